What follows belongs to an exercise in optimizing a design on an open flow for small area; a production flow would make more cautious choices.
At most, simulation tests tie the RTL to the original design; equivalence was not proved.
Runs are listed by start time; runs that overlapped did not see each other's results, and the first one shown may already differ from the original design.
Some runs may be left out. An edit can pass the tests and still lose a function that they never use.
Function not checked in runs 1 and 3 to 5: the RTL went through the layout flow alone.
No activity file was given, so power comes from the tool's default toggle rates.

**config.mk**
```make
export PLATFORM = sky130hd
export DESIGN_NAME = lights
export DESIGN_NICKNAME = lights
export VERILOG_FILES = /design/flow/design.v
export SDC_FILE = /design/flow/constraint.sdc
export NUM_CORES = 4
export LEC_CHECK = 0
export CAP_MARGIN = 20
export CORE_MARGIN = 2
export CORE_UTILIZATION = 45
export SLEW_MARGIN = 20
```
**design.v**
```verilog
`timescale 1ns / 1ps
module ram72bit(
    input clka,
    input wea,
    input [3:0] addra,
    input [71:0] dina,
    output reg [71:0] douta
    );
    reg [71:0] mem [0:15];
    always @ (posedge clka) begin
        if (wea) begin
            mem[addra] <= dina;
            douta <= dina;
        end else begin
            douta <= mem[addra];
        end
    end
endmodule
`timescale 1ns / 1ps
module serial(
    input clk_uart,
    input rst,
    input rx,
    output tx,
    output [7:0] a,
    output [71:0] d,
    output we,
    output [1:0] pattern_type,  
    output [71:0] specific_led_values
    );
    wire done, rdy, xmit, busy;
    wire [7:0] rxd;
    wire [7:0] txd;
    wire tick_8x;
    uart_clk_synth u(clk_uart, rst, tick_8x);
    tx t(.clk(clk_uart),
         .reset(rst),
         .tick_8x(tick_8x),
         .xmit_data(xmit),
         .txd(txd),
         .tx(tx),
         .done(done),
         .busy(busy),
         .error());
    rx r(.clk(clk_uart),
         .reset(rst),
         .tick_8x(tick_8x),
         .rx(rx),
         .data_received(rdy),
         .rxd(rxd));
    new_pattern statem(clk_uart,
                       rst,
                       rxd, 
                       rdy, 
                       txd, 
                       xmit, 
                       busy, 
                       a, 
                       d, 
                       we, 
                       pattern_type, 
                       specific_led_values);
endmodule
module new_pattern(
    input clk,
    input reset,
    input [7:0] rxd,
    input data_received,
    output reg [7:0] txd,
    output reg xmit,
    input busy,
    output reg [7:0] a,
    output reg [71:0] d,
    output reg we,
    output reg [1:0] mode,
    output reg [71:0] individual_leds
    );
    reg [4:0] led;
    reg [2:0] led_brightness;
    integer s;
    always @ (posedge clk) begin
        xmit <= 0;
        we <= 0;
        if (reset) begin
            txd <= 0;
            a <= 0;
            d <= 0;
            mode <= 0;
            individual_leds <= 0;
            led <= 0;
            led_brightness <= 0;
            s <= 0;
        end else
        case (s)
            0: if (data_received) begin
                case (rxd)
                    "w":        s <= 1;
                    "m":        s <= ((2 + 9) + 11);
                    "i":        s <= (((2 + 9) + 11) + 1);
                    default:    s <= 0;
                endcase
            end
            1:      if (data_received) begin a <= rxd; s <= s + 1; end
            2:      if (data_received) begin d <= {d[63:0], rxd}; s <= s + 1; end
            2 + 1:  if (data_received) begin d <= {d[63:0], rxd}; s <= s + 1; end
            2 + 2:  if (data_received) begin d <= {d[63:0], rxd}; s <= s + 1; end
            2 + 3:  if (data_received) begin d <= {d[63:0], rxd}; s <= s + 1; end
            2 + 4:  if (data_received) begin d <= {d[63:0], rxd}; s <= s + 1; end
            2 + 5:  if (data_received) begin d <= {d[63:0], rxd}; s <= s + 1; end
            2 + 6:  if (data_received) begin d <= {d[63:0], rxd}; s <= s + 1; end
            2 + 7:  if (data_received) begin d <= {d[63:0], rxd}; s <= s + 1; end
            2 + 8:  if (data_received) begin d <= {d[63:0], rxd}; txd <= "o"; xmit <= 1; we <= 1; s <= (2 + 9); end
            (2 + 9):          if (!busy) begin txd <= a;          xmit <= 1; s <= s + 1; end
            (2 + 9) + 1:      if (!busy) begin txd <= d[71:64];   xmit <= 1; s <= s + 1; end
            (2 + 9) + 2:      if (!busy) begin txd <= d[63:56];   xmit <= 1; s <= s + 1; end
            (2 + 9) + 3:      if (!busy) begin txd <= d[55:48];   xmit <= 1; s <= s + 1; end
            (2 + 9) + 4:      if (!busy) begin txd <= d[47:40];   xmit <= 1; s <= s + 1; end
            (2 + 9) + 5:      if (!busy) begin txd <= d[39:32];   xmit <= 1; s <= s + 1; end
            (2 + 9) + 6:      if (!busy) begin txd <= d[31:24];   xmit <= 1; s <= s + 1; end
            (2 + 9) + 7:      if (!busy) begin txd <= d[23:16];   xmit <= 1; s <= s + 1; end
            (2 + 9) + 8:      if (!busy) begin txd <= d[15:8];    xmit <= 1; s <= s + 1; end
            (2 + 9) + 9:      if (!busy) begin txd <= d[7:0];     xmit <= 1; s <= s + 1; end
            (2 + 9) +10:      if (!busy) begin txd <= "d";        xmit <= 1; s <= 0; end
            ((2 + 9) + 11):       if (data_received) begin mode <= rxd; txd <= rxd; xmit <= 1; s <= 0; end
            (((2 + 9) + 11) + 1):   if (data_received) begin led <= rxd; s <= s + 1; end
            (((2 + 9) + 11) + 1)+1: if (data_received) begin led_brightness <= rxd; txd <= led; xmit <= 1; s <= s + 1; end
            (((2 + 9) + 11) + 1)+2: if (!busy) begin
                                                         txd <= led_brightness;
                                                         individual_leds <= (individual_leds & (~(3'b111 << (led*3)))) | (led_brightness << (led*3));
                                                         xmit <= 1;
                                                         s <= 0;
                                           end
        endcase
    end
endmodule
module rx(
    input clk,
    input reset,
    input tick_8x,
    input rx,
    output reg [7:0] rxd,
    output reg data_received
    );
    wire go;
    reg rst_clk_cnt;
    clk_div #(.RESET_TYPE(1)) clk_div_i(clk, reset, tick_8x, rst_clk_cnt, go);
    reg [7:0] rxd_shift;
    reg [3:0] receive_cnt;
    always @ (posedge clk) begin
        data_received <= 0;
        rst_clk_cnt <= 0;
        if (reset) begin
            rxd <= 0;
            rxd_shift <= 0;
            receive_cnt <= 0;
        end else if (receive_cnt == 1) begin
            if (rx) receive_cnt <= 0;
        end else if (receive_cnt) begin
            if (go) begin
                rxd_shift <= {rx, rxd_shift[7:1]};
                receive_cnt <= receive_cnt - 1;
                if (receive_cnt == 2) begin
                    data_received <= 1;
                    rxd <= rxd_shift;
                end
            end
        end else begin
            if (!rx) begin
                rst_clk_cnt <= 1;
                receive_cnt <= 11;
            end
        end
    end
endmodule
module tx(
    input clk,
    input reset,
    input tick_8x,
    input [7:0] txd,
    input xmit_data,
    output reg done,
    output busy,
    output tx,
    output reg error
    );
    wire go;
    reg rst_clk_cnt;
    clk_div #(.RESET_TYPE(0)) clk_div_i(clk, reset, tick_8x, rst_clk_cnt, go);
    reg transmitting;
    reg [9:0] txd_shift;
    assign tx = txd_shift[0];
    reg [3:0] xmit_cnt;
    assign busy = xmit_data || (xmit_cnt != 0);
    always @ (posedge clk) begin
        rst_clk_cnt <= 0;
        done <= 0;
        if (reset) begin
            transmitting <= 0;
            xmit_cnt <= 0;
            txd_shift <= 10'b1111111111;
        end else if (xmit_data) begin
            transmitting <= 1;
            rst_clk_cnt <= 1;
            xmit_cnt <= 10;
            txd_shift <= {1'b1, txd, 1'b0};
        end else if (xmit_cnt) begin
            if (go) begin
                txd_shift <= {1'b1, txd_shift[9:1]};
                xmit_cnt <= xmit_cnt - 1;
                if (xmit_cnt == 1) begin
                    transmitting <= 0;
                    done <= 1;
                    if (xmit_data) begin
                        transmitting <= 1;
                        rst_clk_cnt <= 1;
                        xmit_cnt <= 10;
                        txd_shift <= {1'b1, txd, 1'b0};
                    end 
                end
            end
        end
    end
    always @ (posedge clk) begin
        error <= 0;
        if (!reset && xmit_data) begin
            if (!transmitting) begin
            end else if (go && xmit_cnt == 1) begin
            end else begin
                error <= 1;
            end
        end
    end
endmodule
module uart_clk_synth(
    input clk,
    input reset,
    output reg uart_8x_tick
    );
    reg [2:0] clk_div;
    always @ (posedge clk) begin
        clk_div <= clk_div + 1;
        uart_8x_tick <= 0;
        if (reset) begin
            clk_div <= 0;
        end else if (clk_div == 6) begin
            clk_div <= 0;
            uart_8x_tick <= 1;
        end
    end
endmodule
module clk_div(
    input clk,
    input reset,
    input tick_8x,
    input rst,
    output go
    );
    parameter RESET_TYPE = 0;  
    reg [2:0] clk_div;
    always @ (posedge clk) begin
        if (reset) begin
            clk_div <= 0;
        end else if (rst) begin
            if (RESET_TYPE == 0) begin
                clk_div <= 0;
            end else begin
                clk_div <= 4;
            end
        end else if (tick_8x) begin 
            clk_div <= clk_div + 1;
        end
    end
    assign go = !rst & tick_8x & clk_div == 3'b111;
endmodule
`timescale 1ns / 1ps
module lights(
    input clk,
    input rst,
    input rx,
    output tx,
    output [2*12-1:0] leds
    );
    wire clk_uart = clk;
    wire rx_i;
    reg [4:0] rx_sync;
    always @ (posedge clk_uart)
        if (rst) rx_sync <= 5'b11111;
        else     rx_sync <= {rx_sync[3:0], rx};
    assign rx_i = rx_sync[4];
    reg [20:0] clk_div;
    always @ (posedge clk_uart)
        if (rst) clk_div <= 0;
        else     clk_div <= clk_div + 1;
    wire clk_step = clk_div[11];
    reg clk_step_l;
    always @ (posedge clk_uart)
        if (rst) clk_step_l <= 0;
        else     clk_step_l <= clk_step;
    reg step;
    always @ (posedge clk_uart)
        if (rst)                        step <= 0;
        else if (clk_step && ~clk_step_l) step <= 1;
        else                            step <= 0;
    wire [7:0] pwm_counter = clk_div[7:0];
    wire [71:0] leds_p, leds_r, leds_i;
    reg [71:0] leds_mux;
    wire [7:0] pat_up_a;
    wire [71:0] pat_up_d;
    wire pat_up_we;
    wire [1:0] pattern_type;  
    genvar gi;
    generate
        for (gi = 0; gi < 12; gi = gi + 1) begin : specific_leds
            led led_i(
                .pwm_counter(pwm_counter),
                .values(leds_mux[6*gi +: 6]),
                .leds(leds[2*gi +: 2])
            );
        end
    endgenerate
    stored_pattern p(clk_uart, rst, step, pat_up_a, pat_up_d, pat_up_we, leds_p);
    random r(clk_uart, rst, step, pwm_counter, leds_r);
    serial s(clk_uart, rst, rx_i, tx, pat_up_a, pat_up_d, pat_up_we, pattern_type, leds_i);
    wire clk_switch = clk_div[20];
    always @ (*)
        case (pattern_type)
            0: begin
                case(clk_switch)
                    0: leds_mux = leds_p;
                    1: leds_mux = leds_r;
                endcase
            end
            1: leds_mux = leds_p;
            2: leds_mux = leds_r;
            3: leds_mux = leds_i;
        endcase
endmodule
module random(
    input clk,
    input reset,
    input step,
    input [7:0] pwm_counter,
    output [71:0] leds
    );
    reg [23:0] initializer;
    always @ (posedge clk)
        if (reset) initializer <= 24'hffffff;
        else if (initializer) if (pwm_counter[2]) initializer <= {initializer[22:0], 1'b0};
    genvar gi;
    generate
        for (gi = 0; gi < 12; gi = gi + 1) begin : l
            random_led rl(
                .clk(clk),
                .reset(reset),
                .rst(initializer[2*gi +: 2]),
                .step(step),
                .values(leds[6*gi +: 6])
            );
        end
    endgenerate
endmodule
module random_led(
    input clk,
    input reset,
    input [1:0] rst,
    input step,
    output [5:0] values);
    genvar gi;
    generate
        for (gi = 0; gi < 2; gi = gi + 1) begin : each_color
            twinkler tw(.clk(clk),
                        .reset(reset),
                        .rst(rst[gi]),
                        .step(step),
                        .signal(values[3*gi +: 3]));
        end
    endgenerate
endmodule
module lfsr3(input clk, input reset, input step, input rst, output value);
    reg [7:0] lfsr;
    wire feedback = lfsr[7] ^ lfsr[5] ^ lfsr[4] ^ lfsr[3];
    always @ (posedge clk)
        if (reset)     lfsr <= 0;
        else if (rst)  lfsr <= lfsr + 1;
        else if (step) lfsr <= {lfsr[6:0], feedback};
    assign value = lfsr[7] & lfsr[6] & lfsr[5] & lfsr[4] & lfsr[3];
endmodule
module twinkler(
    input clk,
    input reset,
    input rst,
    input step,
    output [2:0] signal);
    wire go;
    lfsr3 rng(.clk(clk), .reset(reset), .step(step), .rst(rst), .value(go));
    reg [2:0] intensity;
    assign signal = intensity;
    reg direction;
    reg state;
    always @ (posedge clk) begin
        if (reset) begin
            intensity <= 0;
            direction <= 0;
            state <= 0;
        end else
        case (state)
            0: if (go) state <= 1;
            1: begin
                case (direction)
                    0: begin
                        if (step) begin
                            intensity <= intensity + 1;
                            if (intensity == 3'b110) direction <= 1;
                        end
                    end
                    1: begin
                        if (step) begin
                            intensity <= intensity - 1;
                            if (intensity == 3'b001) begin
                                direction <= 0;
                                state <= 0;
                            end
                        end
                    end
                endcase
            end
        endcase
    end
endmodule
module stored_pattern(
    input clk,
    input reset,
    input step,
    input [7:0] pat_up_a,
    input [71:0] pat_up_d,
    input pat_up_we,
    output [71:0] leds
    );
    wire [71:0] led_values;
    assign leds = led_values;
    reg [3:0] prog_addr;
    ram72bit pattern_ram (
      .clka(clk),  
      .wea(pat_up_we),  
      .addra(pat_up_we ? pat_up_a[3:0] : prog_addr),  
      .dina(pat_up_d),  
      .douta(led_values)  
    );
    always @ (posedge clk)
        if (reset)     prog_addr <= 0;
        else if (step) prog_addr <= prog_addr + 1;
    reg [16:0] clk_div;
    always @ (posedge clk)
        if (reset) clk_div <= 0;
        else       clk_div <= clk_div + 1;
endmodule
module led(
    input [7:0] pwm_counter,
    input [5:0] values,
    output [1:0] leds
);
    genvar gi;
    generate
        for (gi = 0; gi < 2; gi = gi + 1) begin : pwms
            pwm pwm_i(
                .counter(pwm_counter),
                .value(values[3*gi +: 3]),
                .signal(leds[gi])
            );
        end
    endgenerate
endmodule
module pwm(
    input [7:0] counter,
    input [2:0] value,
    output reg signal
);
    reg [7:0] counter_value;
    always @ (*) begin
        case (value)
            0: counter_value = 0;
            1: counter_value = 15;
            2: counter_value = 35;
            3: counter_value = 63;
            4: counter_value = 99;
            5: counter_value = 143;
            6: counter_value = 195;
            7: counter_value = 255;
        endcase
    end
    always @ (*) begin
        signal = (counter_value > counter);
    end
endmodule
```
**constraint.sdc**
```tcl
create_clock -name core_clock -period 10.0 [get_ports {clk}]
set_input_delay 2.0000 -clock core_clock [delete_from_list [all_inputs] [get_ports {clk}]]
set_output_delay 2.0000 -clock core_clock [all_outputs]
set_load 0.01 [all_outputs]
```
**run.sh**
```bash
#!/bin/bash
# synth_recipe.tcl (not shown) runs the flow's synth.tcl, then flattens the netlist and writes it again
# the make line also repeats each setting of config.mk as NAME=value (left out here)
make -C /OpenROAD-flow-scripts/flow DESIGN_CONFIG=/design/flow/config.mk WORK_HOME=/design/flow/orfs CLKGATE_MAP_FILE= SYNTH_SCRIPT=/design/flow/synth_recipe.tcl finish
```
==> impl_metrics.sql, run 1 <==
INSERT INTO impl_metrics (metric_group, metric, value, unit) VALUES
('critical_path', 'worst-path-max-fanout', '39', ''),
('timing', 'transition_time_at_the_pin_with_the_least_slew_margin', '1170', 'ps'),
('floorplan', 'core_area', '0.179', 'sq mm'),
('critical_path', 'worst_setup_path_start_kind', 'flip-flop', ''),
('yosys', 'synth_xor_xnor_area_share', '0.0166', ''),
('detailed_routing', 'vias', '50960', ''),
('timing', 'fin_worst_skew', '60.0', 'ps'),
('timing', 'setup-violations-final', '0', ''),
('timing', 'final_min_period_over_clock_period', '0.815', ''),
('clock_tree', 'postCtsSetupBuffers', '0', ''),
('clock_tree', 'worstSkewPairLatency', '860', 'ps'),
('floorplan', 'io_pins', '28', ''),
('placement', 'place_hpwl', '124000', 'microns'),
('yosys', 'postSynth.asyncResetShare', '0', ''),
('layout', 'finalNonFillerCells', '8756', ''),
('detailed_routing', 'route.antenna.remaining_nets', '0', ''),
('timing', 'finalHoldViolCount', '0', ''),
('floorplan', 'fp.dieArea', '0.184', 'sq mm'),
('yosys', 'syn-mean-instance-area', '12.8', 'sq um'),
('global_route', 'grt_pass1_vias', '49164', ''),
('outcome', 'outcome', 'no timing/DRC/antenna violations', ''),
('placement', 'finalWeightedCongestion', '0.871', ''),
('yosys', 'synth_commonest_cells', 'sky130_fd_sc_hd__edfxtp_1 (1,152), sky130_fd_sc_hd__dfxtp_1 (622), sky130_fd_sc_hd__nand2_1 (547), sky130_fd_sc_hd__nor2_1 (508), sky130_fd_sc_hd__a21oi_1 (412)', ''),
('clock_tree', 'clock_transition_at_the_registers_of_the_reported_paths', '60', 'ps'),
('critical_path', 'cp_data_arrival_time', '6150', 'ps'),
('yosys', 'synthMostInstantiatedCell', 'sky130_fd_sc_hd__edfxtp_1', ''),
('clock_tree', 'cts.root.buffer_cell', 'sky130_fd_sc_hd__clkbuf_16', ''),
('hold_path', 'min-delay-path-class', 'flip-flop to flip-flop', ''),
('placement', 'port_buffers', '27', ''),
('floorplan', 'floorplan.rows', '155', ''),
('yosys', 'synth_cells', '6323', ''),
('global_route', 'grt.total_usage', '0.218', ''),
('critical_path', 'crit_path_end_kind', 'primary output', ''),
('yosys', 'share_of_the_synthesized_area_in_compound_gates_ao_oa_aoi_oai', '0.0807', ''),
('global_route', 'grt_pass1_wl', '307000', 'microns'),
('timing', 'report.final.slew_viol_count', '0', ''),
('yosys', 'synth_flop_cell', 'sky130_fd_sc_hd__edfxtp_1', ''),
('critical_path', 'cp_data_required_time', '8000', 'ps'),
('yosys', 'post_synth_main_area_contributors', 'sky130_fd_sc_hd__edfxtp_1 (43%), sky130_fd_sc_hd__dfxtp_1 (15%), sky130_fd_sc_hd__mux4_2 (10%)', ''),
('yosys', 'synth_enable_flop_cells', '1152', ''),
('global_route', 'grt_antenna_before_repair', '7', ''),
('clock_tree', 'holdBufCountCts', '0', ''),
('timing', 'totalNegativeSetupSlack', '0', 'ps'),
('yosys', 'syn-cell-area', '0.0812', 'sq mm'),
('clock_tree', 'ctsHtreeMaxLevel', '4', ''),
('yosys', 'synth_warnings', '13', ''),
('job', 'cap_violations', '0', ''),
('clock_tree', 'cts.path.max_buffers', '3', ''),
('yosys', 'ys_seq_elements', '1774', ''),
('pwr', 'powerDensity', '168', 'mW/mm^2'),
('pwr', 'static_leakage', '31.2', 'nW'),
('detailed_routing', 'drc_violations_left', '0', ''),
('layout', 'final_cell_area', '0.0899', 'sq mm'),
('timing', 'timing.slew.headroom', '0.223', ''),
('layout', 'area.growth.synth_to_final', '10.8', '%'),
('placement', 'placement.cell_area', '0.0837', 'sq mm'),
('global_route', 'global_route.overflow_total', '0', ''),
('yosys', 'synth_fa_ha_area_frac', '0.0620', ''),
('floorplan', 'die_h', '429', 'microns'),
('global_route', 'largest_net_degree_at_the_start_of_global_routing', '187', ''),
('yosys', 'yosysSeqAreaShare', '0.579', ''),
('clock_tree', 'cts_repair_resized_insts', '0', ''),
('layout', 'layout-drive-gt1-share', '0.125', ''),
('yosys', 'synth_cell_types', '75', ''),
('yosys', 'yosysTopAreaCellShare', '0.426', ''),
('yosys', 'synth_top_family_by_area', 'multiplexers', ''),
('timing', 'max_freq', '0.123', 'GHz'),
('layout', 'finish.utilization', '0.503', ''),
('detailed_routing', 'drt_first_pass_iters', '6', ''),
('yosys', 'mux_share_of_post_synthesis_cell_area', '0.130', ''),
('yosys', 'synth_nets', '6728', '');
-- registers in the layout, indices dropped and copies added, names as in the netlist, 32 cells and up, named ones only --
register	flops
p.pattern_ram.mem	1152
r.l.rl.each_color.tw.intensity	72
r.l.rl.each_color.tw.rng.lfsr	192
s.statem.d	72
s.statem.individual_leds	72
s.statem.s	32
-- critical path: stages, from the launching register on --
cell and delay (ps):
sky130_fd_sc_hd__dfxtp_4 960, sky130_fd_sc_hd__buf_4 630, sky130_fd_sc_hd__mux4_2 600, sky130_fd_sc_hd__mux4_2 580, sky130_fd_sc_hd__nand2b_1 140, sky130_fd_sc_hd__nand2_1 80, sky130_fd_sc_hd__o21a_1 180, sky130_fd_sc_hd__inv_1 80
sky130_fd_sc_hd__ha_1 150, sky130_fd_sc_hd__nand2_1 70, sky130_fd_sc_hd__ha_1 300, sky130_fd_sc_hd__nor2b_1 130, sky130_fd_sc_hd__o21a_1 120, sky130_fd_sc_hd__o21ai_0 70, sky130_fd_sc_hd__nand2b_1 70, sky130_fd_sc_hd__a21oi_1 60
sky130_fd_sc_hd__o21ai_0 140, sky130_fd_sc_hd__o31a_1 280, sky130_fd_sc_hd__clkdlybuf4s50_1 580
-- metal layers --
metal,routed length [microns],global-route usage,vias up
met3,12200,0.0335,284
met4,4960,0.0629,0
li1,-,-,23511
met1,90100,0.302,25781
met5,0,0,-
met2,97000,0.357,1384
-- placed cells by master (no fill, tap or decap), types with 93 or more instances in the layout --
| cell type | n |
|---|---|
| sky130_fd_sc_hd__a211oi_1 | 98 |
| sky130_fd_sc_hd__a21oi_1 | 412 |
| sky130_fd_sc_hd__clkbuf_16 | 187 |
| sky130_fd_sc_hd__dfxtp_1 | 612 |
| sky130_fd_sc_hd__edfxtp_1 | 1152 |
| sky130_fd_sc_hd__ha_1 | 402 |
| sky130_fd_sc_hd__inv_1 | 180 |
| sky130_fd_sc_hd__mux2i_1 | 232 |
| sky130_fd_sc_hd__mux4_2 | 360 |
| sky130_fd_sc_hd__nand2_1 | 547 |
| sky130_fd_sc_hd__nand2b_1 | 93 |
| sky130_fd_sc_hd__nand3_1 | 109 |
| sky130_fd_sc_hd__nor2_1 | 495 |
| sky130_fd_sc_hd__nor2b_1 | 97 |
| sky130_fd_sc_hd__nor3_1 | 129 |
| sky130_fd_sc_hd__o21ai_0 | 206 |
| sky130_fd_sc_hd__xnor2_1 | 105 |
-- cells by family (layout without fill, tap and decap cells) --
family | count (synthesis) | count (layout)
fa+ha+maj | 402 | 402
other cells | 0 | 2
compound gates | 1045 | 1045
xor+xnor | 154 | 154
flops | 1774 | 1774
simple gates | 1785 | 1785
buf+inv | 558 | 634
mux | 605 | 605
-- metrics by stage --
stage	hold slack (ps)	setup WS [ps]	power, W
after floorplan	367	3470	0.00817
after global placement	363	2620	0.00824
after detailed placement	372	2600	0.00825
after CTS	382	1690	0.0153
after global routing	388	1420	0.0156
final	379	1850	0.0151
-- where the power goes --
group	leakage [nW]	switching [W]	total, W	internal (W)
logic	12.4	0.000196	0.000308	0.000112
registers	15.7	0.0000459	0.00779	0.00774
clock network	3.03	0.00295	0.00702	0.00407
-- final cells by class --
cell class | instances | area (sq um)
multi-input cells | 3991 | 32000
fillers | 15121 | 88900
inverters | 188 | 706
repair buffers | 105 | 961
clock inverters | 90 | 1120
diodes | 2 | 5.00
clock buffers | 251 | 5110
well taps | 2355 | 2950
flip-flops and latches | 1774 | 47100
-- final timing paths --
path / startpoint / to / slack [ps] / cells past startpoint
setup / recovery: flip-flop / leds[10] / 1850 / 18
hold / removal: clk_step_l / step / 380 / 1
setup reg to reg: s.statem.we / p.pattern_ram.mem[2][38] / 6410 / 4
hold reg to reg: clk_step_l / step / 380 / 1
==> run 2, diff against run 1 <==
==> design.v (replaced) <==
`timescale 1ns / 1ps
module ram72bit(
    input clk,
    input we,               
    input [3:0] wa,         
    input [71:0] wd,        
    input [3:0] pa,         
    input adv,              
    output [71:0] douta
    );
    reg [15*72-1:0] ring;    
    reg [3:0] q;
    reg pend;
    reg [71:0] w0, cur, nxt;
    reg byp;
    wire ins = pend && (q == wa);
    wire [71:0] x = ins ? wd : ring[71:0];
    always @ (posedge clk) begin
        ring <= {x, ring[15*72-1:72]};
        q <= (q == 4'd15) ? 4'd1 : q + 4'd1;
    end
    always @ (posedge clk) begin
        if (we && wa != 0) pend <= 1'b1;
        else if (ins)      pend <= 1'b0;
        if (we && wa == 0) w0 <= wd;
        if (q == pa + 4'd1) nxt <= x;
        if (pa == 0)        cur <= w0;
        else if (q == pa)   cur <= x;
        else if (adv)       cur <= nxt;
        byp <= we || (pend && wa == pa);
    end
    assign douta = byp ? wd : cur;
endmodule
`timescale 1ns / 1ps
module serial(
    input clk,
    input rst,
    input rx,                    
    output tx,
    output [3:0] wa,             
    output reg [71:0] d,         
    output reg we,               
    output reg [1:0] mode,       
    output reg [71:0] ind        
    );
    reg [2:0] tdiv7;
    always @ (posedge clk)
        if (rst)                tdiv7 <= 3'd7;
        else if (tdiv7 == 3'd6) tdiv7 <= 3'd0;
        else if (tdiv7 == 3'd7) tdiv7 <= 3'd1;
        else                    tdiv7 <= tdiv7 + 3'd1;
    wire tick = (tdiv7 == 3'd0);
    reg [2:0] rdiv;
    reg rrst;
    reg [3:0] rcnt;
    reg [7:0] rsh;               
    reg dr;                      
    wire rgo = !rrst && tick && rdiv == 3'd7;
    always @ (posedge clk) begin
        if (rst)       rdiv <= 3'd0;
        else if (rrst) rdiv <= 3'd4;
        else if (tick) rdiv <= rdiv + 3'd1;
    end
    always @ (posedge clk) begin
        dr <= 1'b0;
        rrst <= 1'b0;
        if (rst) begin
            rcnt <= 4'd0;
        end else if (rcnt == 4'd1) begin
            if (rx) rcnt <= 4'd0;
        end else if (rcnt != 4'd0) begin
            if (rgo) begin
                if (rcnt != 4'd2) rsh <= {rx, rsh[7:1]};
                else              dr <= 1'b1;
                rcnt <= rcnt - 4'd1;
            end
        end else if (!rx) begin
            rrst <= 1'b1;
            rcnt <= 4'd11;
        end
    end
    reg xmit;
    reg [2:0] tdiv;
    reg trst;
    reg [3:0] tcnt;
    reg [8:0] tsh;               
    wire [7:0] src;              
    assign tx = tsh[0];
    wire tgo = !trst && tick && tdiv == 3'd7;
    wire busy = xmit || tcnt != 4'd0;
    always @ (posedge clk) begin
        if (rst || trst) tdiv <= 3'd0;
        else if (tick)   tdiv <= tdiv + 3'd1;
    end
    always @ (posedge clk) begin
        trst <= 1'b0;
        if (rst) begin
            tcnt <= 4'd0;
            tsh <= 9'h1ff;
        end else if (xmit) begin
            trst <= 1'b1;
            tcnt <= 4'd10;
            tsh <= {src, 1'b0};
        end else if (tcnt != 4'd0 && tgo) begin
            tsh <= {1'b1, tsh[8:1]};
            tcnt <= tcnt - 4'd1;
        end
    end
    localparam [4:0] IDLE = 5'd0, IDLE_D = 5'd1, IDLE_M = 5'd2, IDLE_I = 5'd3,
                     RA = 5'd4, RD0 = 5'd5, RD8 = 5'd13,
                     RB0 = 5'd14, RB1 = 5'd15, RB2 = 5'd16, RB10 = 5'd24,
                     SM = 5'd25, IND = 5'd26, IND1 = 5'd27, IND2 = 5'd28;
    reg [4:0] s;
    reg [7:0] a;
    reg [4:0] led;
    reg [2:0] lb;
    assign wa = a[3:0];
    wire in_rd = s >= RD0 && s <= RD8;
    wire in_rbd = s >= RB2 && s <= RB10;
    wire idle = s <= IDLE_I;
    assign src = (s == RB0)    ? 8'h6f :
                 (s == RB1)    ? a :
                 in_rbd        ? d[71:64] :
                 (s == IDLE_D) ? 8'h64 :
                 (s == IDLE_M) ? rsh :
                 (s == IDLE_I) ? {5'd0, lb} :
                                 {3'd0, led};
    always @ (posedge clk)
        if ((dr && in_rd) || (xmit && in_rbd)) d <= {d[63:0], rsh};
    integer c;
    always @ (posedge clk) begin
        xmit <= 1'b0;
        we <= 1'b0;
        if (rst) begin
            mode <= 2'd0;
            ind <= 72'd0;
            s <= IDLE;
        end else if (idle) begin
            if (dr) begin
                if (rsh == "w")      s <= RA;
                else if (rsh == "m") s <= SM;
                else if (rsh == "i") s <= IND;
                else                 s <= IDLE;
            end
        end else if (s == RA) begin
            if (dr) begin a <= rsh; s <= RD0; end
        end else if (in_rd) begin
            if (dr) begin
                s <= s + 5'd1;
                if (s == RD8) begin xmit <= 1'b1; we <= 1'b1; end
            end
        end else if (s >= RB0 && s <= RB10) begin
            if (!busy) begin
                xmit <= 1'b1;
                s <= (s == RB10) ? IDLE_D : s + 5'd1;
            end
        end else if (s == SM) begin
            if (dr) begin mode <= rsh[1:0]; xmit <= 1'b1; s <= IDLE_M; end
        end else if (s == IND) begin
            if (dr) begin led <= rsh[4:0]; s <= IND1; end
        end else if (s == IND1) begin
            if (dr) begin lb <= rsh[2:0]; xmit <= 1'b1; s <= IND2; end
        end else if (s == IND2) begin
            if (!busy) begin
                for (c = 0; c < 24; c = c + 1)
                    if (led == c) ind[3*c +: 3] <= lb;
                xmit <= 1'b1;
                s <= IDLE_I;
            end
        end else begin
            s <= IDLE;
        end
    end
endmodule
`timescale 1ns / 1ps
module lights(
    input clk,
    input rst,
    input rx,
    output tx,
    output [2*12-1:0] leds
    );
    reg [4:0] rx_sync;
    always @ (posedge clk)
        if (rst) rx_sync <= 5'b11111;
        else     rx_sync <= {rx_sync[3:0], rx};
    reg [20:0] clk_div;
    always @ (posedge clk)
        if (rst) clk_div <= 21'd0;
        else     clk_div <= clk_div + 21'd1;
    wire step = clk_div[11:0] == 12'h801;
    wire adv  = clk_div[11:0] == 12'h802;    
    reg [3:0] pa;
    always @ (posedge clk)
        if (rst)       pa <= 4'd0;
        else if (step) pa <= pa + 4'd1;
    wire [3:0] wa;
    wire [71:0] wd, leds_i, leds_p;
    wire we;
    wire [1:0] mode;
    serial s(.clk(clk), .rst(rst), .rx(rx_sync[4]), .tx(tx),
             .wa(wa), .d(wd), .we(we), .mode(mode), .ind(leds_i));
    ram72bit p(.clk(clk), .we(we), .wa(wa), .wd(wd), .pa(pa), .adv(adv),
               .douta(leds_p));
    reg [7:0] r;
    always @ (posedge clk)
        if (rst)       r <= 8'd5;
        else if (step) r <= {r[6:0], r[7] ^ r[5] ^ r[4] ^ r[3]};
    wire [23:0] go;
    assign go[0] = (r[3]) & (r[4]) & (r[5]) & (r[6]) & (r[7]);
    assign go[1] = (r[0] ^ r[1] ^ r[2] ^ r[4] ^ r[6] ^ r[7]) & (r[0] ^ r[1] ^ r[2] ^ r[3] ^ r[4] ^ r[6] ^ r[7]) & (r[0] ^ r[1] ^ r[2] ^ r[3] ^ r[6] ^ r[7]) & (r[0] ^ r[1] ^ r[2] ^ r[3] ^ r[5] ^ r[6] ^ r[7]) & (r[0] ^ r[1] ^ r[2] ^ r[3] ^ r[5] ^ r[7]);
    assign go[2] = (r[1] ^ r[4] ^ r[7]) & (r[0] ^ r[2] ^ r[4] ^ r[6]) & (r[1] ^ r[3] ^ r[5] ^ r[7]) & (r[0] ^ r[2] ^ r[5]) & (r[1] ^ r[3] ^ r[6]);
    assign go[3] = (r[1] ^ r[2] ^ r[3] ^ r[4] ^ r[7]) & (r[0] ^ r[2] ^ r[3] ^ r[6]) & (r[1] ^ r[3] ^ r[4] ^ r[7]) & (r[0] ^ r[2] ^ r[6]) & (r[1] ^ r[3] ^ r[7]);
    assign go[4] = (r[1] ^ r[2] ^ r[4] ^ r[7]) & (r[0] ^ r[2] ^ r[3] ^ r[4] ^ r[6]) & (r[1] ^ r[3] ^ r[4] ^ r[5] ^ r[7]) & (r[0] ^ r[2]) & (r[1] ^ r[3]);
    assign go[5] = (r[0] ^ r[3] ^ r[6]) & (r[1] ^ r[4] ^ r[7]) & (r[0] ^ r[2] ^ r[4] ^ r[6]) & (r[1] ^ r[3] ^ r[5] ^ r[7]) & (r[0] ^ r[2] ^ r[5]);
    assign go[6] = (r[2] ^ r[3]) & (r[3] ^ r[4]) & (r[4] ^ r[5]) & (r[5] ^ r[6]) & (r[6] ^ r[7]);
    assign go[7] = (r[1] ^ r[3]) & (r[2] ^ r[4]) & (r[3] ^ r[5]) & (r[4] ^ r[6]) & (r[5] ^ r[7]);
    assign go[8] = (r[1]) & (r[2]) & (r[3]) & (r[4]) & (r[5]);
    assign go[9] = (r[0] ^ r[2] ^ r[3] ^ r[4] ^ r[6] ^ r[7]) & (r[0] ^ r[1] ^ r[3] ^ r[6] ^ r[7]) & (r[0] ^ r[1] ^ r[2] ^ r[5] ^ r[6] ^ r[7]) & (r[0] ^ r[1] ^ r[2] ^ r[3] ^ r[4] ^ r[5] ^ r[7]) & (r[0] ^ r[1] ^ r[2] ^ r[3]);
    assign go[10] = (r[3] ^ r[4] ^ r[7]) & (r[0] ^ r[6]) & (r[1] ^ r[7]) & (r[0] ^ r[2] ^ r[4] ^ r[5] ^ r[6]) & (r[1] ^ r[3] ^ r[5] ^ r[6] ^ r[7]);
    assign go[11] = (r[2] ^ r[4] ^ r[7]) & (r[0] ^ r[3] ^ r[4] ^ r[6]) & (r[1] ^ r[4] ^ r[5] ^ r[7]) & (r[0] ^ r[2] ^ r[4]) & (r[1] ^ r[3] ^ r[5]);
    assign go[12] = (r[2] ^ r[3] ^ r[4] ^ r[7]) & (r[0] ^ r[3] ^ r[6]) & (r[1] ^ r[4] ^ r[7]) & (r[0] ^ r[2] ^ r[4] ^ r[6]) & (r[1] ^ r[3] ^ r[5] ^ r[7]);
    assign go[13] = (r[0] ^ r[1] ^ r[6]) & (r[1] ^ r[2] ^ r[7]) & (r[0] ^ r[2] ^ r[3] ^ r[4] ^ r[5] ^ r[6]) & (r[1] ^ r[3] ^ r[4] ^ r[5] ^ r[6] ^ r[7]) & (r[0] ^ r[2] ^ r[7]);
    assign go[14] = (r[1] ^ r[2]) & (r[2] ^ r[3]) & (r[3] ^ r[4]) & (r[4] ^ r[5]) & (r[5] ^ r[6]);
    assign go[15] = (r[6]) & (r[7]) & (r[0] ^ r[4] ^ r[5] ^ r[6]) & (r[1] ^ r[5] ^ r[6] ^ r[7]) & (r[0] ^ r[2] ^ r[4] ^ r[5] ^ r[7]);
    assign go[16] = (r[3] ^ r[6]) & (r[4] ^ r[7]) & (r[0] ^ r[4] ^ r[6]) & (r[1] ^ r[5] ^ r[7]) & (r[0] ^ r[2] ^ r[4] ^ r[5]);
    assign go[17] = (r[0] ^ r[1] ^ r[2] ^ r[4] ^ r[7]) & (r[0] ^ r[1] ^ r[2] ^ r[3] ^ r[4] ^ r[6]) & (r[1] ^ r[2] ^ r[3] ^ r[4] ^ r[5] ^ r[7]) & (r[0] ^ r[2] ^ r[3]) & (r[1] ^ r[3] ^ r[4]);
    assign go[18] = (r[1] ^ r[4] ^ r[6] ^ r[7]) & (r[0] ^ r[2] ^ r[4] ^ r[6] ^ r[7]) & (r[0] ^ r[1] ^ r[3] ^ r[4] ^ r[6] ^ r[7]) & (r[0] ^ r[1] ^ r[2] ^ r[6] ^ r[7]) & (r[0] ^ r[1] ^ r[2] ^ r[3] ^ r[4] ^ r[5] ^ r[6] ^ r[7]);
    assign go[19] = (r[1] ^ r[2] ^ r[3] ^ r[4] ^ r[6] ^ r[7]) & (r[0] ^ r[2] ^ r[3] ^ r[6] ^ r[7]) & (r[0] ^ r[1] ^ r[3] ^ r[5] ^ r[6] ^ r[7]) & (r[0] ^ r[1] ^ r[2] ^ r[5] ^ r[7]) & (r[0] ^ r[1] ^ r[2] ^ r[3] ^ r[4] ^ r[5]);
    assign go[20] = (r[1] ^ r[2] ^ r[4] ^ r[6] ^ r[7]) & (r[0] ^ r[2] ^ r[3] ^ r[4] ^ r[6] ^ r[7]) & (r[0] ^ r[1] ^ r[3] ^ r[6] ^ r[7]) & (r[0] ^ r[1] ^ r[2] ^ r[5] ^ r[6] ^ r[7]) & (r[0] ^ r[1] ^ r[2] ^ r[3] ^ r[4] ^ r[5] ^ r[7]);
    assign go[21] = (r[0] ^ r[3]) & (r[1] ^ r[4]) & (r[2] ^ r[5]) & (r[3] ^ r[6]) & (r[4] ^ r[7]);
    assign go[22] = (r[2] ^ r[3] ^ r[6]) & (r[3] ^ r[4] ^ r[7]) & (r[0] ^ r[6]) & (r[1] ^ r[7]) & (r[0] ^ r[2] ^ r[4] ^ r[5] ^ r[6]);
    assign go[23] = (r[1] ^ r[3] ^ r[6]) & (r[2] ^ r[4] ^ r[7]) & (r[0] ^ r[3] ^ r[4] ^ r[6]) & (r[1] ^ r[4] ^ r[5] ^ r[7]) & (r[0] ^ r[2] ^ r[4]);
    reg [2:0] tw_i [0:23];
    reg [23:0] tw_d;
    wire [71:0] leds_r;
    genvar k;
    generate
        for (k = 0; k < 24; k = k + 1) begin : tw
            always @ (posedge clk)
                if (rst) begin
                    tw_i[k] <= 3'd0;
                    tw_d[k] <= 1'b0;
                end else if (step) begin
                    if (tw_i[k] == 3'd0) begin
                        if (go[k]) tw_i[k] <= 3'd1;
                    end else if (!tw_d[k]) begin
                        tw_i[k] <= tw_i[k] + 3'd1;
                        if (tw_i[k] == 3'd6) tw_d[k] <= 1'b1;
                    end else begin
                        tw_i[k] <= tw_i[k] - 3'd1;
                        if (tw_i[k] == 3'd1) tw_d[k] <= 1'b0;
                    end
                end
            assign leds_r[3*k +: 3] = tw_i[k];
        end
    endgenerate
    wire [7:0] pc = clk_div[7:0];
    wire [2:0] lvl = (pc < 8'd15)  ? 3'd0 :
                     (pc < 8'd35)  ? 3'd1 :
                     (pc < 8'd63)  ? 3'd2 :
                     (pc < 8'd99)  ? 3'd3 :
                     (pc < 8'd143) ? 3'd4 :
                     (pc < 8'd195) ? 3'd5 :
                     (pc < 8'd255) ? 3'd6 : 3'd7;
    wire sel_r = mode == 2'd2 || (mode == 2'd0 && clk_div[20]);
    wire sel_i = mode == 2'd3;
    wire [71:0] v = sel_i ? leds_i : sel_r ? leds_r : leds_p;
    generate
        for (k = 0; k < 24; k = k + 1) begin : pwm
            assign leds[k] = v[3*k +: 3] > lvl;
        end
    endgenerate
endmodule
==> impl_metrics.sql, run 2 <==
INSERT INTO impl_metrics (metric_group, metric, value, unit) VALUES
('critical_path', 'critical_path_buf_inv_count', '3', ''),
('yosys', 'ys_seq_elements', '1642', ''),
('detailed_routing', 'drt_first_pass_iters', '5', ''),
('critical_path', 'worst-path-max-fanout', '32', ''),
('placement', 'port_buffers', '27', ''),
('yosys', 'synth_commonest_cells', 'sky130_fd_sc_hd__dfxtp_1 (1,330), sky130_fd_sc_hd__edfxtp_1 (312), sky130_fd_sc_hd__nand2_1 (298), sky130_fd_sc_hd__o21ai_0 (242), sky130_fd_sc_hd__ha_1 (195)', ''),
('clock_tree', 'clock_transition_at_the_registers_of_the_reported_paths', '60', 'ps'),
('placement', 'pre_cts_slack', '4330', 'ps'),
('layout', 'layout-drive-gt1-share', '0.113', ''),
('pwr', 'vdd_ir_drop_max', '0.155', 'mV'),
('floorplan', 'floorplan.die.width', '344', 'microns'),
('pwr', 'power_switching', '0.00269', 'W'),
('critical_path', 'critPathSlowestCell', 'sky130_fd_sc_hd__clkdlybuf4s50_1', ''),
('yosys', 'synth_flop_cell', 'sky130_fd_sc_hd__dfxtp_1', ''),
('yosys', 'synth_cells', '4027', ''),
('pwr', 'cellInternalPower', '0.0102', 'W'),
('clock_tree', 'ctsHtreeMaxLevel', '4', ''),
('layout', 'nets', '4253', ''),
('pwr', 'static_leakage', '23.0', 'nW'),
('yosys', 'synth_nets', '4225', ''),
('timing', 'setup_repair_after_global_routing_missed_its_margin', 'no', ''),
('global_route', 'largest_net_degree_at_the_start_of_global_routing', '87', ''),
('global_route', 'grt_pass1_wl', '162000', 'microns'),
('critical_path', 'cp_data_arrival_time', '4450', 'ps'),
('yosys', 'syn-mean-instance-area', '12.9', 'sq um'),
('timing', 'smallest_setup_slack_after_layout', '3550', 'ps'),
('layout', 'fill_cells', '9755', ''),
('layout', 'number_of_flip_flops_under_the_largest_register_name', '1080', ''),
('critical_path', 'worst_path_most_repeated_cell', 'sky130_fd_sc_hd__o21ai_0', ''),
('floorplan', 'floorplan.rows', '124', ''),
('critical_path', 'worst-setup-path-type', 'flip-flop to primary output', ''),
('critical_path', 'cp_data_required_time', '8000', 'ps'),
('clock_tree', 'cts-buffers-inserted', '154', ''),
('detailed_routing', 'route.antenna.remaining_nets', '0', ''),
('timing', 'setup-violations-final', '0', ''),
('global_route', 'grt.total_usage', '0.176', ''),
('detailed_routing', 'wl_per_cell', '18.3', 'microns'),
('yosys', 'yosysTopAreaCellShare', '0.512', ''),
('floorplan', 'fp.dieArea', '0.118', 'sq mm'),
('timing', 'transition_time_at_the_pin_with_the_least_slew_margin', '1150', 'ps'),
('floorplan', 'core_area', '0.115', 'sq mm'),
('timing', 'final_min_period_over_clock_period', '0.645', ''),
('timing', 'fin_crit', '6450', 'ps'),
('clock_tree', 'tritoncts_clock_tree', 'done', ''),
('clock_tree', 'worstSkewPairLatency', '770', 'ps'),
('timing', 'max_freq', '0.155', 'GHz'),
('yosys', 'postSynth.asyncResetShare', '0', ''),
('pwr', 'power_frac_comb', '0.021', ''),
('critical_path', 'slowest_delay', '650', 'ps'),
('clock_tree', 'cts.root.buffer_cell', 'sky130_fd_sc_hd__clkbuf_16', ''),
('placement', 'place_hpwl', '64600', 'microns'),
('yosys', 'synth_warnings', '4', ''),
('critical_path', 'cpLargestDelayFamily', 'buffers and inverters', ''),
('yosys', 'synthMostInstantiatedCell', 'sky130_fd_sc_hd__dfxtp_1', ''),
('clock_tree', 'holdBufCountCts', '0', ''),
('layout', 'mostFrequentLayoutCells', 'sky130_fd_sc_hd__dfxtp_1 (1,328), sky130_fd_sc_hd__edfxtp_1 (312), sky130_fd_sc_hd__nand2_1 (296), sky130_fd_sc_hd__o21ai_0 (241), sky130_fd_sc_hd__ha_1 (195)', ''),
('floorplan', 'io_pins', '28', ''),
('yosys', 'synthDominantAreaCellType', 'sky130_fd_sc_hd__dfxtp_1', ''),
('detailed_routing', 'detailedRoute.firstIterationViolations', '2029', ''),
('clock_tree', 'cts_repair_resized_insts', '0', ''),
('critical_path', 'critical_path.cell_chain', 'buf_4, and2_2, buf_4, o21ai_0, ha_1, o21ai_0, o21ba_2, o21ai_0, clkdlybuf4s50_1', ''),
('critical_path', 'crit_path_end_kind', 'primary output', ''),
('detailed_routing', 'drc_violations_left', '0', ''),
('layout', 'finish.utilization', '0.515', ''),
('detailed_routing', 'vias', '28982', ''),
('timing', 'totalNegativeSetupSlack', '0', 'ps'),
('yosys', 'synth_cell_types', '89', ''),
('layout', 'final_common_cell', 'sky130_fd_sc_hd__dfxtp_1', ''),
('timing', 'finalHoldViolCount', '0', ''),
('global_route', 'grt_pass1_vias', '27906', ''),
('clock_tree', 'cts_num_sinks', '1642', ''),
('job', 'cap_violations', '0', ''),
('timing', 'timing.slew.headroom', '0.224', ''),
('layout', 'top_register', 'p.ring', ''),
('detailed_routing', 'vias_per_cell', '5.09', ''),
('placement', 'finalWeightedCongestion', '0.877', ''),
('yosys', 'synth_enable_flop_cells', '312', ''),
('outcome', 'outcome', 'no timing/DRC/antenna violations', ''),
('critical_path', 'worst_setup_path_start_kind', 'flip-flop', ''),
('pwr', 'share_clk_of_total_power', '0.451', ''),
('yosys', 'syn-cell-area', '0.0520', 'sq mm'),
('yosys', 'post_synth_main_area_contributors', 'sky130_fd_sc_hd__dfxtp_1 (51%), sky130_fd_sc_hd__edfxtp_1 (18%), sky130_fd_sc_hd__ha_1 (4.7%)', ''),
('detailed_routing', 'wl', '104000', 'microns'),
('clock_tree', 'cts.path.max_buffers', '3', ''),
('yosys', 'yosysSeqAreaShare', '0.692', ''),
('pwr', 'power.share.sequential', '0.528', ''),
('global_route', 'grt_antenna_before_repair', '1', ''),
('clock_tree', 'postCtsSetupBuffers', '0', ''),
('pwr', 'swShare', '0.209', ''),
('floorplan', 'initial_core_util', '0.454', ''),
('layout', 'area.growth.synth_to_final', '13.3', '%'),
('hold_path', 'min-delay-path-class', 'flip-flop to flip-flop', ''),
('floorplan', 'die_h', '344', 'microns'),
('timing', 'fin_worst_skew', '29.8', 'ps'),
('timing', 'report.final.slew_viol_count', '0', ''),
('timing', 'holdWs', '312', 'ps'),
('global_route', 'global_route.overflow_total', '0', ''),
('pwr', 'powerDensity', '218', 'mW/mm^2'),
('critical_path', 'rrSetupSlack', '6640', 'ps');
## run 2: final timing paths
kind / start / endpoint / depth (start not counted)
worst min register to register: p.ring[92] / p.ring[20] / 0
worst min-delay path: p.ring[92] / p.ring[20] / 0
worst max-delay path: s.mode[1] / leds[7] / 9
worst max register to register: pa[2] / p.cur[33] / 6
## run 2: cell type report
class	instances	area, sq um	area share
well taps	1512	1890	0.0321
multi-input cells	2102	15000	0.254
clock buffers	221	4590	0.0778
repair buffers	69	587	0.00995
flip-flops and latches	1642	36000	0.611
diodes	1	2.50	0.0000424
inverters	86	323	0.00548
clock inverters	63	584	0.00991
## run 2: kinds of logic (layout without fill, tap and decap cells)
logic type / count (synthesis) / count (layout) / synth area share
fa+ha+maj: 201 / 201 / 0.0480
other cells: 0 / 1 / 0
simple gates: 793 / 793 / 0.0745
mux: 308 / 308 / 0.0621
flops: 1642 / 1642 / 0.692
compound gates: 684 / 684 / 0.0800
buf+inv: 283 / 439 / 0.0222
xor+xnor: 116 / 116 / 0.0215
## run 2: metal layers
layer  routed length, microns  vias to the layer above  GRT usage
li1                         -                    14116          -
met1                    51900                    14034      0.257
met4                     2570                        0     0.0593
met5                        0                        -          0
met3                     4680                      197     0.0304
met2                    44900                      635      0.264
## run 2: power by group through the flow
| stage | Clock (W) | Combinational (W) | Sequential [W] |
|---|---|---|---|
| 4_1_cts | 0.00595 | 0.000270 | 0.00679 |
| 6_report | 0.00580 | 0.000276 | 0.00679 |
| 3_3_place_gp | 0 | 0.000266 | 0.00694 |
| 5_1_grt | 0.00621 | 0.000303 | 0.00679 |
| 2_1_floorplan | 0 | 0.000228 | 0.00691 |
| 3_5_place_dp | 0 | 0.000269 | 0.00694 |
## run 2: through the flow
| step | total power (W) | area (sq um) | std cells |
|---|---|---|---|
| after floorplan | 0.00714 | 52000 | 4027 |
| after global placement | 0.00720 | 53800 | 5411 |
| after detailed placement | 0.00721 | 53800 | 5411 |
| after CTS | 0.0130 | 58900 | 5695 |
| after global routing | 0.0133 | 59000 | 5695 |
| final | 0.0129 | 59000 | 5696 |
==> run 3, diff against run 2 <==
--- a/design.v
+++ b/design.v
@@ -7,13 +7,17 @@
     input [3:0] pa,         
     input adv,              
-    output [71:0] douta
+    output reg [71:0] w0,
+    output reg [71:0] cur,
+    output reg [71:0] nxt,
+    output reg byp,         
+    output reg pz,          
+    output reg nsel         
     );
     reg [15*72-1:0] ring;    
     reg [3:0] q;
     reg pend;
-    reg [71:0] w0, cur, nxt;
-    reg byp;
     wire ins = pend && (q == wa);
     wire [71:0] x = ins ? wd : ring[71:0];
+    wire stale = adv || nsel;
     always @ (posedge clk) begin
         ring <= {x, ring[15*72-1:72]};
@@ -24,11 +28,10 @@
         else if (ins)      pend <= 1'b0;
         if (we && wa == 0) w0 <= wd;
-        if (q == pa + 4'd1) nxt <= x;
-        if (pa == 0)        cur <= w0;
-        else if (q == pa)   cur <= x;
-        else if (adv)       cur <= nxt;
+        if (q == pa) cur <= x;
+        if (q == pa + 4'd1 && !stale) nxt <= x;
+        nsel <= stale && q != pa && pa != 0;
+        pz <= pa == 0;
         byp <= we || (pend && wa == pa);
     end
-    assign douta = byp ? wd : cur;
 endmodule
 `timescale 1ns / 1ps
@@ -196,5 +199,6 @@
         else if (step) pa <= pa + 4'd1;
     wire [3:0] wa;
-    wire [71:0] wd, leds_i, leds_p;
+    wire [71:0] wd, leds_i, w0, cur, nxt;
+    wire byp, pz, nsel;
     wire we;
     wire [1:0] mode;
@@ -202,5 +206,5 @@
              .wa(wa), .d(wd), .we(we), .mode(mode), .ind(leds_i));
     ram72bit p(.clk(clk), .we(we), .wa(wa), .wd(wd), .pa(pa), .adv(adv),
-               .douta(leds_p));
+               .w0(w0), .cur(cur), .nxt(nxt), .byp(byp), .pz(pz), .nsel(nsel));
     reg [7:0] r;
     always @ (posedge clk)
@@ -232,26 +236,33 @@
     assign go[22] = (r[2] ^ r[3] ^ r[6]) & (r[3] ^ r[4] ^ r[7]) & (r[0] ^ r[6]) & (r[1] ^ r[7]) & (r[0] ^ r[2] ^ r[4] ^ r[5] ^ r[6]);
     assign go[23] = (r[1] ^ r[3] ^ r[6]) & (r[2] ^ r[4] ^ r[7]) & (r[0] ^ r[3] ^ r[4] ^ r[6]) & (r[1] ^ r[4] ^ r[5] ^ r[7]) & (r[0] ^ r[2] ^ r[4]);
-    reg [2:0] tw_i [0:23];
-    reg [23:0] tw_d;
     wire [71:0] leds_r;
     genvar k;
     generate
         for (k = 0; k < 24; k = k + 1) begin : tw
+            reg [3:0] st;
+            reg f;
+            reg [2:0] o;
+            always @ (*)
+                case (st)
+                    4'b0000: begin f = go[k]; o = 3'd0; end
+                    4'b0001: begin f = 1'b0;  o = 3'd1; end
+                    4'b0010: begin f = 1'b0;  o = 3'd2; end
+                    4'b0100: begin f = 1'b1;  o = 3'd3; end
+                    4'b1001: begin f = 1'b1;  o = 3'd4; end
+                    4'b0011: begin f = 1'b1;  o = 3'd5; end
+                    4'b0111: begin f = 1'b1;  o = 3'd6; end
+                    4'b1111: begin f = 1'b0;  o = 3'd7; end
+                    4'b1110: begin f = 1'b1;  o = 3'd6; end
+                    4'b1101: begin f = 1'b1;  o = 3'd5; end
+                    4'b1011: begin f = 1'b0;  o = 3'd4; end
+                    4'b0110: begin f = 1'b0;  o = 3'd3; end
+                    4'b1100: begin f = 1'b0;  o = 3'd2; end
+                    4'b1000: begin f = 1'b0;  o = 3'd1; end
+                    default: begin f = 1'b0;  o = 3'd0; end
+                endcase
             always @ (posedge clk)
-                if (rst) begin
-                    tw_i[k] <= 3'd0;
-                    tw_d[k] <= 1'b0;
-                end else if (step) begin
-                    if (tw_i[k] == 3'd0) begin
-                        if (go[k]) tw_i[k] <= 3'd1;
-                    end else if (!tw_d[k]) begin
-                        tw_i[k] <= tw_i[k] + 3'd1;
-                        if (tw_i[k] == 3'd6) tw_d[k] <= 1'b1;
-                    end else begin
-                        tw_i[k] <= tw_i[k] - 3'd1;
-                        if (tw_i[k] == 3'd1) tw_d[k] <= 1'b0;
-                    end
-                end
-            assign leds_r[3*k +: 3] = tw_i[k];
+                if (rst)       st <= 4'b0000;
+                else if (step) st <= {st[2:0], f};
+            assign leds_r[3*k +: 3] = o;
         end
     endgenerate
@@ -266,5 +277,11 @@
     wire sel_r = mode == 2'd2 || (mode == 2'd0 && clk_div[20]);
     wire sel_i = mode == 2'd3;
-    wire [71:0] v = sel_i ? leds_i : sel_r ? leds_r : leds_p;
+    wire sel_p = !sel_r && !sel_i;
+    wire e_wd = sel_p && byp;
+    wire e_w0 = sel_p && !byp && pz;
+    wire e_n  = sel_p && !byp && !pz && nsel;
+    wire e_c  = sel_p && !byp && !pz && !nsel;
+    wire [71:0] v = ({72{e_wd}} & wd) | ({72{e_w0}} & w0) | ({72{e_n}} & nxt) |
+                    ({72{e_c}} & cur) | ({72{sel_r}} & leds_r) | ({72{sel_i}} & leds_i);
     generate
         for (k = 0; k < 24; k = k + 1) begin : pwm
--- a/config.mk
+++ b/config.mk
@@ -6,6 +6,7 @@
 export NUM_CORES = 4
 export LEC_CHECK = 0
-export CAP_MARGIN = 20
+export CAP_MARGIN = 0
 export CORE_MARGIN = 2
-export CORE_UTILIZATION = 45
-export SLEW_MARGIN = 20
+export CORE_UTILIZATION = 70
+export CTS_BUF_LIST = sky130_fd_sc_hd__clkbuf_4
+export SLEW_MARGIN = 0
==> impl_metrics.sql, run 3 <==
INSERT INTO impl_metrics (metric_group, metric, value, unit) VALUES
('global_route', 'grt_pass1_wl', '176000', 'microns'),
('floorplan', 'floorplan.die.width', '271', 'microns'),
('global_route', 'grt_pass1_vias', '32318', ''),
('hold_path', 'min-delay-path-class', 'flip-flop to flip-flop', ''),
('yosys', 'synthDominantAreaCellType', 'sky130_fd_sc_hd__dfxtp_1', ''),
('pwr', 'static_leakage', '21.4', 'nW'),
('yosys', 'yosysSeqAreaShare', '0.720', ''),
('timing', 'totalNegativeSetupSlack', '0', 'ps'),
('clock_tree', 'holdBufCountCts', '0', ''),
('detailed_routing', 'vias', '31059', ''),
('timing', 'transition_time_at_the_pin_with_the_least_slew_margin', '1220', 'ps'),
('clock_tree', 'worstSkewPairLatency', '1230', 'ps'),
('timing', 'fin_crit', '6870', 'ps'),
('pwr', 'powerDensity', '221', 'mW/mm^2'),
('layout', 'final_cell_area', '0.0557', 'sq mm'),
('hold_path', 'min-delay-start', 'p.ring[207]', ''),
('yosys', 'postSynth.asyncResetShare', '0', ''),
('clock_tree', 'cts.path.max_buffers', '4', ''),
('detailed_routing', 'drc_violations_left', '0', ''),
('floorplan', 'die_h', '271', 'microns'),
('floorplan', 'floorplan.rows', '98', ''),
('yosys', 'syn-mean-instance-area', '12.9', 'sq um'),
('critical_path', 'worst-setup-path-type', 'flip-flop to primary output', ''),
('detailed_routing', 'drt_first_pass_iters', '6', ''),
('timing', 'max_freq', '0.146', 'GHz'),
('critical_path', 'critPathSlowestCell', 'sky130_fd_sc_hd__and2_2', ''),
('timing', 'fin_worst_skew', '193', 'ps'),
('detailed_routing', 'wl', '113000', 'microns'),
('global_route', 'global_route.overflow_total', '0', ''),
('clock_tree', 'tritoncts_clock_tree', 'done', ''),
('layout', 'final_common_cell', 'sky130_fd_sc_hd__dfxtp_1', ''),
('pwr', 'power_frac_comb', '0.027', ''),
('pwr', 'vdd_ir_drop_max', '0.208', 'mV'),
('layout', 'finalNonFillerCells', '5336', ''),
('detailed_routing', 'vias_per_cell', '5.82', ''),
('floorplan', 'initial_core_util', '0.704', ''),
('placement', 'finalWeightedCongestion', '0.860', ''),
('hold_path', 'endpoint_worst_hold', 'p.ring[135]', ''),
('clock_tree', 'cts_repair_resized_insts', '0', ''),
('job', 'cap_violations', '0', ''),
('layout', 'number_of_flip_flops_under_the_largest_register_name', '1080', ''),
('critical_path', 'critical_path_buf_inv_count', '2', ''),
('placement', 'place_hpwl', '65600', 'microns'),
('layout', 'area.growth.synth_to_final', '11.2', '%'),
('yosys', 'synth_cell_types', '83', ''),
('layout', 'nets', '4206', ''),
('timing', 'finalHoldViolCount', '0', ''),
('critical_path', 'critical_path.cell_chain', 'and2_2, nor3b_2, buf_4, a222oi_1, nand2_1, ha_1, a21o_1, a21oi_1, a31oi_1, clkdlybuf4s50_1', ''),
('yosys', 'synth_nets', '3989', ''),
('yosys', 'ys_seq_elements', '1644', ''),
('yosys', 'synth_commonest_cells', 'sky130_fd_sc_hd__dfxtp_1 (1,332), sky130_fd_sc_hd__nand2_1 (351), sky130_fd_sc_hd__edfxtp_1 (312), sky130_fd_sc_hd__a21oi_1 (292), sky130_fd_sc_hd__clkbuf_1 (170)', ''),
('clock_tree', 'clock_transition_at_the_registers_of_the_reported_paths', '70', 'ps'),
('layout', 'mostFrequentLayoutCells', 'sky130_fd_sc_hd__dfxtp_1 (1,331), sky130_fd_sc_hd__clkbuf_4 (575), sky130_fd_sc_hd__nand2_1 (350), sky130_fd_sc_hd__edfxtp_1 (312), sky130_fd_sc_hd__a21oi_1 (292)', ''),
('critical_path', 'cpLargestDelayFamily', 'simple AND/OR/NAND/NOR gates', ''),
('timing', 'timing.slew.headroom', '0.172', ''),
('layout', 'layout-drive-gt1-share', '0.185', ''),
('yosys', 'synth_enable_flop_cells', '312', ''),
('timing', 'setup_repair_after_global_routing_missed_its_margin', 'no', ''),
('global_route', 'grt_antenna_before_repair', '1', ''),
('clock_tree', 'ctsHtreeMaxLevel', '5', ''),
('floorplan', 'core_area', '0.0711', 'sq mm'),
('critical_path', 'critical_path.reg2reg.endpoint', 's.d[71]', ''),
('critical_path', 'worst-path-max-fanout', '39', ''),
('layout', 'largestRegisters', 'p.ring x1080, tw.st x96', ''),
('yosys', 'synth_cells', '3887', ''),
('clock_tree', 'cts_num_sinks', '1644', ''),
('pwr', 'share_clk_of_total_power', '0.419', ''),
('detailed_routing', 'detailedRoute.firstIterationViolations', '2728', ''),
('critical_path', 'slowest_delay', '890', 'ps'),
('yosys', 'yosysTopAreaCellShare', '0.533', ''),
('timing', 'setup-violations-final', '0', ''),
('yosys', 'synth_warnings', '3', ''),
('global_route', 'largest_net_degree_at_the_start_of_global_routing', '93', ''),
('outcome', 'outcome', 'no timing/DRC/antenna violations', ''),
('clock_tree', 'postCtsSetupBuffers', '0', ''),
('placement', 'port_buffers', '27', ''),
('detailed_routing', 'wl_per_cell', '21.2', 'microns'),
('critical_path', 'cp_data_arrival_time', '4870', 'ps'),
('placement', 'placement.cell_area', '0.0509', 'sq mm'),
('critical_path', 'worst_setup_path_start_kind', 'flip-flop', ''),
('critical_path', 'cp_data_required_time', '8000', 'ps'),
('yosys', 'syn-cell-area', '0.0500', 'sq mm'),
('yosys', 'synth_flop_cell', 'sky130_fd_sc_hd__dfxtp_1', ''),
('pwr', 'power.share.sequential', '0.554', ''),
('clock_tree', 'cts-buffers-inserted', '383', ''),
('pwr', 'cellInternalPower', '0.00952', 'W'),
('placement', 'placed_cells', '4669', ''),
('floorplan', 'fp.dieArea', '0.0737', 'sq mm'),
('critical_path', 'crit_path_end_kind', 'primary output', ''),
('critical_path', 'start_of_the_worst_register_to_register_path', 's.s[1]', ''),
('hold_path', 'worst_hold_path.num_cells', '0', ''),
('global_route', 'grt.total_usage', '0.309', ''),
('pwr', 'power_switching', '0.00277', 'W'),
('critical_path', 'rrSetupSlack', '6660', 'ps'),
('yosys', 'synthMostInstantiatedCell', 'sky130_fd_sc_hd__dfxtp_1', ''),
('timing', 'final_min_period_over_clock_period', '0.687', ''),
('floorplan', 'io_pins', '28', ''),
('timing', 'report.final.slew_viol_count', '0', ''),
('clock_tree', 'cts.root.buffer_cell', 'sky130_fd_sc_hd__clkbuf_4', ''),
('layout', 'top_register', 'p.ring', ''),
('critical_path', 'timing.reg2reg.worst_path_depth', '7', ''),
('detailed_routing', 'route.antenna.remaining_nets', '0', ''),
('pwr', 'swShare', '0.225', ''),
('yosys', 'post_synth_main_area_contributors', 'sky130_fd_sc_hd__dfxtp_1 (53%), sky130_fd_sc_hd__edfxtp_1 (19%), sky130_fd_sc_hd__mux2_2 (3.1%)', '');
run 3: changes by cell type after synthesis, sizes merged, moves of 21 or more:
cell	delta
a31oi	+21
a21oi	+113
o21ai	-119
clkbuf	+49
and3	-23
nand2	+53
ha	-96
mux2i	-131
o221ai	-30
a222oi	+46
o211ai	-31
run 3: cell type report:
type | instances | area (sq um)
repair buffers | 61 | 527
clock buffers | 575 | 4320
diodes | 5 | 12.5
inverters | 77 | 289
flip-flops and latches | 1644 | 36000
fillers | 4106 | 15500
well taps | 950 | 1190
clock inverters | 87 | 395
multi-input cells | 1937 | 12900
run 3: power groups by stage:
stage          combinational (W)  clock (W)  sequential, W
4_1_cts                 0.000330    0.00529        0.00680
3_5_place_dp            0.000328          0        0.00696
6_report                0.000330    0.00516        0.00681
3_3_place_gp            0.000322          0        0.00695
2_1_floorplan           0.000265          0        0.00693
5_1_grt                 0.000373    0.00559        0.00681
run 3: worst reg2reg max path: cells and delay by family (launching register included):
kind / cells / cell delay (ps)
and+or+nand+nor: 1 / 400
buffers and inverters: 3 / 1380
adders and majority gates: 1 / 440
DFF: 1 / 400
AOI/OAI and AO/OA: 2 / 280
run 3: cell families after synthesis:
group / share of synthesized area
AOI/OAI and AO/OA: 0.0891
xor gates and xnor gates: 0.0217
adders and majority gates: 0.0248
buffers and inverters: 0.0245
DFF: 0.720
muxes: 0.0426
and+or+nand+nor: 0.0774
run 3: how the worst max path moves through the flow:
stage	from	endpoint	slack, ps	cells past startpoint
detailed placement	p.nsel	leds[22]	4300	9
CTS	p.nsel	leds[11]	3100	9
global placement	p.nsel	leds[22]	4400	9
floorplan	pa[0]	p.cur[0]	1700	3
finish	s.mode[0]	leds[14]	3130	10
global route	s.mode[0]	leds[19]	2860	11
run 3: metrics by stage:
step / util / hold slack, ps / power (W) / worst slack (ps)
finish: 0.783 / 249 / 0.0123 / 3130
global route: 0.782 / 234 / 0.0128 / 2860
CTS: 0.782 / 234 / 0.0124 / 3100
detailed placement: 0.716 / 312 / 0.00728 / 4300
global placement: 0.716 / 310 / 0.00728 / 4400
floorplan: - / 310 / 0.00719 / 1700
run 3: routing by layer:
layer,track usage,wire (microns)
met1,0.386,45100
met3,0.0732,8610
met2,0.503,54800
met5,0,0
met4,0.161,4630
==> run 4, diff against run 3 <==
--- a/design.v
+++ b/design.v
@@ -275,4 +275,8 @@
                      (pc < 8'd195) ? 3'd5 :
                      (pc < 8'd255) ? 3'd6 : 3'd7;
+    function gt3(input [2:0] a, input [2:0] b);
+        gt3 = (a[2] & ~b[2]) |
+              (~(a[2] ^ b[2]) & ((a[1] & ~b[1]) | (~(a[1] ^ b[1]) & a[0] & ~b[0])));
+    endfunction
     wire sel_r = mode == 2'd2 || (mode == 2'd0 && clk_div[20]);
     wire sel_i = mode == 2'd3;
@@ -286,5 +290,5 @@
     generate
         for (k = 0; k < 24; k = k + 1) begin : pwm
-            assign leds[k] = v[3*k +: 3] > lvl;
+            assign leds[k] = gt3(v[3*k +: 3], lvl);
         end
     endgenerate
==> flow/run.sh (new file) <==
#!/bin/bash
# Standard ORFS layout (standard.sh) with clock tree synthesis
# arguments of our own: one clock buffer type, sized sink clusters and no
# dummy loads. The make output goes to flow.log; ORFS keeps each step's log
# under orfs/logs.
set -euo pipefail
export CTS_ARGS="-sink_clustering_enable -repair_clock_nets -dont_use_dummy_load -buf_list sky130_fd_sc_hd__clkbuf_8 -sink_clustering_size 18 -sink_clustering_max_diameter 50"
bash standard.sh > flow.log 2>&1
==> standard.sh (new file) <==
#!/bin/bash
# synth_recipe.tcl (not shown) runs the flow's synth.tcl, then flattens the netlist and writes it again
# the make line also repeats each setting of config.mk as NAME=value (left out here)
make -C /OpenROAD-flow-scripts/flow DESIGN_CONFIG=/design/flow/config.mk WORK_HOME=/design/flow/orfs CLKGATE_MAP_FILE= SYNTH_SCRIPT=/design/flow/synth_recipe.tcl "${@:-finish}"
--- a/config.mk
+++ b/config.mk
@@ -6,7 +6,6 @@
 export NUM_CORES = 4
 export LEC_CHECK = 0
-export CAP_MARGIN = 0
+export CAP_MARGIN = 20
 export CORE_MARGIN = 2
 export CORE_UTILIZATION = 70
-export CTS_BUF_LIST = sky130_fd_sc_hd__clkbuf_4
-export SLEW_MARGIN = 0
+export SLEW_MARGIN = 20
removed: run.sh
==> impl_metrics.sql, run 4 <==
INSERT INTO impl_metrics (metric_group, metric, value, unit) VALUES
('outcome', 'outcome', 'no timing/DRC/antenna violations', ''),
('timing', 'timing.slew.headroom', '0.223', ''),
('timing', 'transition_time_at_the_pin_with_the_least_slew_margin', '1160', 'ps'),
('timing', 'setup-violations-final', '0', ''),
('timing', 'smallest_setup_slack_after_layout', '3430', 'ps'),
('layout', 'finalNonFillerCells', '4724', ''),
('yosys', 'ys_seq_elements', '1644', ''),
('global_route', 'grt-busiest-layer', 'met2', ''),
('yosys', 'synth_cell_types', '83', ''),
('critical_path', 'cp_data_required_time', '8000', 'ps'),
('yosys', 'synth_cells', '3874', ''),
('detailed_routing', 'drc_violations_left', '0', ''),
('detailed_routing', 'detailedRoute.firstIterationViolations', '2695', ''),
('clock_tree', 'cts_repair_resized_insts', '0', ''),
('clock_tree', 'cts_num_sinks', '1644', ''),
('timing', 'fin_crit', '6570', 'ps'),
('critical_path', 'critPathLaunch', 's.mode[1]', ''),
('clock_tree', 'cts.path.max_buffers', '3', ''),
('layout', 'final_common_cell', 'sky130_fd_sc_hd__dfxtp_1', ''),
('yosys', 'share_of_the_synthesized_area_in_compound_gates_ao_oa_aoi_oai', '0.0895', ''),
('pwr', 'powerDensity', '191', 'mW/mm^2'),
('layout', 'layout-drive-gt1-share', '0.0854', ''),
('yosys', 'synth_simple_gate_area_share', '0.0761', ''),
('detailed_routing', 'route.antenna.remaining_nets', '0', ''),
('critical_path', 'rrSetupSlack', '6640', 'ps'),
('yosys', 'synth_enable_flop_cells', '312', ''),
('yosys', 'yosysSeqAreaShare', '0.722', ''),
('layout', 'top_register', 'p.ring', ''),
('layout', 'mostFrequentLayoutCells', 'sky130_fd_sc_hd__dfxtp_1 (1,331), sky130_fd_sc_hd__nand2_1 (368), sky130_fd_sc_hd__edfxtp_1 (312), sky130_fd_sc_hd__a21oi_1 (246), sky130_fd_sc_hd__nor2_1 (148)', ''),
('clock_tree', 'clock_transition_at_the_registers_of_the_reported_paths', '100', 'ps'),
('clock_tree', 'worstSkewPairLatency', '780', 'ps'),
('yosys', 'postSynth.asyncResetShare', '0', ''),
('critical_path', 'cp_data_arrival_time', '4570', 'ps'),
('global_route', 'global_route_met3_usage', '0.0448', ''),
('yosys', 'syn-mean-instance-area', '12.9', 'sq um'),
('global_route', 'grt_pass1_wl', '157000', 'microns'),
('timing', 'finalHoldViolCount', '0', ''),
('critical_path', 'worst-path-max-fanout', '42', ''),
('floorplan', 'fp.dieArea', '0.0734', 'sq mm'),
('placement', 'place_hpwl', '64200', 'microns'),
('global_route', 'grt_antenna_before_repair', '1', ''),
('floorplan', 'die_h', '271', 'microns'),
('placement', 'finalWeightedCongestion', '0.878', ''),
('job', 'cap_violations', '0', ''),
('critical_path', 'crit_path_end_kind', 'primary output', ''),
('detailed_routing', 'wl_per_cell', '21.4', 'microns'),
('hold_path', 'min-delay-path-class', 'flip-flop to flip-flop', ''),
('global_route', 'groute.layer.met1.usage', '0.372', ''),
('critical_path', 'critical_path.reg2reg.endpoint', 's.led[2]', ''),
('yosys', 'synth_flop_cell', 'sky130_fd_sc_hd__dfxtp_1', ''),
('timing', 'setup_repair_after_global_routing_missed_its_margin', 'no', ''),
('critical_path', 'worst-setup-path-type', 'flip-flop to primary output', ''),
('yosys', 'synthMostInstantiatedCell', 'sky130_fd_sc_hd__dfxtp_1', ''),
('placement', 'port_buffers', '27', ''),
('layout', 'fill_cells', '4318', ''),
('timing', 'max_freq', '0.152', 'GHz'),
('layout', 'area.growth.synth_to_final', '4.64', '%'),
('clock_tree', 'cts-buffers-inserted', '118', ''),
('global_route', 'global_route.overflow_total', '0', ''),
('layout', 'largestRegisters', 'p.ring x1080, tw.st x96', ''),
('yosys', 'post_synth_main_area_contributors', 'sky130_fd_sc_hd__dfxtp_1 (53%), sky130_fd_sc_hd__edfxtp_1 (19%), sky130_fd_sc_hd__nand2_1 (2.8%)', ''),
('floorplan', 'core_area', '0.0703', 'sq mm'),
('yosys', 'mux_share_of_post_synthesis_cell_area', '0.0421', ''),
('layout', 'nets', '3863', ''),
('clock_tree', 'ctsHtreeMaxLevel', '3', ''),
('yosys', 'synth_fa_ha_area_frac', '0.0188', ''),
('floorplan', 'io_pins', '28', ''),
('yosys', 'yosysTopAreaCellShare', '0.534', ''),
('layout', 'ff_latch_area', '0.0360', 'sq mm'),
('floorplan', 'floorplan.rows', '97', ''),
('pwr', 'vdd_ir_drop_max', '0.231', 'mV'),
('critical_path', 'setup.worst_path.end', 'leds[21]', ''),
('timing', 'final_min_period_over_clock_period', '0.657', ''),
('global_route', 'grt.total_usage', '0.274', ''),
('detailed_routing', 'vias', '28218', ''),
('clock_tree', 'holdBufCountCts', '0', ''),
('layout', 'number_of_flip_flops_under_the_largest_register_name', '1080', ''),
('critical_path', 'worst_setup_path_start_kind', 'flip-flop', ''),
('timing', 'fin_worst_skew', '87.0', 'ps'),
('clock_tree', 'tritoncts_clock_tree', 'done', ''),
('yosys', 'synth_xor_xnor_area_share', '0.0234', ''),
('detailed_routing', 'vias_per_cell', '5.97', ''),
('placement', 'pre_cts_slack', '4200', 'ps'),
('yosys', 'synthDominantAreaCellType', 'sky130_fd_sc_hd__dfxtp_1', ''),
('yosys', 'synth_top_family_by_area', 'compound AO/OA/AOI/OAI gates', ''),
('yosys', 'synth_nets', '3952', ''),
('floorplan', 'initial_core_util', '0.710', ''),
('critical_path', 'start_of_the_worst_register_to_register_path', 's.s[1]', ''),
('layout', 'multi_input_area', '0.0126', 'sq mm'),
('detailed_routing', 'drt_first_pass_iters', '8', ''),
('yosys', 'synth_commonest_cells', 'sky130_fd_sc_hd__dfxtp_1 (1,332), sky130_fd_sc_hd__nand2_1 (369), sky130_fd_sc_hd__edfxtp_1 (312), sky130_fd_sc_hd__a21oi_1 (246), sky130_fd_sc_hd__clkbuf_1 (191)', ''),
('detailed_routing', 'wl', '101000', 'microns'),
('placement', 'placed_cells', '4603', ''),
('global_route', 'grt_pass1_vias', '27832', ''),
('clock_tree', 'cts.root.buffer_cell', 'sky130_fd_sc_hd__clkbuf_8', ''),
('yosys', 'syn-cell-area', '0.0499', 'sq mm'),
('critical_path', 'timing.reg2reg.worst_path_depth', '8', ''),
('yosys', 'synth_warnings', '3', ''),
('floorplan', 'floorplan.die.width', '271', 'microns'),
('global_route', 'largest_net_degree_at_the_start_of_global_routing', '103', ''),
('pwr', 'static_leakage', '19.2', 'nW'),
('timing', 'totalNegativeSetupSlack', '0', 'ps'),
('global_route', 'grt_util_met2', '0.444', ''),
('layout', 'finish.utilization', '0.743', ''),
('clock_tree', 'postCtsSetupBuffers', '0', ''),
('timing', 'report.final.slew_viol_count', '0', ''),
('pwr', 'design_power_total', '0.00995', 'W');
run 4: worst max-delay path, stage by stage (launching register included):
cell and delay [ps]:
sky130_fd_sc_hd__dfxtp_1 460, sky130_fd_sc_hd__nor2_1 120, sky130_fd_sc_hd__nor2_4 800, sky130_fd_sc_hd__nor4b_4 100, sky130_fd_sc_hd__buf_4 310, sky130_fd_sc_hd__a222oi_1 430, sky130_fd_sc_hd__nand2_1 110, sky130_fd_sc_hd__ha_1 280
sky130_fd_sc_hd__nand2_1 50, sky130_fd_sc_hd__o31ai_1 510, sky130_fd_sc_hd__clkdlybuf4s50_1 650
run 4: area by class of cell:
| cell class | count | share of cell area |
|---|---|---|
| Multi-Input combinational cell | 1901 | 0.241 |
| Timing Repair Buffer | 63 | 0.0111 |
| Tap cell | 940 | 0.0225 |
| Sequential cell | 1644 | 0.690 |
| Inverter | 57 | 0.00410 |
| Antenna cell | 1 | 0.0000479 |
| Clock buffer | 118 | 0.0311 |
run 4: worst min-delay path by stage:
stage,startpoint,to,cells past startpoint
after floorplan,p.ring[72],p.ring[0],0
after global placement,p.ring[601],p.ring[529],0
after detailed placement,p.ring[281],p.ring[209],0
after CTS,p.ring[1009],p.ring[937],0
after global routing,p.ring[1009],p.ring[937],0
final,p.ring[1009],p.ring[937],0
run 4: through the flow:
step	area (sq um)	hold WS [ps]
2_1_floorplan	49900	310
3_3_place_gp	50500	310
3_5_place_dp	50500	312
4_1_cts	52100	253
5_1_grt	52200	264
6_report	52200	262
run 4: cell families (layout without fill, tap and decap cells):
kind of cell / count (synthesis) / count (layout)
xor gates and xnor gates: 130 / 130
AOI/OAI and AO/OA: 684 / 684
buffers and inverters: 329 / 238
muxes: 195 / 195
DFF: 1644 / 1644
adders and majority gates: 75 / 75
other: 0 / 1
and+or+nand+nor: 817 / 817
run 4: where the power goes:
part	switching (W)	internal, W
sequential	0.0000531	0.00675
combinational	0.000158	0.0000966
clock	0.00184	0.00105
run 4: metal layers:
| layer | vias to the layer above | share of wire |
|---|---|---|
| met1 | 13617 | 0.42 |
| met3 | 254 | 0.067 |
| li1 | 13239 | - |
| met2 | 1108 | 0.47 |
| met4 | 0 | 0.039 |
| met5 | - | 0 |
==> run 5, diff against run 4 <==
==> flow/run.sh (replaced) <==
#!/bin/bash
# Standard ORFS layout (standard.sh) with clock tree synthesis
# arguments of our own: one clock buffer type, sized sink clusters and no
# dummy loads. The make output goes to flow.log; ORFS keeps each step's log
# under orfs/logs.
set -euo pipefail
export CTS_ARGS="-sink_clustering_enable -repair_clock_nets -dont_use_dummy_load -buf_list sky130_fd_sc_hd__clkbuf_16 -sink_clustering_size 30 -sink_clustering_max_diameter 60"
bash standard.sh > flow.log 2>&1
==> impl_metrics.sql, run 5 <==
INSERT INTO impl_metrics (metric_group, metric, value, unit) VALUES
('timing', 'max_freq', '0.152', 'GHz'),
('layout', 'layout-drive-gt1-share', '0.0766', ''),
('pwr', 'powerDensity', '198', 'mW/mm^2'),
('critical_path', 'slowest_delay', '740', 'ps'),
('layout', 'finish.utilization', '0.749', ''),
('layout', 'number_of_diodes', '0', ''),
('floorplan', 'floorplan.die.width', '271', 'microns'),
('yosys', 'synthMostInstantiatedCell', 'sky130_fd_sc_hd__dfxtp_1', ''),
('detailed_routing', 'vias_per_cell', '6.09', ''),
('yosys', 'synth_cell_types', '83', ''),
('detailed_routing', 'route.antenna.remaining_nets', '0', ''),
('global_route', 'grt.total_usage', '0.290', ''),
('timing', 'setup_repair_after_global_routing_missed_its_margin', 'no', ''),
('floorplan', 'die_h', '271', 'microns'),
('global_route', 'grt_antenna_before_repair', '2', ''),
('critical_path', 'cp_data_arrival_time', '4560', 'ps'),
('global_route', 'grt_util_met2', '0.473', ''),
('layout', 'nets', '3827', ''),
('global_route', 'largest_net_degree_at_the_start_of_global_routing', '103', ''),
('clock_tree', 'clock_transition_at_the_registers_of_the_reported_paths', '90', 'ps'),
('yosys', 'syn-mean-instance-area', '12.9', 'sq um'),
('timing', 'totalNegativeSetupSlack', '0', 'ps'),
('global_route', 'groute.layer.met1.usage', '0.391', ''),
('yosys', 'synth_cells', '3874', ''),
('yosys', 'synth_enable_flop_cells', '312', ''),
('global_route', 'grt-busiest-layer', 'met2', ''),
('clock_tree', 'postCtsSetupBuffers', '0', ''),
('detailed_routing', 'detailedRoute.firstIterationViolations', '3003', ''),
('critical_path', 'worst-setup-path-type', 'flip-flop to primary output', ''),
('detailed_routing', 'drt_first_pass_iters', '6', ''),
('clock_tree', 'worstSkewPairLatency', '690', 'ps'),
('yosys', 'postSynth.asyncResetShare', '0', ''),
('job', 'cap_violations', '0', ''),
('global_route', 'global_route.overflow_total', '0', ''),
('global_route', 'global_route_met3_usage', '0.0441', ''),
('clock_tree', 'holdBufCountCts', '0', ''),
('timing', 'fin_crit', '6560', 'ps'),
('timing', 'holdWs', '281', 'ps'),
('timing', 'final_min_period_over_clock_period', '0.656', ''),
('yosys', 'synth_warnings', '3', ''),
('global_route', 'grt_pass1_wl', '165000', 'microns'),
('pwr', 'vdd_ir_drop_max', '0.219', 'mV'),
('critical_path', 'critical_path.cell_chain', 'buf_4, mux2_2, a221oi_1, nand2_1, ha_1, nand2_1, o31ai_1, clkdlybuf4s50_1', ''),
('layout', 'top_register', 'p.ring', ''),
('yosys', 'synth_flop_cell', 'sky130_fd_sc_hd__dfxtp_1', ''),
('layout', 'ff_latch_area', '0.0360', 'sq mm'),
('critical_path', 'worst_setup_path_start_kind', 'flip-flop', ''),
('yosys', 'ys_seq_elements', '1644', ''),
('critical_path', 'worst_path_most_repeated_cell', 'sky130_fd_sc_hd__nand2_1', ''),
('clock_tree', 'cts.path.max_buffers', '3', ''),
('clock_tree', 'cts_repair_resized_insts', '0', ''),
('yosys', 'synthDominantAreaCellType', 'sky130_fd_sc_hd__dfxtp_1', ''),
('clock_tree', 'cts-buffers-inserted', '81', ''),
('floorplan', 'io_pins', '28', ''),
('yosys', 'post_synth_main_area_contributors', 'sky130_fd_sc_hd__dfxtp_1 (53%), sky130_fd_sc_hd__edfxtp_1 (19%), sky130_fd_sc_hd__nand2_1 (2.8%)', ''),
('layout', 'final_cell_area', '0.0526', 'sq mm'),
('critical_path', 'cp_data_required_time', '8000', 'ps'),
('floorplan', 'fp.dieArea', '0.0734', 'sq mm'),
('detailed_routing', 'drc_violations_left', '0', ''),
('layout', 'mostFrequentLayoutCells', 'sky130_fd_sc_hd__dfxtp_1 (1,331), sky130_fd_sc_hd__nand2_1 (368), sky130_fd_sc_hd__edfxtp_1 (312), sky130_fd_sc_hd__a21oi_1 (246), sky130_fd_sc_hd__nor2_1 (148)', ''),
('hold_path', 'min-delay-path-class', 'flip-flop to flip-flop', ''),
('timing', 'fin_worst_skew', '99.6', 'ps'),
('clock_tree', 'tritoncts_clock_tree', 'done', ''),
('outcome', 'outcome', 'no timing/DRC/antenna violations', ''),
('layout', 'final_common_cell', 'sky130_fd_sc_hd__dfxtp_1', ''),
('placement', 'port_buffers', '27', ''),
('yosys', 'synth_nets', '3952', ''),
('placement', 'place_hpwl', '64200', 'microns'),
('layout', 'area.growth.synth_to_final', '5.47', '%'),
('layout', 'number_of_flip_flops_under_the_largest_register_name', '1080', ''),
('detailed_routing', 'wl', '107000', 'microns'),
('floorplan', 'core_area', '0.0703', 'sq mm'),
('layout', 'multi_input_area', '0.0126', 'sq mm'),
('detailed_routing', 'vias', '28522', ''),
('critical_path', 'worst-path-max-fanout', '39', ''),
('placement', 'finalWeightedCongestion', '0.878', ''),
('global_route', 'grt_pass1_vias', '28395', ''),
('timing', 'timing.slew.headroom', '0.176', ''),
('critical_path', 'critPathSlowestCell', 'sky130_fd_sc_hd__dfxtp_4', ''),
('clock_tree', 'ctsHtreeMaxLevel', '3', ''),
('yosys', 'syn-cell-area', '0.0499', 'sq mm'),
('timing', 'transition_time_at_the_pin_with_the_least_slew_margin', '1240', 'ps'),
('floorplan', 'floorplan.rows', '97', ''),
('yosys', 'synth_commonest_cells', 'sky130_fd_sc_hd__dfxtp_1 (1,332), sky130_fd_sc_hd__nand2_1 (369), sky130_fd_sc_hd__edfxtp_1 (312), sky130_fd_sc_hd__a21oi_1 (246), sky130_fd_sc_hd__clkbuf_1 (191)', ''),
('critical_path', 'crit_path_end_kind', 'primary output', ''),
('pwr', 'static_leakage', '19.4', 'nW'),
('critical_path', 'cpLargestDelayFamily', 'buffers and inverters', ''),
('layout', 'largestRegisters', 'p.ring x1080, tw.st x96', ''),
('placement', 'placement.cell_area', '0.0505', 'sq mm'),
('timing', 'report.final.slew_viol_count', '0', ''),
('detailed_routing', 'wl_per_cell', '22.8', 'microns'),
('placement', 'placed_cells', '4603', ''),
('yosys', 'yosysTopAreaCellShare', '0.534', ''),
('critical_path', 'critical_path_buf_inv_count', '2', ''),
('layout', 'fill_cells', '4204', ''),
('layout', 'finalNonFillerCells', '4687', ''),
('floorplan', 'initial_core_util', '0.710', ''),
('yosys', 'yosysSeqAreaShare', '0.722', ''),
('timing', 'finalHoldViolCount', '0', ''),
('clock_tree', 'cts.root.buffer_cell', 'sky130_fd_sc_hd__clkbuf_16', ''),
('clock_tree', 'cts_num_sinks', '1644', ''),
('timing', 'setup-violations-final', '0', '');
==> run 5: worst paths after layout <==
path,start,to,slack [ps],cells after the start
min reg2reg,p.ring[1009],p.ring[937],280,0
max,p.nsel,leds[11],3440,8
min,p.ring[1009],p.ring[937],280,0
max reg2reg,s.s[1],s.led[2],6600,8
==> run 5: worst register-to-register path, cell delays in order, from the launching register on <==
cell and delay (ps):
sky130_fd_sc_hd__dfxtp_1 610, sky130_fd_sc_hd__inv_1 160, sky130_fd_sc_hd__ha_1 360, sky130_fd_sc_hd__or4_4 460, sky130_fd_sc_hd__o211ai_2 170, sky130_fd_sc_hd__nand2_1 260, sky130_fd_sc_hd__nor2_1 190, sky130_fd_sc_hd__nand2_1 100
sky130_fd_sc_hd__nor3_1 680
==> run 5: cell type report <==
type | count | area share
multi-input cells | 1901 | 0.239
inverters | 57 | 0.00407
repair buffers | 64 | 0.0113
flip-flops and latches | 1644 | 0.685
clock buffers | 81 | 0.0385
well taps | 940 | 0.0223
==> run 5: report_power, final <==
part           internal (W)  leakage, nW  total [W]  switching (W)
combinational     0.0000978         4.57   0.000258       0.000160
clock               0.00145        0.998    0.00337        0.00192
sequential          0.00675         13.8    0.00681      0.0000537
==> run 5: cells by family (layout without fill, tap and decap cells) <==
kind of cell | Yosys count | in the layout | share of synthesized area
xor gates and xnor gates | 130 | 130 | 0.0234
AOI/OAI and AO/OA | 684 | 684 | 0.0895
DFF | 1644 | 1644 | 0.722
adders and majority gates | 75 | 75 | 0.0188
buffers and inverters | 329 | 202 | 0.0279
muxes | 195 | 195 | 0.0421
and+or+nand+nor | 817 | 817 | 0.0761
==> run 5: through the flow <==
stage / setup slack [ps] / total power [W]
after floorplan: 1650 / 0.00715
after global placement: 4280 / 0.00720
after detailed placement: 4200 / 0.00721
after CTS: 3520 / 0.0105
after global routing: 3350 / 0.0107
final: 3440 / 0.0104
==> run 5: metal layers <==
layer	part of all wire	routed length (microns)
met5	0.00012	13
met4	0.043	4640
met3	0.069	7380
met2	0.47	50700
met1	0.41	44300
==> run 6, diff against run 5 <==
--- a/design.v
+++ b/design.v
@@ -131,5 +131,10 @@
     always @ (posedge clk)
         if ((dr && in_rd) || (xmit && in_rbd)) d <= {d[63:0], rsh};
+    wire upd = s == IND2 && !busy;
+    wire [2:0] lbr = lb & {3{~rst}};
     integer c;
+    always @ (posedge clk)
+        for (c = 0; c < 24; c = c + 1)
+            if (rst || (upd && led == c)) ind[3*c +: 3] <= lbr;
     always @ (posedge clk) begin
         xmit <= 1'b0;
@@ -137,5 +142,4 @@
         if (rst) begin
             mode <= 2'd0;
-            ind <= 72'd0;
             s <= IDLE;
         end else if (idle) begin
@@ -166,6 +170,4 @@
         end else if (s == IND2) begin
             if (!busy) begin
-                for (c = 0; c < 24; c = c + 1)
-                    if (led == c) ind[3*c +: 3] <= lb;
                 xmit <= 1'b1;
                 s <= IDLE_I;
@@ -196,6 +198,5 @@
     reg [3:0] pa;
     always @ (posedge clk)
-        if (rst)       pa <= 4'd0;
-        else if (step) pa <= pa + 4'd1;
+        if (rst || step) pa <= (pa + 4'd1) & {4{~rst}};
     wire [3:0] wa;
     wire [71:0] wd, leds_i, w0, cur, nxt;
@@ -209,6 +210,5 @@
     reg [7:0] r;
     always @ (posedge clk)
-        if (rst)       r <= 8'd5;
-        else if (step) r <= {r[6:0], r[7] ^ r[5] ^ r[4] ^ r[3]};
+        if (rst || step) r <= rst ? 8'd5 : {r[6:0], r[7] ^ r[5] ^ r[4] ^ r[3]};
     wire [23:0] go;
     assign go[0] = (r[3]) & (r[4]) & (r[5]) & (r[6]) & (r[7]);
@@ -262,6 +262,5 @@
                 endcase
             always @ (posedge clk)
-                if (rst)       st <= 4'b0000;
-                else if (step) st <= {st[2:0], f};
+                if (rst || step) st <= {st[2:0], f} & {4{~rst}};
             assign leds_r[3*k +: 3] = o;
         end
==> flow/run.sh (replaced) <==
#!/bin/bash
# Standard ORFS layout (standard.sh) with clock tree synthesis
# arguments of our own: one clock buffer type, sized sink clusters and no
# dummy loads. The make output goes to flow.log; ORFS keeps each step's log
# under orfs/logs.
set -euo pipefail
export CTS_ARGS="-sink_clustering_enable -repair_clock_nets -dont_use_dummy_load -buf_list sky130_fd_sc_hd__clkbuf_8 -sink_clustering_size 18 -sink_clustering_max_diameter 50"
bash standard.sh > flow.log 2>&1
==> impl_metrics.sql, run 6 <==
INSERT INTO impl_metrics (metric_group, metric, value, unit) VALUES
('critical_path', 'crit_path_end_kind', 'primary output', ''),
('clock_tree', 'postCtsSetupBuffers', '0', ''),
('critical_path', 'worst_setup_path_start_kind', 'flip-flop', ''),
('clock_tree', 'worstSkewPairLatency', '790', 'ps'),
('pwr', 'power.share.sequential', '0.677', ''),
('clock_tree', 'holdBufCountCts', '0', ''),
('yosys', 'postSynth.asyncResetShare', '0', ''),
('layout', 'nets', '3496', ''),
('critical_path', 'timing.reg2reg.worst_path_depth', '5', ''),
('layout', 'largestRegisters', 'p.ring x1080, tw.st x96', ''),
('timing', 'fin_crit', '6670', 'ps'),
('critical_path', 'worst-path-max-fanout', '32', ''),
('detailed_routing', 'route.antenna.remaining_nets', '0', ''),
('outcome', 'outcome', 'no timing/DRC/antenna violations', ''),
('yosys', 'synth_warnings', '3', ''),
('yosys', 'synth_commonest_cells', 'sky130_fd_sc_hd__dfxtp_1 (1,152), sky130_fd_sc_hd__edfxtp_1 (492), sky130_fd_sc_hd__nand2_1 (169), sky130_fd_sc_hd__o21ai_0 (143), sky130_fd_sc_hd__nor2b_1 (141)', ''),
('detailed_routing', 'drc_violations_left', '0', ''),
('global_route', 'largest_net_degree_at_the_start_of_global_routing', '109', ''),
('floorplan', 'floorplan.rows', '97', ''),
('detailed_routing', 'route.layer.met1.wl', '42700', 'microns'),
('pwr', 'static_leakage', '19.2', 'nW'),
('pwr', 'power_switching', '0.00219', 'W'),
('critical_path', 'critPathSlowestCell', 'sky130_fd_sc_hd__clkdlybuf4s50_1', ''),
('pwr', 'swShare', '0.211', ''),
('global_route', 'grt_antenna_before_repair', '1', ''),
('yosys', 'synthDominantAreaCellType', 'sky130_fd_sc_hd__dfxtp_1', ''),
('yosys', 'synth_cells', '3424', ''),
('timing', 'setup_repair_after_global_routing_missed_its_margin', 'no', ''),
('detailed_routing', 'length_of_routed_met2_wiring', '44300', 'microns'),
('timing', 'fin_worst_skew', '125', 'ps'),
('floorplan', 'fp.dieArea', '0.0736', 'sq mm'),
('placement', 'finalWeightedCongestion', '0.853', ''),
('critical_path', 'cpLargestDelayFamily', 'buffers and inverters', ''),
('critical_path', 'slowest_delay', '620', 'ps'),
('floorplan', 'floorplan.die.width', '271', 'microns'),
('detailed_routing', 'top_layer_used', 'met4', ''),
('hold_path', 'min-delay-path-class', 'flip-flop to flip-flop', ''),
('yosys', 'ys_seq_elements', '1644', ''),
('pwr', 'powerDensity', '197', 'mW/mm^2'),
('detailed_routing', 'vias', '26192', ''),
('placement', 'port_buffers', '27', ''),
('yosys', 'synth_flop_cell', 'sky130_fd_sc_hd__dfxtp_1', ''),
('global_route', 'grt_pass1_vias', '25993', ''),
('placement', 'place_hpwl', '61900', 'microns'),
('timing', 'finalHoldViolCount', '0', ''),
('timing', 'smallest_setup_slack_after_layout', '3330', 'ps'),
('global_route', 'grt_pass1_wl', '149000', 'microns'),
('layout', 'top_register', 'p.ring', ''),
('clock_tree', 'ctsHtreeMaxLevel', '3', ''),
('hold_path', 'worst_hold_path.num_cells', '0', ''),
('detailed_routing', 'routed-wl-met3', '6480', 'microns'),
('timing', 'holdWs', '263', 'ps'),
('pwr', 'cellInternalPower', '0.00816', 'W'),
('detailed_routing', 'wl', '96400', 'microns'),
('timing', 'max_freq', '0.150', 'GHz'),
('yosys', 'synth_cell_types', '90', ''),
('detailed_routing', 'wl_per_cell', '22.1', 'microns'),
('critical_path', 'cp_num_cells', '10', ''),
('layout', 'area.growth.synth_to_final', '5.09', '%'),
('clock_tree', 'cts_repair_resized_insts', '0', ''),
('timing', 'totalNegativeSetupSlack', '0', 'ps'),
('floorplan', 'die_h', '271', 'microns'),
('yosys', 'syn-cell-area', '0.0500', 'sq mm'),
('clock_tree', 'clock_transition_at_the_registers_of_the_reported_paths', '110', 'ps'),
('critical_path', 'worst_path_most_repeated_cell', 'sky130_fd_sc_hd__o21ai_0', ''),
('yosys', 'post_synth_main_area_contributors', 'sky130_fd_sc_hd__dfxtp_1 (46%), sky130_fd_sc_hd__edfxtp_1 (30%), sky130_fd_sc_hd__mux2_2 (2.3%)', ''),
('layout', 'number_of_flip_flops_under_the_largest_register_name', '1080', ''),
('detailed_routing', 'drt_first_pass_iters', '6', ''),
('critical_path', 'cp_data_arrival_time', '4670', 'ps'),
('critical_path', 'cp_data_required_time', '8000', 'ps'),
('critical_path', 'worst-setup-path-type', 'flip-flop to primary output', ''),
('floorplan', 'io_pins', '28', ''),
('placement', 'pre_cts_slack', '4160', 'ps'),
('global_route', 'grt.total_usage', '0.261', ''),
('detailed_routing', 'detailedRoute.firstIterationViolations', '2456', ''),
('critical_path', 'critical_path.cell_chain', 'nor2b_1, or4_2, buf_4, o21ai_0, a221oi_1, o21ai_0, ha_1, nand2_1, o31ai_1, clkdlybuf4s50_1', ''),
('clock_tree', 'cts.path.max_buffers', '3', ''),
('critical_path', 'critical_path_buf_inv_count', '2', ''),
('detailed_routing', 'vias_per_cell', '6.01', ''),
('floorplan', 'initial_core_util', '0.710', ''),
('timing', 'report.final.slew_viol_count', '0', ''),
('yosys', 'synthMostInstantiatedCell', 'sky130_fd_sc_hd__dfxtp_1', ''),
('floorplan', 'core_area', '0.0704', 'sq mm'),
('pwr', 'vdd_ir_drop_max', '0.188', 'mV'),
('pwr', 'power_frac_comb', '0.046', ''),
('timing', 'final_min_period_over_clock_period', '0.667', ''),
('clock_tree', 'tritoncts_clock_tree', 'done', ''),
('layout', 'layout-drive-gt1-share', '0.0852', ''),
('layout', 'mostFrequentLayoutCells', 'sky130_fd_sc_hd__dfxtp_1 (1,151), sky130_fd_sc_hd__edfxtp_1 (492), sky130_fd_sc_hd__nand2_1 (167), sky130_fd_sc_hd__o21ai_0 (143), sky130_fd_sc_hd__nor2b_1 (140)', ''),
('clock_tree', 'cts.root.buffer_cell', 'sky130_fd_sc_hd__clkbuf_8', ''),
('timing', 'transition_time_at_the_pin_with_the_least_slew_margin', '1140', 'ps'),
('job', 'cap_violations', '0', ''),
('yosys', 'yosysSeqAreaShare', '0.757', ''),
('clock_tree', 'cts_num_sinks', '1644', ''),
('timing', 'timing.slew.headroom', '0.235', ''),
('layout', 'final_common_cell', 'sky130_fd_sc_hd__dfxtp_1', ''),
('pwr', 'share_clk_of_total_power', '0.277', ''),
('timing', 'setup-violations-final', '0', ''),
('global_route', 'global_route.overflow_total', '0', ''),
('yosys', 'yosysTopAreaCellShare', '0.461', ''),
('yosys', 'synth_nets', '3502', ''),
('clock_tree', 'cts-buffers-inserted', '116', ''),
('yosys', 'syn-mean-instance-area', '14.6', 'sq um'),
('yosys', 'synth_enable_flop_cells', '492', '');
==> run 6: cell count changes after synthesis, moves of 105 or more <==
cell,previous run,this run
sky130_fd_sc_hd__clkbuf_1,191,86
sky130_fd_sc_hd__nand2_1,369,169
sky130_fd_sc_hd__dfxtp_1,1332,1152
sky130_fd_sc_hd__edfxtp_1,312,492
sky130_fd_sc_hd__nor2b_1,16,141
sky130_fd_sc_hd__a21oi_1,246,73
==> run 6: kinds of logic after synthesis <==
| logic type | Yosys count | synth area share |
|---|---|---|
| compound gates | 547 | 0.0775 |
| xor+xnor | 99 | 0.0185 |
| fa+ha+maj | 75 | 0.0188 |
| buf+inv | 228 | 0.0208 |
| flops | 1644 | 0.757 |
| mux | 175 | 0.0376 |
| simple gates | 656 | 0.0701 |
==> run 6: area by class of cell <==
class,count,area (sq um)
fill,4161,17900
clock buffer,116,1600
tap,940,1180
timing repair buffer,55,529
multi-input combinational,1552,11200
antenna,2,5.00
sequential,1644,37800
inverter,49,184
==> run 6: through the flow <==
stage / area, sq um / power (W) / utilization / std cells
final: 52500 / 0.0103 / 0.746 / 4358
after global placement: 50900 / 0.00758 / 0.723 / 4237
after floorplan: 50000 / 0.00749 / - / 3424
after global routing: 52500 / 0.0107 / 0.746 / 4357
after CTS: 52500 / 0.0104 / 0.746 / 4354
after detailed placement: 50900 / 0.00763 / 0.723 / 4238
==> run 6: worst paths after layout <==
check / from / end / slack (ps)
max: clk_div[20] / leds[20] / 3330
min: p.ring[1002] / p.ring[930] / 260
max reg2reg: clk_div[6] / r[0] / 6430
min reg2reg: p.ring[1002] / p.ring[930] / 260
==> run 6: power by group through the flow <==
stage	logic (W)	clock network, W	registers, W
after global placement	0.000442	0	0.00714
after CTS	0.000477	0.00293	0.00700
after floorplan	0.000379	0	0.00712
after global routing	0.000529	0.00315	0.00701
final	0.000481	0.00286	0.00700
after detailed placement	0.000475	0	0.00715
==> run 6: layer usage <==
metal  vias to the layer above  global-route usage
met1                     12918               0.374
met5                         -                   0
met3                       204              0.0425
met4                         0              0.0870
met2                       945               0.413
li1                      12125                   -
==> run 7, diff against run 6 <==
==> flow/run.sh (replaced) <==
#!/bin/bash
# Standard ORFS layout (standard.sh) with clock tree synthesis
# arguments of our own: one clock buffer type, sized sink clusters and no
# dummy loads. The make output goes to flow.log; ORFS keeps each step's log
# under orfs/logs.
set -euo pipefail
export CTS_ARGS="-sink_clustering_enable -repair_clock_nets -dont_use_dummy_load -buf_list sky130_fd_sc_hd__clkbuf_8 -sink_clustering_size 22 -sink_clustering_max_diameter 55"
bash standard.sh > flow.log 2>&1
==> impl_metrics.sql, run 7 <==
INSERT INTO impl_metrics (metric_group, metric, value, unit) VALUES
('placement', 'finalWeightedCongestion', '0.853', ''),
('global_route', 'global_route.overflow_total', '0', ''),
('floorplan', 'core_area', '0.0704', 'sq mm'),
('yosys', 'synthDominantAreaCellType', 'sky130_fd_sc_hd__dfxtp_1', ''),
('placement', 'placement.cell_area', '0.0509', 'sq mm'),
('yosys', 'synth_simple_gate_area_share', '0.0701', ''),
('pwr', 'static_leakage', '19.0', 'nW'),
('yosys', 'synth_cells', '3424', ''),
('critical_path', 'worst_path_most_repeated_cell', 'sky130_fd_sc_hd__o21ai_0', ''),
('detailed_routing', 'detailedRoute.firstIterationViolations', '2418', ''),
('timing', 'timing.slew.headroom', '0.249', ''),
('placement', 'port_buffers', '27', ''),
('critical_path', 'cp_data_required_time', '8000', 'ps'),
('hold_path', 'min-delay-path-class', 'flip-flop to flip-flop', ''),
('timing', 'transition_time_at_the_pin_with_the_least_slew_margin', '1120', 'ps'),
('detailed_routing', 'wl_per_cell', '22.2', 'microns'),
('yosys', 'syn-cell-area', '0.0500', 'sq mm'),
('layout', 'final_cell_area', '0.0523', 'sq mm'),
('clock_tree', 'cts-buffers-inserted', '98', ''),
('yosys', 'synth_xor_xnor_area_share', '0.0185', ''),
('timing', 'finalHoldViolCount', '0', ''),
('detailed_routing', 'route.antenna.remaining_nets', '0', ''),
('yosys', 'postSynth.asyncResetShare', '0', ''),
('layout', 'mostFrequentLayoutCells', 'sky130_fd_sc_hd__dfxtp_1 (1,151), sky130_fd_sc_hd__edfxtp_1 (492), sky130_fd_sc_hd__nand2_1 (167), sky130_fd_sc_hd__o21ai_0 (143), sky130_fd_sc_hd__nor2b_1 (140)', ''),
('critical_path', 'worst-setup-path-type', 'flip-flop to primary output', ''),
('timing', 'fin_worst_skew', '100', 'ps'),
('timing', 'fin_crit', '6650', 'ps'),
('yosys', 'synth_fa_ha_area_frac', '0.0188', ''),
('critical_path', 'critPathLaunch', 'clk_div[20]', ''),
('floorplan', 'floorplan.die.width', '271', 'microns'),
('floorplan', 'floorplan.rows', '97', ''),
('clock_tree', 'holdBufCountCts', '0', ''),
('clock_tree', 'cts.path.max_buffers', '3', ''),
('layout', 'largestRegisters', 'p.ring x1080, tw.st x96', ''),
('timing', 'setup-violations-final', '0', ''),
('layout', 'area.growth.synth_to_final', '4.58', '%'),
('yosys', 'synth_nets', '3502', ''),
('placement', 'place_hpwl', '61900', 'microns'),
('hold_path', 'min-delay-start', 'p.ring[1048]', ''),
('global_route', 'grt_antenna_before_repair', '2', ''),
('layout', 'layout-drive-gt1-share', '0.0803', ''),
('detailed_routing', 'vias_per_cell', '6.01', ''),
('yosys', 'yosysSeqAreaShare', '0.757', ''),
('yosys', 'share_of_the_synthesized_area_in_compound_gates_ao_oa_aoi_oai', '0.0775', ''),
('yosys', 'ys_seq_elements', '1644', ''),
('critical_path', 'critPathSlowestCell', 'sky130_fd_sc_hd__clkdlybuf4s50_1', ''),
('clock_tree', 'tritoncts_clock_tree', 'done', ''),
('timing', 'totalNegativeSetupSlack', '0', 'ps'),
('outcome', 'outcome', 'no timing/DRC/antenna violations', ''),
('yosys', 'synth_top_family_by_area', 'compound AO/OA/AOI/OAI gates', ''),
('critical_path', 'cp_data_arrival_time', '4650', 'ps'),
('clock_tree', 'cts.root.buffer_cell', 'sky130_fd_sc_hd__clkbuf_8', ''),
('yosys', 'synth_enable_flop_cells', '492', ''),
('yosys', 'synthMostInstantiatedCell', 'sky130_fd_sc_hd__dfxtp_1', ''),
('critical_path', 'slowest_delay', '630', 'ps'),
('critical_path', 'crit_path_end_kind', 'primary output', ''),
('layout', 'nets', '3478', ''),
('global_route', 'grt_pass1_vias', '25848', ''),
('floorplan', 'fp.dieArea', '0.0736', 'sq mm'),
('critical_path', 'start_of_the_worst_register_to_register_path', 'clk_div[6]', ''),
('detailed_routing', 'wl', '96100', 'microns'),
('detailed_routing', 'drc_violations_left', '0', ''),
('job', 'cap_violations', '0', ''),
('timing', 'setup_repair_after_global_routing_missed_its_margin', 'no', ''),
('yosys', 'synth_commonest_cells', 'sky130_fd_sc_hd__dfxtp_1 (1,152), sky130_fd_sc_hd__edfxtp_1 (492), sky130_fd_sc_hd__nand2_1 (169), sky130_fd_sc_hd__o21ai_0 (143), sky130_fd_sc_hd__nor2b_1 (141)', ''),
('critical_path', 'worst-path-max-fanout', '32', ''),
('yosys', 'synth_warnings', '3', ''),
('clock_tree', 'cts_repair_resized_insts', '0', ''),
('yosys', 'synth_flop_cell', 'sky130_fd_sc_hd__dfxtp_1', ''),
('pwr', 'vdd_ir_drop_max', '0.202', 'mV'),
('clock_tree', 'clock_transition_at_the_registers_of_the_reported_paths', '120', 'ps'),
('yosys', 'post_synth_main_area_contributors', 'sky130_fd_sc_hd__dfxtp_1 (46%), sky130_fd_sc_hd__edfxtp_1 (30%), sky130_fd_sc_hd__mux2_2 (2.3%)', ''),
('floorplan', 'io_pins', '28', ''),
('global_route', 'grt_pass1_wl', '148000', 'microns'),
('floorplan', 'die_h', '271', 'microns'),
('yosys', 'yosysTopAreaCellShare', '0.461', ''),
('yosys', 'syn-mean-instance-area', '14.6', 'sq um'),
('timing', 'holdWs', '255', 'ps'),
('layout', 'top_register', 'p.ring', ''),
('clock_tree', 'postCtsSetupBuffers', '0', ''),
('clock_tree', 'cts_num_sinks', '1644', ''),
('timing', 'final_min_period_over_clock_period', '0.665', ''),
('timing', 'max_freq', '0.150', 'GHz'),
('yosys', 'synth_cell_types', '90', ''),
('detailed_routing', 'vias', '26081', ''),
('floorplan', 'initial_core_util', '0.710', ''),
('timing', 'report.final.slew_viol_count', '0', ''),
('global_route', 'grt.total_usage', '0.260', ''),
('global_route', 'largest_net_degree_at_the_start_of_global_routing', '109', ''),
('yosys', 'mux_share_of_post_synthesis_cell_area', '0.0376', ''),
('detailed_routing', 'drt_first_pass_iters', '8', ''),
('layout', 'number_of_flip_flops_under_the_largest_register_name', '1080', ''),
('pwr', 'powerDensity', '195', 'mW/mm^2'),
('clock_tree', 'worstSkewPairLatency', '760', 'ps'),
('clock_tree', 'ctsHtreeMaxLevel', '3', ''),
('layout', 'final_common_cell', 'sky130_fd_sc_hd__dfxtp_1', ''),
('critical_path', 'critical_path.cell_chain', 'nor2b_1, or4_2, buf_4, o21ai_0, a221oi_1, o21ai_0, ha_1, nand2_1, o31ai_1, clkdlybuf4s50_1', ''),
('critical_path', 'worst_setup_path_start_kind', 'flip-flop', ''),
('layout', 'finish.utilization', '0.743', ''),
('pwr', 'design_power_total', '0.0102', 'W');
## run 7: cell counts after synthesis
Identical to the previous run, type by type.
## run 7: layout make-up
type	count	area, sq um
diodes	1	2.50
clock buffers	98	1350
fillers	4202	18100
inverters	49	184
multi-input cells	1552	11200
flip-flops and latches	1644	37800
well taps	940	1180
repair buffers	55	529
## run 7: critical path, delay by kind of cell (launching register included)
| family | cells | cell delay, ps |
|---|---|---|
| buffers and inverters | 2 | 1100 |
| and+or+nand+nor | 3 | 1030 |
| AOI/OAI and AO/OA | 4 | 980 |
| DFF | 1 | 450 |
| adders and majority gates | 1 | 360 |
## run 7: stage by stage
stage	setup WS, ps	cells
5_1_grt	3210	4339
4_1_cts	3370	4336
3_3_place_gp	4350	4237
3_5_place_dp	4160	4238
2_1_floorplan	1610	3424
6_report	3350	4339
## run 7: cell families after synthesis
group,count (synthesis)
AO/OA/AOI/OAI,547
flip-flops,1644
XOR/XNOR,99
adder cells (fa/ha/maj),75
AND/OR/NAND/NOR,656
multiplexers,175
buffers and inverters,228
## run 7: path summary, 6_finish.rpt
check	endpoint	slack, ps	depth (start not counted)
min	p.ring[976]	250	0
min reg2reg	p.ring[976]	250	0
max	leds[20]	3350	10
max reg2reg	r[1]	6460	5
## run 7: power breakdown
part	total (W)	switching [W]	internal [W]
combinational	0.000481	0.000277	0.000204
sequential	0.00700	0.0000806	0.00692
clock	0.00269	0.00181	0.000883
total	0.0102	0.00216	0.00801
## run 7: metal layers
| layer | share of wire | track usage | vias to the layer above | wire [microns] |
|---|---|---|---|---|
| met5 | 0 | 0 | - | 0 |
| met4 | 0.031 | 0.0888 | 0 | 3010 |
| met3 | 0.071 | 0.0411 | 215 | 6790 |
| met2 | 0.46 | 0.410 | 1000 | 44100 |
| met1 | 0.44 | 0.372 | 12791 | 42200 |
| li1 | - | - | 12075 | - |
==> run 8, diff against run 7 <==
==> flow/run.sh (replaced) <==
#!/bin/bash
# Standard ORFS layout (standard.sh) with clock tree synthesis
# arguments of our own: one clock buffer type, sized sink clusters and no
# dummy loads. The make output goes to flow.log; ORFS keeps each step's log
# under orfs/logs.
set -euo pipefail
export CTS_ARGS="-sink_clustering_enable -repair_clock_nets -dont_use_dummy_load -buf_list sky130_fd_sc_hd__clkbuf_8 -sink_clustering_size 18 -sink_clustering_max_diameter 50"
bash standard.sh > flow.log 2>&1
--- a/config.mk
+++ b/config.mk
@@ -6,4 +6,5 @@
 export NUM_CORES = 4
 export LEC_CHECK = 0
+export ABC_AREA = 1
 export CAP_MARGIN = 20
 export CORE_MARGIN = 2
==> impl_metrics.sql, run 8 <==
INSERT INTO impl_metrics (metric_group, metric, value, unit) VALUES
('detailed_routing', 'vias', '29916', ''),
('timing', 'final_min_period_over_clock_period', '0.692', ''),
('pwr', 'static_leakage', '21.5', 'nW'),
('timing', 'report.final.slew_viol_count', '0', ''),
('hold_path', 'worst_hold_path.num_cells', '0', ''),
('yosys', 'synth_warnings', '3', ''),
('timing', 'timing.slew.headroom', '0.184', ''),
('placement', 'pre_cts_slack', '3940', 'ps'),
('critical_path', 'cp_data_arrival_time', '4920', 'ps'),
('layout', 'final_common_cell', 'sky130_fd_sc_hd__dfxtp_1', ''),
('yosys', 'syn-cell-area', '0.0508', 'sq mm'),
('floorplan', 'die_h', '273', 'microns'),
('yosys', 'synthMostInstantiatedCell', 'sky130_fd_sc_hd__dfxtp_1', ''),
('timing', 'max_freq', '0.144', 'GHz'),
('clock_tree', 'worstSkewPairLatency', '850', 'ps'),
('layout', 'fill_cells', '4579', ''),
('placement', 'port_buffers', '27', ''),
('yosys', 'ys_seq_elements', '1644', ''),
('layout', 'nets', '4437', ''),
('layout', 'finish.utilization', '0.748', ''),
('yosys', 'synth_nets', '4386', ''),
('global_route', 'grt.total_usage', '0.291', ''),
('timing', 'totalNegativeSetupSlack', '0', 'ps'),
('critical_path', 'crit_path_end_kind', 'primary output', ''),
('yosys', 'synth_cells', '4308', ''),
('yosys', 'synthDominantAreaCellType', 'sky130_fd_sc_hd__dfxtp_1', ''),
('global_route', 'grt_pass1_wl', '163000', 'microns'),
('critical_path', 'worst_path_most_repeated_cell', 'sky130_fd_sc_hd__nand2_1', ''),
('timing', 'finalHoldViolCount', '0', ''),
('global_route', 'grt_antenna_before_repair', '9', ''),
('timing', 'setup_repair_after_global_routing_missed_its_margin', 'no', ''),
('critical_path', 'slowest_delay', '710', 'ps'),
('detailed_routing', 'wl_per_cell', '20.2', 'microns'),
('layout', 'area.growth.synth_to_final', '5.54', '%'),
('yosys', 'yosysTopAreaCellShare', '0.454', ''),
('clock_tree', 'holdBufCountCts', '0', ''),
('yosys', 'syn-mean-instance-area', '11.8', 'sq um'),
('placement', 'finalWeightedCongestion', '0.959', ''),
('timing', 'fin_worst_skew', '101', 'ps'),
('global_route', 'grt_pass1_vias', '28564', ''),
('yosys', 'yosysSeqAreaShare', '0.745', ''),
('yosys', 'synth_flop_cell', 'sky130_fd_sc_hd__dfxtp_1', ''),
('layout', 'mostFrequentLayoutCells', 'sky130_fd_sc_hd__dfxtp_1 (1,152), sky130_fd_sc_hd__nand2_1 (832), sky130_fd_sc_hd__edfxtp_1 (492), sky130_fd_sc_hd__inv_1 (374), sky130_fd_sc_hd__nor2_1 (310)', ''),
('clock_tree', 'cts-buffers-inserted', '131', ''),
('layout', 'layout-drive-gt1-share', '0.0537', ''),
('detailed_routing', 'vias_per_cell', '5.63', ''),
('outcome', 'outcome', 'no timing/DRC/antenna violations', ''),
('detailed_routing', 'detailedRoute.firstIterationViolations', '3349', ''),
('detailed_routing', 'drt_first_pass_iters', '8', ''),
('detailed_routing', 'drc_violations_left', '0', ''),
('timing', 'transition_time_at_the_pin_with_the_least_slew_margin', '1210', 'ps'),
('placement', 'place_hpwl', '71900', 'microns'),
('timing', 'setup-violations-final', '0', ''),
('clock_tree', 'ctsHtreeMaxLevel', '4', ''),
('yosys', 'synth_enable_flop_cells', '492', ''),
('critical_path', 'worst-setup-path-type', 'flip-flop to primary output', ''),
('layout', 'largestRegisters', 'p.ring x1080, tw.st x96', ''),
('yosys', 'synth_cell_types', '58', ''),
('floorplan', 'io_pins', '28', ''),
('critical_path', 'timing.reg2reg.worst_path_depth', '6', ''),
('timing', 'smallest_setup_slack_after_layout', '3080', 'ps'),
('detailed_routing', 'wl', '108000', 'microns'),
('floorplan', 'core_area', '0.0716', 'sq mm'),
('floorplan', 'floorplan.rows', '98', ''),
('critical_path', 'critical_path.cell_chain', 'inv_2, a21oi_4, nand3_4, clkinv_2, buf_4, nand2_1, o21ai_0, a21oi_1, nand4_1, ha_1, inv_1, nor2_1, nand2_1, nand2_1, nand2_1, nand2_1, clkdlybuf4s50_1', ''),
('yosys', 'post_synth_main_area_contributors', 'sky130_fd_sc_hd__dfxtp_1 (45%), sky130_fd_sc_hd__edfxtp_1 (29%), sky130_fd_sc_hd__nand2_1 (6.2%)', ''),
('pwr', 'vdd_ir_drop_max', '0.195', 'mV'),
('clock_tree', 'cts.path.max_buffers', '3', ''),
('timing', 'fin_crit', '6920', 'ps'),
('critical_path', 'critPathSlowestCell', 'sky130_fd_sc_hd__a21oi_4', ''),
('critical_path', 'critical_path.reg2reg.endpoint', 's.d[45]', ''),
('critical_path', 'worst_setup_path_start_kind', 'flip-flop', ''),
('critical_path', 'cp_data_required_time', '8000', 'ps'),
('clock_tree', 'cts_num_sinks', '1644', ''),
('clock_tree', 'clock_transition_at_the_registers_of_the_reported_paths', '100', 'ps'),
('yosys', 'synth_commonest_cells', 'sky130_fd_sc_hd__dfxtp_1 (1,152), sky130_fd_sc_hd__nand2_1 (832), sky130_fd_sc_hd__edfxtp_1 (492), sky130_fd_sc_hd__inv_1 (377), sky130_fd_sc_hd__nor2_1 (312)', ''),
('job', 'cap_violations', '0', ''),
('hold_path', 'min-delay-path-class', 'flip-flop to flip-flop', ''),
('clock_tree', 'cts.root.buffer_cell', 'sky130_fd_sc_hd__clkbuf_8', ''),
('clock_tree', 'cts_repair_resized_insts', '0', ''),
('global_route', 'largest_net_degree_at_the_start_of_global_routing', '85', ''),
('hold_path', 'endpoint_worst_hold', 'p.ring[913]', ''),
('layout', 'number_of_flip_flops_under_the_largest_register_name', '1080', ''),
('floorplan', 'initial_core_util', '0.709', ''),
('layout', 'top_register', 'p.ring', ''),
('critical_path', 'worst-path-max-fanout', '50', ''),
('yosys', 'postSynth.asyncResetShare', '0', ''),
('floorplan', 'floorplan.die.width', '273', 'microns'),
('critical_path', 'start_of_the_worst_register_to_register_path', 's.s[2]', ''),
('clock_tree', 'tritoncts_clock_tree', 'done', ''),
('detailed_routing', 'route.antenna.remaining_nets', '0', ''),
('clock_tree', 'postCtsSetupBuffers', '0', ''),
('global_route', 'global_route.overflow_total', '0', ''),
('floorplan', 'fp.dieArea', '0.0747', 'sq mm'),
('critical_path', 'rrSetupSlack', '6900', 'ps'),
('critical_path', 'critPathLaunch', 's.mode[0]', ''),
('hold_path', 'min-delay-start', 'p.ring[985]', ''),
('pwr', 'powerDensity', '198', 'mW/mm^2');
==> run 8: changes by cell type after synthesis, sizes merged, moves of 46 or more <==
cell,delta
a222oi,-47
inv,+346
mux2,-101
mux2i,-74
nand2,+675
nand3,+181
nand4,+79
nor2,+202
nor2b,-141
o21ai,+74
xnor2,-46
==> run 8: final cells by class <==
cell class / instances / area, sq um / area share
antenna: 7 / 17.5 / 0.000327
inverter: 395 / 1490 / 0.0277
sequential: 1644 / 37800 / 0.706
clock buffer: 131 / 1800 / 0.0337
multi-input combinational: 2133 / 10800 / 0.201
tap: 950 / 1190 / 0.0222
timing repair buffer: 54 / 470 / 0.00878
==> run 8: cell families after synthesis <==
kind of cell    after synthesis  synth area share
flops                      1644             0.745
simple gates               1550             0.130
buf+inv                     531            0.0441
compound gates              454            0.0519
fa+ha+maj                    75            0.0185
xor+xnor                     54            0.0102
==> run 8: metrics by stage <==
step           total power (W)  hold WS (ps)  std cells  cell area, sq um
2_1_floorplan          0.00752           310       4308             50800
6_report                0.0106           286       5314             53600
3_5_place_dp           0.00766           312       5176             51700
5_1_grt                 0.0109           296       5310             53600
3_3_place_gp           0.00764           310       5176             51700
4_1_cts                 0.0106           282       5307             53500
==> run 8: power breakdown <==
part / internal, W / switching [W]
clock network: 0.00117 / 0.00189
logic: 0.000174 / 0.000351
registers: 0.00693 / 0.0000649
total: 0.00828 / 0.00231
==> run 8: routing by layer <==
layer / global-route usage / vias to the layer above / share of wire
met3: 0.0554 / 261 / 0.094
met1: 0.408 / 14011 / 0.42
met4: 0.118 / 0 / 0.036
li1: - / 14241 / -
met2: 0.452 / 1403 / 0.45
met5: 0 / - / 0
==> run 8: worst max path at each step <==
stage               endpoint  slack, ps
floorplan              pa[0]       1000
global placement    leds[21]       4130
detailed placement  leds[23]       3940
CTS                 leds[23]       3140
global route        leds[23]       2890
finish              leds[21]       3080
==> run 8: critical path: cells and delay by family, from the launching register on <==
family	cells	cell delay, ps
AO/OA/AOI/OAI	3	900
flip-flops	1	420
buffers and inverters	5	1650
adder cells (fa/ha/maj)	1	130
AND/OR/NAND/NOR	8	980
==> run 9, diff against run 8 <==
--- a/design.v
+++ b/design.v
@@ -190,13 +190,12 @@
         if (rst) rx_sync <= 5'b11111;
         else     rx_sync <= {rx_sync[3:0], rx};
-    reg [20:0] clk_div;
-    always @ (posedge clk)
-        if (rst) clk_div <= 21'd0;
-        else     clk_div <= clk_div + 21'd1;
-    wire step = clk_div[11:0] == 12'h801;
-    wire adv  = clk_div[11:0] == 12'h802;    
-    reg [3:0] pa;
-    always @ (posedge clk)
-        if (rst || step) pa <= (pa + 4'd1) & {4{~rst}};
+    reg [20:0] cd;
+    always @ (posedge clk)
+        if (rst) cd <= 21'h7fe;
+        else     cd <= cd + 21'd1;
+    wire step = &cd[11:0];
+    wire adv  = ~|cd[11:0];                  
+    wire [3:0] pa = cd[15:12];
+    wire cd20 = cd[20] ^ (cd[19:0] < 20'h7fe);    
     wire [3:0] wa;
     wire [71:0] wd, leds_i, w0, cur, nxt;
@@ -266,17 +265,18 @@
         end
     endgenerate
-    wire [7:0] pc = clk_div[7:0];
-    wire [2:0] lvl = (pc < 8'd15)  ? 3'd0 :
-                     (pc < 8'd35)  ? 3'd1 :
-                     (pc < 8'd63)  ? 3'd2 :
-                     (pc < 8'd99)  ? 3'd3 :
-                     (pc < 8'd143) ? 3'd4 :
-                     (pc < 8'd195) ? 3'd5 :
-                     (pc < 8'd255) ? 3'd6 : 3'd7;
+    wire [7:0] pc = cd[7:0];
+    wire [2:0] lvl = (pc >= 8'd254) ? 3'd0 :
+                     (pc < 8'd13)   ? 3'd0 :
+                     (pc < 8'd33)   ? 3'd1 :
+                     (pc < 8'd61)   ? 3'd2 :
+                     (pc < 8'd97)   ? 3'd3 :
+                     (pc < 8'd141)  ? 3'd4 :
+                     (pc < 8'd193)  ? 3'd5 :
+                     (pc < 8'd253)  ? 3'd6 : 3'd7;
     function gt3(input [2:0] a, input [2:0] b);
         gt3 = (a[2] & ~b[2]) |
               (~(a[2] ^ b[2]) & ((a[1] & ~b[1]) | (~(a[1] ^ b[1]) & a[0] & ~b[0])));
     endfunction
-    wire sel_r = mode == 2'd2 || (mode == 2'd0 && clk_div[20]);
+    wire sel_r = mode == 2'd2 || (mode == 2'd0 && cd20);
     wire sel_i = mode == 2'd3;
     wire sel_p = !sel_r && !sel_i;
==> flow/run.sh (replaced) <==
#!/bin/bash
# The standard layout (standard.sh) with two changes:
#  - synthesis maps the logic with an area-oriented ABC script (flow/area.abc)
#    in place of ORFS's speed script; the standard flow's synthesis script is otherwise
#    used as is (same flip-flop mapping and register names);
#  - clock tree synthesis uses clkbuf_8 leaf clusters of at most 18 sinks and
#    no dummy loads.
# The make output goes to flow.log; ORFS keeps each step's log in orfs/logs.
set -euo pipefail
here=$(pwd)
cat > "$here/area_synth.tcl" <<TCL
proc abc {args} {
    set i [lsearch -exact \$args -script]
    if {\$i >= 0} { lset args [expr {\$i + 1}] $here/flow/area.abc }
    yosys abc {*}\$args
}
source $here/synth_recipe.tcl
TCL
sed "s#SYNTH_SCRIPT=[^ ]*#SYNTH_SCRIPT=$here/area_synth.tcl#" standard.sh > area_standard.sh
export CTS_ARGS="-sink_clustering_enable -repair_clock_nets -dont_use_dummy_load -buf_list sky130_fd_sc_hd__clkbuf_8 -sink_clustering_size 18 -sink_clustering_max_diameter 50"
bash area_standard.sh > flow.log 2>&1
==> flow/area.abc (new file) <==
strash
dch -f
map -a
mfs2
strash
dch -f
map -a
mfs2
strash
dch -f
map -a
topo
--- a/config.mk
+++ b/config.mk
@@ -6,5 +6,4 @@
 export NUM_CORES = 4
 export LEC_CHECK = 0
-export ABC_AREA = 1
 export CAP_MARGIN = 20
 export CORE_MARGIN = 2
==> impl_metrics.sql, run 9 <==
INSERT INTO impl_metrics (metric_group, metric, value, unit) VALUES
('detailed_routing', 'detailedRoute.firstIterationViolations', '3208', ''),
('floorplan', 'fp.dieArea', '0.0705', 'sq mm'),
('global_route', 'grt_util_met2', '0.479', ''),
('timing', 'transition_time_at_the_pin_with_the_least_slew_margin', '1060', 'ps'),
('clock_tree', 'postCtsSetupBuffers', '0', ''),
('clock_tree', 'clock_transition_at_the_registers_of_the_reported_paths', '100', 'ps'),
('detailed_routing', 'drt_first_pass_iters', '8', ''),
('placement', 'port_buffers', '27', ''),
('layout', 'number_of_flip_flops_under_the_largest_register_name', '1080', ''),
('layout', 'layout-drive-gt1-share', '0.0602', ''),
('placement', 'finalWeightedCongestion', '0.897', ''),
('critical_path', 'worst_setup_path_start_kind', 'flip-flop', ''),
('clock_tree', 'worstSkewPairLatency', '810', 'ps'),
('detailed_routing', 'route.antenna.remaining_nets', '0', ''),
('pwr', 'vdd_ir_drop_max', '0.186', 'mV'),
('timing', 'timing.slew.headroom', '0.294', ''),
('timing', 'totalNegativeSetupSlack', '0', 'ps'),
('yosys', 'yosysTopAreaCellShare', '0.482', ''),
('timing', 'report.final.slew_viol_count', '0', ''),
('yosys', 'synth_commonest_cells', 'sky130_fd_sc_hd__dfxtp_1 (1,152), sky130_fd_sc_hd__edfxtp_1 (488), sky130_fd_sc_hd__clkinv_1 (302), sky130_fd_sc_hd__nor2_1 (302), sky130_fd_sc_hd__nand2_1 (208)', ''),
('critical_path', 'cp_data_arrival_time', '5880', 'ps'),
('pwr', 'design_power_total', '0.0113', 'W'),
('timing', 'fin_crit', '7880', 'ps'),
('critical_path', 'worst-setup-path-type', 'flip-flop to primary output', ''),
('layout', 'final_common_cell', 'sky130_fd_sc_hd__dfxtp_1', ''),
('job', 'cap_violations', '0', ''),
('global_route', 'global_route_met3_usage', '0.0458', ''),
('detailed_routing', 'vias_per_cell', '6.07', ''),
('yosys', 'post_synth_main_area_contributors', 'sky130_fd_sc_hd__dfxtp_1 (48%), sky130_fd_sc_hd__edfxtp_1 (31%), sky130_fd_sc_hd__a22oi_1 (2.4%)', ''),
('yosys', 'synth_flop_cell', 'sky130_fd_sc_hd__dfxtp_1', ''),
('timing', 'setup-violations-final', '0', ''),
('pwr', 'static_leakage', '18.9', 'nW'),
('global_route', 'grt_antenna_before_repair', '2', ''),
('yosys', 'postSynth.asyncResetShare', '0', ''),
('floorplan', 'core_area', '0.0674', 'sq mm'),
('yosys', 'synth_nets', '3549', ''),
('timing', 'fin_worst_skew', '145', 'ps'),
('hold_path', 'min-delay-path-class', 'flip-flop to flip-flop', ''),
('detailed_routing', 'wl', '104000', 'microns'),
('placement', 'placement.cell_area', '0.0494', 'sq mm'),
('floorplan', 'die_h', '266', 'microns'),
('timing', 'final_min_period_over_clock_period', '0.788', ''),
('critical_path', 'cp_data_required_time', '8000', 'ps'),
('yosys', 'synth_cells', '3472', ''),
('layout', 'final_cell_area', '0.0510', 'sq mm'),
('yosys', 'syn-cell-area', '0.0479', 'sq mm'),
('timing', 'setup_repair_after_global_routing_missed_its_margin', 'no', ''),
('floorplan', 'io_pins', '28', ''),
('placement', 'placed_cells', '4375', ''),
('detailed_routing', 'wl_per_cell', '23.1', 'microns'),
('yosys', 'synth_cell_types', '38', ''),
('layout', 'area.growth.synth_to_final', '6.53', '%'),
('global_route', 'grt-busiest-layer', 'met2', ''),
('layout', 'mostFrequentLayoutCells', 'sky130_fd_sc_hd__dfxtp_1 (1,152), sky130_fd_sc_hd__edfxtp_1 (488), sky130_fd_sc_hd__nor2_1 (299), sky130_fd_sc_hd__clkinv_1 (298), sky130_fd_sc_hd__nand2_1 (206)', ''),
('critical_path', 'worst-path-max-fanout', '38', ''),
('clock_tree', 'ctsHtreeMaxLevel', '3', ''),
('pwr', 'powerDensity', '221', 'mW/mm^2'),
('yosys', 'synth_enable_flop_cells', '488', ''),
('global_route', 'grt_pass1_vias', '27144', ''),
('layout', 'finalNonFillerCells', '4494', ''),
('clock_tree', 'cts.root.buffer_cell', 'sky130_fd_sc_hd__clkbuf_8', ''),
('floorplan', 'initial_core_util', '0.710', ''),
('global_route', 'global_route.overflow_total', '0', ''),
('detailed_routing', 'drc_violations_left', '0', ''),
('yosys', 'synth_warnings', '3', ''),
('yosys', 'synthDominantAreaCellType', 'sky130_fd_sc_hd__dfxtp_1', ''),
('yosys', 'syn-mean-instance-area', '13.8', 'sq um'),
('critical_path', 'crit_path_end_kind', 'primary output', ''),
('clock_tree', 'cts-buffers-inserted', '118', ''),
('clock_tree', 'cts_num_sinks', '1640', ''),
('placement', 'place_hpwl', '66000', 'microns'),
('floorplan', 'floorplan.die.width', '266', 'microns'),
('clock_tree', 'cts.path.max_buffers', '3', ''),
('layout', 'nets', '3699', ''),
('clock_tree', 'tritoncts_clock_tree', 'done', ''),
('timing', 'finalHoldViolCount', '0', ''),
('layout', 'top_register', 'p.ring', ''),
('yosys', 'ys_seq_elements', '1640', ''),
('global_route', 'grt_pass1_wl', '158000', 'microns'),
('outcome', 'outcome', 'no timing/DRC/antenna violations', ''),
('yosys', 'yosysSeqAreaShare', '0.788', ''),
('global_route', 'groute.layer.met1.usage', '0.403', ''),
('floorplan', 'floorplan.rows', '95', ''),
('clock_tree', 'cts_repair_resized_insts', '0', ''),
('layout', 'fill_cells', '3751', ''),
('global_route', 'largest_net_degree_at_the_start_of_global_routing', '74', ''),
('clock_tree', 'holdBufCountCts', '0', ''),
('detailed_routing', 'vias', '27279', ''),
('yosys', 'synthMostInstantiatedCell', 'sky130_fd_sc_hd__dfxtp_1', ''),
('timing', 'max_freq', '0.127', 'GHz'),
('layout', 'largestRegisters', 'p.ring x1080, tw.st x96', ''),
('global_route', 'grt.total_usage', '0.296', '');
## run 9: cell count changes in the layout (fill, tap and decap cells not counted), moves of 22 or more
cell and delta:
sky130_fd_sc_hd__a21oi_1 +46, sky130_fd_sc_hd__a22oi_1 +146, sky130_fd_sc_hd__a31oi_1 +44, sky130_fd_sc_hd__clkinv_1 +296, sky130_fd_sc_hd__inv_1 -374, sky130_fd_sc_hd__mux2_2 +45, sky130_fd_sc_hd__nand2_1 -626, sky130_fd_sc_hd__nand3_1 -135
sky130_fd_sc_hd__nand4_1 -61, sky130_fd_sc_hd__o2111ai_1 +22, sky130_fd_sc_hd__o21ai_0 -41, sky130_fd_sc_hd__o21bai_1 +23
## run 9: per-stage QoR
stage	setup WS [ps]	hold slack, ps	util
global route	1780	272	0.757
finish	2120	265	0.757
CTS	2100	258	0.757
global placement	3230	310	0.733
detailed placement	3070	312	0.733
floorplan	1800	310	-
## run 9: worst paths after layout
check | start | slack (ps) | to | cells past startpoint
max | cd[6] | 2120 | leds[7] | 20
min | p.ring[92] | 260 | p.ring[20] | 0
max reg2reg | s.s[3] | 6000 | s.d[60] | 12
min reg2reg | p.ring[92] | 260 | p.ring[20] | 0
## run 9: logic make-up after synthesis
| group | synth area share |
|---|---|
| AO/OA/AOI/OAI | 0.0870 |
| adder cells (fa/ha/maj) | 0.0193 |
| XOR/XNOR | 0.00878 |
| multiplexers | 0.0106 |
| buffers and inverters | 0.0274 |
| AND/OR/NAND/NOR | 0.0591 |
| flip-flops | 0.788 |
## run 9: worst max-delay path, cell delays in order, from the launching register on
cell and delay, ps:
sky130_fd_sc_hd__dfxtp_1 420, sky130_fd_sc_hd__clkinv_1 150, sky130_fd_sc_hd__nor2_1 160, sky130_fd_sc_hd__clkinv_1 100, sky130_fd_sc_hd__nor2_1 140, sky130_fd_sc_hd__clkinv_1 120, sky130_fd_sc_hd__nor2_1 200, sky130_fd_sc_hd__clkinv_1 130
sky130_fd_sc_hd__o2111ai_1 290, sky130_fd_sc_hd__or2_2 190, sky130_fd_sc_hd__a31oi_4 90, sky130_fd_sc_hd__buf_4 310, sky130_fd_sc_hd__inv_2 520, sky130_fd_sc_hd__buf_4 410, sky130_fd_sc_hd__a211oi_1 110, sky130_fd_sc_hd__a221oi_1 300
sky130_fd_sc_hd__o211ai_1 200, sky130_fd_sc_hd__ha_1 350, sky130_fd_sc_hd__clkinv_1 60, sky130_fd_sc_hd__o21bai_1 270, sky130_fd_sc_hd__clkdlybuf4s50_1 600
## run 9: power breakdown
group	internal, W	switching (W)
logic	0.000454	0.000868
registers	0.00694	0.0000991
clock network	0.00105	0.00187
## run 9: area by class of cell
cell class,count,area (sq um),share of cell area
clock buffer,118,1620,0.0318
tap,873,1090,0.0214
antenna,1,2.50,0.0000491
timing repair buffer,54,499,0.00979
sequential,1640,37700,0.739
multi-input combinational,1506,8940,0.175
inverter,302,1130,0.0222
## run 9: routing by layer
layer	wire [microns]	part of all wire
met5	0	0
met4	4440	0.043
met3	7900	0.076
met2	49000	0.47
met1	42300	0.41
==> run 10, diff against run 9 <==
--- a/flow/run.sh
+++ b/flow/run.sh
@@ -18,4 +18,4 @@
 TCL
 sed "s#SYNTH_SCRIPT=[^ ]*#SYNTH_SCRIPT=$here/area_synth.tcl#" standard.sh > area_standard.sh
-export CTS_ARGS="-sink_clustering_enable -repair_clock_nets -dont_use_dummy_load -buf_list sky130_fd_sc_hd__clkbuf_8 -sink_clustering_size 18 -sink_clustering_max_diameter 50"
+export CTS_ARGS="-sink_clustering_enable -repair_clock_nets -dont_use_dummy_load -buf_list sky130_fd_sc_hd__clkbuf_8 -sink_clustering_size 20 -sink_clustering_max_diameter 45"
 bash area_standard.sh > flow.log 2>&1
==> impl_metrics.sql, run 10 <==
INSERT INTO impl_metrics (metric_group, metric, value, unit) VALUES
('outcome', 'outcome', 'no timing/DRC/antenna violations', ''),
('floorplan', 'die_h', '266', 'microns'),
('yosys', 'synth_flop_cell', 'sky130_fd_sc_hd__dfxtp_1', ''),
('yosys', 'syn-cell-area', '0.0479', 'sq mm'),
('yosys', 'synth_nets', '3549', ''),
('floorplan', 'fp.dieArea', '0.0705', 'sq mm'),
('pwr', 'static_leakage', '18.9', 'nW'),
('pwr', 'power.share.sequential', '0.623', ''),
('placement', 'finalWeightedCongestion', '0.897', ''),
('layout', 'final_common_cell', 'sky130_fd_sc_hd__dfxtp_1', ''),
('timing', 'totalNegativeSetupSlack', '0', 'ps'),
('global_route', 'grt.total_usage', '0.292', ''),
('critical_path', 'worst-setup-path-type', 'flip-flop to primary output', ''),
('floorplan', 'io_pins', '28', ''),
('yosys', 'postSynth.asyncResetShare', '0', ''),
('yosys', 'ys_seq_elements', '1640', ''),
('layout', 'area.growth.synth_to_final', '6.63', '%'),
('yosys', 'post_synth_main_area_contributors', 'sky130_fd_sc_hd__dfxtp_1 (48%), sky130_fd_sc_hd__edfxtp_1 (31%), sky130_fd_sc_hd__a22oi_1 (2.4%)', ''),
('clock_tree', 'cts-buffers-inserted', '121', ''),
('detailed_routing', 'vias_per_cell', '6.06', ''),
('detailed_routing', 'wl', '102000', 'microns'),
('timing', 'setup_repair_after_global_routing_missed_its_margin', 'no', ''),
('hold_path', 'min-delay-path-class', 'flip-flop to flip-flop', ''),
('floorplan', 'floorplan.die.width', '266', 'microns'),
('timing', 'finalHoldViolCount', '0', ''),
('detailed_routing', 'vias', '27269', ''),
('layout', 'nets', '3702', ''),
('yosys', 'synth_cells', '3472', ''),
('clock_tree', 'cts.path.max_buffers', '3', ''),
('layout', 'top_register', 'p.ring', ''),
('yosys', 'yosysSeqAreaShare', '0.788', ''),
('detailed_routing', 'drt_first_pass_iters', '6', ''),
('floorplan', 'core_area', '0.0674', 'sq mm'),
('layout', 'finalNonFillerCells', '4499', ''),
('layout', 'fill_cells', '3751', ''),
('timing', 'transition_time_at_the_pin_with_the_least_slew_margin', '1040', 'ps'),
('clock_tree', 'cts.root.buffer_cell', 'sky130_fd_sc_hd__clkbuf_8', ''),
('floorplan', 'initial_core_util', '0.710', ''),
('critical_path', 'critical_path_buf_inv_count', '9', ''),
('critical_path', 'critical_path.cell_chain', 'clkinv_1, nor2_1, clkinv_1, nor2_1, clkinv_1, nor2_1, clkinv_1, o2111ai_1, or2_2, a31oi_4, buf_4, inv_2, buf_4, a21oi_1, a221oi_1, nand3_1, ha_1, clkinv_1, o21bai_1, clkdlybuf4s50_1', ''),
('timing', 'timing.slew.headroom', '0.297', ''),
('detailed_routing', 'detailedRoute.firstIterationViolations', '3107', ''),
('layout', 'ff_latch_area', '0.0377', 'sq mm'),
('yosys', 'synth_enable_flop_cells', '488', ''),
('pwr', 'power_frac_comb', '0.116', ''),
('clock_tree', 'worstSkewPairLatency', '790', 'ps'),
('timing', 'fin_worst_skew', '116', 'ps'),
('detailed_routing', 'route.antenna.remaining_nets', '0', ''),
('timing', 'report.final.slew_viol_count', '0', ''),
('pwr', 'share_clk_of_total_power', '0.261', ''),
('layout', 'largestRegisters', 'p.ring x1080, tw.st x96', ''),
('timing', 'holdWs', '277', 'ps'),
('yosys', 'synth_cell_types', '38', ''),
('pwr', 'swShare', '0.251', ''),
('clock_tree', 'cts_num_sinks', '1640', ''),
('clock_tree', 'clock_transition_at_the_registers_of_the_reported_paths', '110', 'ps'),
('detailed_routing', 'drc_violations_left', '0', ''),
('yosys', 'synthDominantAreaCellType', 'sky130_fd_sc_hd__dfxtp_1', ''),
('global_route', 'grt_pass1_wl', '157000', 'microns'),
('timing', 'final_min_period_over_clock_period', '0.791', ''),
('critical_path', 'crit_path_end_kind', 'primary output', ''),
('layout', 'multi_input_area', '0.00894', 'sq mm'),
('floorplan', 'floorplan.rows', '95', ''),
('global_route', 'largest_net_degree_at_the_start_of_global_routing', '74', ''),
('clock_tree', 'ctsHtreeMaxLevel', '3', ''),
('timing', 'setup-violations-final', '0', ''),
('layout', 'mostFrequentLayoutCells', 'sky130_fd_sc_hd__dfxtp_1 (1,152), sky130_fd_sc_hd__edfxtp_1 (488), sky130_fd_sc_hd__nor2_1 (299), sky130_fd_sc_hd__clkinv_1 (298), sky130_fd_sc_hd__nand2_1 (206)', ''),
('pwr', 'cellInternalPower', '0.00847', 'W'),
('layout', 'number_of_flip_flops_under_the_largest_register_name', '1080', ''),
('critical_path', 'cp_data_arrival_time', '5910', 'ps'),
('layout', 'finish.utilization', '0.758', ''),
('placement', 'port_buffers', '27', ''),
('yosys', 'synthMostInstantiatedCell', 'sky130_fd_sc_hd__dfxtp_1', ''),
('clock_tree', 'postCtsSetupBuffers', '0', ''),
('critical_path', 'cpLargestDelayFamily', 'buffers and inverters', ''),
('critical_path', 'worst_path_most_repeated_cell', 'sky130_fd_sc_hd__clkinv_1', ''),
('yosys', 'synth_commonest_cells', 'sky130_fd_sc_hd__dfxtp_1 (1,152), sky130_fd_sc_hd__edfxtp_1 (488), sky130_fd_sc_hd__clkinv_1 (302), sky130_fd_sc_hd__nor2_1 (302), sky130_fd_sc_hd__nand2_1 (208)', ''),
('clock_tree', 'tritoncts_clock_tree', 'done', ''),
('pwr', 'powerDensity', '222', 'mW/mm^2'),
('yosys', 'syn-mean-instance-area', '13.8', 'sq um'),
('global_route', 'global_route.overflow_total', '0', ''),
('clock_tree', 'cts_repair_resized_insts', '0', ''),
('yosys', 'yosysTopAreaCellShare', '0.482', ''),
('critical_path', 'worst_setup_path_start_kind', 'flip-flop', ''),
('pwr', 'vdd_ir_drop_max', '0.178', 'mV'),
('critical_path', 'cp_data_required_time', '8000', 'ps'),
('global_route', 'grt_pass1_vias', '27133', ''),
('critical_path', 'worst-path-max-fanout', '38', ''),
('pwr', 'power_switching', '0.00284', 'W'),
('detailed_routing', 'wl_per_cell', '22.8', 'microns'),
('yosys', 'synth_warnings', '3', ''),
('critical_path', 'slowest_delay', '600', 'ps'),
('timing', 'max_freq', '0.126', 'GHz'),
('layout', 'layout-drive-gt1-share', '0.0610', ''),
('placement', 'placed_cells', '4375', ''),
('placement', 'place_hpwl', '66000', 'microns'),
('job', 'cap_violations', '0', ''),
('timing', 'fin_crit', '7910', 'ps'),
('global_route', 'grt_antenna_before_repair', '3', ''),
('critical_path', 'critPathSlowestCell', 'sky130_fd_sc_hd__clkdlybuf4s50_1', ''),
('clock_tree', 'holdBufCountCts', '0', '');
run 10: layout make-up:
| class | instances | share of cell area |
|---|---|---|
| Antenna cell | 3 | 0.000147 |
| Clock buffer | 121 | 0.0326 |
| Inverter | 302 | 0.0222 |
| Multi-Input combinational cell | 1506 | 0.175 |
| Sequential cell | 1640 | 0.739 |
| Tap cell | 873 | 0.0214 |
| Timing Repair Buffer | 54 | 0.00978 |
run 10: metal layers:
| layer | up-vias | global-route usage | part of all wire |
|---|---|---|---|
| met2 | 1502 | 0.475 | 0.47 |
| met3 | 321 | 0.0393 | 0.080 |
| met1 | 13095 | 0.399 | 0.41 |
| met5 | - | 0 | 0 |
| met4 | 0 | 0.126 | 0.044 |
| li1 | 12351 | - | - |
run 10: path summary, 6_finish.rpt:
| kind | cells after the start | from | slack, ps | to |
|---|---|---|---|---|
| setup / recovery | 20 | cd[6] | 2090 | leds[5] |
| hold / removal | 0 | p.ring[486] | 280 | p.ring[414] |
| setup reg to reg | 12 | s.s[3] | 6000 | s.d[60] |
| hold reg to reg | 0 | p.ring[486] | 280 | p.ring[414] |
run 10: per-stage QoR:
stage	area (sq um)	power, W	worst slack [ps]
floorplan	47900	0.00800	1800
global placement	49400	0.00837	3230
detailed placement	49400	0.00847	3070
CTS	51000	0.0113	2160
global route	51100	0.0117	1830
finish	51100	0.0113	2090
run 10: cell families (layout without fill, tap and decap cells):
logic type / Yosys count / count (layout) / synth area share
buf+inv: 326 / 477 / 0.0274
other cells: 0 / 3 / 0
simple gates: 680 / 680 / 0.0591
xor+xnor: 48 / 48 / 0.00878
fa+ha+maj: 74 / 74 / 0.0193
mux: 45 / 45 / 0.0106
flops: 1640 / 1640 / 0.788
compound gates: 659 / 659 / 0.0870
run 10: power groups by stage:
| stage | Sequential, W | Clock [W] | Combinational (W) |
|---|---|---|---|
| floorplan | 0.00716 | 0 | 0.000848 |
| CTS | 0.00704 | 0.00300 | 0.00130 |
| global placement | 0.00718 | 0 | 0.00119 |
| finish | 0.00704 | 0.00295 | 0.00132 |
| detailed placement | 0.00719 | 0 | 0.00128 |
| global route | 0.00705 | 0.00320 | 0.00143 |
==> run 11, diff against run 10 <==
--- a/flow/run.sh
+++ b/flow/run.sh
@@ -18,4 +18,4 @@
 TCL
 sed "s#SYNTH_SCRIPT=[^ ]*#SYNTH_SCRIPT=$here/area_synth.tcl#" standard.sh > area_standard.sh
-export CTS_ARGS="-sink_clustering_enable -repair_clock_nets -dont_use_dummy_load -buf_list sky130_fd_sc_hd__clkbuf_8 -sink_clustering_size 20 -sink_clustering_max_diameter 45"
+export CTS_ARGS="-sink_clustering_enable -repair_clock_nets -dont_use_dummy_load -buf_list sky130_fd_sc_hd__clkbuf_8 -sink_clustering_size 18 -sink_clustering_max_diameter 50"
 bash area_standard.sh > flow.log 2>&1
==> flow/area.abc (replaced) <==
strash
&get -n
&deepsyn -T 60
&put
dc2
strash
dch -f
map -a
mfs2
strash
dc2
strash
dch -f
map -a
mfs2
strash
dc2
dch -f
map -a
topo
==> impl_metrics.sql, run 11 <==
INSERT INTO impl_metrics (metric_group, metric, value, unit) VALUES
('job', 'cap_violations', '0', ''),
('floorplan', 'io_pins', '28', ''),
('clock_tree', 'clock_transition_at_the_registers_of_the_reported_paths', '90', 'ps'),
('critical_path', 'start_of_the_worst_register_to_register_path', 's.s[2]', ''),
('critical_path', 'cpLargestDelayFamily', 'simple AND/OR/NAND/NOR gates', ''),
('detailed_routing', 'drt_first_pass_iters', '6', ''),
('layout', 'finish.utilization', '0.753', ''),
('critical_path', 'crit_path_end_kind', 'primary output', ''),
('global_route', 'largest_net_degree_at_the_start_of_global_routing', '78', ''),
('yosys', 'share_of_the_synthesized_area_in_compound_gates_ao_oa_aoi_oai', '0.0763', ''),
('layout', 'nets', '3607', ''),
('yosys', 'synth_cells', '3380', ''),
('yosys', 'synthDominantAreaCellType', 'sky130_fd_sc_hd__dfxtp_1', ''),
('yosys', 'synth_commonest_cells', 'sky130_fd_sc_hd__dfxtp_1 (1,152), sky130_fd_sc_hd__edfxtp_1 (488), sky130_fd_sc_hd__nor2_1 (297), sky130_fd_sc_hd__clkinv_1 (272), sky130_fd_sc_hd__nand2_1 (226)', ''),
('layout', 'final_common_cell', 'sky130_fd_sc_hd__dfxtp_1', ''),
('critical_path', 'cp_num_cells', '21', ''),
('timing', 'setup_repair_after_global_routing_missed_its_margin', 'no', ''),
('layout', 'mostFrequentLayoutCells', 'sky130_fd_sc_hd__dfxtp_1 (1,149), sky130_fd_sc_hd__edfxtp_1 (488), sky130_fd_sc_hd__nor2_1 (293), sky130_fd_sc_hd__clkinv_1 (267), sky130_fd_sc_hd__nand2_1 (223)', ''),
('pwr', 'design_power_total', '0.0110', 'W'),
('yosys', 'synth_xor_xnor_area_share', '0.00683', ''),
('yosys', 'synth_warnings', '3', ''),
('detailed_routing', 'vias_per_cell', '5.97', ''),
('clock_tree', 'tritoncts_clock_tree', 'done', ''),
('timing', 'report.final.slew_viol_count', '0', ''),
('placement', 'port_buffers', '27', ''),
('floorplan', 'die_h', '264', 'microns'),
('detailed_routing', 'wl', '98100', 'microns'),
('critical_path', 'critical_path.reg2reg.endpoint', 's.d[71]', ''),
('critical_path', 'slowest_delay', '770', 'ps'),
('yosys', 'yosysTopAreaCellShare', '0.486', ''),
('layout', 'fill_cells', '3824', ''),
('critical_path', 'timing.reg2reg.worst_path_depth', '10', ''),
('yosys', 'synth_enable_flop_cells', '488', ''),
('detailed_routing', 'wl_per_cell', '22.3', 'microns'),
('outcome', 'outcome', 'no timing/DRC/antenna violations', ''),
('clock_tree', 'postCtsSetupBuffers', '0', ''),
('layout', 'number_of_flip_flops_under_the_largest_register_name', '1080', ''),
('hold_path', 'min-delay-path-class', 'flip-flop to flip-flop', ''),
('clock_tree', 'cts_repair_resized_insts', '0', ''),
('timing', 'timing.slew.headroom', '0.272', ''),
('layout', 'largestRegisters', 'p.ring x1080, tw.st x96', ''),
('detailed_routing', 'drc_violations_left', '0', ''),
('yosys', 'postSynth.asyncResetShare', '0', ''),
('layout', 'top_register', 'p.ring', ''),
('timing', 'transition_time_at_the_pin_with_the_least_slew_margin', '1080', 'ps'),
('floorplan', 'fp.dieArea', '0.0698', 'sq mm'),
('floorplan', 'initial_core_util', '0.706', ''),
('detailed_routing', 'vias', '26280', ''),
('floorplan', 'floorplan.die.width', '264', 'microns'),
('placement', 'finalWeightedCongestion', '0.940', ''),
('yosys', 'post_synth_main_area_contributors', 'sky130_fd_sc_hd__dfxtp_1 (49%), sky130_fd_sc_hd__edfxtp_1 (31%), sky130_fd_sc_hd__nor2_1 (2.4%)', ''),
('clock_tree', 'holdBufCountCts', '0', ''),
('global_route', 'grt_pass1_wl', '151000', 'microns'),
('timing', 'setup-violations-final', '0', ''),
('critical_path', 'cp_data_required_time', '8000', 'ps'),
('timing', 'max_freq', '0.122', 'GHz'),
('clock_tree', 'cts.path.max_buffers', '3', ''),
('floorplan', 'core_area', '0.0672', 'sq mm'),
('timing', 'fin_worst_skew', '77.6', 'ps'),
('critical_path', 'critPathSlowestCell', 'sky130_fd_sc_hd__buf_4', ''),
('critical_path', 'cp_data_arrival_time', '6170', 'ps'),
('global_route', 'grt_antenna_before_repair', '2', ''),
('timing', 'fin_crit', '8170', 'ps'),
('yosys', 'synth_nets', '3457', ''),
('detailed_routing', 'route.antenna.remaining_nets', '0', ''),
('yosys', 'yosysSeqAreaShare', '0.795', ''),
('yosys', 'synth_top_family_by_area', 'compound AO/OA/AOI/OAI gates', ''),
('yosys', 'synth_flop_cell', 'sky130_fd_sc_hd__dfxtp_1', ''),
('timing', 'finalHoldViolCount', '0', ''),
('clock_tree', 'cts_num_sinks', '1640', ''),
('layout', 'ff_latch_area', '0.0377', 'sq mm'),
('clock_tree', 'worstSkewPairLatency', '750', 'ps'),
('pwr', 'static_leakage', '18.9', 'nW'),
('placement', 'place_hpwl', '64200', 'microns'),
('global_route', 'global_route.overflow_total', '0', ''),
('yosys', 'synth_fa_ha_area_frac', '0.0195', ''),
('layout', 'multi_input_area', '0.00863', 'sq mm'),
('yosys', 'synth_cell_types', '43', ''),
('yosys', 'synthMostInstantiatedCell', 'sky130_fd_sc_hd__dfxtp_1', ''),
('yosys', 'synth_simple_gate_area_share', '0.0623', ''),
('critical_path', 'worst-setup-path-type', 'flip-flop to primary output', ''),
('clock_tree', 'cts.root.buffer_cell', 'sky130_fd_sc_hd__clkbuf_8', ''),
('critical_path', 'critical_path.cell_chain', 'clkinv_2, nor3_2, clkinv_1, a21oi_2, nand2_1, nor2_1, nor4_1, xor2_1, nand2_2, nand2_8, clkinv_8, nor2_1, nand3_1, nor2_4, buf_4, nand2_1, nand3_1, ha_1, clkinv_1, o21bai_1, clkdlybuf4s50_1', ''),
('critical_path', 'setup.worst_path.end', 'leds[6]', ''),
('yosys', 'mux_share_of_post_synthesis_cell_area', '0.0142', ''),
('yosys', 'syn-mean-instance-area', '14.0', 'sq um'),
('pwr', 'vdd_ir_drop_max', '0.203', 'mV'),
('global_route', 'grt_pass1_vias', '26491', ''),
('detailed_routing', 'detailedRoute.firstIterationViolations', '2852', ''),
('floorplan', 'floorplan.rows', '95', ''),
('layout', 'layout-drive-gt1-share', '0.0689', ''),
('clock_tree', 'ctsHtreeMaxLevel', '3', ''),
('timing', 'final_min_period_over_clock_period', '0.817', ''),
('clock_tree', 'cts-buffers-inserted', '116', ''),
('global_route', 'grt.total_usage', '0.283', ''),
('critical_path', 'worst-path-max-fanout', '63', ''),
('critical_path', 'worst_setup_path_start_kind', 'flip-flop', ''),
('yosys', 'syn-cell-area', '0.0474', 'sq mm'),
('critical_path', 'critical_path_buf_inv_count', '6', ''),
('critical_path', 'rrSetupSlack', '6230', 'ps'),
('pwr', 'powerDensity', '218', 'mW/mm^2'),
('critical_path', 'critPathLaunch', 'cd[7]', ''),
('layout', 'area.growth.synth_to_final', '6.69', '%'),
('yosys', 'ys_seq_elements', '1640', '');
[run 11: cell count changes after synthesis, moves of 14 or more]
cell                        delta
sky130_fd_sc_hd__a22oi_1      -58
sky130_fd_sc_hd__xnor2_1      -14
sky130_fd_sc_hd__clkinv_1     -30
sky130_fd_sc_hd__nand2_1      +18
sky130_fd_sc_hd__o21ai_0      -37
sky130_fd_sc_hd__o2111ai_1    -18
sky130_fd_sc_hd__nand3_1      +14
sky130_fd_sc_hd__mux2_2       +15
sky130_fd_sc_hd__a221oi_1     +22
sky130_fd_sc_hd__a31oi_1      -14
[run 11: kinds of logic after synthesis]
logic type / Yosys count
AO/OA/AOI/OAI: 567
XOR/XNOR: 37
adder cells (fa/ha/maj): 74
buffers and inverters: 296
flip-flops: 1640
multiplexers: 60
AND/OR/NAND/NOR: 706
[run 11: final cells by class]
class,count,share of cell area
antenna,3,0.000148
clock buffer,116,0.0316
inverter,272,0.0205
multi-input combinational,1444,0.171
sequential,1640,0.746
tap,873,0.0216
timing repair buffer,56,0.00999
[run 11: stage by stage]
stage               area, sq um  TNS, ps  setup slack [ps]  cells  hold slack, ps
floorplan                 47500    -2880              -185   3380             310
global placement          48900        0              2880   4284             310
finish                    50600        0              1830   4404             286
CTS                       50600        0              1930   4401             276
detailed placement        49000        0              2750   4285             312
global route              50600        0              1380   4404             276
[run 11: how the worst min path moves through the flow]
| stage | start | to | cells after the start |
|---|---|---|---|
| finish | p.ring[498] | p.ring[426] | 0 |
| CTS | p.ring[784] | p.ring[712] | 0 |
| global placement | p.ring[1003] | p.ring[931] | 0 |
| global route | p.ring[784] | p.ring[712] | 0 |
| floorplan | p.ring[72] | p.ring[0] | 0 |
| detailed placement | p.ring[632] | p.ring[560] | 0 |
[run 11: report_power, final]
group          leakage, nW  switching, W  internal (W)  total (W)
combinational         3.85      0.000772      0.000432    0.00120
sequential            14.2     0.0000681       0.00691    0.00698
clock                0.834       0.00182       0.00103    0.00286
total                 18.9       0.00266       0.00837     0.0110
[run 11: layer usage]
layer,global-route usage,share of wire,vias up
li1,-,-,11995
met1,0.384,0.41,12650
met2,0.455,0.47,1339
met3,0.0513,0.081,296
met4,0.118,0.040,0
met5,0,0,-
==> run 12, diff against run 11 <==
--- a/flow/run.sh
+++ b/flow/run.sh
@@ -19,3 +19,4 @@
 sed "s#SYNTH_SCRIPT=[^ ]*#SYNTH_SCRIPT=$here/area_synth.tcl#" standard.sh > area_standard.sh
 export CTS_ARGS="-sink_clustering_enable -repair_clock_nets -dont_use_dummy_load -buf_list sky130_fd_sc_hd__clkbuf_8 -sink_clustering_size 18 -sink_clustering_max_diameter 50"
+export BUFFER_PORTS_ARGS="-buffer_cell sky130_fd_sc_hd__buf_1"
 bash area_standard.sh > flow.log 2>&1
==> impl_metrics.sql, run 12 <==
INSERT INTO impl_metrics (metric_group, metric, value, unit) VALUES
('outcome', 'outcome', 'no timing/DRC/antenna violations', ''),
('yosys', 'yosysTopAreaCellShare', '0.486', ''),
('timing', 'report.final.slew_viol_count', '0', ''),
('floorplan', 'core_area', '0.0672', 'sq mm'),
('critical_path', 'timing.reg2reg.worst_path_depth', '10', ''),
('critical_path', 'critical_path.reg2reg.endpoint', 's.d[58]', ''),
('critical_path', 'cp_data_arrival_time', '5980', 'ps'),
('floorplan', 'floorplan.die.width', '264', 'microns'),
('layout', 'fill_cells', '3855', ''),
('detailed_routing', 'vias', '26263', ''),
('placement', 'place_hpwl', '63600', 'microns'),
('layout', 'top_register', 'p.ring', ''),
('yosys', 'synthMostInstantiatedCell', 'sky130_fd_sc_hd__dfxtp_1', ''),
('layout', 'multi_input_area', '0.00862', 'sq mm'),
('yosys', 'post_synth_main_area_contributors', 'sky130_fd_sc_hd__dfxtp_1 (49%), sky130_fd_sc_hd__edfxtp_1 (31%), sky130_fd_sc_hd__nor2_1 (2.4%)', ''),
('layout', 'number_of_flip_flops_under_the_largest_register_name', '1080', ''),
('critical_path', 'crit_path_end_kind', 'primary output', ''),
('detailed_routing', 'route.antenna.remaining_nets', '0', ''),
('layout', 'area.growth.synth_to_final', '6.28', '%'),
('layout', 'largestRegisters', 'p.ring x1080, tw.st x96', ''),
('yosys', 'synthDominantAreaCellType', 'sky130_fd_sc_hd__dfxtp_1', ''),
('placement', 'port_buffers', '27', ''),
('pwr', 'powerDensity', '218', 'mW/mm^2'),
('layout', 'nets', '3606', ''),
('timing', 'holdWs', '273', 'ps'),
('placement', 'finalWeightedCongestion', '0.898', ''),
('yosys', 'synth_flop_cell', 'sky130_fd_sc_hd__dfxtp_1', ''),
('timing', 'timing.slew.headroom', '0.249', ''),
('yosys', 'postSynth.asyncResetShare', '0', ''),
('detailed_routing', 'vias_per_cell', '5.96', ''),
('yosys', 'synth_enable_flop_cells', '488', ''),
('critical_path', 'rrSetupSlack', '6100', 'ps'),
('timing', 'smallest_setup_slack_after_layout', '2020', 'ps'),
('clock_tree', 'tritoncts_clock_tree', 'done', ''),
('yosys', 'ys_seq_elements', '1640', ''),
('timing', 'fin_worst_skew', '101', 'ps'),
('detailed_routing', 'drt_first_pass_iters', '7', ''),
('clock_tree', 'cts_num_sinks', '1640', ''),
('clock_tree', 'cts_repair_resized_insts', '0', ''),
('critical_path', 'slowest_delay', '650', 'ps'),
('detailed_routing', 'wl_per_cell', '22.6', 'microns'),
('layout', 'ff_latch_area', '0.0377', 'sq mm'),
('layout', 'layout-drive-gt1-share', '0.0683', ''),
('timing', 'fin_crit', '7980', 'ps'),
('critical_path', 'cp_data_required_time', '8000', 'ps'),
('job', 'cap_violations', '0', ''),
('layout', 'finalNonFillerCells', '4403', ''),
('global_route', 'largest_net_degree_at_the_start_of_global_routing', '84', ''),
('yosys', 'syn-cell-area', '0.0474', 'sq mm'),
('placement', 'placed_cells', '4284', ''),
('clock_tree', 'ctsHtreeMaxLevel', '3', ''),
('timing', 'totalNegativeSetupSlack', '0', 'ps'),
('critical_path', 'cp_num_cells', '20', ''),
('yosys', 'synth_warnings', '3', ''),
('critical_path', 'worst-path-max-fanout', '42', ''),
('floorplan', 'die_h', '264', 'microns'),
('timing', 'finalHoldViolCount', '0', ''),
('clock_tree', 'holdBufCountCts', '0', ''),
('yosys', 'synth_commonest_cells', 'sky130_fd_sc_hd__dfxtp_1 (1,152), sky130_fd_sc_hd__edfxtp_1 (488), sky130_fd_sc_hd__nor2_1 (297), sky130_fd_sc_hd__clkinv_1 (272), sky130_fd_sc_hd__nand2_1 (226)', ''),
('timing', 'transition_time_at_the_pin_with_the_least_slew_margin', '1120', 'ps'),
('global_route', 'grt_antenna_before_repair', '2', ''),
('yosys', 'synth_cell_types', '43', ''),
('global_route', 'grt_pass1_wl', '152000', 'microns'),
('critical_path', 'critical_path_buf_inv_count', '6', ''),
('critical_path', 'setup.worst_path.end', 'leds[17]', ''),
('pwr', 'design_power_total', '0.0110', 'W'),
('critical_path', 'critPathLaunch', 'cd[6]', ''),
('global_route', 'grt.total_usage', '0.287', ''),
('yosys', 'yosysSeqAreaShare', '0.795', ''),
('critical_path', 'worst_setup_path_start_kind', 'flip-flop', ''),
('timing', 'max_freq', '0.125', 'GHz'),
('detailed_routing', 'drc_violations_left', '0', ''),
('detailed_routing', 'detailedRoute.firstIterationViolations', '2728', ''),
('yosys', 'synth_nets', '3457', ''),
('pwr', 'vdd_ir_drop_max', '0.175', 'mV'),
('global_route', 'grt_pass1_vias', '26225', ''),
('critical_path', 'worst-setup-path-type', 'flip-flop to primary output', ''),
('clock_tree', 'worstSkewPairLatency', '770', 'ps'),
('critical_path', 'start_of_the_worst_register_to_register_path', 's.s[2]', ''),
('layout', 'final_common_cell', 'sky130_fd_sc_hd__dfxtp_1', ''),
('critical_path', 'critical_path.cell_chain', 'clkinv_2, nor3_2, clkinv_1, a21oi_2, nand2_1, nor2_1, nor4_1, xor2_1, nand2_2, nand2_8, clkinv_8, nor4_2, buf_4, buf_4, a221oi_1, nand3_1, ha_1, a31oi_1, o21bai_1, buf_1', ''),
('detailed_routing', 'wl', '99500', 'microns'),
('hold_path', 'min-delay-path-class', 'flip-flop to flip-flop', ''),
('floorplan', 'floorplan.rows', '95', ''),
('floorplan', 'io_pins', '28', ''),
('floorplan', 'fp.dieArea', '0.0698', 'sq mm'),
('clock_tree', 'postCtsSetupBuffers', '0', ''),
('timing', 'final_min_period_over_clock_period', '0.798', ''),
('clock_tree', 'cts.root.buffer_cell', 'sky130_fd_sc_hd__clkbuf_8', ''),
('critical_path', 'critPathSlowestCell', 'sky130_fd_sc_hd__nor4_2', ''),
('global_route', 'global_route.overflow_total', '0', ''),
('timing', 'setup-violations-final', '0', ''),
('pwr', 'static_leakage', '18.8', 'nW'),
('clock_tree', 'cts-buffers-inserted', '116', ''),
('clock_tree', 'cts.path.max_buffers', '3', ''),
('clock_tree', 'clock_transition_at_the_registers_of_the_reported_paths', '100', 'ps'),
('critical_path', 'worst_path_most_repeated_cell', 'sky130_fd_sc_hd__buf_4', ''),
('yosys', 'syn-mean-instance-area', '14.0', 'sq um'),
('floorplan', 'initial_core_util', '0.706', ''),
('placement', 'pre_cts_slack', '2940', 'ps'),
('timing', 'setup_repair_after_global_routing_missed_its_margin', 'no', ''),
('critical_path', 'cpLargestDelayFamily', 'simple AND/OR/NAND/NOR gates', ''),
('layout', 'mostFrequentLayoutCells', 'sky130_fd_sc_hd__dfxtp_1 (1,149), sky130_fd_sc_hd__edfxtp_1 (488), sky130_fd_sc_hd__nor2_1 (293), sky130_fd_sc_hd__clkinv_1 (267), sky130_fd_sc_hd__nand2_1 (223)', ''),
('yosys', 'synth_cells', '3380', '');
-- run 12: cell counts after synthesis --
Identical to the previous run, type by type.
-- run 12: cells by family (layout without fill, tap and decap cells) --
kind of cell / count (synthesis) / count (layout) / synth area share
AO/OA/AOI/OAI: 567 / 567 / 0.0763
adder cells (fa/ha/maj): 74 / 74 / 0.0195
AND/OR/NAND/NOR: 706 / 706 / 0.0623
XOR/XNOR: 37 / 37 / 0.00683
buffers and inverters: 296 / 443 / 0.0253
other: 0 / 3 / 0
flip-flops: 1640 / 1640 / 0.795
multiplexers: 60 / 60 / 0.0142
-- run 12: worst reg2reg max path, cell delays in order, from the launching register on --
cell and delay [ps]:
sky130_fd_sc_hd__dfxtp_1 370, sky130_fd_sc_hd__clkinv_1 230, sky130_fd_sc_hd__nand2_1 150, sky130_fd_sc_hd__nor2_1 110, sky130_fd_sc_hd__clkinv_1 60, sky130_fd_sc_hd__nor2_1 50, sky130_fd_sc_hd__nor3_1 690, sky130_fd_sc_hd__clkinv_1 400
sky130_fd_sc_hd__o22ai_4 240, sky130_fd_sc_hd__buf_4 580, sky130_fd_sc_hd__buf_4 610
-- run 12: through the flow --
step	util	instance area, sq um
floorplan	-	47500
global placement	0.726	48800
detailed placement	0.726	48800
CTS	0.750	50400
global route	0.750	50400
finish	0.750	50400
-- run 12: report_power, final --
part	total [W]	leakage (nW)	switching (W)	internal [W]
clock	0.00287	0.834	0.00184	0.00103
sequential	0.00698	14.2	0.0000693	0.00691
combinational	0.00112	3.77	0.000763	0.000357
total	0.0110	18.8	0.00267	0.00830
-- run 12: area by class of cell --
class                   instances  area share
flip-flops and latches       1640       0.748
multi-input cells            1444       0.171
clock buffers                 116      0.0317
well taps                     873      0.0217
inverters                     272      0.0206
repair buffers                 55     0.00633
diodes                          3    0.000149
-- run 12: worst min-delay path by stage --
stage	end	slack [ps]	depth (start not counted)	start
2_1_floorplan	p.ring[0]	310	0	p.ring[72]
6_report	p.ring[982]	270	0	p.ring[1054]
4_1_cts	p.ring[712]	260	0	p.ring[784]
3_3_place_gp	p.ring[222]	310	0	p.ring[294]
3_5_place_dp	p.ring[554]	310	0	p.ring[626]
5_1_grt	p.ring[712]	240	0	p.ring[784]
-- run 12: metal layers --
metal,vias to the layer above,routed length (microns),track usage
li1,11991,-,-
met5,-,0,0
met2,1372,47000,0.467
met3,285,8030,0.0446
met1,12615,40500,0.392
met4,0,3920,0.115
==> run 13, diff against run 12 <==
--- a/flow/run.sh
+++ b/flow/run.sh
@@ -18,5 +18,5 @@
 TCL
 sed "s#SYNTH_SCRIPT=[^ ]*#SYNTH_SCRIPT=$here/area_synth.tcl#" standard.sh > area_standard.sh
-export CTS_ARGS="-sink_clustering_enable -repair_clock_nets -dont_use_dummy_load -buf_list sky130_fd_sc_hd__clkbuf_8 -sink_clustering_size 18 -sink_clustering_max_diameter 50"
+export CTS_ARGS="-sink_clustering_enable -repair_clock_nets -dont_use_dummy_load -buf_list {sky130_fd_sc_hd__clkbuf_4 sky130_fd_sc_hd__clkbuf_8} -sink_clustering_size 12 -sink_clustering_max_diameter 40"
 export BUFFER_PORTS_ARGS="-buffer_cell sky130_fd_sc_hd__buf_1"
 bash area_standard.sh > flow.log 2>&1
==> impl_metrics.sql, run 13 <==
INSERT INTO impl_metrics (metric_group, metric, value, unit) VALUES
('outcome', 'outcome', 'no timing/DRC/antenna violations', ''),
('clock_tree', 'tritoncts_clock_tree', 'done', ''),
('critical_path', 'worst-setup-path-type', 'flip-flop to primary output', ''),
('global_route', 'grt.total_usage', '0.291', ''),
('global_route', 'grt_pass1_vias', '26867', ''),
('floorplan', 'floorplan.die.width', '264', 'microns'),
('global_route', 'grt-busiest-layer', 'met2', ''),
('yosys', 'synth_nets', '3457', ''),
('pwr', 'power_frac_comb', '0.097', ''),
('timing', 'finalHoldViolCount', '0', ''),
('clock_tree', 'postCtsSetupBuffers', '0', ''),
('detailed_routing', 'wl', '101000', 'microns'),
('detailed_routing', 'detailedRoute.firstIterationViolations', '2763', ''),
('layout', 'finalNonFillerCells', '4459', ''),
('pwr', 'powerDensity', '227', 'mW/mm^2'),
('global_route', 'grt_util_met2', '0.469', ''),
('pwr', 'design_power_total', '0.0116', 'W'),
('floorplan', 'fp.dieArea', '0.0698', 'sq mm'),
('yosys', 'synth_enable_flop_cells', '488', ''),
('detailed_routing', 'vias', '26518', ''),
('floorplan', 'die_h', '264', 'microns'),
('layout', 'area.growth.synth_to_final', '7.91', '%'),
('timing', 'fin_worst_skew', '90.1', 'ps'),
('critical_path', 'cp_data_required_time', '8000', 'ps'),
('clock_tree', 'cts_num_sinks', '1640', ''),
('global_route', 'grt_antenna_before_repair', '2', ''),
('critical_path', 'worst_setup_path_start_kind', 'flip-flop', ''),
('layout', 'mostFrequentLayoutCells', 'sky130_fd_sc_hd__dfxtp_1 (1,149), sky130_fd_sc_hd__edfxtp_1 (488), sky130_fd_sc_hd__nor2_1 (293), sky130_fd_sc_hd__clkinv_1 (267), sky130_fd_sc_hd__nand2_1 (223)', ''),
('placement', 'placement.cell_area', '0.0488', 'sq mm'),
('critical_path', 'cpLargestDelayFamily', 'simple AND/OR/NAND/NOR gates', ''),
('detailed_routing', 'drt_first_pass_iters', '8', ''),
('layout', 'fill_cells', '3717', ''),
('clock_tree', 'cts.root.buffer_cell', 'sky130_fd_sc_hd__clkbuf_8', ''),
('floorplan', 'initial_core_util', '0.706', ''),
('critical_path', 'cp_data_arrival_time', '6060', 'ps'),
('placement', 'finalWeightedCongestion', '0.898', ''),
('timing', 'setup_repair_after_global_routing_missed_its_margin', 'no', ''),
('placement', 'port_buffers', '27', ''),
('layout', 'ff_latch_area', '0.0377', 'sq mm'),
('pwr', 'share_clk_of_total_power', '0.301', ''),
('clock_tree', 'holdBufCountCts', '0', ''),
('global_route', 'largest_net_degree_at_the_start_of_global_routing', '84', ''),
('yosys', 'yosysTopAreaCellShare', '0.486', ''),
('detailed_routing', 'wl_per_cell', '22.5', 'microns'),
('yosys', 'synth_warnings', '3', ''),
('clock_tree', 'cts.path.max_buffers', '3', ''),
('pwr', 'power_switching', '0.00280', 'W'),
('yosys', 'synth_flop_cell', 'sky130_fd_sc_hd__dfxtp_1', ''),
('placement', 'placed_cells', '4284', ''),
('hold_path', 'min-delay-path-class', 'flip-flop to flip-flop', ''),
('floorplan', 'io_pins', '28', ''),
('timing', 'timing.slew.headroom', '0.229', ''),
('clock_tree', 'cts-buffers-inserted', '172', ''),
('pwr', 'swShare', '0.242', ''),
('yosys', 'syn-mean-instance-area', '14.0', 'sq um'),
('pwr', 'vdd_ir_drop_max', '0.219', 'mV'),
('global_route', 'groute.layer.met1.usage', '0.388', ''),
('yosys', 'post_synth_main_area_contributors', 'sky130_fd_sc_hd__dfxtp_1 (49%), sky130_fd_sc_hd__edfxtp_1 (31%), sky130_fd_sc_hd__nor2_1 (2.4%)', ''),
('pwr', 'power.share.sequential', '0.602', ''),
('critical_path', 'critical_path.cell_chain', 'clkinv_2, nor3_2, clkinv_1, a21oi_2, nand2_1, nor2_1, nor4_1, xor2_1, nand2_2, nand2_8, clkinv_8, nor4_2, buf_4, buf_4, a221oi_1, nand3_1, ha_1, a31oi_1, o21bai_1, buf_1', ''),
('floorplan', 'floorplan.rows', '95', ''),
('global_route', 'global_route_met3_usage', '0.0567', ''),
('timing', 'final_min_period_over_clock_period', '0.806', ''),
('critical_path', 'crit_path_end_kind', 'primary output', ''),
('layout', 'largestRegisters', 'p.ring x1080, tw.st x96', ''),
('timing', 'max_freq', '0.124', 'GHz'),
('yosys', 'synthMostInstantiatedCell', 'sky130_fd_sc_hd__dfxtp_1', ''),
('critical_path', 'slowest_delay', '630', 'ps'),
('timing', 'report.final.slew_viol_count', '0', ''),
('floorplan', 'core_area', '0.0672', 'sq mm'),
('yosys', 'synth_commonest_cells', 'sky130_fd_sc_hd__dfxtp_1 (1,152), sky130_fd_sc_hd__edfxtp_1 (488), sky130_fd_sc_hd__nor2_1 (297), sky130_fd_sc_hd__clkinv_1 (272), sky130_fd_sc_hd__nand2_1 (226)', ''),
('yosys', 'syn-cell-area', '0.0474', 'sq mm'),
('layout', 'number_of_flip_flops_under_the_largest_register_name', '1080', ''),
('layout', 'top_register', 'p.ring', ''),
('timing', 'transition_time_at_the_pin_with_the_least_slew_margin', '1150', 'ps'),
('clock_tree', 'clock_transition_at_the_registers_of_the_reported_paths', '70', 'ps'),
('detailed_routing', 'vias_per_cell', '5.95', ''),
('layout', 'layout-drive-gt1-share', '0.0829', ''),
('critical_path', 'worst-path-max-fanout', '42', ''),
('critical_path', 'critical_path_buf_inv_count', '6', ''),
('global_route', 'global_route.overflow_total', '0', ''),
('critical_path', 'worst_path_most_repeated_cell', 'sky130_fd_sc_hd__buf_4', ''),
('layout', 'multi_input_area', '0.00862', 'sq mm'),
('yosys', 'synthDominantAreaCellType', 'sky130_fd_sc_hd__dfxtp_1', ''),
('layout', 'final_common_cell', 'sky130_fd_sc_hd__dfxtp_1', ''),
('clock_tree', 'cts_repair_resized_insts', '0', ''),
('pwr', 'static_leakage', '19.2', 'nW'),
('clock_tree', 'ctsHtreeMaxLevel', '4', ''),
('job', 'cap_violations', '0', ''),
('clock_tree', 'worstSkewPairLatency', '810', 'ps'),
('yosys', 'yosysSeqAreaShare', '0.795', ''),
('timing', 'fin_crit', '8060', 'ps'),
('pwr', 'cellInternalPower', '0.00879', 'W'),
('yosys', 'postSynth.asyncResetShare', '0', ''),
('yosys', 'synth_cell_types', '43', ''),
('detailed_routing', 'route.antenna.remaining_nets', '0', ''),
('layout', 'final_cell_area', '0.0512', 'sq mm'),
('global_route', 'grt_pass1_wl', '154000', 'microns'),
('timing', 'setup-violations-final', '0', ''),
('timing', 'totalNegativeSetupSlack', '0', 'ps'),
('yosys', 'synth_cells', '3380', ''),
('detailed_routing', 'drc_violations_left', '0', ''),
('yosys', 'ys_seq_elements', '1640', ''),
('layout', 'nets', '3662', ''),
('critical_path', 'critPathSlowestCell', 'sky130_fd_sc_hd__nor4_2', ''),
('placement', 'place_hpwl', '63600', 'microns');
## run 13: cell types whose count changed in the layout (fill, tap and decap cells not counted)
cell	delta
sky130_fd_sc_hd__clkbuf_8	+56
## run 13: power by group through the flow
stage               clock, W  sequential (W)  combinational, W
finish               0.00349         0.00698           0.00112
global route         0.00378         0.00699           0.00123
detailed placement         0         0.00713           0.00109
global placement           0         0.00712           0.00103
floorplan                  0         0.00711          0.000790
CTS                  0.00356         0.00698           0.00111
## run 13: cells by family after synthesis
group                      count (synthesis)  share of synthesized area
DFF                                     1640                      0.795
and+or+nand+nor                          706                     0.0623
AOI/OAI and AO/OA                        567                     0.0763
buffers and inverters                    296                     0.0253
adders and majority gates                 74                     0.0195
muxes                                     60                     0.0142
xor gates and xnor gates                  37                    0.00683
## run 13: path summary, 6_finish.rpt
kind                                     to  cells after the start   startpoint  slack (ps)
worst max-delay path               leds[17]                     20        cd[7]        1940
worst min-delay path            p.ring[433]                      0  p.ring[505]         280
worst max register to register      s.d[58]                     10       s.s[2]        6130
worst min register to register  p.ring[433]                      0  p.ring[505]         280
## run 13: final cells by class
cell class	count	share of cell area
Sequential cell	1640	0.737
Multi-Input combinational cell	1444	0.169
Clock buffer	172	0.0463
Tap cell	873	0.0213
Inverter	272	0.0203
Timing Repair Buffer	55	0.00624
Antenna cell	3	0.000147
## run 13: per-layer routing
metal	vias to the layer above	wire length [microns]
met5	-	0
met4	0	3950
li1	12114	-
met2	1399	47300
met3	288	8310
met1	12717	41000
## run 13: through the flow
stage / hold WS, ps / utilization / setup WS [ps]
final: 282 / 0.762 / 1940
after global routing: 278 / 0.762 / 1590
after CTS: 277 / 0.762 / 1980
after detailed placement: 312 / 0.726 / 2940
after global placement: 310 / 0.726 / 3170
after floorplan: 310 / - / -185
==> run 14, diff against run 13 <==
--- a/flow/run.sh
+++ b/flow/run.sh
@@ -4,4 +4,5 @@
 #    in place of ORFS's speed script; the standard flow's synthesis script is otherwise
 #    used as is (same flip-flop mapping and register names);
+#  - ports are buffered with buf_1 (BUFFER_PORTS_ARGS);
 #  - clock tree synthesis uses clkbuf_8 leaf clusters of at most 18 sinks and
 #    no dummy loads.
@@ -18,5 +19,5 @@
 TCL
 sed "s#SYNTH_SCRIPT=[^ ]*#SYNTH_SCRIPT=$here/area_synth.tcl#" standard.sh > area_standard.sh
-export CTS_ARGS="-sink_clustering_enable -repair_clock_nets -dont_use_dummy_load -buf_list {sky130_fd_sc_hd__clkbuf_4 sky130_fd_sc_hd__clkbuf_8} -sink_clustering_size 12 -sink_clustering_max_diameter 40"
+export CTS_ARGS="-sink_clustering_enable -repair_clock_nets -dont_use_dummy_load -buf_list sky130_fd_sc_hd__clkbuf_8 -sink_clustering_size 18 -sink_clustering_max_diameter 50"
 export BUFFER_PORTS_ARGS="-buffer_cell sky130_fd_sc_hd__buf_1"
 bash area_standard.sh > flow.log 2>&1
==> impl_metrics.sql, run 14 <==
INSERT INTO impl_metrics (metric_group, metric, value, unit) VALUES
('yosys', 'syn-cell-area', '0.0474', 'sq mm'),
('timing', 'setup_repair_after_global_routing_missed_its_margin', 'no', ''),
('placement', 'finalWeightedCongestion', '0.898', ''),
('detailed_routing', 'route.antenna.remaining_nets', '0', ''),
('detailed_routing', 'drc_violations_left', '0', ''),
('global_route', 'grt_antenna_before_repair', '2', ''),
('clock_tree', 'cts_num_sinks', '1640', ''),
('timing', 'finalHoldViolCount', '0', ''),
('critical_path', 'worst-setup-path-type', 'flip-flop to primary output', ''),
('yosys', 'synth_nets', '3457', ''),
('detailed_routing', 'vias_per_cell', '5.96', ''),
('critical_path', 'cp_data_arrival_time', '5980', 'ps'),
('global_route', 'largest_net_degree_at_the_start_of_global_routing', '84', ''),
('layout', 'number_of_flip_flops_under_the_largest_register_name', '1080', ''),
('global_route', 'grt_pass1_wl', '152000', 'microns'),
('floorplan', 'floorplan.die.width', '264', 'microns'),
('timing', 'totalNegativeSetupSlack', '0', 'ps'),
('yosys', 'yosysSeqAreaShare', '0.795', ''),
('outcome', 'outcome', 'no timing/DRC/antenna violations', ''),
('clock_tree', 'worstSkewPairLatency', '770', 'ps'),
('timing', 'timing.slew.headroom', '0.249', ''),
('yosys', 'synth_warnings', '3', ''),
('pwr', 'cellInternalPower', '0.00830', 'W'),
('timing', 'report.final.slew_viol_count', '0', ''),
('floorplan', 'fp.dieArea', '0.0698', 'sq mm'),
('layout', 'mostFrequentLayoutCells', 'sky130_fd_sc_hd__dfxtp_1 (1,149), sky130_fd_sc_hd__edfxtp_1 (488), sky130_fd_sc_hd__nor2_1 (293), sky130_fd_sc_hd__clkinv_1 (267), sky130_fd_sc_hd__nand2_1 (223)', ''),
('clock_tree', 'cts.root.buffer_cell', 'sky130_fd_sc_hd__clkbuf_8', ''),
('layout', 'multi_input_area', '0.00862', 'sq mm'),
('layout', 'finish.utilization', '0.750', ''),
('pwr', 'share_clk_of_total_power', '0.262', ''),
('global_route', 'grt_pass1_vias', '26225', ''),
('yosys', 'synth_enable_flop_cells', '488', ''),
('detailed_routing', 'drt_first_pass_iters', '7', ''),
('pwr', 'design_power_total', '0.0110', 'W'),
('yosys', 'post_synth_main_area_contributors', 'sky130_fd_sc_hd__dfxtp_1 (49%), sky130_fd_sc_hd__edfxtp_1 (31%), sky130_fd_sc_hd__nor2_1 (2.4%)', ''),
('layout', 'nets', '3606', ''),
('timing', 'max_freq', '0.125', 'GHz'),
('layout', 'final_common_cell', 'sky130_fd_sc_hd__dfxtp_1', ''),
('timing', 'smallest_setup_slack_after_layout', '2020', 'ps'),
('yosys', 'synthMostInstantiatedCell', 'sky130_fd_sc_hd__dfxtp_1', ''),
('clock_tree', 'cts_repair_resized_insts', '0', ''),
('critical_path', 'worst_setup_path_start_kind', 'flip-flop', ''),
('yosys', 'synth_cell_types', '43', ''),
('pwr', 'power_frac_comb', '0.102', ''),
('hold_path', 'min-delay-path-class', 'flip-flop to flip-flop', ''),
('critical_path', 'worst-path-max-fanout', '42', ''),
('layout', 'layout-drive-gt1-share', '0.0683', ''),
('yosys', 'postSynth.asyncResetShare', '0', ''),
('clock_tree', 'cts.path.max_buffers', '3', ''),
('layout', 'largestRegisters', 'p.ring x1080, tw.st x96', ''),
('floorplan', 'initial_core_util', '0.706', ''),
('layout', 'ff_latch_area', '0.0377', 'sq mm'),
('floorplan', 'floorplan.rows', '95', ''),
('yosys', 'synthDominantAreaCellType', 'sky130_fd_sc_hd__dfxtp_1', ''),
('pwr', 'power.share.sequential', '0.636', ''),
('job', 'cap_violations', '0', ''),
('detailed_routing', 'detailedRoute.firstIterationViolations', '2728', ''),
('pwr', 'power_switching', '0.00267', 'W'),
('pwr', 'vdd_ir_drop_max', '0.175', 'mV'),
('detailed_routing', 'wl', '99500', 'microns'),
('global_route', 'grt.total_usage', '0.287', ''),
('clock_tree', 'holdBufCountCts', '0', ''),
('yosys', 'synth_flop_cell', 'sky130_fd_sc_hd__dfxtp_1', ''),
('yosys', 'yosysTopAreaCellShare', '0.486', ''),
('timing', 'fin_worst_skew', '101', 'ps'),
('layout', 'area.growth.synth_to_final', '6.28', '%'),
('critical_path', 'crit_path_end_kind', 'primary output', ''),
('clock_tree', 'tritoncts_clock_tree', 'done', ''),
('pwr', 'powerDensity', '218', 'mW/mm^2'),
('global_route', 'global_route.overflow_total', '0', ''),
('placement', 'place_hpwl', '63600', 'microns'),
('yosys', 'syn-mean-instance-area', '14.0', 'sq um'),
('timing', 'setup-violations-final', '0', ''),
('layout', 'fill_cells', '3855', ''),
('timing', 'fin_crit', '7980', 'ps'),
('clock_tree', 'ctsHtreeMaxLevel', '3', ''),
('pwr', 'swShare', '0.244', ''),
('timing', 'transition_time_at_the_pin_with_the_least_slew_margin', '1120', 'ps'),
('pwr', 'static_leakage', '18.8', 'nW'),
('layout', 'top_register', 'p.ring', ''),
('clock_tree', 'cts-buffers-inserted', '116', ''),
('detailed_routing', 'vias', '26263', ''),
('placement', 'port_buffers', '27', ''),
('detailed_routing', 'wl_per_cell', '22.6', 'microns'),
('critical_path', 'cp_data_required_time', '8000', 'ps'),
('floorplan', 'die_h', '264', 'microns'),
('placement', 'pre_cts_slack', '2940', 'ps'),
('clock_tree', 'clock_transition_at_the_registers_of_the_reported_paths', '100', 'ps'),
('floorplan', 'core_area', '0.0672', 'sq mm'),
('floorplan', 'io_pins', '28', ''),
('yosys', 'synth_cells', '3380', ''),
('timing', 'final_min_period_over_clock_period', '0.798', ''),
('yosys', 'ys_seq_elements', '1640', ''),
('yosys', 'synth_commonest_cells', 'sky130_fd_sc_hd__dfxtp_1 (1,152), sky130_fd_sc_hd__edfxtp_1 (488), sky130_fd_sc_hd__nor2_1 (297), sky130_fd_sc_hd__clkinv_1 (272), sky130_fd_sc_hd__nand2_1 (226)', ''),
('clock_tree', 'postCtsSetupBuffers', '0', '');
run 14: cell counts after synthesis:
No cell type changed its count.
run 14: layout make-up:
class	instances	area share
antenna	3	0.000149
clock buffer	116	0.0317
inverter	272	0.0206
multi-input combinational	1444	0.171
sequential	1640	0.748
tap	873	0.0217
timing repair buffer	55	0.00633
run 14: per-layer routing:
metal / routed length [microns] / GRT usage
met5: 0 / 0
met4: 3920 / 0.115
met3: 8030 / 0.0446
met2: 47000 / 0.467
met1: 40500 / 0.392
run 14: per-stage QoR:
step | hold WS [ps] | instance area (sq um) | std cells
after global routing | 244 | 50400 | 4402
final | 273 | 50400 | 4403
after global placement | 310 | 48800 | 4284
after detailed placement | 312 | 48800 | 4284
after CTS | 259 | 50400 | 4400
after floorplan | 310 | 47500 | 3380
run 14: final timing paths:
| check | startpoint | endpoint | slack, ps | cells past startpoint |
|---|---|---|---|---|
| min reg2reg | p.ring[1054] | p.ring[982] | 270 | 0 |
| max reg2reg | s.s[2] | s.d[58] | 6100 | 10 |
| min | p.ring[1054] | p.ring[982] | 270 | 0 |
| max | cd[6] | leds[17] | 2020 | 20 |
run 14: worst max-delay path, stage by stage (launching register included):
cell,delay (ps)
sky130_fd_sc_hd__dfxtp_2,390
sky130_fd_sc_hd__clkinv_2,80
sky130_fd_sc_hd__nor3_2,230
sky130_fd_sc_hd__clkinv_1,130
sky130_fd_sc_hd__a21oi_2,180
sky130_fd_sc_hd__nand2_1,140
sky130_fd_sc_hd__nor2_1,190
sky130_fd_sc_hd__nor4_1,80
sky130_fd_sc_hd__xor2_1,190
sky130_fd_sc_hd__nand2_2,120
sky130_fd_sc_hd__nand2_8,310
sky130_fd_sc_hd__clkinv_8,270
sky130_fd_sc_hd__nor4_2,650
sky130_fd_sc_hd__buf_4,560
sky130_fd_sc_hd__buf_4,510
sky130_fd_sc_hd__a221oi_1,230
sky130_fd_sc_hd__nand3_1,150
sky130_fd_sc_hd__ha_1,240
sky130_fd_sc_hd__a31oi_1,210
sky130_fd_sc_hd__o21bai_1,90
sky130_fd_sc_hd__buf_1,130
run 14: kinds of logic after synthesis:
kind of cell	count (synthesis)	share of synthesized area
simple gates	706	0.0623
buf+inv	296	0.0253
xor+xnor	37	0.00683
flops	1640	0.795
mux	60	0.0142
compound gates	567	0.0763
fa+ha+maj	74	0.0195
run 14: power by group through the flow:
stage                     Sequential [W]  Combinational, W  Clock (W)
after floorplan                  0.00711          0.000790          0
after global placement           0.00712           0.00103          0
after detailed placement         0.00713           0.00109          0
after CTS                        0.00698           0.00111    0.00292
after global routing             0.00699           0.00123    0.00314
final                            0.00698           0.00112    0.00287
==> run 15, diff against run 14 <==
--- a/flow/run.sh
+++ b/flow/run.sh
@@ -19,5 +19,5 @@
 TCL
 sed "s#SYNTH_SCRIPT=[^ ]*#SYNTH_SCRIPT=$here/area_synth.tcl#" standard.sh > area_standard.sh
-export CTS_ARGS="-sink_clustering_enable -repair_clock_nets -dont_use_dummy_load -buf_list sky130_fd_sc_hd__clkbuf_8 -sink_clustering_size 18 -sink_clustering_max_diameter 50"
+export CTS_ARGS="-sink_clustering_enable -repair_clock_nets -dont_use_dummy_load -buf_list sky130_fd_sc_hd__clkbuf_8 -sink_clustering_size 16 -sink_clustering_max_diameter 65"
 export BUFFER_PORTS_ARGS="-buffer_cell sky130_fd_sc_hd__buf_1"
 bash area_standard.sh > flow.log 2>&1
==> impl_metrics.sql, run 15 <==
INSERT INTO impl_metrics (metric_group, metric, value, unit) VALUES
('outcome', 'outcome', 'no timing/DRC/antenna violations', ''),
('pwr', 'power.share.sequential', '0.637', ''),
('floorplan', 'core_area', '0.0672', 'sq mm'),
('critical_path', 'worst-path-max-fanout', '42', ''),
('global_route', 'grt_antenna_before_repair', '3', ''),
('yosys', 'synth_cells', '3380', ''),
('timing', 'max_freq', '0.125', 'GHz'),
('yosys', 'synthDominantAreaCellType', 'sky130_fd_sc_hd__dfxtp_1', ''),
('floorplan', 'fp.dieArea', '0.0698', 'sq mm'),
('hold_path', 'min-delay-path-class', 'flip-flop to flip-flop', ''),
('yosys', 'ys_seq_elements', '1640', ''),
('critical_path', 'worst-setup-path-type', 'flip-flop to primary output', ''),
('floorplan', 'io_pins', '28', ''),
('layout', 'layout-drive-gt1-share', '0.0675', ''),
('timing', 'report.final.slew_viol_count', '0', ''),
('detailed_routing', 'drc_violations_left', '0', ''),
('global_route', 'grt_pass1_vias', '26125', ''),
('timing', 'smallest_setup_slack_after_layout', '2030', 'ps'),
('clock_tree', 'cts-buffers-inserted', '113', ''),
('yosys', 'synth_warnings', '3', ''),
('layout', 'mostFrequentLayoutCells', 'sky130_fd_sc_hd__dfxtp_1 (1,149), sky130_fd_sc_hd__edfxtp_1 (488), sky130_fd_sc_hd__nor2_1 (293), sky130_fd_sc_hd__clkinv_1 (267), sky130_fd_sc_hd__nand2_1 (223)', ''),
('detailed_routing', 'vias_per_cell', '5.98', ''),
('timing', 'fin_worst_skew', '114', 'ps'),
('global_route', 'grt_pass1_wl', '151000', 'microns'),
('pwr', 'power_frac_comb', '0.102', ''),
('floorplan', 'die_h', '264', 'microns'),
('yosys', 'postSynth.asyncResetShare', '0', ''),
('placement', 'port_buffers', '27', ''),
('detailed_routing', 'route.antenna.remaining_nets', '0', ''),
('clock_tree', 'cts.path.max_buffers', '3', ''),
('yosys', 'yosysTopAreaCellShare', '0.486', ''),
('timing', 'totalNegativeSetupSlack', '0', 'ps'),
('yosys', 'syn-cell-area', '0.0474', 'sq mm'),
('layout', 'largestRegisters', 'p.ring x1080, tw.st x96', ''),
('floorplan', 'initial_core_util', '0.706', ''),
('layout', 'top_register', 'p.ring', ''),
('timing', 'fin_crit', '7970', 'ps'),
('yosys', 'synth_flop_cell', 'sky130_fd_sc_hd__dfxtp_1', ''),
('yosys', 'synth_cell_types', '43', ''),
('pwr', 'power_switching', '0.00268', 'W'),
('critical_path', 'worst_setup_path_start_kind', 'flip-flop', ''),
('clock_tree', 'clock_transition_at_the_registers_of_the_reported_paths', '90', 'ps'),
('global_route', 'largest_net_degree_at_the_start_of_global_routing', '84', ''),
('pwr', 'design_power_total', '0.0110', 'W'),
('detailed_routing', 'drt_first_pass_iters', '6', ''),
('clock_tree', 'holdBufCountCts', '0', ''),
('placement', 'finalWeightedCongestion', '0.898', ''),
('yosys', 'yosysSeqAreaShare', '0.795', ''),
('clock_tree', 'tritoncts_clock_tree', 'done', ''),
('detailed_routing', 'wl', '99200', 'microns'),
('floorplan', 'floorplan.rows', '95', ''),
('yosys', 'synth_enable_flop_cells', '488', ''),
('clock_tree', 'cts_num_sinks', '1640', ''),
('pwr', 'swShare', '0.245', ''),
('yosys', 'synth_nets', '3457', ''),
('yosys', 'post_synth_main_area_contributors', 'sky130_fd_sc_hd__dfxtp_1 (49%), sky130_fd_sc_hd__edfxtp_1 (31%), sky130_fd_sc_hd__nor2_1 (2.4%)', ''),
('detailed_routing', 'wl_per_cell', '22.6', 'microns'),
('detailed_routing', 'vias', '26291', ''),
('pwr', 'powerDensity', '218', 'mW/mm^2'),
('floorplan', 'floorplan.die.width', '264', 'microns'),
('layout', 'fill_cells', '3866', ''),
('pwr', 'static_leakage', '18.8', 'nW'),
('critical_path', 'crit_path_end_kind', 'primary output', ''),
('layout', 'final_common_cell', 'sky130_fd_sc_hd__dfxtp_1', ''),
('placement', 'pre_cts_slack', '2940', 'ps'),
('detailed_routing', 'detailedRoute.firstIterationViolations', '3057', ''),
('pwr', 'vdd_ir_drop_max', '0.202', 'mV'),
('pwr', 'cellInternalPower', '0.00827', 'W'),
('clock_tree', 'cts_repair_resized_insts', '0', ''),
('placement', 'placed_cells', '4284', ''),
('placement', 'place_hpwl', '63600', 'microns'),
('layout', 'area.growth.synth_to_final', '6.20', '%'),
('pwr', 'share_clk_of_total_power', '0.261', ''),
('timing', 'timing.slew.headroom', '0.248', ''),
('clock_tree', 'cts.root.buffer_cell', 'sky130_fd_sc_hd__clkbuf_8', ''),
('yosys', 'syn-mean-instance-area', '14.0', 'sq um'),
('layout', 'nets', '3603', ''),
('timing', 'transition_time_at_the_pin_with_the_least_slew_margin', '1120', 'ps'),
('layout', 'number_of_flip_flops_under_the_largest_register_name', '1080', ''),
('yosys', 'synth_commonest_cells', 'sky130_fd_sc_hd__dfxtp_1 (1,152), sky130_fd_sc_hd__edfxtp_1 (488), sky130_fd_sc_hd__nor2_1 (297), sky130_fd_sc_hd__clkinv_1 (272), sky130_fd_sc_hd__nand2_1 (226)', ''),
('timing', 'finalHoldViolCount', '0', ''),
('global_route', 'global_route.overflow_total', '0', ''),
('timing', 'final_min_period_over_clock_period', '0.797', ''),
('job', 'cap_violations', '0', ''),
('yosys', 'synthMostInstantiatedCell', 'sky130_fd_sc_hd__dfxtp_1', ''),
('global_route', 'grt.total_usage', '0.286', ''),
('layout', 'finalNonFillerCells', '4400', ''),
('timing', 'setup-violations-final', '0', ''),
('timing', 'setup_repair_after_global_routing_missed_its_margin', 'no', ''),
('clock_tree', 'ctsHtreeMaxLevel', '3', ''),
('clock_tree', 'worstSkewPairLatency', '790', 'ps'),
('critical_path', 'cp_data_required_time', '8000', 'ps'),
('clock_tree', 'postCtsSetupBuffers', '0', ''),
('critical_path', 'cp_data_arrival_time', '5970', 'ps');
## run 15: cell families after synthesis
family | share of synthesized area
mux | 0.0142
flops | 0.795
buf+inv | 0.0253
xor+xnor | 0.00683
fa+ha+maj | 0.0195
simple gates | 0.0623
compound gates | 0.0763
## run 15: final cells by class
class | count | area (sq um) | area share
sequential | 1640 | 37700 | 0.749
tap | 873 | 1090 | 0.0217
inverter | 272 | 1040 | 0.0206
multi-input combinational | 1444 | 8620 | 0.171
clock buffer | 113 | 1560 | 0.0309
timing repair buffer | 55 | 319 | 0.00634
antenna | 3 | 7.51 | 0.000149
## run 15: power by group through the flow
stage          logic [W]  clock network (W)  registers [W]
2_1_floorplan   0.000790                  0        0.00711
3_3_place_gp     0.00103                  0        0.00712
3_5_place_dp     0.00109                  0        0.00713
4_1_cts          0.00111            0.00292        0.00697
5_1_grt          0.00123            0.00312        0.00699
6_report         0.00112            0.00286        0.00698
## run 15: worst paths after layout
| check | startpoint | end | slack, ps | cells after the start |
|---|---|---|---|---|
| setup / recovery | cd[7] | leds[17] | 2030 | 20 |
| hold / removal | p.ring[74] | p.ring[2] | 270 | 0 |
| setup reg to reg | s.s[2] | s.d[35] | 6160 | 10 |
| hold reg to reg | p.ring[74] | p.ring[2] | 270 | 0 |
## run 15: worst max-delay path, stage by stage (launching register included)
cell and delay (ps):
sky130_fd_sc_hd__dfxtp_2 400, sky130_fd_sc_hd__clkinv_2 120, sky130_fd_sc_hd__nor3_2 220, sky130_fd_sc_hd__clkinv_1 130, sky130_fd_sc_hd__a21oi_2 180, sky130_fd_sc_hd__nand2_1 140, sky130_fd_sc_hd__nor2_1 190, sky130_fd_sc_hd__nor4_1 80
sky130_fd_sc_hd__xor2_1 200, sky130_fd_sc_hd__nand2_2 120, sky130_fd_sc_hd__nand2_8 320, sky130_fd_sc_hd__clkinv_8 270, sky130_fd_sc_hd__nor4_2 630, sky130_fd_sc_hd__buf_4 560, sky130_fd_sc_hd__buf_4 510, sky130_fd_sc_hd__a221oi_1 220
sky130_fd_sc_hd__nand3_1 150, sky130_fd_sc_hd__ha_1 240, sky130_fd_sc_hd__a31oi_1 210, sky130_fd_sc_hd__o21bai_1 90, sky130_fd_sc_hd__buf_1 130
## run 15: per-layer routing
layer | global-route usage | up-vias | wire (microns)
li1 | - | 11983 | -
met1 | 0.388 | 12605 | 40100
met2 | 0.466 | 1414 | 47000
met3 | 0.0486 | 289 | 8350
met4 | 0.112 | 0 | 3840
met5 | 0 | - | 0
## run 15: stage by stage
| step | utilization | hold slack (ps) | area [sq um] |
|---|---|---|---|
| after global placement | 0.726 | 310 | 48800 |
| after global routing | 0.750 | 257 | 50400 |
| after CTS | 0.750 | 253 | 50300 |
| after detailed placement | 0.726 | 312 | 48800 |
| after floorplan | - | 310 | 47500 |
| final | 0.750 | 269 | 50400 |
==> run 16, diff against run 15 <==
--- a/flow/run.sh
+++ b/flow/run.sh
@@ -19,5 +19,5 @@
 TCL
 sed "s#SYNTH_SCRIPT=[^ ]*#SYNTH_SCRIPT=$here/area_synth.tcl#" standard.sh > area_standard.sh
-export CTS_ARGS="-sink_clustering_enable -repair_clock_nets -dont_use_dummy_load -buf_list sky130_fd_sc_hd__clkbuf_8 -sink_clustering_size 16 -sink_clustering_max_diameter 65"
+export CTS_ARGS="-sink_clustering_enable -repair_clock_nets -dont_use_dummy_load -buf_list sky130_fd_sc_hd__clkbuf_8 -sink_clustering_size 18 -sink_clustering_max_diameter 60"
 export BUFFER_PORTS_ARGS="-buffer_cell sky130_fd_sc_hd__buf_1"
 bash area_standard.sh > flow.log 2>&1
==> impl_metrics.sql, run 16 <==
INSERT INTO impl_metrics (metric_group, metric, value, unit) VALUES
('critical_path', 'critPathLaunch', 'cd[7]', ''),
('layout', 'number_of_flip_flops_under_the_largest_register_name', '1080', ''),
('critical_path', 'cp_data_arrival_time', '5940', 'ps'),
('clock_tree', 'ctsHtreeMaxLevel', '3', ''),
('critical_path', 'setup.worst_path.end', 'leds[17]', ''),
('pwr', 'vdd_ir_drop_max', '0.233', 'mV'),
('pwr', 'static_leakage', '18.7', 'nW'),
('critical_path', 'worst_setup_path_start_kind', 'flip-flop', ''),
('yosys', 'synthDominantAreaCellType', 'sky130_fd_sc_hd__dfxtp_1', ''),
('layout', 'largestRegisters', 'p.ring x1080, tw.st x96', ''),
('timing', 'timing.slew.headroom', '0.243', ''),
('layout', 'finish.utilization', '0.748', ''),
('detailed_routing', 'route.antenna.remaining_nets', '0', ''),
('yosys', 'yosysTopAreaCellShare', '0.486', ''),
('layout', 'top_register', 'p.ring', ''),
('detailed_routing', 'wl', '98000', 'microns'),
('clock_tree', 'cts_repair_resized_insts', '0', ''),
('floorplan', 'die_h', '264', 'microns'),
('pwr', 'power.share.sequential', '0.645', ''),
('critical_path', 'rrSetupSlack', '6120', 'ps'),
('global_route', 'global_route.overflow_total', '0', ''),
('yosys', 'post_synth_main_area_contributors', 'sky130_fd_sc_hd__dfxtp_1 (49%), sky130_fd_sc_hd__edfxtp_1 (31%), sky130_fd_sc_hd__nor2_1 (2.4%)', ''),
('clock_tree', 'worstSkewPairLatency', '760', 'ps'),
('pwr', 'design_power_total', '0.0108', 'W'),
('timing', 'finalHoldViolCount', '0', ''),
('critical_path', 'start_of_the_worst_register_to_register_path', 's.s[2]', ''),
('floorplan', 'fp.dieArea', '0.0698', 'sq mm'),
('placement', 'placement.cell_area', '0.0488', 'sq mm'),
('placement', 'port_buffers', '27', ''),
('yosys', 'syn-cell-area', '0.0474', 'sq mm'),
('yosys', 'synth_cell_types', '43', ''),
('clock_tree', 'cts-buffers-inserted', '103', ''),
('clock_tree', 'clock_transition_at_the_registers_of_the_reported_paths', '100', 'ps'),
('layout', 'area.growth.synth_to_final', '5.90', '%'),
('pwr', 'swShare', '0.243', ''),
('timing', 'final_min_period_over_clock_period', '0.794', ''),
('yosys', 'synth_nets', '3457', ''),
('yosys', 'postSynth.asyncResetShare', '0', ''),
('floorplan', 'floorplan.rows', '95', ''),
('outcome', 'outcome', 'no timing/DRC/antenna violations', ''),
('detailed_routing', 'vias', '26183', ''),
('yosys', 'synth_cells', '3380', ''),
('global_route', 'largest_net_degree_at_the_start_of_global_routing', '84', ''),
('layout', 'final_common_cell', 'sky130_fd_sc_hd__dfxtp_1', ''),
('pwr', 'cellInternalPower', '0.00819', 'W'),
('clock_tree', 'tritoncts_clock_tree', 'done', ''),
('yosys', 'synth_commonest_cells', 'sky130_fd_sc_hd__dfxtp_1 (1,152), sky130_fd_sc_hd__edfxtp_1 (488), sky130_fd_sc_hd__nor2_1 (297), sky130_fd_sc_hd__clkinv_1 (272), sky130_fd_sc_hd__nand2_1 (226)', ''),
('global_route', 'grt_pass1_vias', '26069', ''),
('layout', 'mostFrequentLayoutCells', 'sky130_fd_sc_hd__dfxtp_1 (1,149), sky130_fd_sc_hd__edfxtp_1 (488), sky130_fd_sc_hd__nor2_1 (293), sky130_fd_sc_hd__clkinv_1 (267), sky130_fd_sc_hd__nand2_1 (223)', ''),
('timing', 'holdWs', '290', 'ps'),
('yosys', 'synth_enable_flop_cells', '488', ''),
('critical_path', 'critical_path.reg2reg.endpoint', 's.d[48]', ''),
('timing', 'transition_time_at_the_pin_with_the_least_slew_margin', '1120', 'ps'),
('detailed_routing', 'wl_per_cell', '22.3', 'microns'),
('critical_path', 'cp_data_required_time', '8000', 'ps'),
('detailed_routing', 'drt_first_pass_iters', '8', ''),
('layout', 'nets', '3593', ''),
('yosys', 'synth_warnings', '3', ''),
('global_route', 'grt.total_usage', '0.282', ''),
('placement', 'place_hpwl', '63600', 'microns'),
('detailed_routing', 'detailedRoute.firstIterationViolations', '2627', ''),
('timing', 'setup-violations-final', '0', ''),
('pwr', 'power_switching', '0.00263', 'W'),
('yosys', 'yosysSeqAreaShare', '0.795', ''),
('placement', 'finalWeightedCongestion', '0.898', ''),
('placement', 'placed_cells', '4284', ''),
('yosys', 'ys_seq_elements', '1640', ''),
('timing', 'setup_repair_after_global_routing_missed_its_margin', 'no', ''),
('critical_path', 'worst-setup-path-type', 'flip-flop to primary output', ''),
('global_route', 'grt_pass1_wl', '150000', 'microns'),
('yosys', 'syn-mean-instance-area', '14.0', 'sq um'),
('yosys', 'synth_flop_cell', 'sky130_fd_sc_hd__dfxtp_1', ''),
('timing', 'fin_worst_skew', '77.1', 'ps'),
('floorplan', 'core_area', '0.0672', 'sq mm'),
('pwr', 'powerDensity', '215', 'mW/mm^2'),
('clock_tree', 'cts.path.max_buffers', '3', ''),
('timing', 'fin_crit', '7940', 'ps'),
('global_route', 'grt_antenna_before_repair', '3', ''),
('clock_tree', 'cts_num_sinks', '1640', ''),
('critical_path', 'worst-path-max-fanout', '42', ''),
('job', 'cap_violations', '0', ''),
('critical_path', 'timing.reg2reg.worst_path_depth', '10', ''),
('pwr', 'share_clk_of_total_power', '0.252', ''),
('floorplan', 'initial_core_util', '0.706', ''),
('clock_tree', 'holdBufCountCts', '0', ''),
('clock_tree', 'cts.root.buffer_cell', 'sky130_fd_sc_hd__clkbuf_8', ''),
('layout', 'finalNonFillerCells', '4389', ''),
('hold_path', 'min-delay-path-class', 'flip-flop to flip-flop', ''),
('layout', 'layout-drive-gt1-share', '0.0649', ''),
('detailed_routing', 'vias_per_cell', '5.97', ''),
('timing', 'max_freq', '0.126', 'GHz'),
('detailed_routing', 'drc_violations_left', '0', ''),
('critical_path', 'crit_path_end_kind', 'primary output', ''),
('clock_tree', 'postCtsSetupBuffers', '0', ''),
('timing', 'report.final.slew_viol_count', '0', ''),
('pwr', 'power_frac_comb', '0.103', ''),
('layout', 'fill_cells', '3874', ''),
('layout', 'final_cell_area', '0.0502', 'sq mm'),
('yosys', 'synthMostInstantiatedCell', 'sky130_fd_sc_hd__dfxtp_1', ''),
('floorplan', 'io_pins', '28', ''),
('floorplan', 'floorplan.die.width', '264', 'microns');
[run 16: per-layer routing]
| layer | GRT usage | routed length (microns) | vias to the layer above |
|---|---|---|---|
| met5 | 0 | 36 | - |
| met4 | 0.115 | 4220 | 2 |
| met3 | 0.0479 | 8500 | 285 |
| met2 | 0.455 | 45600 | 1400 |
| met1 | 0.386 | 39600 | 12526 |
| li1 | - | - | 11970 |
[run 16: kinds of logic after synthesis]
kind of cell | synth area share
AO/OA/AOI/OAI | 0.0763
XOR/XNOR | 0.00683
adder cells (fa/ha/maj) | 0.0195
buffers and inverters | 0.0253
flip-flops | 0.795
multiplexers | 0.0142
AND/OR/NAND/NOR | 0.0623
[run 16: per-stage QoR]
step,worst slack [ps],setup TNS (ps)
2_1_floorplan,-185,-2880
3_3_place_gp,3170,0
3_5_place_dp,2940,0
4_1_cts,2120,0
5_1_grt,1660,0
6_report,2060,0
[run 16: power groups by stage]
stage          registers (W)  logic, W  clock network, W
5_1_grt              0.00699   0.00122           0.00300
4_1_cts              0.00697   0.00110           0.00279
3_3_place_gp         0.00712   0.00103                 0
3_5_place_dp         0.00713   0.00109                 0
6_report             0.00698   0.00111           0.00273
2_1_floorplan        0.00711  0.000790                 0
[run 16: layout make-up]
| type | instances | area [sq um] | area share |
|---|---|---|---|
| well taps | 873 | 1090 | 0.0218 |
| clock buffers | 103 | 1420 | 0.0282 |
| multi-input cells | 1444 | 8620 | 0.172 |
| repair buffers | 55 | 319 | 0.00635 |
| flip-flops and latches | 1640 | 37700 | 0.751 |
| inverters | 272 | 1040 | 0.0207 |
| diodes | 2 | 5.00 | 0.0000997 |
[run 16: worst min path at each step]
stage,startpoint,end,slack [ps],depth (start not counted)
detailed placement,p.ring[626],p.ring[554],310,0
global placement,p.ring[294],p.ring[222],310,0
floorplan,p.ring[72],p.ring[0],310,0
CTS,p.ring[993],p.ring[921],290,0
global route,p.ring[993],p.ring[921],290,0
finish,p.ring[993],p.ring[921],290,0
[run 16: worst max-delay path: stages (launching register included)]
cell and delay [ps]:
sky130_fd_sc_hd__dfxtp_2 400, sky130_fd_sc_hd__clkinv_2 120, sky130_fd_sc_hd__nor3_2 220, sky130_fd_sc_hd__clkinv_1 130, sky130_fd_sc_hd__a21oi_2 180, sky130_fd_sc_hd__nand2_1 140
sky130_fd_sc_hd__nor2_1 190, sky130_fd_sc_hd__nor4_1 80, sky130_fd_sc_hd__xor2_1 200, sky130_fd_sc_hd__nand2_2 120, sky130_fd_sc_hd__nand2_8 310, sky130_fd_sc_hd__clkinv_8 270
sky130_fd_sc_hd__nor4_2 640, sky130_fd_sc_hd__buf_4 560, sky130_fd_sc_hd__buf_4 500, sky130_fd_sc_hd__a221oi_1 230, sky130_fd_sc_hd__nand3_1 150, sky130_fd_sc_hd__ha_1 240
sky130_fd_sc_hd__a31oi_1 210, sky130_fd_sc_hd__o21bai_1 90, sky130_fd_sc_hd__buf_1 130
==> run 17, diff against run 16 <==
--- a/flow/run.sh
+++ b/flow/run.sh
@@ -1,10 +1,10 @@
 #!/bin/bash
-# The standard layout (standard.sh) with two changes:
+# The standard layout (standard.sh) with three changes:
 #  - synthesis maps the logic with an area-oriented ABC script (flow/area.abc)
 #    in place of ORFS's speed script; the standard flow's synthesis script is otherwise
 #    used as is (same flip-flop mapping and register names);
 #  - ports are buffered with buf_1 (BUFFER_PORTS_ARGS);
-#  - clock tree synthesis uses clkbuf_8 leaf clusters of at most 18 sinks and
-#    no dummy loads.
+#  - clock tree synthesis uses clkbuf_8 leaf clusters of at most 18 sinks
+#    within 60 um and no dummy loads.
 # The make output goes to flow.log; ORFS keeps each step's log in orfs/logs.
 set -euo pipefail
==> impl_metrics.sql, run 17 <==
INSERT INTO impl_metrics (metric_group, metric, value, unit) VALUES
('yosys', 'share_of_the_synthesized_area_in_compound_gates_ao_oa_aoi_oai', '0.0763', ''),
('clock_tree', 'holdBufCountCts', '0', ''),
('detailed_routing', 'wl_per_cell', '22.3', 'microns'),
('layout', 'layout-drive-gt1-share', '0.0649', ''),
('yosys', 'synth_fa_ha_area_frac', '0.0195', ''),
('clock_tree', 'worstSkewPairLatency', '760', 'ps'),
('job', 'cap_violations', '0', ''),
('critical_path', 'worst-path-max-fanout', '42', ''),
('detailed_routing', 'vias', '26183', ''),
('global_route', 'grt_pass1_vias', '26069', ''),
('hold_path', 'worst_hold_path.num_cells', '0', ''),
('yosys', 'synth_cells', '3380', ''),
('detailed_routing', 'drc_violations_left', '0', ''),
('yosys', 'synthMostInstantiatedCell', 'sky130_fd_sc_hd__dfxtp_1', ''),
('layout', 'area.growth.synth_to_final', '5.90', '%'),
('layout', 'fill_cells', '3874', ''),
('yosys', 'synth_top_family_by_area', 'compound AO/OA/AOI/OAI gates', ''),
('yosys', 'post_synth_main_area_contributors', 'sky130_fd_sc_hd__dfxtp_1 (49%), sky130_fd_sc_hd__edfxtp_1 (31%), sky130_fd_sc_hd__nor2_1 (2.4%)', ''),
('yosys', 'synth_cell_types', '43', ''),
('yosys', 'synthDominantAreaCellType', 'sky130_fd_sc_hd__dfxtp_1', ''),
('detailed_routing', 'vias_per_cell', '5.97', ''),
('yosys', 'synth_xor_xnor_area_share', '0.00683', ''),
('yosys', 'synth_simple_gate_area_share', '0.0623', ''),
('timing', 'finalHoldViolCount', '0', ''),
('pwr', 'powerDensity', '215', 'mW/mm^2'),
('placement', 'finalWeightedCongestion', '0.898', ''),
('yosys', 'ys_seq_elements', '1640', ''),
('timing', 'transition_time_at_the_pin_with_the_least_slew_margin', '1120', 'ps'),
('timing', 'max_freq', '0.126', 'GHz'),
('global_route', 'grt.total_usage', '0.282', ''),
('detailed_routing', 'route.antenna.remaining_nets', '0', ''),
('timing', 'smallest_setup_slack_after_layout', '2060', 'ps'),
('floorplan', 'initial_core_util', '0.706', ''),
('floorplan', 'fp.dieArea', '0.0698', 'sq mm'),
('layout', 'finalNonFillerCells', '4389', ''),
('yosys', 'synth_commonest_cells', 'sky130_fd_sc_hd__dfxtp_1 (1,152), sky130_fd_sc_hd__edfxtp_1 (488), sky130_fd_sc_hd__nor2_1 (297), sky130_fd_sc_hd__clkinv_1 (272), sky130_fd_sc_hd__nand2_1 (226)', ''),
('yosys', 'mux_share_of_post_synthesis_cell_area', '0.0142', ''),
('layout', 'final_common_cell', 'sky130_fd_sc_hd__dfxtp_1', ''),
('critical_path', 'cp_data_required_time', '8000', 'ps'),
('timing', 'timing.slew.headroom', '0.243', ''),
('yosys', 'syn-cell-area', '0.0474', 'sq mm'),
('yosys', 'synth_nets', '3457', ''),
('layout', 'mostFrequentLayoutCells', 'sky130_fd_sc_hd__dfxtp_1 (1,149), sky130_fd_sc_hd__edfxtp_1 (488), sky130_fd_sc_hd__nor2_1 (293), sky130_fd_sc_hd__clkinv_1 (267), sky130_fd_sc_hd__nand2_1 (223)', ''),
('yosys', 'yosysSeqAreaShare', '0.795', ''),
('clock_tree', 'postCtsSetupBuffers', '0', ''),
('pwr', 'static_leakage', '18.7', 'nW'),
('detailed_routing', 'detailedRoute.firstIterationViolations', '2627', ''),
('hold_path', 'min-delay-path-class', 'flip-flop to flip-flop', ''),
('global_route', 'largest_net_degree_at_the_start_of_global_routing', '84', ''),
('pwr', 'vdd_ir_drop_max', '0.233', 'mV'),
('yosys', 'synth_warnings', '3', ''),
('critical_path', 'worst-setup-path-type', 'flip-flop to primary output', ''),
('timing', 'holdWs', '290', 'ps'),
('timing', 'fin_crit', '7940', 'ps'),
('floorplan', 'io_pins', '28', ''),
('critical_path', 'cp_data_arrival_time', '5940', 'ps'),
('clock_tree', 'ctsHtreeMaxLevel', '3', ''),
('outcome', 'outcome', 'no timing/DRC/antenna violations', ''),
('layout', 'top_register', 'p.ring', ''),
('placement', 'port_buffers', '27', ''),
('clock_tree', 'cts_repair_resized_insts', '0', ''),
('placement', 'place_hpwl', '63600', 'microns'),
('timing', 'fin_worst_skew', '77.1', 'ps'),
('clock_tree', 'tritoncts_clock_tree', 'done', ''),
('detailed_routing', 'wl', '98000', 'microns'),
('placement', 'placed_cells', '4284', ''),
('floorplan', 'floorplan.die.width', '264', 'microns'),
('global_route', 'grt_pass1_wl', '150000', 'microns'),
('floorplan', 'die_h', '264', 'microns'),
('clock_tree', 'cts.root.buffer_cell', 'sky130_fd_sc_hd__clkbuf_8', ''),
('yosys', 'syn-mean-instance-area', '14.0', 'sq um'),
('clock_tree', 'clock_transition_at_the_registers_of_the_reported_paths', '100', 'ps'),
('clock_tree', 'cts-buffers-inserted', '103', ''),
('layout', 'largestRegisters', 'p.ring x1080, tw.st x96', ''),
('timing', 'final_min_period_over_clock_period', '0.794', ''),
('critical_path', 'timing.reg2reg.worst_path_depth', '10', ''),
('clock_tree', 'cts_num_sinks', '1640', ''),
('floorplan', 'floorplan.rows', '95', ''),
('timing', 'report.final.slew_viol_count', '0', ''),
('yosys', 'synth_enable_flop_cells', '488', ''),
('global_route', 'global_route.overflow_total', '0', ''),
('detailed_routing', 'drt_first_pass_iters', '8', ''),
('yosys', 'yosysTopAreaCellShare', '0.486', ''),
('critical_path', 'crit_path_end_kind', 'primary output', ''),
('placement', 'pre_cts_slack', '2940', 'ps'),
('yosys', 'postSynth.asyncResetShare', '0', ''),
('timing', 'setup-violations-final', '0', ''),
('global_route', 'grt_antenna_before_repair', '3', ''),
('critical_path', 'worst_setup_path_start_kind', 'flip-flop', ''),
('pwr', 'design_power_total', '0.0108', 'W'),
('layout', 'nets', '3593', ''),
('clock_tree', 'cts.path.max_buffers', '3', ''),
('layout', 'number_of_flip_flops_under_the_largest_register_name', '1080', ''),
('timing', 'setup_repair_after_global_routing_missed_its_margin', 'no', ''),
('floorplan', 'core_area', '0.0672', 'sq mm'),
('yosys', 'synth_flop_cell', 'sky130_fd_sc_hd__dfxtp_1', '');
==> run 17: cell counts in the layout (fill, tap and decap cells not counted) <==
No cell type changed its count.
==> run 17: cells by family (layout without fill, tap and decap cells) <==
| group | after synthesis | in the layout |
|---|---|---|
| other | 0 | 2 |
| adder cells (fa/ha/maj) | 74 | 74 |
| AND/OR/NAND/NOR | 706 | 706 |
| XOR/XNOR | 37 | 37 |
| AO/OA/AOI/OAI | 567 | 567 |
| flip-flops | 1640 | 1640 |
| buffers and inverters | 296 | 430 |
| multiplexers | 60 | 60 |
==> run 17: layer usage <==
layer  wire, microns  vias to the layer above  track usage  part of all wire
met1           39600                    12526        0.386              0.40
met4            4220                        2        0.115             0.043
met3            8500                      285       0.0479             0.087
li1                -                    11970            -                 -
met5              36                        -            0           0.00037
met2           45600                     1400        0.455              0.47
==> run 17: path summary, 6_finish.rpt <==
path                from     endpoint  slack [ps]
max reg2reg       s.s[2]      s.d[48]        6120
min reg2reg  p.ring[993]  p.ring[921]         290
min          p.ring[993]  p.ring[921]         290
max                cd[7]     leds[17]        2060
==> run 17: layout make-up <==
cell class	instances	area (sq um)	share of cell area
timing repair buffer	55	319	0.00635
antenna	2	5.00	0.0000997
multi-input combinational	1444	8620	0.172
inverter	272	1040	0.0207
sequential	1640	37700	0.751
clock buffer	103	1420	0.0282
tap	873	1090	0.0218
==> run 17: where the power goes <==
part	leakage [nW]	internal, W	switching, W	total, W
registers	14.2	0.00691	0.0000693	0.00698
logic	3.77	0.000356	0.000757	0.00111
clock network	0.741	0.000926	0.00181	0.00273
total	18.7	0.00819	0.00263	0.0108
==> run 17: critical path, stage by stage (launching register included) <==
cell                       delay (ps)
sky130_fd_sc_hd__dfxtp_2          400
sky130_fd_sc_hd__clkinv_2         120
sky130_fd_sc_hd__nor3_2           220
sky130_fd_sc_hd__clkinv_1         130
sky130_fd_sc_hd__a21oi_2          180
sky130_fd_sc_hd__nand2_1          140
sky130_fd_sc_hd__nor2_1           190
sky130_fd_sc_hd__nor4_1            80
sky130_fd_sc_hd__xor2_1           200
sky130_fd_sc_hd__nand2_2          120
sky130_fd_sc_hd__nand2_8          310
sky130_fd_sc_hd__clkinv_8         270
sky130_fd_sc_hd__nor4_2           640
sky130_fd_sc_hd__buf_4            560
sky130_fd_sc_hd__buf_4            500
sky130_fd_sc_hd__a221oi_1         230
sky130_fd_sc_hd__nand3_1          150
sky130_fd_sc_hd__ha_1             240
sky130_fd_sc_hd__a31oi_1          210
sky130_fd_sc_hd__o21bai_1          90
sky130_fd_sc_hd__buf_1            130
==> run 17: stage by stage <==
step                      TNS [ps]  instance area, sq um   util
after floorplan              -2880                 47500      -
after global placement           0                 48800  0.726
after detailed placement         0                 48800  0.726
after CTS                        0                 50200  0.748
after global routing             0                 50200  0.748
final                            0                 50200  0.748
==> run 18, diff against run 17 <==
--- a/flow/area.abc
+++ b/flow/area.abc
@@ -1,5 +1,5 @@
 strash
 &get -n
-&deepsyn -T 60
+&deepsyn -T 150
 &put
 dc2
==> impl_metrics.sql, run 18 <==
INSERT INTO impl_metrics (metric_group, metric, value, unit) VALUES
('yosys', 'postSynth.asyncResetShare', '0', ''),
('detailed_routing', 'top_layer_used', 'met4', ''),
('yosys', 'synth_commonest_cells', 'sky130_fd_sc_hd__dfxtp_1 (1,152), sky130_fd_sc_hd__edfxtp_1 (488), sky130_fd_sc_hd__nor2_1 (311), sky130_fd_sc_hd__clkinv_1 (274), sky130_fd_sc_hd__nand2_1 (227)', ''),
('global_route', 'grt_antenna_before_repair', '1', ''),
('yosys', 'synthDominantAreaCellType', 'sky130_fd_sc_hd__dfxtp_1', ''),
('hold_path', 'min-delay-start', 'p.ring[977]', ''),
('yosys', 'post_synth_main_area_contributors', 'sky130_fd_sc_hd__dfxtp_1 (49%), sky130_fd_sc_hd__edfxtp_1 (31%), sky130_fd_sc_hd__nor2_1 (2.5%)', ''),
('critical_path', 'rrSetupSlack', '6650', 'ps'),
('critical_path', 'worst-path-max-fanout', '53', ''),
('clock_tree', 'clock_transition_at_the_registers_of_the_reported_paths', '100', 'ps'),
('timing', 'timing.slew.headroom', '0.250', ''),
('layout', 'final_cell_area', '0.0502', 'sq mm'),
('layout', 'layout-drive-gt1-share', '0.0643', ''),
('floorplan', 'fp.dieArea', '0.0698', 'sq mm'),
('critical_path', 'timing.reg2reg.worst_path_depth', '9', ''),
('outcome', 'outcome', 'no timing/DRC/antenna violations', ''),
('critical_path', 'cp_data_arrival_time', '6260', 'ps'),
('floorplan', 'core_area', '0.0670', 'sq mm'),
('yosys', 'synth_warnings', '3', ''),
('clock_tree', 'cts_num_sinks', '1640', ''),
('clock_tree', 'cts.path.max_buffers', '3', ''),
('timing', 'finalHoldViolCount', '0', ''),
('clock_tree', 'cts.root.buffer_cell', 'sky130_fd_sc_hd__clkbuf_8', ''),
('timing', 'transition_time_at_the_pin_with_the_least_slew_margin', '1100', 'ps'),
('hold_path', 'endpoint_worst_hold', 'p.ring[905]', ''),
('floorplan', 'initial_core_util', '0.707', ''),
('detailed_routing', 'route.antenna.remaining_nets', '0', ''),
('pwr', 'static_leakage', '18.6', 'nW'),
('layout', 'top_register', 'p.ring', ''),
('layout', 'nets', '3592', ''),
('layout', 'fill_cells', '3968', ''),
('yosys', 'synth_enable_flop_cells', '488', ''),
('timing', 'max_freq', '0.121', 'GHz'),
('yosys', 'synth_nets', '3458', ''),
('placement', 'placement.cell_area', '0.0487', 'sq mm'),
('detailed_routing', 'wl', '97600', 'microns'),
('floorplan', 'io_pins', '28', ''),
('layout', 'largestRegisters', 'p.ring x1080, tw.st x96', ''),
('placement', 'finalWeightedCongestion', '0.891', ''),
('detailed_routing', 'drc_violations_left', '0', ''),
('detailed_routing', 'drt_first_pass_iters', '5', ''),
('layout', 'final_common_cell', 'sky130_fd_sc_hd__dfxtp_1', ''),
('yosys', 'syn-cell-area', '0.0474', 'sq mm'),
('timing', 'holdWs', '280', 'ps'),
('global_route', 'global_route.overflow_total', '0', ''),
('layout', 'mostFrequentLayoutCells', 'sky130_fd_sc_hd__dfxtp_1 (1,150), sky130_fd_sc_hd__edfxtp_1 (488), sky130_fd_sc_hd__nor2_1 (306), sky130_fd_sc_hd__clkinv_1 (268), sky130_fd_sc_hd__nand2_1 (224)', ''),
('clock_tree', 'cts_repair_resized_insts', '0', ''),
('yosys', 'synth_cells', '3381', ''),
('floorplan', 'floorplan.die.width', '264', 'microns'),
('clock_tree', 'ctsHtreeMaxLevel', '3', ''),
('clock_tree', 'holdBufCountCts', '0', ''),
('timing', 'totalNegativeSetupSlack', '0', 'ps'),
('critical_path', 'critPathLaunch', 'cd[12]', ''),
('yosys', 'synthMostInstantiatedCell', 'sky130_fd_sc_hd__dfxtp_1', ''),
('timing', 'setup_repair_after_global_routing_missed_its_margin', 'no', ''),
('layout', 'area.growth.synth_to_final', '5.95', '%'),
('yosys', 'yosysSeqAreaShare', '0.796', ''),
('detailed_routing', 'vias', '26165', ''),
('floorplan', 'die_h', '264', 'microns'),
('global_route', 'grt_pass1_vias', '26264', ''),
('critical_path', 'slowest_delay', '660', 'ps'),
('critical_path', 'worst-setup-path-type', 'flip-flop to primary output', ''),
('timing', 'fin_worst_skew', '125', 'ps'),
('hold_path', 'worst_hold_path.num_cells', '0', ''),
('detailed_routing', 'routed-wl-met3', '7280', 'microns'),
('global_route', 'largest_net_degree_at_the_start_of_global_routing', '75', ''),
('critical_path', 'critical_path.cell_chain', 'clkinv_1, ha_1, nand2_1, nor2_1, nand3_1, a2111oi_2, a21oi_1, o21ai_1, nand2_4, clkinv_8, nor2_1, nand2_1, inv_2, buf_4, a221oi_1, nand3_1, ha_1, clkinv_1, o21bai_1, buf_1', ''),
('global_route', 'grt_pass1_wl', '150000', 'microns'),
('timing', 'report.final.slew_viol_count', '0', ''),
('critical_path', 'start_of_the_worst_register_to_register_path', 'cd[2]', ''),
('timing', 'final_min_period_over_clock_period', '0.826', ''),
('yosys', 'synth_flop_cell', 'sky130_fd_sc_hd__dfxtp_1', ''),
('critical_path', 'critical_path.reg2reg.endpoint', 'r[0]', ''),
('yosys', 'yosysTopAreaCellShare', '0.487', ''),
('critical_path', 'cp_data_required_time', '8000', 'ps'),
('critical_path', 'worst_setup_path_start_kind', 'flip-flop', ''),
('layout', 'number_of_flip_flops_under_the_largest_register_name', '1080', ''),
('critical_path', 'crit_path_end_kind', 'primary output', ''),
('placement', 'port_buffers', '27', ''),
('detailed_routing', 'route.layer.met1.wl', '40900', 'microns'),
('critical_path', 'critPathSlowestCell', 'sky130_fd_sc_hd__nand2_1', ''),
('timing', 'fin_crit', '8260', 'ps'),
('pwr', 'vdd_ir_drop_max', '0.217', 'mV'),
('detailed_routing', 'vias_per_cell', '5.96', ''),
('pwr', 'design_power_total', '0.0107', 'W'),
('detailed_routing', 'wl_per_cell', '22.2', 'microns'),
('yosys', 'ys_seq_elements', '1640', ''),
('job', 'cap_violations', '0', ''),
('yosys', 'synth_cell_types', '39', ''),
('placement', 'place_hpwl', '62100', 'microns'),
('hold_path', 'min-delay-path-class', 'flip-flop to flip-flop', ''),
('clock_tree', 'cts-buffers-inserted', '104', ''),
('detailed_routing', 'detailedRoute.firstIterationViolations', '2692', ''),
('floorplan', 'floorplan.rows', '95', ''),
('clock_tree', 'tritoncts_clock_tree', 'done', ''),
('global_route', 'grt.total_usage', '0.283', ''),
('clock_tree', 'worstSkewPairLatency', '780', 'ps'),
('yosys', 'syn-mean-instance-area', '14.0', 'sq um'),
('detailed_routing', 'length_of_routed_met2_wiring', '46000', 'microns'),
('timing', 'setup-violations-final', '0', ''),
('pwr', 'powerDensity', '214', 'mW/mm^2'),
('clock_tree', 'postCtsSetupBuffers', '0', '');
run 18: metrics by stage:
stage | std cells | utilization | setup slack [ps]
after floorplan | 3381 | - | -206
after global placement | 4282 | 0.727 | 2930
after detailed placement | 4282 | 0.727 | 2660
after CTS | 4386 | 0.748 | 1790
after global routing | 4388 | 0.749 | 1460
final | 4389 | 0.749 | 1740
run 18: layout make-up:
class / count / area (sq um) / area share
clock buffer: 104 / 1430 / 0.0285
timing repair buffer: 52 / 309 / 0.00616
tap: 873 / 1090 / 0.0218
sequential: 1640 / 37700 / 0.752
antenna: 3 / 7.51 / 0.000150
inverter: 274 / 1050 / 0.0209
multi-input combinational: 1443 / 8580 / 0.171
run 18: cells by family after synthesis:
family | count (synthesis) | share of synthesized area
flip-flops | 1640 | 0.796
AO/OA/AOI/OAI | 554 | 0.0750
AND/OR/NAND/NOR | 726 | 0.0641
multiplexers | 61 | 0.0145
buffers and inverters | 298 | 0.0255
adder cells (fa/ha/maj) | 74 | 0.0195
XOR/XNOR | 28 | 0.00518
run 18: routing by layer:
| layer | vias to the layer above | track usage |
|---|---|---|
| met5 | - | 0 |
| met1 | 12682 | 0.391 |
| met3 | 252 | 0.0407 |
| li1 | 11977 | - |
| met4 | 0 | 0.106 |
| met2 | 1254 | 0.460 |
run 18: how the worst max path moves through the flow:
stage / end / cells after the start
floorplan: leds[11] / 16
global placement: leds[9] / 19
detailed placement: leds[9] / 19
CTS: leds[8] / 20
global route: leds[8] / 20
finish: leds[8] / 20
run 18: critical path, delay by kind of cell (launching register included):
| family | cells | cell delay (ps) |
|---|---|---|
| and+or+nand+nor | 7 | 1700 |
| adders and majority gates | 2 | 490 |
| AOI/OAI and AO/OA | 5 | 1360 |
| DFF | 1 | 370 |
| buffers and inverters | 6 | 1530 |
run 18: power by group:
part | internal (W) | switching, W
Sequential | 0.00691 | 0.0000646
Clock | 0.000934 | 0.00181
Combinational | 0.000318 | 0.000697
Total | 0.00816 | 0.00257

[port drivers added, routing unchanged]
The results above use ideal ports. As a check the final layouts listed here were re-extracted and re-timed, cells and wires unchanged. Step 1 assumes that a clkbuf_16 drives the clock port and a buf_2 every other input. Step 2 also shifts input and output timing later by t, the mid clock arrival at the registers, as if the neighbouring blocks saw the same clock. Three values: no drivers, after step 1, after step 2; two values: the first two.
| run | shift t [ns] | slack for setup (ns) | worst setup path after step 2 | slew at the worst register clock pin (ns) | cell pins on the clock port's net |
|---|---|---|---|---|---|
| run 1 | 0.912 | 1.848 / 1.761 / 2.673 | register to output | 0.07 / 0.07 | 1 |
| run 2 | 0.821 | 3.554 / 3.483 / 4.303 | register to output | 0.07 / 0.07 | 1 |
| run 3 | 1.195 | 3.132 / 3.064 / 4.259 | register to output | 0.13 / 0.13 | 1 |
| run 4 | 0.790 | 3.428 / 3.366 / 4.156 | register to output | 0.11 / 0.11 | 1 |
| run 5 | 0.707 | 3.439 / 3.372 / 4.078 | register to output | 0.11 / 0.11 | 1 |
| run 6 | 0.788 | 3.329 / 3.265 / 4.053 | register to output | 0.11 / 0.11 | 1 |
| run 7 | 0.771 | 3.349 / 3.284 / 4.055 | register to output | 0.12 / 0.12 | 1 |
| run 8 | 0.848 | 3.076 / 3.015 / 3.863 | register to output | 0.11 / 0.11 | 1 |
| run 9 | 0.794 | 2.121 / 2.062 / 2.856 | register to output | 0.11 / 0.11 | 1 |
| run 10 | 0.790 | 2.091 / 2.032 / 2.822 | register to output | 0.12 / 0.12 | 1 |
| run 11 | 0.782 | 1.834 / 1.776 / 2.558 | register to output | 0.11 / 0.11 | 1 |
| run 12 | 0.784 | 2.024 / 1.965 / 2.749 | register to output | 0.11 / 0.11 | 1 |
| run 13 | 0.826 | 1.939 / 1.880 / 2.706 | register to output | 0.08 / 0.08 | 1 |
| run 14 | 0.784 | 2.024 / 1.965 / 2.749 | register to output | 0.11 / 0.11 | 1 |
| run 15 | 0.808 | 2.028 / 1.961 / 2.769 | register to output | 0.12 / 0.12 | 1 |
| run 16 | 0.780 | 2.060 / 2.003 / 2.783 | register to output | 0.12 / 0.12 | 1 |
| run 17 | 0.780 | 2.060 / 2.003 / 2.783 | register to output | 0.12 / 0.12 | 1 |
| run 18 | 0.774 | 1.740 / 1.680 / 2.455 | register to output | 0.11 / 0.11 | 1 |
After both steps every run listed still meets setup and hold.
